From an optimization exercise on the open Yosys and OpenROAD flow, aimed at small area; shortcuts taken in it are not production practice.
Where RTL was checked, it was by simulation tests only, not by an equivalence proof against the original.
The runs stand in the order in which they began. Some may have run side by side, so a run need not build on the results above it, and the first need not be the original design.
The series may have gaps, and a smaller design here may also do less where the tests do not look.
The RTL of runs 2 to 7 was laid out without a check of its function.
In runs 11 to 19 the design's own scripts or RTL, not TritonCTS, make the clock network.
No driver is modelled on the clock port, so clock power and skew are understated where the tree is cut down; a real chip needs a root buffer or a tree.
Power figures rest on the tool's default switching activity, not on a simulated workload.

==> design.v <==
`timescale 1ns / 1ps
module DigitalClock(
    input clk,  
    input rst,  
    input btnC, btnU, btnL, btnR, btnD,  
    input [2:0] sw, 
    output reg [6:0] seg,
    output reg [3:0] an,  
    output reg [0:0] led  
    );
    reg [31:0] counter;
    reg [31:0] d_counter;
    parameter max_counter = 32767;  
    parameter set_counter = 8191;  
    parameter display_counter = 163;  
    reg [5:0] Hours, Minutes, Seconds; 
    reg [3:0] D0,D1, D2, D3; 
    reg current_bit;       
    reg [1:0] current_LED;
    reg [7:0] LED_out [3:0];
    reg [5:0] Seconds_alarm;
    reg [5:0] Minutes_alarm;
    reg [5:0] Seconds_alarm_reset;
    reg [5:0] Minutes_alarm_reset;
    parameter Hours_And_Minutes = 1'b0;  
    parameter Set_Clock = 1'b1;          
    reg Current_Mode;  
    wire [3:0] four_bit_data [3:0]; 
    assign  four_bit_data[0] = D0;
    assign  four_bit_data[1] = D1;
    assign  four_bit_data[2] = D2;
    assign  four_bit_data[3] = D3;
    integer i;
    always @(posedge clk) begin
      if (rst) begin
        counter <= 0;
        d_counter <= 0;
        Hours <= 0;
        Minutes <= 0;
        Seconds <= 0;
        D0 <= 0;
        D1 <= 0;
        D2 <= 0;
        D3 <= 0;
        current_bit <= 0;
        current_LED <= 0;
        for (i = 0; i < 4; i = i + 1)
            LED_out[i] <= 0;
        Seconds_alarm <= 0;
        Minutes_alarm <= 12;
        Seconds_alarm_reset <= 0;
        Minutes_alarm_reset <= 12;
        Current_Mode <= Set_Clock;
        seg <= 0;
        an <= 0;
        led <= 0;
      end else begin
        if (counter < max_counter) begin
            counter <= counter+1;
        end 
        else begin
            counter <= 0;
        end
        if(d_counter < display_counter) begin
            d_counter <= d_counter + 1; 
        end 
        else begin
            current_LED <= current_LED + 1;
            d_counter <= 0;
        end
		case(four_bit_data[current_LED])  
			 4'b0000 : LED_out[current_LED] <= 7'b1000000;  
			 4'b0001 : LED_out[current_LED] <= 7'b1111001;  
			 4'b0010 : LED_out[current_LED] <= 7'b0100100;  
			 4'b0011 : LED_out[current_LED] <= 7'b0110000;  
			 4'b0100 : LED_out[current_LED] <= 7'b0011001;  
			 4'b0101 : LED_out[current_LED] <= 7'b0010010;  
			 4'b0110 : LED_out[current_LED] <= 7'b0000010;  
			 4'b0111 : LED_out[current_LED] <= 7'b1111000;  
			 4'b1000 : LED_out[current_LED] <= 7'b0000000;  
			 4'b1001 : LED_out[current_LED] <= 7'b0011000;  
			 default : LED_out[current_LED] <= 7'b1000000;  
		 endcase
        case(current_LED)
            0: begin
                an <= 4'b1110; 
                seg <= LED_out[0];
            end
            1: begin
                an <= 4'b1101;
                seg <= LED_out[1];            
            end
            2: begin
                an <= 4'b1011;
                seg <= LED_out[2];
            end
            3: begin
                an <= 4'b0111;
                seg <= LED_out[3];
            end                
        endcase 
        case(Current_Mode)
            Hours_And_Minutes: begin  
                if (btnC) begin
                    Current_Mode <= Set_Clock;  
                    counter <= 0;
                    current_bit <= 0;
                    Seconds <= 59;  
                end
                if (counter < max_counter) begin  
                    counter <= counter + 1;
                end 
                else begin
                    counter <= 0;
                    Seconds <= Seconds + 1;
                end                                
            end  
            Set_Clock: begin
                if (btnC) begin  
                    Current_Mode <= Hours_And_Minutes;
                    Seconds_alarm_reset <= Seconds;  
                    Minutes_alarm_reset <= Minutes;  
                end
                if (counter < set_counter) begin  
                    counter <= counter + 1;
                end 
                else begin
                    counter <= 0;
                    case (current_bit)
                        1'b0: begin  
                            if (btnU) begin  
                                Seconds <= Seconds + 1;
                            end
                            if (btnD) begin  
                                if (Seconds > 0) begin
                                    Seconds <= Seconds - 1;
                                end 
                                else if (Minutes > 1) begin
                                    Minutes <= Minutes - 1;
                                    Seconds <= 59;
                                end 
                                else if (Minutes == 1) begin
                                    Minutes <= 12;
                                    Seconds <= 59;
                                end
                            end
                            if (btnL || btnR) begin  
                                current_bit <= 1;
                            end
                        end  
                        1'b1: begin  
                            if (btnU) begin  
                                Minutes <= Minutes + 1;
                            end
                            if (btnD) begin  
                                if (Minutes > 1) begin
                                    Minutes <= Minutes - 1;
                                end else if (Minutes == 1) begin
                                    Minutes <= 12;
                                end
                            end
                            if (btnL || btnR) begin  
                                current_bit <= 0;
                            end
                        end  
                endcase    
                if(sw[2] == 1)begin
                Seconds <= Seconds_alarm_reset;
                Minutes <= Minutes_alarm_reset;
                end
                if(sw[1] == 1)begin
                Seconds_alarm <= Seconds;
                Minutes_alarm <= Minutes;
                end
                if(sw[0] == 1) begin
                    if(Minutes_alarm == Minutes && Seconds_alarm == Seconds)
                        led <= 1; 
                     else 
                        led <= 0;
                    if (counter < max_counter) begin  
                        counter <= counter + 1;
                    end 
                    else begin
                    counter <= 0;
                    Seconds <= Seconds + 1;  
                    end    
                end  
                end                    
            end  
        endcase  
        if (Seconds >= 60) begin  
                Seconds <= 0;
                Minutes <= Minutes + 1;
        end
        if (Minutes >= 12) begin  
                Minutes <= 0;
                Hours <= Hours + 1;
        end
        if (Hours >= 24) begin  
            Hours <= 0;
        end
        D0 <= Seconds % 10;   
        D1 <= Seconds / 10;   
        if (Minutes < 12) begin
            if (Minutes == 0) begin  
                D2 <= 2;
                D3 <= 1;
            end else begin
                D2 <= Minutes % 10;     
                D3 <= Minutes / 10;     
            end
            end else begin  
                if (Minutes == 12) begin  
                    D2 <= 2;
                    D3 <= 1;
                end else begin
                    D2 <= (Minutes - 12) % 10;     
                    D3 <= (Minutes - 12) / 10;     
                end
        end  
      end  
    end  
endmodule
==> run.sh <==
#!/bin/bash
# synth_recipe.tcl (not shown) runs the flow's synth.tcl, then flattens the netlist and writes it again
# the make line also repeats each setting of config.mk as NAME=value (left out here)
make -C /OpenROAD-flow-scripts/flow DESIGN_CONFIG=/design/flow/config.mk WORK_HOME=/design/flow/orfs CLKGATE_MAP_FILE= SYNTH_SCRIPT=/design/flow/synth_recipe.tcl finish
==> config.mk <==
export PLATFORM = sky130hd
export DESIGN_NAME = DigitalClock
export DESIGN_NICKNAME = DigitalClock
export VERILOG_FILES = /design/flow/design.v
export SDC_FILE = /design/flow/constraint.sdc
export NUM_CORES = 4
export LEC_CHECK = 0
export CAP_MARGIN = 20
export CORE_MARGIN = 2
export CORE_UTILIZATION = 40
export SLEW_MARGIN = 20
==> constraint.sdc <==
create_clock -name core_clock -period 10.0 [get_ports {clk}]
set_input_delay 2.0000 -clock core_clock [delete_from_list [all_inputs] [get_ports {clk}]]
set_output_delay 2.0000 -clock core_clock [all_outputs]
set_load 0.01 [all_outputs]
==> results of run 1 <==
-- kinds of logic after synthesis --
| kind of cell | after synthesis |
|---|---|
| AND/OR/NAND/NOR | 335 |
| AO/OA/AOI/OAI | 184 |
| flip-flops | 159 |
| buffers and inverters | 78 |
| XOR/XNOR | 45 |
| multiplexers | 27 |
| adder cells (fa/ha/maj) | 24 |
| other | 1 |
-- routing by layer --
| layer | up-vias | global-route usage [%] | wire [µm] |
|---|---|---|---|
| li1 | 3114 | - | - |
| met1 | 2881 | 25.5 | 8480 |
| met2 | 194 | 28.1 | 7870 |
| met3 | 21 | 3.62 | 911 |
| met4 | 0 | 7.09 | 277 |
| met5 | - | 0 | 0 |
-- worst register-to-register path, stage by stage (launching register included) --
cell and delay [ps]:
dfxtp_1 700, ha_1 630, o31ai_1 170, xnor2_1 680
nand2_1 120, a21oi_1 170, a31oi_1 60, ha_1 270
or4_1 500, nand3_1 110, a22oi_1 100, o32ai_1 270
-- power breakdown --
part	internal, mW	switching (mW)	total [mW]	leakage, nW
logic	0.165	0.252	0.417	1.71
clock network	0.356	0.291	0.646	0.287
registers	0.703	0.0438	0.747	1.37
total	1.22	0.587	1.81	3.37
-- state kept, by name, indices dropped and copies added, names as in the netlist, 3 cells and up --
| register | flops |
|---|---|
| D2 | 4 |
| d_counter | 32 |
| Minutes | 6 |
| Seconds_alarm_reset | 6 |
| Minutes_alarm | 6 |
| Minutes_alarm_reset | 6 |
| seg | 7 |
| D3 | 4 |
| D1 | 3 |
| counter | 32 |
| Seconds_alarm | 6 |
| an | 4 |
| Seconds | 6 |
| LED_out | 28 |
| D0 | 4 |
-- final cells by class --
cell class | count | area (µm²) | area share (%)
sequential | 159 | 3460 | 39.5
tap | 234 | 293 | 3.34
multi-input combinational | 656 | 4060 | 46.3
clock inverter | 15 | 166 | 1.90
timing repair buffer | 27 | 250 | 2.85
inverter | 31 | 116 | 1.33
clock buffer | 17 | 425 | 4.85
-- per-stage QoR --
stage | setup WS, ps | utilization [%] | instance area (µm²) | hold WS, ps
after floorplan | 6620 | - | 7850 | 430
after global placement | 5560 | 43.6 | 8180 | 443
after detailed placement | 5530 | 43.6 | 8180 | 450
after CTS | 5980 | 46.8 | 8780 | 468
after global routing | 5740 | 46.8 | 8780 | 508
final | 5910 | 46.8 | 8780 | 461
-- final timing paths --
kind	slack, ps	depth (start not counted)	end
setup / recovery	5910	7	Minutes[2]$_SDFFE_PP0P_
hold / removal	460	1	counter[0]$_SDFF_PP0_
setup reg to reg	6150	11	D2[3]$_SDFF_PP0_
hold reg to reg	460	1	counter[0]$_SDFF_PP0_
-- cells in the final DEF (no fill, tap or decap), types with 5 or more instances in the layout --
master / instances
a211o_1: 5
a21o_1: 7
a21oi_1: 41
a222oi_1: 11
a311oi_1: 5
a31oi_1: 10
and2_1: 7
and3_1: 5
buf_4: 6
clkbuf_16: 17
clkdlybuf4s50_1: 20
conb_1: 41
dfxtp_1: 131
edfxtp_1: 28
ha_1: 22
inv_1: 29
inv_8: 5
mux2i_1: 25
nand2_1: 58
nand2b_1: 10
nand3_1: 41
nand3b_1: 5
nand4_1: 13
nor2_1: 127
nor2b_1: 13
nor3_1: 19
nor4_1: 10
o211ai_1: 7
o21ai_0: 31
o31ai_1: 7
or2_2: 10
xnor2_1: 30
xor2_1: 15
==> results.tsv, run 1 <==
metric	value	unit
via_per_inst	5.45	
yosysTopAreaCellShare	34.1	%
layout.nets	924	
synth-main-ff-cell	dfxtp_1	
die_y	143	µm
min_from	counter[0]$_SDFF_PP0_	
tritoncts	yes	
synth_top_family_by_area	simple AND/OR/NAND/NOR gates	
critPathTopFamily	buffers and inverters	
irDropWorstVdd	0.128	mV
muxShareOfSynthArea	3.54	%
drc	0	
routabilityCongestion	0.884	
die_area	20400	µm²
fin_crit_sh	40.9	%
drtAntennaViolNets	0	
grt_pass1_vias	5773	
cts_setup_buffers	0	
setup_viol	0	
finalPower	1.81	mW
ys_ff_latch	159	
syn_to_final_growth	14.0	%
max_stage_delay	1050	ps
io_buffers	21	
die_x	143	µm
ys_seq_area_share	45.0	%
yosys.cell_count.top_type	dfxtp_1	
finalSetupTns	0	ps
numCtsBuffers	17	
path_buf_inv	2	
dp_cells	1107	
start_util	41.0	%
grt_overflow	0	
core	18800	µm²
first_pass_iters	7	
crit_chain	clkdlybuf4s50_1 -> inv_1 -> a32o_1 -> a221oi_1 -> a21oi_1 -> a211o_1 -> a31oi_1	
clockRootBuffer	clkbuf_16	
post-route-min-period	4090	ps
num_rows	50	
post_cts_resized	0	
clock-sinks	159	
synth_edf_count	28	
cts_hold_buf	0	
cp-end-kind	register	
routed_wl	17500	µm
r2r-start	Minutes[3]$_SDFFE_PP0P_	
cts-htree-levels	4	
clk_latency	430	ps
drt_iter0_markers	528	
critPathLaunchType	input pin	
clockBufferDepth	2	
grt_pass1_wl	29700	µm
wire_per_inst	15.4	µm
maxCapViolCount	0	
hold_viol_final	0	
yosys.area_share.simple	21.1	%
synth_cell_types	79	
max_freq	0.244	GHz
synth_fa_ha_area_share	3.84	%
antenna_found_initial	0	
critPathLaunch	sw[2]	
tightest_slew	909	ps
synth_xor_area_share	5.12	%
synthArstFlopShare	0	%
critPathSlowestCell	clkdlybuf4s50_1	
syn_area_per_cell	9.03	µm²
maxSlewViolCount	0	
path_class	input pin to register	
synth_commonest_cells	dfxtp_1, nor2_1, nand2_1, a21oi_1, nand3_1	
clk_pin_slew	70	ps
hold_class	register to register	
cp.required	10340	ps
synth.area.top_cells	dfxtp_1, edfxtp_1, nor2_1	
dpl.hpwl	11500	µm
fillCellCount	1798	
final_cells	1139	
drive_above_1_share	6.63	%
fin_skew	11.0	ps
ys.warnings.count	1	
cp.arrival	4430	ps
grt_usage	18.3	%
dr_total_vias	6210	
synth_compound_area_share	17.2	%
slew-limit-headroom	39.4	%
status	complete, no violations	
powerDensity	206	nW/µm²
ios	22	
synth_area	7700	µm²
synth_top_cell_by_area	dfxtp_1	
cp_max_fo	23	
total_leakage_power	3.37	nW
grt_max_degree	58	
rsz0062_at_grt	false	
n_antenna_cell	0	
synthCells	853	
==> run 2: changes to the inputs <==
==> design.v (replaced) <==
`timescale 1ns / 1ps
module DigitalClock(
    input clk,  
    input rst,  
    input btnC, btnU, btnL, btnR, btnD,  
    input [2:0] sw,
    output reg [6:0] seg,
    output reg [3:0] an,
    output reg [0:0] led
    );
    reg [14:0] counter;
    reg [7:0]  d_counter;
    reg [1:0]  current_LED;
    reg [2:0]  Sec_t;   
    reg [3:0]  Sec_u;   
    wire [6:0] Seconds = {Sec_t, Sec_u};
    reg [3:0]  Minutes;
    reg        current_bit;
    reg        Current_Mode;       
    reg [6:0]  Seconds_alarm, Seconds_alarm_reset;
    reg [3:0]  Minutes_alarm, Minutes_alarm_reset;
    reg [3:0]  dig;                
    reg [3:0]  mem0, mem2;   
    reg [2:0]  mem1;         
    reg [1:0]  mem3;         
    reg [3:0]  seg_code;           
    wire full  = &counter;                                    
    wire tick  = Current_Mode & ((|counter[14:13]) | (&counter[12:0]));  
    wire sec_inc = full & (~Current_Mode | sw[0]);
    wire d_wrap = (d_counter == 8'd163);
    wire [1:0] cl_next = current_LED + {1'b0, d_wrap};
    wire S_pos   = |Seconds;
    wire S_ge60  = Sec_t[2] & Sec_t[1];
    wire [6:0] S_inc = (Sec_u == 4'd9) ? {Sec_t + 3'd1, 4'd0} : {Sec_t, Sec_u + 4'd1};
    wire [6:0] S_dec = (Sec_u == 4'd0) ? {Sec_t - 3'd1, 4'd9} : {Sec_t, Sec_u - 4'd1};
    wire M_gt1   = |Minutes[3:1];
    wire M_eq1   = (Minutes == 4'd1);
    wire M_ge12  = Minutes[3] & Minutes[2];
    reg [6:0] S1;
    reg [3:0] M1;
    always @* begin
        S1 = Seconds;
        M1 = Minutes;
        if (!Current_Mode) begin
            if (btnC) S1 = 7'h59;
        end else if (tick) begin
            if (!current_bit) begin
                if (btnU) S1 = S_inc;
                if (btnD) begin
                    if (S_pos) S1 = S_dec;
                    else if (M_gt1) begin M1 = Minutes - 4'd1; S1 = 7'h59; end
                    else if (M_eq1) begin M1 = 4'd12; S1 = 7'h59; end
                end
            end else begin
                if (btnU) M1 = Minutes + 4'd1;
                if (btnD) begin
                    if (M_gt1) M1 = Minutes - 4'd1;
                    else if (M_eq1) M1 = 4'd12;
                end
            end
            if (sw[2]) begin S1 = Seconds_alarm_reset; M1 = Minutes_alarm_reset; end
        end
        if (sec_inc) S1 = S_inc;
        if (S_ge60) begin S1 = 7'd0; M1 = Minutes + 4'd1; end
        if (M_ge12) M1 = 4'd0;
    end
    reg [3:0] dig_next;
    always @* begin
        case (cl_next)
            2'd0: dig_next = Sec_u;
            2'd1: dig_next = {1'b0, Sec_t};
            2'd2: dig_next = (Minutes == 4'd0 || Minutes >= 4'd12) ? 4'd2 : Minutes % 10;
            default: dig_next = (Minutes == 4'd0 || Minutes >= 4'd12) ? 4'd1 : Minutes / 10;
        endcase
    end
    reg [3:0] mem_cur;
    always @* begin
        case (current_LED)
            2'd0: mem_cur = mem0;
            2'd1: mem_cur = (&mem1) ? 4'd8 : {1'b0, mem1};
            2'd2: mem_cur = mem2;
            default: mem_cur = {mem3[1], 2'b00, mem3[0]};
        endcase
    end
    reg [6:0] pattern;
    always @* begin
        case (seg_code)
            4'd1: pattern = 7'b1111001;
            4'd2: pattern = 7'b0100100;
            4'd3: pattern = 7'b0110000;
            4'd4: pattern = 7'b0011001;
            4'd5: pattern = 7'b0010010;
            4'd6: pattern = 7'b0000010;
            4'd7: pattern = 7'b1111000;
            4'd8: pattern = 7'b0000000;
            4'd9: pattern = 7'b0011000;
            default: pattern = 7'b1000000;
        endcase
        seg = pattern;
    end
    always @(posedge clk) begin
        if (rst) begin
            counter <= 0;
            d_counter <= 0;
            current_LED <= 0;
            Sec_t <= 0;
            Sec_u <= 0;
            Minutes <= 0;
            current_bit <= 0;
            Current_Mode <= 1'b1;
            Seconds_alarm <= 0;
            Minutes_alarm <= 12;
            Seconds_alarm_reset <= 0;
            Minutes_alarm_reset <= 12;
            dig <= 0;
            mem0 <= 8; mem1 <= 7; mem2 <= 8; mem3 <= 2;
            seg_code <= 8;
            an <= 0;
            led <= 0;
        end else begin
            counter <= (tick & ~sw[0]) ? 15'd0 : counter + 15'd1;
            d_counter <= d_wrap ? 8'd0 : d_counter + 8'd1;
            current_LED <= cl_next;
            Current_Mode <= Current_Mode ^ btnC;
            if (!Current_Mode && btnC) current_bit <= 0;
            else if (tick && (btnL || btnR)) current_bit <= ~current_bit;
            if (Current_Mode && btnC) begin
                Seconds_alarm_reset <= Seconds;
                Minutes_alarm_reset <= Minutes;
            end
            if (tick && sw[1]) begin
                Seconds_alarm <= Seconds;
                Minutes_alarm <= Minutes;
            end
            if (tick && sw[0])
                led <= (Minutes_alarm == Minutes) && (Seconds_alarm == Seconds);
            {Sec_t, Sec_u} <= S1;
            Minutes <= M1;
            dig <= dig_next;
            case (current_LED)
                2'd0: mem0 <= dig;
                2'd1: mem1 <= dig[2:0] | {3{dig[3]}};
                2'd2: mem2 <= dig;
                default: mem3 <= {dig[3], dig[0]};
            endcase
            seg_code <= mem_cur;
            case (current_LED)
                2'd0: an <= 4'b1110;
                2'd1: an <= 4'b1101;
                2'd2: an <= 4'b1011;
                default: an <= 4'b0111;
            endcase
        end
    end
endmodule
--- a/config.mk
+++ b/config.mk
@@ -5,6 +5,7 @@
 export SDC_FILE = /design/flow/constraint.sdc
 export NUM_CORES = 4
 export LEC_CHECK = 0
+export ABC_AREA = 1
 export CAP_MARGIN = 20
 export CORE_MARGIN = 2
 export CORE_UTILIZATION = 40
==> results.tsv, run 2 <==
metric	value	unit
n_antenna_cell	0	
synth_edf_count	0	
synth_commonest_cells	nand2_1, nor2_1, dfxtp_1, inv_1, o21ai_0	
synthArstFlopShare	0	%
yosys.cell_count.top_type	nand2_1	
core	12000	µm²
cp.arrival	4600	ps
cp-end-kind	register	
syn_to_final_growth	11.4	%
critPathLaunchType	input pin	
clk_pin_slew	70	ps
grt_overflow	0	
ios	22	
die_area	13200	µm²
setup_viol	0	
reg2reg_depth	10	
max_stage_delay	830	ps
grt_max_degree	40	
synthCells	709	
num_rows	40	
reg_top3	counter (15), d_counter (8)	
routed_wl	11900	µm
cts_setup_buffers	0	
clk_latency	350	ps
finalSetupTns	0	ps
cts-htree-levels	3	
grt_pass1_wl	20000	µm
max_freq	0.232	GHz
layout.nets	748	
drive_above_1_share	7.33	%
numCtsBuffers	9	
io_buffers	21	
wire_per_inst	13.7	µm
slew-limit-headroom	45.4	%
powerDensity	152	nW/µm²
hold_class	register to register	
hold_viol_final	0	
min_from	counter[0]$_SDFF_PP0_	
tritoncts	yes	
crit_chain	clkdlybuf4s50_1 -> inv_2 -> nand2_1 -> a21oi_1 -> inv_1 -> ha_1 -> o21ai_0	
yosysTopAreaCellShare	36.3	%
routabilityCongestion	0.905	
clock-sinks	89	
first_pass_iters	5	
start_util	40.8	%
grt_usage	19.0	%
maxSlewViolCount	0	
syn_area_per_cell	6.91	µm²
grt_pass1_vias	4285	
die_y	115	µm
cp_max_fo	39	
dr_total_vias	4546	
synth_cell_types	44	
synth.area.top_cells	dfxtp_1, nand2_1, nor2_1	
synth_top_cell_by_area	dfxtp_1	
status	complete, no violations	
drc	0	
rsz0062_at_grt	false	
total_leakage_power	2.40	nW
maxCapViolCount	0	
via_per_inst	5.23	
layout_common_cells	nand2_1, nor2_1, dfxtp_1	
irDropWorstVdd	0.115	mV
ys.warnings.count	1	
die_x	115	µm
drt_iter0_markers	317	
path_class	input pin to register	
final_common_cell	nand2_1	
fin_skew	9.30	ps
antenna_found_initial	0	
clockRootBuffer	clkbuf_16	
synth_area	4900	µm²
clockBufferDepth	2	
post_cts_resized	0	
whs_path_depth	1	
largest_reg_flops	15	
ys_seq_area_share	36.3	%
r2r-start	Sec_u[0]$_SDFFE_PP0P_	
cp.required	10280	ps
post-route-min-period	4320	ps
tightest_slew	816	ps
fin_crit_sh	43.2	%
ys_ff_latch	89	
cts_hold_buf	0	
critPathSlowestCell	clkdlybuf4s50_1	
drtAntennaViolNets	0	
whs	440	ps
dpl.hpwl	8450	µm
top_register	counter	
critPathLaunch	rst	
synth-main-ff-cell	dfxtp_1	
==> run 2: cell types whose count changed after synthesis, sizes merged, moves of 12 or more <==
cell    previous run  this run
clkbuf            28         9
dfxtp            131        89
edfxtp            28         0
inv               29        80
mux2i             25         0
nand2             58       149
nor2             127       113
nor2b             13         0
nor3              19         7
o21ai             33        58
xnor2             30         7
==> run 2: final timing paths <==
kind | slack [ps] | to
worst max-delay path | 5680 | seg[3]$_DFF_P_
worst min-delay path | 440 | counter[0]$_SDFF_PP0_
worst max register to register | 7750 | Sec_t[0]$_SDFFE_PP0P_
worst min register to register | 440 | counter[0]$_SDFF_PP0_
==> run 2: through the flow <==
step	utilization (%)	cell area [µm²]	cells	total power [mW]	setup WS, ps
after floorplan	-	4900	709	0.479	6600
after global placement	43.1	5180	854	0.511	5100
after detailed placement	43.1	5180	854	0.513	4960
after CTS	45.5	5460	870	0.839	5300
after global routing	45.5	5460	870	0.872	5440
final	45.5	5460	870	0.831	5680
==> run 2: report_power, final <==
part | switching, mW | total (mW) | internal, mW
Sequential | 0.0167 | 0.385 | 0.368
Combinational | 0.0798 | 0.123 | 0.0434
Clock | 0.152 | 0.324 | 0.172
Total | 0.248 | 0.831 | 0.583
==> run 2: routing by layer <==
layer  global-route usage (%)  up-vias  routed length, µm
met2                     31.6      138               5650
met5                        0        -                  0
met4                     8.03        0                196
met3                     3.81       17                579
li1                         -     2311                  -
met1                     24.1     2080               5470
==> run 2: final cells by class <==
type | count | area, µm²
tap | 147 | 184
clock buffer | 10 | 229
timing repair buffer | 21 | 210
clock inverter | 6 | 51.3
sequential | 89 | 1780
multi-input combinational | 516 | 2700
inverter | 81 | 304
fill | 1205 | 6550
==> run 2: critical path, delay by kind of cell <==
family	cells	cell delay, ps
buffers and inverters	3	1660
AO/OA/AOI/OAI	2	490
adder cells (fa/ha/maj)	1	320
AND/OR/NAND/NOR	1	110
==> run 2: kinds of logic (layout without fill, tap and decap cells) <==
group,count (synthesis),count (layout),synth area share (%)
simple gates,346,346,31.4
compound gates,129,129,14.9
buf+inv,104,118,8.52
flops,89,89,36.3
xor+xnor,21,21,3.75
fa+ha+maj,20,20,5.10
==> run 3: changes to the inputs <==
--- a/design.v
+++ b/design.v
@@ -8,7 +8,8 @@
     output reg [3:0] an,
     output reg [0:0] led
     );
-    reg [14:0] counter;
+    reg [1:0]  cnt_hi;
+    reg [12:0] cnt_lo;
     reg [7:0]  d_counter;
     reg [1:0]  current_LED;
     reg [2:0]  Sec_t;   
@@ -24,10 +25,14 @@
     reg [2:0]  mem1;         
     reg [1:0]  mem3;         
     reg [3:0]  seg_code;           
-    wire full  = &counter;                                    
-    wire tick  = Current_Mode & ((|counter[14:13]) | (&counter[12:0]));  
+    wire lo_zero12 = ~|cnt_lo[11:0];
+    wire lo_last = cnt_lo[12] & lo_zero12;                    
+    wire [12:0] lo_next = {cnt_lo[11:0], cnt_lo[12] ^ cnt_lo[3] ^ cnt_lo[2] ^ cnt_lo[0] ^ lo_zero12};
+    wire full  = lo_last & (&cnt_hi);                         
+    wire tick  = Current_Mode & ((|cnt_hi) | lo_last);        
     wire sec_inc = full & (~Current_Mode | sw[0]);
-    wire d_wrap = (d_counter == 8'd163);
+    wire d_wrap = d_counter[1] & d_counter[2] & d_counter[3] & d_counter[4] & d_counter[6];
+    wire [7:0] d_next = {d_counter[6:0], ~(d_counter[7] ^ d_counter[3] ^ d_counter[2] ^ d_counter[1])};
     wire [1:0] cl_next = current_LED + {1'b0, d_wrap};
     wire S_pos   = |Seconds;
     wire S_ge60  = Sec_t[2] & Sec_t[1];
@@ -100,8 +105,9 @@
     end
     always @(posedge clk) begin
         if (rst) begin
-            counter <= 0;
-            d_counter <= 0;
+            cnt_hi <= 0;
+            cnt_lo <= 0;
+            d_counter <= 8'h60;
             current_LED <= 0;
             Sec_t <= 0;
             Sec_u <= 0;
@@ -118,8 +124,14 @@
             an <= 0;
             led <= 0;
         end else begin
-            counter <= (tick & ~sw[0]) ? 15'd0 : counter + 15'd1;
-            d_counter <= d_wrap ? 8'd0 : d_counter + 8'd1;
+            if (tick & ~sw[0]) begin
+                cnt_hi <= 0;
+                cnt_lo <= 0;
+            end else begin
+                cnt_hi <= cnt_hi + {1'b0, lo_last};
+                cnt_lo <= lo_next;
+            end
+            d_counter <= d_wrap ? 8'h60 : d_next;
             current_LED <= cl_next;
             Current_Mode <= Current_Mode ^ btnC;
             if (!Current_Mode && btnC) current_bit <= 0;
--- a/config.mk
+++ b/config.mk
@@ -5,8 +5,9 @@
 export SDC_FILE = /design/flow/constraint.sdc
 export NUM_CORES = 4
 export LEC_CHECK = 0
-export ABC_AREA = 1
 export CAP_MARGIN = 20
 export CORE_MARGIN = 2
 export CORE_UTILIZATION = 40
+export CTS_CLUSTER_DIAMETER = 500
+export CTS_CLUSTER_SIZE = 100
 export SLEW_MARGIN = 20
==> results.tsv, run 3 <==
metric	value	unit
critPathLaunchType	input pin	
die_area	12700	µm²
reg2reg_depth	8	
routabilityCongestion	0.967	
numCtsBuffers	9	
yosys.cell_count.top_type	dfxtp_1	
synth-main-ff-cell	dfxtp_1	
dr_total_vias	3867	
fin_crit_sh	40.8	%
fin_ws	5920	ps
layout.area.seq	1780	µm²
tightest_slew	819	ps
drive_above_1_share	6.17	%
ios	22	
ys_seq_area_share	37.8	%
path_class	input pin to register	
cp.required	10250	ps
pre_cts_slack	5610	ps
ys.warnings.count	1	
path_buf_inv	2	
whs	434	ps
max_stage_delay	830	ps
core	11500	µm²
cp-end-kind	register	
irDropWorstVdd	0.0822	mV
antenna_found_initial	0	
critPathTopFamily	buffers and inverters	
hold_class	register to register	
tritoncts	yes	
synth_cell_types	65	
hold_viol_final	0	
syn_to_final_growth	12.5	%
layout_common_cells	dfxtp_1, nand2_1, nor2_1	
finalPower	0.867	mW
cellInternalPower	0.656	mW
syn_area_per_cell	8.58	µm²
finalSetupTns	0	ps
whs_path_depth	1	
grt_max_degree	51	
die_y	112	µm
synth_edf_count	0	
setup_viol	0	
powerDensity	164	nW/µm²
yosys.area_share.simple	23.0	%
p_seq_share	44.6	%
wire_per_inst	15.6	µm
synth.area.top_cells	dfxtp_1, ha_1, xnor2_1	
post_cts_resized	0	
power_switching	0.211	mW
switching_share	24.3	%
grt_overflow	0	
yosysTopAreaCellShare	37.8	%
maxCapViolCount	0	
status	complete, no violations	
io_buffers	21	
clockBufferDepth	2	
cts_setup_buffers	0	
combPwrFrac	11.2	%
post-route-min-period	4080	ps
synth_fa_ha_area_share	6.11	%
clk_pin_slew	70	ps
synthCells	549	
grt_usage	17.4	%
muxShareOfSynthArea	5.71	%
cp_num_cells	7	
total_leakage_power	1.98	nW
die_x	112	µm
grt_pass1_vias	3444	
drc	0	
clk_latency	340	ps
synth_area	4710	µm²
clock-sinks	89	
multi_input_area	2720	µm²
final_common_cell	dfxtp_1	
num_rows	39	
synth_xor_area_share	5.39	%
cts_hold_buf	0	
synth_commonest_cells	dfxtp_1, nand2_1, nor2_1, a21oi_1, clkbuf_1	
routed_wl	10800	µm
clockRootBuffer	clkbuf_16	
ys_ff_latch	89	
drt_iter0_markers	293	
crit_chain	clkdlybuf4s50_1 -> clkinv_1 -> nand2_1 -> nor3b_1 -> o221ai_2 -> a21oi_1 -> a211oi_1	
cp.arrival	4320	ps
synth_top_cell_by_area	dfxtp_1	
first_pass_iters	5	
synthArstFlopShare	0	%
start_util	41.1	%
rsz0062_at_grt	false	
slew-limit-headroom	45.0	%
top_register	cnt_lo	
max_freq	0.245	GHz
largest_reg_flops	13	
n_antenna_cell	0	
maxSlewViolCount	0	
fin_skew	6.59	ps
dpl.hpwl	7630	µm
layout.nets	580	
cts-htree-levels	3	
drtAntennaViolNets	0	
clkPwrFrac	44.2	%
cp_max_fo	15	
via_per_inst	5.57	
fillCellCount	1108	
grt_pass1_wl	17800	µm
synth_compound_area_share	17.5	%
synth_top_family_by_area	simple AND/OR/NAND/NOR gates	
reg_top3	cnt_lo (13), d_counter (8)	
critPathSlowestCell	clkdlybuf4s50_1	
## run 3: changes by cell type after synthesis, moves of 23 or more
| cell | before | now |
|---|---|---|
| and2_1 | 0 | 24 |
| inv_1 | 77 | 19 |
| nand2_1 | 139 | 54 |
| nand3_1 | 47 | 24 |
| nor2_1 | 106 | 43 |
| o21ai_0 | 53 | 21 |
## run 3: layout make-up
cell class	count	share of cell area, %
Clock inverter	5	1.96
Tap cell	143	3.38
Sequential cell	89	33.6
Inverter	20	1.42
Multi-Input combinational cell	405	51.3
Timing Repair Buffer	22	4.02
Clock buffer	10	4.32
## run 3: worst reg2reg max path, delay by kind of cell, from the launching register on
family,cells,cell delay (ps)
simple gates,2,240
buf+inv,1,240
compound gates,4,1260
fa+ha+maj,1,230
flops,1,590
## run 3: cell families (layout without fill, tap and decap cells)
| family | after synthesis | in the layout |
|---|---|---|
| XOR/XNOR | 29 | 29 |
| adder cells (fa/ha/maj) | 23 | 23 |
| flip-flops | 89 | 89 |
| multiplexers | 24 | 24 |
| buffers and inverters | 55 | 57 |
| AO/OA/AOI/OAI | 122 | 122 |
| AND/OR/NAND/NOR | 207 | 207 |
## run 3: through the flow
step           utilization, %  std cells  area, µm²
2_1_floorplan               -        549       4710
3_3_place_gp             43.3        679       4960
3_5_place_dp             43.3        679       4960
4_1_cts                  46.2        694       5300
5_1_grt                  46.2        694       5300
6_report                 46.2        694       5300
## run 3: final timing paths
check / from / end / slack, ps
max: sw[2] / Sec_t[2]$_SDFFE_PP0P_ / 5920
min: d_counter[5]$_SDFF_PP1_ / d_counter[6]$_SDFF_PP1_ / 430
max reg2reg: Minutes[1]$_SDFFE_PP0P_ / Minutes[0]$_SDFFE_PP0P_ / 7360
min reg2reg: d_counter[5]$_SDFF_PP1_ / d_counter[6]$_SDFF_PP1_ / 430
## run 3: power groups by stage
stage | clock [mW] | combinational (mW) | sequential [mW]
after floorplan | 0 | 0.0803 | 0.384
after global placement | 0 | 0.0949 | 0.395
after detailed placement | 0 | 0.0959 | 0.396
after CTS | 0.389 | 0.0966 | 0.388
after global routing | 0.404 | 0.107 | 0.389
final | 0.383 | 0.0969 | 0.387
## run 3: layer usage
| metal | share of wire (%) | track usage [%] | vias up |
|---|---|---|---|
| li1 | - | - | 1931 |
| met1 | 50 | 25.9 | 1801 |
| met2 | 43 | 26.0 | 125 |
| met3 | 5.5 | 2.32 | 10 |
| met4 | 1.2 | 5.93 | 0 |
| met5 | 0 | 0 | - |
==> run 4: changes to the inputs <==
--- a/config.mk
+++ b/config.mk
@@ -8,6 +8,7 @@
 export CAP_MARGIN = 20
 export CORE_MARGIN = 2
 export CORE_UTILIZATION = 40
+export CTS_BUF_LIST = sky130_fd_sc_hd__clkbuf_8
 export CTS_CLUSTER_DIAMETER = 500
 export CTS_CLUSTER_SIZE = 100
 export SLEW_MARGIN = 20
==> results.tsv, run 4 <==
metric	value	unit
fillCellCount	1123	
fin_crit_sh	40.7	%
slew-limit-headroom	44.8	%
dpl.hpwl	7630	µm
drive_above_1_share	6.17	%
max_stage_delay	840	ps
cp-end-kind	register	
synth_commonest_cells	dfxtp_1, nand2_1, nor2_1, a21oi_1, clkbuf_1	
layout_common_cells	dfxtp_1, nand2_1, nor2_1	
finalSetupTns	0	ps
dpl_cell_area	4960	µm²
fin_ws	5930	ps
cp.required	10270	ps
grt_overflow	0	
die_x	112	µm
synthCells	549	
ios	22	
io_buffers	21	
rsz0062_at_grt	false	
first_pass_iters	5	
drc	0	
drt_iter0_markers	322	
ys.warnings.count	1	
drtAntennaViolNets	0	
pre_cts_slack	5610	ps
clockBufferDepth	2	
post-route-min-period	4070	ps
stdcell_area	5200	µm²
maxCapViolCount	0	
core	11500	µm²
crit_chain	clkdlybuf4s50_1 -> clkinv_1 -> nand2_1 -> nor3b_1 -> o221ai_2 -> a21oi_1 -> a211oi_1	
clock-sinks	89	
antenna_found_initial	0	
layout.area.seq	1780	µm²
cts_hold_buf	0	
total_leakage_power	1.94	nW
fin_util	45.3	%
power_switching	0.201	mW
critPathTopFamily	buffers and inverters	
critPathSlowestCell	clkdlybuf4s50_1	
die_y	112	µm
path_class	input pin to register	
ys_seq_area_share	37.8	%
switching_share	25.8	%
syn_to_final_growth	10.4	%
status	complete, no violations	
grt_usage	17.4	%
critPathLaunch	sw[2]	
irDropWorstVdd	0.0781	mV
setup_viol	0	
hold_end	d_counter[6]$_SDFF_PP1_	
hold_class	register to register	
wire_per_inst	15.6	µm
grt_pass1_wl	17900	µm
clkPwrFrac	37.7	%
die_area	12700	µm²
grt_max_degree	51	
syn_area_per_cell	8.58	µm²
synth.area.top_cells	dfxtp_1, ha_1, xnor2_1	
synth_cell_types	65	
combPwrFrac	12.5	%
post_cts_resized	0	
cts_setup_buffers	0	
layout.nets	580	
cellInternalPower	0.577	mW
dr_total_vias	3867	
min_from	d_counter[5]$_SDFF_PP1_	
cts-htree-levels	3	
synthArstFlopShare	0	%
tritoncts	yes	
grt_pass1_vias	3448	
worstReg2RegEnd	Minutes[0]$_SDFFE_PP0P_	
yosysTopAreaCellShare	37.8	%
clk_pin_slew	90	ps
fin_skew	10.5	ps
routabilityCongestion	0.967	
critPathLaunchType	input pin	
synth-main-ff-cell	dfxtp_1	
n_antenna_cell	0	
top_register	cnt_lo	
tightest_slew	822	ps
synth_top_cell_by_area	dfxtp_1	
multi_input_area	2720	µm²
synth_area	4710	µm²
cp.arrival	4340	ps
cp_max_fo	15	
whs_path_depth	1	
largest_reg_flops	13	
via_per_inst	5.57	
clk_latency	360	ps
ys_ff_latch	89	
hold_viol_final	0	
max_freq	0.246	GHz
r2r-start	Minutes[1]$_SDFFE_PP0P_	
reg2reg_depth	8	
powerDensity	150	nW/µm²
reg_top3	cnt_lo (13), d_counter (8)	
routed_wl	10800	µm
num_rows	39	
path_buf_inv	2	
maxSlewViolCount	0	
yosys.cell_count.top_type	dfxtp_1	
numCtsBuffers	9	
final_common_cell	dfxtp_1	
r2r_slack	7360	ps
p_seq_share	49.8	%
clockRootBuffer	clkbuf_8	
synth_edf_count	0	
start_util	41.1	%
==> run 4: worst max path at each step <==
stage | endpoint | slack (ps) | cells past startpoint
2_1_floorplan | Sec_t[0]$_SDFFE_PP0P_ | 6620 | 7
3_3_place_gp | Sec_t[2]$_SDFFE_PP0P_ | 5750 | 7
3_5_place_dp | Sec_t[2]$_SDFFE_PP0P_ | 5610 | 7
4_1_cts | Sec_t[2]$_SDFFE_PP0P_ | 5980 | 7
5_1_grt | Sec_t[2]$_SDFFE_PP0P_ | 5750 | 7
6_report | Sec_t[2]$_SDFFE_PP0P_ | 5930 | 7
==> run 4: per-layer routing <==
layer | vias up | wire length [µm] | track usage (%)
met3 | 14 | 545 | 2.48
met4 | 0 | 159 | 5.69
met5 | - | 0 | 0
met2 | 118 | 4580 | 25.9
li1 | 1928 | - | -
met1 | 1807 | 5560 | 26.0
==> run 4: cell type report <==
cell class / instances / area share, %
Multi-Input combinational cell: 405 / 52.3
Sequential cell: 89 / 34.3
Clock inverter: 6 / 2.07
Timing Repair Buffer: 22 / 4.09
Tap cell: 143 / 3.44
Inverter: 20 / 1.44
Clock buffer: 9 / 2.38
==> run 4: logic make-up (layout without fill, tap and decap cells) <==
kind of cell / after synthesis / after routing / share of synthesized area, %
buffers and inverters: 55 / 57 / 4.46
flip-flops: 89 / 89 / 37.8
XOR/XNOR: 29 / 29 / 5.39
AO/OA/AOI/OAI: 122 / 122 / 17.5
adder cells (fa/ha/maj): 23 / 23 / 6.11
AND/OR/NAND/NOR: 207 / 207 / 23.0
multiplexers: 24 / 24 / 5.71
==> run 4: power by group through the flow <==
stage               Combinational, mW  Clock, mW  Sequential [mW]
global route                    0.107      0.315            0.389
global placement               0.0949          0            0.395
CTS                            0.0966      0.299            0.387
finish                         0.0972      0.293            0.387
detailed placement             0.0959          0            0.396
floorplan                      0.0803          0            0.384
==> run 4: metrics by stage <==
stage,instances,hold WS [ps],total power [mW]
floorplan,549,390,0.464
global placement,679,403,0.490
detailed placement,679,429,0.492
CTS,694,446,0.783
global route,694,473,0.811
finish,694,439,0.777
==> run 5: changes to the inputs <==
--- a/design.v
+++ b/design.v
@@ -34,41 +34,35 @@
     wire d_wrap = d_counter[1] & d_counter[2] & d_counter[3] & d_counter[4] & d_counter[6];
     wire [7:0] d_next = {d_counter[6:0], ~(d_counter[7] ^ d_counter[3] ^ d_counter[2] ^ d_counter[1])};
     wire [1:0] cl_next = current_LED + {1'b0, d_wrap};
-    wire S_pos   = |Seconds;
+    wire S_zero  = ~|Seconds;
     wire S_ge60  = Sec_t[2] & Sec_t[1];
-    wire [6:0] S_inc = (Sec_u == 4'd9) ? {Sec_t + 3'd1, 4'd0} : {Sec_t, Sec_u + 4'd1};
-    wire [6:0] S_dec = (Sec_u == 4'd0) ? {Sec_t - 3'd1, 4'd9} : {Sec_t, Sec_u - 4'd1};
-    wire M_gt1   = |Minutes[3:1];
-    wire M_eq1   = (Minutes == 4'd1);
+    wire M_zero  = ~|Minutes;
     wire M_ge12  = Minutes[3] & Minutes[2];
-    reg [6:0] S1;
-    reg [3:0] M1;
-    always @* begin
-        S1 = Seconds;
-        M1 = Minutes;
-        if (!Current_Mode) begin
-            if (btnC) S1 = 7'h59;
-        end else if (tick) begin
-            if (!current_bit) begin
-                if (btnU) S1 = S_inc;
-                if (btnD) begin
-                    if (S_pos) S1 = S_dec;
-                    else if (M_gt1) begin M1 = Minutes - 4'd1; S1 = 7'h59; end
-                    else if (M_eq1) begin M1 = 4'd12; S1 = 7'h59; end
-                end
-            end else begin
-                if (btnU) M1 = Minutes + 4'd1;
-                if (btnD) begin
-                    if (M_gt1) M1 = Minutes - 4'd1;
-                    else if (M_eq1) M1 = 4'd12;
-                end
-            end
-            if (sw[2]) begin S1 = Seconds_alarm_reset; M1 = Minutes_alarm_reset; end
-        end
-        if (sec_inc) S1 = S_inc;
-        if (S_ge60) begin S1 = 7'd0; M1 = Minutes + 4'd1; end
-        if (M_ge12) M1 = 4'd0;
-    end
+    wire u9 = Sec_u[3] & Sec_u[0];
+    wire u0 = ~|Sec_u;
+    wire [6:0] S_inc = u9 ? {Sec_t + 3'd1, 4'd0} : {Sec_t, Sec_u + 4'd1};
+    wire [6:0] S_dec = u0 ? {(Sec_t == 3'd0) ? 3'd5 : Sec_t - 3'd1, 4'd9} : {Sec_t, Sec_u - 4'd1};
+    wire [3:0] M_inc = Minutes + 4'd1;
+    wire [3:0] M_dec = (Minutes == 4'd1) ? 4'd12 : Minutes - 4'd1;
+    wire restore = tick & sw[2];
+    wire bt   = tick & ~sw[2];                    
+    wire dS   = btnD & ~(S_zero & M_zero);        
+    wire zS   = rst | S_ge60;
+    wire sInc = ~zS & (sec_inc | (bt & ~current_bit & btnU & ~dS));
+    wire sSr  = ~zS & ~sec_inc & restore;
+    wire sDec = ~zS & ~sec_inc & bt & ~current_bit & dS;
+    wire s59  = ~zS & ~sec_inc & ~Current_Mode & btnC;
+    wire sHold = ~(zS | sInc | sSr | sDec | s59);
+    wire [6:0] S1 = ({7{sInc}} & S_inc) | ({7{sSr}} & Seconds_alarm_reset) | ({7{sDec}} & S_dec)
+                  | ({7{s59}} & 7'h59) | ({7{sHold}} & Seconds);
+    wire zM   = rst | M_ge12;
+    wire dM   = btnD & ~M_zero & (current_bit | S_zero);
+    wire mInc = ~zM & (S_ge60 | (bt & current_bit & btnU & ~btnD) | (bt & current_bit & btnU & M_zero));
+    wire mMr  = ~zM & ~S_ge60 & restore;
+    wire mDec = ~zM & ~S_ge60 & bt & dM;
+    wire mHold = ~(zM | mInc | mMr | mDec);
+    wire [3:0] M1 = ({4{mInc}} & M_inc) | ({4{mMr}} & Minutes_alarm_reset) | ({4{mDec}} & M_dec)
+                  | ({4{mHold}} & Minutes);
     reg [3:0] dig_next;
     always @* begin
         case (cl_next)
@@ -104,14 +98,13 @@
         seg = pattern;
     end
     always @(posedge clk) begin
+        {Sec_t, Sec_u} <= S1;    
+        Minutes <= M1;
         if (rst) begin
             cnt_hi <= 0;
             cnt_lo <= 0;
             d_counter <= 8'h60;
             current_LED <= 0;
-            Sec_t <= 0;
-            Sec_u <= 0;
-            Minutes <= 0;
             current_bit <= 0;
             Current_Mode <= 1'b1;
             Seconds_alarm <= 0;
@@ -146,8 +139,6 @@
             end
             if (tick && sw[0])
                 led <= (Minutes_alarm == Minutes) && (Seconds_alarm == Seconds);
-            {Sec_t, Sec_u} <= S1;
-            Minutes <= M1;
             dig <= dig_next;
             case (current_LED)
                 2'd0: mem0 <= dig;
==> flow/run.sh (new file) <==
#!/bin/bash
# Own layout flow: the standard ORFS flow, with a smaller clock tree (one cluster,
# no dummy loads) and the smallest buffer cell on the ports.
set -euo pipefail
export BUFFER_PORTS_ARGS="-buffer_cell sky130_fd_sc_hd__buf_1"
export CTS_ARGS="-sink_clustering_enable -repair_clock_nets -sink_clustering_size 100 -sink_clustering_max_diameter 1000 -buf_list sky130_fd_sc_hd__clkbuf_16 -dont_use_dummy_load"
bash standard.sh finish > standard.log 2>&1
==> standard.sh (new file) <==
#!/bin/bash
# synth_recipe.tcl (not shown) runs the flow's synth.tcl, then flattens the netlist and writes it again
# the make line also repeats each setting of config.mk as NAME=value (left out here)
make -C /OpenROAD-flow-scripts/flow DESIGN_CONFIG=/design/flow/config.mk WORK_HOME=/design/flow/orfs CLKGATE_MAP_FILE= SYNTH_SCRIPT=/design/flow/synth_recipe.tcl "${@:-finish}"
--- a/config.mk
+++ b/config.mk
@@ -8,7 +8,4 @@
 export CAP_MARGIN = 20
 export CORE_MARGIN = 2
 export CORE_UTILIZATION = 40
-export CTS_BUF_LIST = sky130_fd_sc_hd__clkbuf_8
-export CTS_CLUSTER_DIAMETER = 500
-export CTS_CLUSTER_SIZE = 100
 export SLEW_MARGIN = 20
removed: run.sh
==> results.tsv, run 5 <==
metric	value	unit
synth_fa_ha_area_share	5.83	%
io_buffers	21	
start_util	41.2	%
ys_ff_latch	89	
cts_hold_buf	0	
critPathTopFamily	compound AO/OA/AOI/OAI gates	
total_leakage_power	1.89	nW
rsz0062_at_grt	false	
crit_chain	clkbuf_2 -> buf_4 -> a21oi_1 -> and2_1 -> a21bo_1 -> a2111oi_4 -> o21ai_1 -> o311ai_1	
clockRootBuffer	clkbuf_16	
synth_top_family_by_area	simple AND/OR/NAND/NOR gates	
synth_edf_count	0	
synth_compound_area_share	17.3	%
tightest_slew	955	ps
muxShareOfSynthArea	5.22	%
layout.nets	536	
reg_top3	cnt_lo (13), d_counter (8)	
largest_reg_flops	13	
clk_latency	340	ps
synth_area	4510	µm²
dpl_cell_area	4610	µm²
setup_viol	0	
clockBufferDepth	2	
top_register	cnt_lo	
slew-limit-headroom	35.9	%
drtAntennaViolNets	0	
yosysTopAreaCellShare	39.5	%
grt_overflow	0	
endpoint	Sec_t[0]$_DFF_P_	
drt_iter0_markers	217	
num_rows	38	
post-route-min-period	3840	ps
die_y	110	µm
ios	22	
cp_num_cells	8	
critPathSlowestCell	a2111oi_4	
reg2reg_depth	8	
cts-htree-levels	3	
yosys.cell_count.top_type	dfxtp_1	
n_antenna_cell	0	
post_cts_resized	0	
tritoncts	yes	
hold_class	register to register	
critPathLaunch	rst	
cp_max_fo	65	
via_per_inst	5.44	
finalSetupTns	0	ps
clk_pin_slew	70	ps
path_buf_inv	2	
hold_viol_final	0	
cp.arrival	4080	ps
cp-end-kind	register	
layout_common_cells	dfxtp_1, nor2_1, nand2_1	
ys_seq_area_share	39.5	%
grt_pass1_wl	16000	µm
r2r_slack	7280	ps
wire_per_inst	14.7	µm
grt_usage	17.0	%
routabilityCongestion	0.884	
cts_setup_buffers	0	
cp.required	10240	ps
ys.warnings.count	1	
yosys.area_share.simple	22.9	%
final_common_cell	dfxtp_1	
synthCells	504	
grt_max_degree	66	
core	10900	µm²
synth_top_cell_by_area	dfxtp_1	
grt_pass1_vias	3226	
synth_commonest_cells	dfxtp_1, nor2_1, nand2_1, a21oi_1	
maxSlewViolCount	0	
synth_cell_types	68	
maxCapViolCount	0	
die_area	12100	µm²
drc	0	
synth.area.top_cells	dfxtp_1, ha_1, mux2i_1	
synthArstFlopShare	0	%
drive_above_1_share	5.96	%
max_stage_delay	530	ps
first_pass_iters	4	
status	complete, no violations	
dr_total_vias	3496	
dpl.hpwl	6530	µm
irDropWorstVdd	0.113	mV
r2r-start	Minutes[1]$_DFF_P_	
numCtsBuffers	9	
routed_wl	9430	µm
worstReg2RegEnd	Sec_t[0]$_DFF_P_	
die_x	110	µm
powerDensity	159	nW/µm²
fin_skew	17.1	ps
synth_xor_area_share	4.47	%
antenna_found_initial	0	
synth-main-ff-cell	dfxtp_1	
clock-sinks	89	
syn_area_per_cell	8.94	µm²
stdcell_area	4840	µm²
max_freq	0.260	GHz
fin_crit_sh	38.4	%
critPathLaunchType	input pin	
path_class	input pin to register	
finalPower	0.771	mW
syn_to_final_growth	7.41	%
run 5: cell types whose count changed after synthesis, sizes merged, moves of 4 or more:
cell	previous run	this run
nand2	54	39
xnor2	24	20
a211o	3	8
and2	25	19
o31ai	5	1
clkbuf	26	20
o21ai	21	17
o21a	4	0
a21oi	37	41
a31oi	6	1
run 5: where the power goes:
group / internal, mW / total (mW) / switching (mW) / leakage [nW]
clock network: 0.158 / 0.279 / 0.121 / 0.111
logic: 0.0460 / 0.101 / 0.0552 / 1.05
registers: 0.370 / 0.391 / 0.0210 / 0.723
total: 0.574 / 0.771 / 0.197 / 1.89
run 5: layout make-up:
class                      instances  area (µm²)
sequential                        89        1780
tap                              140         175
fill                            1077        6100
inverter                          16        60.1
clock buffer                       9         225
timing repair buffer              22        87.6
multi-input combinational        367        2510
run 5: worst min path at each step:
stage,startpoint,depth (start not counted),slack (ps),to
final,d_counter[5]$_SDFF_PP1_,1,420,d_counter[6]$_SDFF_PP1_
after global routing,d_counter[5]$_SDFF_PP1_,1,450,d_counter[6]$_SDFF_PP1_
after CTS,d_counter[5]$_SDFF_PP1_,1,430,d_counter[6]$_SDFF_PP1_
after detailed placement,d_counter[5]$_SDFF_PP1_,1,400,d_counter[6]$_SDFF_PP1_
after global placement,d_counter[5]$_SDFF_PP1_,1,400,d_counter[6]$_SDFF_PP1_
after floorplan,d_counter[5]$_SDFF_PP1_,1,390,d_counter[6]$_SDFF_PP1_
run 5: routing by layer:
layer  routed length, µm  part of all wire (%)  global-route usage [%]  up-vias
met2                4390                    47                    26.7       66
met4                 161                   1.7                    5.80        0
met5                   0                     0                       0        -
li1                    -                     -                       -     1778
met1                4510                    48                    22.3     1643
met3                 372                   3.9                    4.76        9
run 5: cells by family after synthesis:
kind of cell    count (synthesis)
compound gates                113
xor+xnor                       23
fa+ha+maj                      21
buf+inv                        48
flops                          89
mux                            22
simple gates                  188
run 5: stage by stage:
step / worst slack [ps] / hold slack (ps) / cells / utilization [%]
floorplan: 6560 / 390 / 504 / -
global placement: 5830 / 398 / 634 / 42.2
detailed placement: 5780 / 397 / 634 / 42.2
CTS: 6140 / 430 / 643 / 44.3
global route: 5900 / 449 / 643 / 44.3
finish: 6160 / 425 / 643 / 44.3
==> run 6: changes to the inputs <==
--- a/design.v
+++ b/design.v
@@ -81,21 +81,15 @@
             default: mem_cur = {mem3[1], 2'b00, mem3[0]};
         endcase
     end
-    reg [6:0] pattern;
+    wire [3:0] c = seg_code;
     always @* begin
-        case (seg_code)
-            4'd1: pattern = 7'b1111001;
-            4'd2: pattern = 7'b0100100;
-            4'd3: pattern = 7'b0110000;
-            4'd4: pattern = 7'b0011001;
-            4'd5: pattern = 7'b0010010;
-            4'd6: pattern = 7'b0000010;
-            4'd7: pattern = 7'b1111000;
-            4'd8: pattern = 7'b0000000;
-            4'd9: pattern = 7'b0011000;
-            default: pattern = 7'b1000000;
-        endcase
-        seg = pattern;
+        seg[0] = (~c[0] & ~c[1] & c[2]) | (c[0] & ~c[1] & ~c[2] & ~c[3]);
+        seg[1] = c[2] & (c[0] ^ c[1]);
+        seg[2] = ~c[0] & c[1] & ~c[2];
+        seg[3] = (c[0] & ~c[1] & ~c[2]) | (~c[0] & ~c[1] & c[2]) | (c[0] & c[1] & c[2]);
+        seg[4] = c[0] | (~c[1] & c[2]);
+        seg[5] = (c[0] & c[1]) | (c[1] & ~c[2]) | (c[0] & ~c[2] & ~c[3]);
+        seg[6] = (c[0] & c[1] & c[2]) | (~c[1] & ~c[2] & ~c[3]);
     end
     always @(posedge clk) begin
         {Sec_t, Sec_u} <= S1;    
==> flow/run.sh (replaced) <==
#!/bin/bash
# Own layout flow: the standard ORFS flow with a smaller clock tree (small leaf
# buffers, no dummy loads) and the smallest buffer cell on the ports.
set -euo pipefail
export BUFFER_PORTS_ARGS="-buffer_cell sky130_fd_sc_hd__buf_1"
export CTS_ARGS="-sink_clustering_enable -repair_clock_nets -sink_clustering_size 100 -sink_clustering_max_diameter 1000 -root_buf sky130_fd_sc_hd__clkbuf_16 -buf_list sky130_fd_sc_hd__clkbuf_4 -dont_use_dummy_load"
bash standard.sh finish > standard.log 2>&1
==> results.tsv, run 6 <==
metric	value	unit
critPathSlowestCell	nor4b_4	
core	10300	µm²
clock-sinks	86	
n_antenna_cell	0	
path_class	input pin to register	
total_leakage_power	1.72	nW
clockBufferDepth	2	
ys_ff_latch	86	
grt_overflow	0	
io_buffers	21	
yosys.cell_count.top_type	dfxtp_1	
antenna_found_initial	0	
synth_edf_count	0	
synth_top_cell_by_area	dfxtp_1	
num_rows	37	
reg_top3	cnt_lo (13), d_counter (8)	
clk_pin_slew	50	ps
die_y	107	µm
final_common_cell	dfxtp_1	
max_stage_delay	580	ps
tightest_slew	949	ps
hold_class	register to register	
dr_total_vias	3286	
ys_seq_area_share	40.9	%
drc	0	
grt_max_degree	65	
synth_commonest_cells	dfxtp_1, nor2_1, a21oi_1, nand2_1, clkbuf_1	
synthArstFlopShare	0	%
critPathLaunchType	input pin	
wire_per_inst	13.9	µm
maxCapViolCount	0	
maxSlewViolCount	0	
drtAntennaViolNets	0	
status	complete, no violations	
crit_chain	clkbuf_2 -> buf_4 -> or2_4 -> or3_4 -> nor4b_4 -> nor4b_2 -> a221oi_1 -> o2111ai_1	
numCtsBuffers	9	
drive_above_1_share	6.54	%
clk_latency	330	ps
fin_crit_sh	41.0	%
finalPower	0.697	mW
cts_hold_buf	0	
cts_setup_buffers	0	
layout_common_cells	dfxtp_1, nor2_1, a21oi_1	
routed_wl	8690	µm
synth_area	4210	µm²
top_register	cnt_lo	
ys.warnings.count	1	
grt_pass1_vias	3116	
setup_viol	0	
layout.nets	521	
hold_viol_final	0	
synth_cell_types	62	
clockRootBuffer	clkbuf_16	
fillCellCount	1056	
routabilityCongestion	0.781	
first_pass_iters	4	
rsz0062_at_grt	false	
post-route-min-period	4100	ps
irDropWorstVdd	0.0711	mV
cts-htree-levels	3	
post_cts_resized	0	
syn_area_per_cell	8.67	µm²
cp.arrival	4290	ps
die_area	11400	µm²
via_per_inst	5.26	
synthCells	485	
max_freq	0.244	GHz
cp_max_fo	64	
dpl.hpwl	6070	µm
slew-limit-headroom	36.3	%
die_x	107	µm
syn_to_final_growth	8.89	%
synth.area.top_cells	dfxtp_1, ha_1, a21oi_1	
cp-end-kind	register	
grt_pass1_wl	15000	µm
synth-main-ff-cell	dfxtp_1	
cp.required	10190	ps
finalSetupTns	0	ps
drt_iter0_markers	246	
ios	22	
powerDensity	152	nW/µm²
start_util	40.9	%
tritoncts	yes	
fin_skew	14.0	ps
grt_usage	16.4	%
yosysTopAreaCellShare	40.9	%
largest_reg_flops	13	
==> run 6: metrics by stage <==
step                      util, %  setup slack, ps  cell area, µm²  hold slack, ps  std cells
after detailed placement     42.4             5560            4360             408        616
final                        44.6             5900            4580             413        625
after global routing         44.6             5730            4580             447        625
after CTS                    44.6             5910            4580             420        625
after global placement       42.4             5660            4360             398        616
after floorplan                 -             6090            4210             390        485
==> run 6: critical path, delay by kind of cell <==
family / cells / cell delay (ps)
AO/OA/AOI/OAI: 2 / 390
buffers and inverters: 2 / 380
AND/OR/NAND/NOR: 4 / 1490
==> run 6: final timing paths <==
check                           depth (start not counted)  slack [ps]                    start                      end
worst max-delay path                                    8        5900                      rst         Sec_t[2]$_DFF_P_
worst min-delay path                                    1         410  d_counter[5]$_SDFF_PP1_  d_counter[6]$_SDFF_PP1_
worst max register to register                          9        7060       Minutes[1]$_DFF_P_         Sec_t[2]$_DFF_P_
worst min register to register                          1         410  d_counter[5]$_SDFF_PP1_  d_counter[6]$_SDFF_PP1_
==> run 6: cell families after synthesis <==
family	share of synthesized area (%)
compound gates	16.4
simple gates	24.5
fa+ha+maj	5.95
flops	40.9
buf+inv	4.19
mux	3.69
xor+xnor	4.37
==> run 6: layout make-up <==
type                    instances  area, µm²  area share [%]
well taps                     136        170            3.71
repair buffers                 22       87.6            1.91
inverters                      18       67.6            1.48
clock buffers                   9        225            4.92
multi-input cells             354       2310            50.4
flip-flops and latches         86       1720            37.6
==> run 6: routing by layer <==
metal,global-route usage [%],wire (µm)
met1,22.1,4320
met2,26.3,3980
met3,3.00,285
met4,5.84,98
met5,0,0
==> run 6: power by group <==
| group | total (mW) | internal [mW] | leakage [nW] | switching, mW |
|---|---|---|---|---|
| Sequential | 0.363 | 0.353 | 0.699 | 0.00968 |
| Combinational | 0.0594 | 0.0279 | 0.915 | 0.0315 |
| Clock | 0.275 | 0.158 | 0.111 | 0.117 |
| Total | 0.697 | 0.539 | 1.72 | 0.158 |
==> run 7: changes to the inputs <==
==> flow/run.sh (replaced) <==
#!/bin/bash
# Own layout flow: the standard ORFS flow with a smaller clock tree (small leaf
# buffers, no dummy loads) and the smallest buffer cell on the ports.
set -euo pipefail
export BUFFER_PORTS_ARGS="-buffer_cell sky130_fd_sc_hd__buf_1"
export CTS_ARGS="-sink_clustering_enable -repair_clock_nets -sink_clustering_size 100 -sink_clustering_max_diameter 1000 -root_buf sky130_fd_sc_hd__clkbuf_8 -buf_list sky130_fd_sc_hd__clkbuf_2 -dont_use_dummy_load"
bash standard.sh finish > standard.log 2>&1
==> results.tsv, run 7 <==
metric	value	unit
status	complete, no violations	
synth_edf_count	0	
syn_to_final_growth	6.48	%
slew-limit-headroom	36.6	%
stdcell_area	4480	µm²
fin_util	43.6	%
drt_iter0_markers	248	
n_antenna_cell	0	
p_seq_share	59.5	%
met1_usage	21.9	%
cp-end-kind	register	
core	10300	µm²
die_y	107	µm
met2_usage	26.1	%
synthCells	485	
grt_pass1_wl	14900	µm
cp.arrival	4320	ps
tightest_slew	944	ps
hold_class	register to register	
clkPwrFrac	30.7	%
reg2reg_depth	9	
whs	417	ps
cp_max_fo	64	
cts-htree-levels	3	
synth.area.top_cells	dfxtp_1, ha_1, a21oi_1	
grt_pass1_vias	3107	
reg_top3	cnt_lo (13), d_counter (8)	
grt_busiest_layer	met2	
start_util	40.9	%
dpl_cell_area	4360	µm²
top_register	cnt_lo	
die_x	107	µm
grt_overflow	0	
fin_crit_sh	41.2	%
syn_area_per_cell	8.67	µm²
num_rows	37	
ios	22	
clk_latency	350	ps
finalPower	0.609	mW
met3_usage	2.45	%
maxSlewViolCount	0	
routabilityCongestion	0.781	
max_freq	0.243	GHz
path_class	input pin to register	
clk_pin_slew	60	ps
grt_usage	16.2	%
dpl.hpwl	6070	µm
synth_cell_types	62	
powerDensity	136	nW/µm²
synth_top_cell_by_area	dfxtp_1	
r2r_slack	7050	ps
worstReg2RegEnd	Sec_t[2]$_DFF_P_	
die_area	11400	µm²
clockRootBuffer	clkbuf_8	
first_pass_iters	5	
wire_per_inst	13.9	µm
cts_hold_buf	0	
synth-main-ff-cell	dfxtp_1	
r2r-start	Minutes[1]$_DFF_P_	
fin_skew	26.8	ps
cellInternalPower	0.462	mW
routed_wl	8680	µm
via_per_inst	5.28	
setup_viol	0	
switching_share	24.2	%
hold_end	d_counter[6]$_SDFF_PP1_	
combPwrFrac	9.8	%
power_switching	0.147	mW
rsz0062_at_grt	false	
yosysTopAreaCellShare	40.9	%
post_cts_resized	0	
total_leakage_power	1.68	nW
largest_reg_flops	13	
drtAntennaViolNets	0	
cts_setup_buffers	0	
irDropWorstVdd	0.0709	mV
maxCapViolCount	0	
io_buffers	21	
layout.nets	521	
ys.warnings.count	1	
synth_commonest_cells	dfxtp_1, nor2_1, a21oi_1, nand2_1, clkbuf_1	
clock-sinks	86	
whs_path_depth	1	
ys_ff_latch	86	
ys_seq_area_share	40.9	%
synth_area	4210	µm²
final_common_cell	dfxtp_1	
hold_viol_final	0	
yosys.cell_count.top_type	dfxtp_1	
min_from	d_counter[5]$_SDFF_PP1_	
finalSetupTns	0	ps
synthArstFlopShare	0	%
tritoncts	yes	
numCtsBuffers	9	
drive_above_1_share	6.54	%
cp.required	10210	ps
post-route-min-period	4120	ps
grt_max_degree	65	
critPathLaunchType	input pin	
layout_common_cells	dfxtp_1, nor2_1, a21oi_1	
dr_total_vias	3297	
drc	0	
antenna_found_initial	0	
clockBufferDepth	2	
[run 7: cell types whose count changed in the layout (fill, tap and decap cells not counted)]
cell,previous run,this run
clkbuf_16,9,0
clkbuf_8,0,9
[run 7: final cells by class]
cell class,instances,area [µm²]
fill,1070,5800
multi-input combinational,354,2310
sequential,86,1720
tap,136,170
clock buffer,9,124
timing repair buffer,22,87.6
inverter,18,67.6
[run 7: per-stage QoR]
stage	worst slack, ps	std cells
detailed placement	5560	616
finish	5880	625
global placement	5660	616
CTS	5930	625
floorplan	6090	485
global route	5740	625
[run 7: cells by family after synthesis]
logic type / share of synthesized area, %
AOI/OAI and AO/OA: 16.4
xor gates and xnor gates: 4.37
adders and majority gates: 5.95
buffers and inverters: 4.19
DFF: 40.9
muxes: 3.69
and+or+nand+nor: 24.5
[run 7: metal layers]
metal	up-vias	wire, µm
li1	1693	-
met4	0	84
met3	8	279
met5	-	0
met1	1530	4400
met2	66	3920
[run 7: worst max path at each step]
| stage | start | endpoint |
|---|---|---|
| after floorplan | rst | Minutes[1]$_DFF_P_ |
| after global placement | rst | Sec_u[1]$_DFF_P_ |
| after detailed placement | rst | Sec_t[2]$_DFF_P_ |
| after CTS | rst | Sec_t[2]$_DFF_P_ |
| after global routing | rst | Sec_t[2]$_DFF_P_ |
| final | rst | Sec_u[1]$_DFF_P_ |
[run 7: power by group through the flow]
stage          combinational [mW]  sequential (mW)  clock (mW)
2_1_floorplan              0.0502            0.367           0
3_3_place_gp               0.0586            0.370           0
3_5_place_dp               0.0591            0.371           0
4_1_cts                    0.0598            0.363       0.195
5_1_grt                    0.0667            0.364       0.210
6_report                   0.0595            0.363       0.187
[run 7: worst max-delay path, cell delays in order]
cell      delay [ps]
clkbuf_2          80
buf_4            310
or2_4            350
or3_4            350
nor4b_4          600
nor4b_2          210
a222oi_1         320
nand2_1           80
==> run 8: changes to the inputs <==
--- a/design.v
+++ b/design.v
@@ -5,7 +5,7 @@
     input btnC, btnU, btnL, btnR, btnD,  
     input [2:0] sw,
     output reg [6:0] seg,
-    output reg [3:0] an,
+    output [3:0] an,
     output reg [0:0] led
     );
     reg [1:0]  cnt_hi;
@@ -25,14 +25,17 @@
     reg [2:0]  mem1;         
     reg [1:0]  mem3;         
     reg [3:0]  seg_code;           
+    reg        fresh;              
     wire lo_zero12 = ~|cnt_lo[11:0];
     wire lo_last = cnt_lo[12] & lo_zero12;                    
     wire [12:0] lo_next = {cnt_lo[11:0], cnt_lo[12] ^ cnt_lo[3] ^ cnt_lo[2] ^ cnt_lo[0] ^ lo_zero12};
     wire full  = lo_last & (&cnt_hi);                         
     wire tick  = Current_Mode & ((|cnt_hi) | lo_last);        
     wire sec_inc = full & (~Current_Mode | sw[0]);
-    wire d_wrap = d_counter[1] & d_counter[2] & d_counter[3] & d_counter[4] & d_counter[6];
-    wire [7:0] d_next = {d_counter[6:0], ~(d_counter[7] ^ d_counter[3] ^ d_counter[2] ^ d_counter[1])};
+    wire d_z = ~(d_counter[0] | d_counter[3] | d_counter[4] | d_counter[7]);
+    wire d_wrap  = d_z & d_counter[5];     
+    wire d_start = d_z & ~d_counter[1];    
+    wire [7:0] d_next = {d_counter[6:0], ~(d_counter[7] ^ d_counter[6] ^ d_counter[5] ^ d_counter[0])};
     wire [1:0] cl_next = current_LED + {1'b0, d_wrap};
     wire S_zero  = ~|Seconds;
     wire S_ge60  = Sec_t[2] & Sec_t[1];
@@ -63,13 +66,14 @@
     wire mHold = ~(zM | mInc | mMr | mDec);
     wire [3:0] M1 = ({4{mInc}} & M_inc) | ({4{mMr}} & Minutes_alarm_reset) | ({4{mDec}} & M_dec)
                   | ({4{mHold}} & Minutes);
+    wire M_ge10 = Minutes[3] & (Minutes[2] | Minutes[1]);
     reg [3:0] dig_next;
     always @* begin
         case (cl_next)
             2'd0: dig_next = Sec_u;
             2'd1: dig_next = {1'b0, Sec_t};
-            2'd2: dig_next = (Minutes == 4'd0 || Minutes >= 4'd12) ? 4'd2 : Minutes % 10;
-            default: dig_next = (Minutes == 4'd0 || Minutes >= 4'd12) ? 4'd1 : Minutes / 10;
+            2'd2: dig_next = M_zero ? 4'd2 : M_ge10 ? {2'b00, Minutes[2], Minutes[0]} : Minutes;
+            default: dig_next = {3'b000, M_zero | M_ge10};
         endcase
     end
     reg [3:0] mem_cur;
@@ -81,6 +85,8 @@
             default: mem_cur = {mem3[1], 2'b00, mem3[0]};
         endcase
     end
+    wire [1:0] shown = current_LED - {1'b0, d_start};
+    assign an = fresh ? 4'b0000 : ~(4'b0001 << shown);
     wire [3:0] c = seg_code;
     always @* begin
         seg[0] = (~c[0] & ~c[1] & c[2]) | (c[0] & ~c[1] & ~c[2] & ~c[3]);
@@ -93,11 +99,12 @@
     end
     always @(posedge clk) begin
         {Sec_t, Sec_u} <= S1;    
+        fresh <= rst;
         Minutes <= M1;
         if (rst) begin
             cnt_hi <= 0;
             cnt_lo <= 0;
-            d_counter <= 8'h60;
+            d_counter <= 8'h00;
             current_LED <= 0;
             current_bit <= 0;
             Current_Mode <= 1'b1;
@@ -108,7 +115,6 @@
             dig <= 0;
             mem0 <= 8; mem1 <= 7; mem2 <= 8; mem3 <= 2;
             seg_code <= 8;
-            an <= 0;
             led <= 0;
         end else begin
             if (tick & ~sw[0]) begin
@@ -118,7 +124,7 @@
                 cnt_hi <= cnt_hi + {1'b0, lo_last};
                 cnt_lo <= lo_next;
             end
-            d_counter <= d_wrap ? 8'h60 : d_next;
+            d_counter <= d_wrap ? 8'h00 : d_next;
             current_LED <= cl_next;
             Current_Mode <= Current_Mode ^ btnC;
             if (!Current_Mode && btnC) current_bit <= 0;
@@ -141,12 +147,6 @@
                 default: mem3 <= {dig[3], dig[0]};
             endcase
             seg_code <= mem_cur;
-            case (current_LED)
-                2'd0: an <= 4'b1110;
-                2'd1: an <= 4'b1101;
-                2'd2: an <= 4'b1011;
-                default: an <= 4'b0111;
-            endcase
         end
     end
 endmodule
--- a/config.mk
+++ b/config.mk
@@ -5,7 +5,7 @@
 export SDC_FILE = /design/flow/constraint.sdc
 export NUM_CORES = 4
 export LEC_CHECK = 0
-export CAP_MARGIN = 20
+export CAP_MARGIN = 0
 export CORE_MARGIN = 2
 export CORE_UTILIZATION = 40
-export SLEW_MARGIN = 20
+export SLEW_MARGIN = 0
==> results.tsv, run 8 <==
metric	value	unit
powerDensity	146	nW/µm²
die_x	106	µm
drtAntennaViolNets	0	
multi_input_area	2320	µm²
pre_cts_slack	5620	ps
cts_setup_buffers	0	
path_buf_inv	2	
num_rows	37	
clockRootBuffer	clkbuf_8	
fillCellCount	1016	
first_pass_iters	5	
slew-limit-headroom	38.8	%
n_antenna_cell	0	
path_class	input pin to register	
cts_hold_buf	0	
synthCells	487	
yosysTopAreaCellShare	39.9	%
clock-sinks	83	
path_common_cell	a21oi_1	
fin_crit_sh	40.5	%
tritoncts	yes	
top_register	cnt_lo	
fin_skew	20.9	ps
max_stage_delay	650	ps
drive_above_1_share	4.68	%
setup_viol	0	
grt_usage	17.1	%
die_area	11200	µm²
clk_latency	350	ps
synth_cell_types	57	
clk_pin_slew	70	ps
grt_max_degree	60	
maxSlewViolCount	0	
drt_iter0_markers	196	
dr_total_vias	3350	
drc	0	
largest_reg_flops	13	
syn_area_per_cell	8.54	µm²
fin_ws	5950	ps
ys_seq_area_share	39.9	%
total_leakage_power	1.76	nW
rsz0062_at_grt	false	
grt_pass1_wl	15600	µm
die_y	106	µm
ys_ff_latch	83	
hold_class	register to register	
reg_top3	cnt_lo (13), d_counter (8)	
maxCapViolCount	0	
routabilityCongestion	0.876	
antenna_found_initial	0	
post_cts_resized	0	
synth-main-ff-cell	dfxtp_1	
layout.area.seq	1660	µm²
tightest_slew	912	ps
synth.area.top_cells	dfxtp_1, nor2_1, ha_1	
critPathTopFamily	simple AND/OR/NAND/NOR gates	
synth_top_cell_by_area	dfxtp_1	
finalSetupTns	0	ps
syn_to_final_growth	6.74	%
grt_overflow	0	
post-route-min-period	4050	ps
synth_commonest_cells	dfxtp_1, nor2_1, a21oi_1, clkbuf_1, nand2_1	
grt_pass1_vias	3236	
ios	22	
critPathLaunchType	input pin	
critPathSlowestCell	nor4_2	
cts-htree-levels	3	
synth_edf_count	0	
max_freq	0.247	GHz
cp.arrival	4300	ps
cp-end-kind	register	
hold_viol_final	0	
yosys.cell_count.top_type	dfxtp_1	
routed_wl	9010	µm
synthArstFlopShare	0	%
via_per_inst	5.34	
layout.nets	520	
start_util	40.7	%
crit_chain	clkbuf_2 -> buf_4 -> a21oi_1 -> and3_1 -> o311a_1 -> nor4_2 -> a21oi_1 -> o221ai_1	
io_buffers	21	
core	10200	µm²
cp_max_fo	59	
numCtsBuffers	9	
final_common_cell	dfxtp_1	
layout_common_cells	dfxtp_1, nor2_1, a21oi_1	
ys.warnings.count	1	
cp.required	10250	ps
irDropWorstVdd	0.0668	mV
dpl.hpwl	6280	µm
status	complete, no violations	
clockBufferDepth	2	
wire_per_inst	14.4	µm
synth_area	4160	µm²
==> run 8: cell families (layout without fill, tap and decap cells) <==
logic type | count (synthesis) | in the layout | share of synthesized area [%]
mux | 22 | 22 | 5.65
xor+xnor | 24 | 24 | 5.05
fa+ha+maj | 17 | 17 | 5.11
buf+inv | 47 | 51 | 4.24
compound gates | 100 | 100 | 16.2
flops | 83 | 83 | 39.9
simple gates | 194 | 194 | 23.8
==> run 8: area by class of cell <==
cell class	count	share of cell area (%)
Inverter	20	1.69
Multi-Input combinational cell	357	52.3
Sequential cell	83	37.4
Tap cell	136	3.83
Timing Repair Buffer	22	1.97
Clock buffer	9	2.79
==> run 8: metal layers <==
layer  vias up  GRT usage (%)  wire, µm  share of wire (%)
li1       1714              -         -                  -
met1      1545           22.2      4220                 47
met2        81           28.1      4220                 47
met3        10           4.17       442                4.9
met4         0           5.55       124                1.4
met5         -              0         0                  0
==> run 8: worst paths after layout <==
kind	depth (start not counted)	slack [ps]	start	endpoint
max	8	5950	rst	Sec_t[1]$_DFF_P_
min	1	430	d_counter[2]$_SDFF_PP0_	d_counter[3]$_SDFF_PP0_
max reg2reg	8	7170	Minutes[0]$_DFF_P_	Sec_t[1]$_DFF_P_
min reg2reg	1	430	d_counter[2]$_SDFF_PP0_	d_counter[3]$_SDFF_PP0_
==> run 8: report_power, final <==
part           switching (mW)  internal, mW  total [mW]
Combinational          0.0575        0.0429       0.100
Clock                   0.106        0.0806       0.187
Sequential             0.0181         0.343       0.362
Total                   0.182         0.467       0.649
==> run 8: through the flow <==
| step | cell area (µm²) | power, mW | instances | utilization, % | hold slack, ps |
|---|---|---|---|---|---|
| 2_1_floorplan | 4160 | 0.443 | 487 | - | 406 |
| 3_3_place_gp | 4320 | 0.469 | 618 | 42.2 | 412 |
| 3_5_place_dp | 4320 | 0.469 | 618 | 42.2 | 412 |
| 4_1_cts | 4440 | 0.657 | 627 | 43.4 | 429 |
| 5_1_grt | 4440 | 0.687 | 627 | 43.4 | 455 |
| 6_report | 4440 | 0.649 | 627 | 43.4 | 426 |
==> run 9: changes to the inputs <==
--- a/config.mk
+++ b/config.mk
@@ -5,7 +5,7 @@
 export SDC_FILE = /design/flow/constraint.sdc
 export NUM_CORES = 4
 export LEC_CHECK = 0
-export CAP_MARGIN = 0
+export CAP_MARGIN = 20
 export CORE_MARGIN = 2
 export CORE_UTILIZATION = 40
-export SLEW_MARGIN = 0
+export SLEW_MARGIN = 20
==> results.tsv, run 9 <==
metric	value	unit
status	complete, no violations	
cp_num_cells	8	
met1_usage	22.2	%
syn_area_per_cell	8.54	µm²
synthCells	487	
grt_max_degree	60	
start_util	40.7	%
post-route-min-period	4050	ps
synth_top_cell_by_area	dfxtp_1	
numCtsBuffers	9	
ys_ff_latch	83	
core	10200	µm²
critPathTopFamily	simple AND/OR/NAND/NOR gates	
routabilityCongestion	0.876	
setup_viol	0	
powerDensity	146	nW/µm²
clk_latency	350	ps
largest_reg_flops	13	
hold_class	register to register	
clockBufferDepth	2	
die_y	106	µm
total_leakage_power	1.76	nW
synth.area.top_cells	dfxtp_1, nor2_1, ha_1	
drt_iter0_markers	196	
layout.nets	520	
grt_busiest_layer	met2	
clock-sinks	83	
layout.area.seq	1660	µm²
multi_input_area	2320	µm²
top_register	cnt_lo	
drc	0	
synth_cell_types	57	
ys_seq_area_share	39.9	%
cp.arrival	4300	ps
dr_total_vias	3350	
path_buf_inv	2	
fillCellCount	1016	
post_cts_resized	0	
synth_area	4160	µm²
grt_pass1_vias	3236	
cts-htree-levels	3	
ios	22	
n_antenna_cell	0	
yosysTopAreaCellShare	39.9	%
routed_wl	9010	µm
cp_max_fo	59	
wire_per_inst	14.4	µm
path_class	input pin to register	
io_buffers	21	
layout_common_cells	dfxtp_1, nor2_1, a21oi_1	
grt_overflow	0	
path_common_cell	a21oi_1	
num_rows	37	
critPathSlowestCell	nor4_2	
syn_to_final_growth	6.74	%
reg2reg_depth	8	
cts_setup_buffers	0	
clockRootBuffer	clkbuf_8	
met3_usage	4.17	%
slew-limit-headroom	38.8	%
synthArstFlopShare	0	%
clk_pin_slew	70	ps
grt_pass1_wl	15600	µm
cp-end-kind	register	
critPathLaunchType	input pin	
met2_usage	28.1	%
finalSetupTns	0	ps
antenna_found_initial	0	
drive_above_1_share	4.68	%
die_area	11200	µm²
fin_crit_sh	40.5	%
dpl_cell_area	4320	µm²
fin_skew	20.9	ps
synth_commonest_cells	dfxtp_1, nor2_1, a21oi_1, clkbuf_1, nand2_1	
ys.warnings.count	1	
irDropWorstVdd	0.0668	mV
die_x	106	µm
cts_hold_buf	0	
via_per_inst	5.34	
rsz0062_at_grt	false	
reg_top3	cnt_lo (13), d_counter (8)	
drtAntennaViolNets	0	
tritoncts	yes	
final_common_cell	dfxtp_1	
grt_usage	17.1	%
whs_path_depth	1	
max_stage_delay	650	ps
yosys.cell_count.top_type	dfxtp_1	
synth_edf_count	0	
tightest_slew	912	ps
synth-main-ff-cell	dfxtp_1	
dpl.hpwl	6280	µm
maxSlewViolCount	0	
first_pass_iters	5	
hold_viol_final	0	
crit_chain	clkbuf_2 -> buf_4 -> a21oi_1 -> and3_1 -> o311a_1 -> nor4_2 -> a21oi_1 -> o221ai_1	
maxCapViolCount	0	
stdcell_area	4440	µm²
cp.required	10250	ps
max_freq	0.247	GHz
## run 9: path summary, 6_finish.rpt
kind,from,to,slack (ps)
min reg2reg,d_counter[2]$_SDFF_PP0_,d_counter[3]$_SDFF_PP0_,430
max reg2reg,Minutes[0]$_DFF_P_,Sec_t[1]$_DFF_P_,7170
max,rst,Sec_t[1]$_DFF_P_,5950
min,d_counter[2]$_SDFF_PP0_,d_counter[3]$_SDFF_PP0_,430
## run 9: final cells by class
| type | count | area share [%] |
|---|---|---|
| inverters | 20 | 1.69 |
| multi-input cells | 357 | 52.3 |
| repair buffers | 22 | 1.97 |
| well taps | 136 | 3.83 |
| flip-flops and latches | 83 | 37.4 |
| clock buffers | 9 | 2.79 |
## run 9: kinds of logic (layout without fill, tap and decap cells)
logic type | after synthesis | after routing | synth area share (%)
mux | 22 | 22 | 5.65
simple gates | 194 | 194 | 23.8
flops | 83 | 83 | 39.9
compound gates | 100 | 100 | 16.2
buf+inv | 47 | 51 | 4.24
xor+xnor | 24 | 24 | 5.05
fa+ha+maj | 17 | 17 | 5.11
## run 9: worst register-to-register path, cell delays in order (launching register included)
cell and delay, ps:
dfxtp_1 410, inv_1 170, ha_1 260, nor3b_1 560, a31oi_1 250, o2111a_1 300
nor4_2 510, a21oi_1 90, o221ai_1 190
## run 9: power breakdown
| group | internal (mW) | switching (mW) | total [mW] | leakage (nW) |
|---|---|---|---|---|
| sequential | 0.343 | 0.0181 | 0.362 | 0.673 |
| clock | 0.0806 | 0.106 | 0.187 | 0.0647 |
| combinational | 0.0429 | 0.0575 | 0.100 | 1.02 |
## run 9: layer usage
layer  share of wire, %  wire [µm]  vias up
met5                  0          0        -
met3                4.9        442       10
li1                   -          -     1714
met1                 47       4220     1545
met2                 47       4220       81
met4                1.4        124        0
## run 9: through the flow
stage | utilization, % | hold slack, ps | instances | total power, mW | setup slack, ps
floorplan | - | 406 | 487 | 0.443 | 6580
global placement | 42.2 | 412 | 618 | 0.469 | 5700
detailed placement | 42.2 | 412 | 618 | 0.469 | 5620
CTS | 43.4 | 429 | 627 | 0.657 | 5990
global route | 43.4 | 455 | 627 | 0.687 | 5680
finish | 43.4 | 426 | 627 | 0.649 | 5950
==> run 10: changes to the inputs <==
--- a/design.v
+++ b/design.v
@@ -90,16 +90,21 @@
     wire [3:0] c = seg_code;
     always @* begin
         seg[0] = (~c[0] & ~c[1] & c[2]) | (c[0] & ~c[1] & ~c[2] & ~c[3]);
-        seg[1] = c[2] & (c[0] ^ c[1]);
+        seg[1] = (c[0] & ~c[1] & c[2]) | (~c[0] & c[1] & c[2]);
         seg[2] = ~c[0] & c[1] & ~c[2];
         seg[3] = (c[0] & ~c[1] & ~c[2]) | (~c[0] & ~c[1] & c[2]) | (c[0] & c[1] & c[2]);
         seg[4] = c[0] | (~c[1] & c[2]);
         seg[5] = (c[0] & c[1]) | (c[1] & ~c[2]) | (c[0] & ~c[2] & ~c[3]);
         seg[6] = (c[0] & c[1] & c[2]) | (~c[1] & ~c[2] & ~c[3]);
     end
+    wire [10:0] sm_r = rst ? {7'd0, 4'd12} : {Seconds, Minutes};
     always @(posedge clk) begin
         {Sec_t, Sec_u} <= S1;    
         fresh <= rst;
+        if (rst | (Current_Mode & btnC))
+            {Seconds_alarm_reset, Minutes_alarm_reset} <= sm_r;
+        if (rst | (tick & sw[1]))
+            {Seconds_alarm, Minutes_alarm} <= sm_r;
         Minutes <= M1;
         if (rst) begin
             cnt_hi <= 0;
@@ -108,10 +113,6 @@
             current_LED <= 0;
             current_bit <= 0;
             Current_Mode <= 1'b1;
-            Seconds_alarm <= 0;
-            Minutes_alarm <= 12;
-            Seconds_alarm_reset <= 0;
-            Minutes_alarm_reset <= 12;
             dig <= 0;
             mem0 <= 8; mem1 <= 7; mem2 <= 8; mem3 <= 2;
             seg_code <= 8;
@@ -129,14 +130,6 @@
             Current_Mode <= Current_Mode ^ btnC;
             if (!Current_Mode && btnC) current_bit <= 0;
             else if (tick && (btnL || btnR)) current_bit <= ~current_bit;
-            if (Current_Mode && btnC) begin
-                Seconds_alarm_reset <= Seconds;
-                Minutes_alarm_reset <= Minutes;
-            end
-            if (tick && sw[1]) begin
-                Seconds_alarm <= Seconds;
-                Minutes_alarm <= Minutes;
-            end
             if (tick && sw[0])
                 led <= (Minutes_alarm == Minutes) && (Seconds_alarm == Seconds);
             dig <= dig_next;
==> flow/run.sh (replaced) <==
#!/bin/bash
# Own layout flow: the standard ORFS flow (standard.sh) with three changes:
#  - synthesis maps the logic with an area-oriented ABC script and without
#    extracting half/full adder cells (registers are mapped exactly as before);
#  - the smallest buffer cell on the ports;
#  - a clock tree without dummy loads.
set -euo pipefail
here=$(pwd)
export BUFFER_PORTS_ARGS="-buffer_cell sky130_fd_sc_hd__buf_1"
export CTS_ARGS="-sink_clustering_enable -repair_clock_nets -sink_clustering_size 100 -sink_clustering_max_diameter 1000 -root_buf sky130_fd_sc_hd__clkbuf_8 -buf_list sky130_fd_sc_hd__clkbuf_2 -dont_use_dummy_load"
export ADDER_MAP_FILE=
export AREA_ABC_SCRIPT=$here/flow/area.abc
export FLOW_SYNTH_TCL=$here/synth_recipe.tcl
# synthesis: standard.sh's make command with the synthesis script above
sed -e "s#SYNTH_SCRIPT=[^ ]*#SYNTH_SCRIPT=$here/flow/synth_area.tcl#" standard.sh > synth_area.sh
bash synth_area.sh synth > synth.log 2>&1
bash standard.sh finish > standard.log 2>&1
==> flow/area.abc (new file) <==
strash
dch -f
amap
topo
==> flow/synth_area.tcl (new file) <==
# The standard synthesis (synth_recipe.tcl), with ABC's technology mapping of the
# combinational logic run with an area-oriented script (flow/area.abc) in place of
# ORFS's delay-oriented one. Flip-flop mapping, flattening and naming are unchanged.
proc abc {args} {
  set i [lsearch -exact $args -script]
  if { $i >= 0 } {
    set args [lreplace $args $i [expr {$i + 1}] -script $::env(AREA_ABC_SCRIPT)]
  }
  yosys abc {*}$args
}
source $::env(FLOW_SYNTH_TCL)
==> results.tsv, run 10 <==
metric	value	unit
largest_reg_flops	13	
clockRootBuffer	clkbuf_8	
clkPwrFrac	30.2	%
num_rows	34	
synth_fa_ha_area_share	0	%
synth_cell_types	32	
cp_max_fo	3	
power_switching	0.143	mW
yosys.area_share.simple	20.4	%
yosys.cell_count.top_type	nor2_1	
whs_path_depth	2	
drc	0	
ys_seq_area_share	53.2	%
syn_area_per_cell	8.46	µm²
synth_area	3530	µm²
finalSetupTns	0	ps
combPwrFrac	8.7	%
synth_top_cell_by_area	dfxtp_1	
routabilityCongestion	0.847	
synth_compound_area_share	20.2	%
synth_top_family_by_area	simple AND/OR/NAND/NOR gates	
fin_skew	33.0	ps
yosysTopAreaCellShare	34.5	%
grt_pass1_vias	2812	
irDropWorstVdd	0.0890	mV
r2r_slack	6770	ps
ys.warnings.count	1	
first_pass_iters	5	
hold_viol_final	0	
fillCellCount	907	
maxCapViolCount	0	
path_class	register to output port	
critPathLaunchType	register	
synth-main-ff-cell	dfxtp_1	
setup_viol	0	
n_antenna_cell	0	
cts-htree-levels	3	
grt_max_degree	31	
rsz0062_at_grt	false	
synthArstFlopShare	0	%
maxSlewViolCount	0	
synth_commonest_cells	nor2_1, dfxtp_1, clkinv_1, o21ai_0, a21oi_1	
dr_total_vias	2990	
numCtsBuffers	9	
powerDensity	154	nW/µm²
die_x	98.0	µm
post_cts_resized	0	
switching_share	23.8	%
slew-limit-headroom	45.8	%
cellInternalPower	0.457	mW
layout_common_cells	nor2_1, dfxtp_1, clkinv_1	
clock-sinks	83	
cp-end-kind	output port	
start_util	40.9	%
wire_per_inst	13.3	µm
synth.area.top_cells	dfxtp_1, edfxtp_1, nor2_1	
synth_xor_area_share	0	%
synth_edf_count	22	
cp.arrival	1750	ps
reg2reg_depth	9	
status	complete, no violations	
grt_overflow	0	
die_y	98.0	µm
p_seq_share	61.0	%
syn_to_final_growth	10.2	%
drive_above_1_share	2.66	%
whs	430	ps
ios	22	
layout.nets	463	
max_freq	0.267	GHz
drt_iter0_markers	239	
hold_class	register to register	
fin_crit_sh	37.5	%
synthCells	418	
drtAntennaViolNets	0	
grt_usage	16.4	%
muxShareOfSynthArea	0	%
fin_util	45.1	%
cp.required	8000	ps
grt_pass1_wl	12800	µm
tightest_slew	806	ps
final_common_cell	nor2_1	
io_buffers	21	
tritoncts	yes	
antenna_found_initial	0	
routed_wl	7420	µm
ys_ff_latch	83	
core	8640	µm²
clk_latency	370	ps
post-route-min-period	3750	ps
cts_setup_buffers	0	
clockBufferDepth	2	
finalPower	0.600	mW
dpl.hpwl	5490	µm
die_area	9600	µm²
total_leakage_power	1.35	nW
clk_pin_slew	60	ps
top_register	cnt_lo	
reg_top3	cnt_lo (13), d_counter (8)	
via_per_inst	5.35	
cts_hold_buf	0	
## run 10: routing by layer
| layer | routed length (µm) | track usage (%) | up-vias |
|---|---|---|---|
| li1 | - | - | 1547 |
| met1 | 3490 | 20.7 | 1351 |
| met2 | 3450 | 27.2 | 74 |
| met3 | 326 | 4.29 | 18 |
| met5 | 0 | 0 | - |
| met4 | 152 | 5.56 | 0 |
## run 10: layout make-up
cell class	instances	area (µm²)	share of cell area (%)
sequential	83	1880	48.3
timing repair buffer	24	101	2.60
multi-input combinational	277	1440	36.8
inverter	58	218	5.59
clock buffer	9	124	3.18
tap	108	135	3.47
## run 10: worst max-delay path, stage by stage (launching register included)
cell,delay [ps]
dfxtp_1,310
clkinv_1,70
nand4_1,120
nor2_1,140
nand2_1,90
o21ai_0,230
clkinv_1,120
a21oi_1,160
buf_1,160
## run 10: path summary, 6_finish.rpt
path / endpoint / start
worst max-delay path: an[3] / d_counter[0]$_SDFF_PP0_
worst min-delay path: d_counter[5]$_SDFF_PP0_ / d_counter[4]$_SDFF_PP0_
worst max register to register: Sec_t[1]$_DFF_P_ / cnt_lo[9]$_SDFF_PP0_
worst min register to register: d_counter[5]$_SDFF_PP0_ / d_counter[4]$_SDFF_PP0_
## run 10: per-stage QoR
| stage | instances | worst slack (ps) | cell area [µm²] |
|---|---|---|---|
| CTS | 559 | 6220 | 3890 |
| detailed placement | 550 | 5980 | 3770 |
| global route | 559 | 6000 | 3890 |
| global placement | 550 | 6060 | 3770 |
| finish | 559 | 6250 | 3890 |
| floorplan | 418 | 6520 | 3530 |
## run 10: power by group through the flow
stage          sequential (mW)  clock [mW]  combinational (mW)
2_1_floorplan            0.371           0              0.0377
6_report                 0.366       0.181              0.0524
4_1_cts                  0.366       0.189              0.0530
3_5_place_dp             0.374           0              0.0528
3_3_place_gp             0.374           0              0.0521
5_1_grt                  0.367       0.204              0.0613
## run 10: kinds of logic after synthesis
logic type | after synthesis
AO/OA/AOI/OAI | 111
buffers and inverters | 58
flip-flops | 83
AND/OR/NAND/NOR | 166
==> run 11: changes to the inputs <==
--- a/design.v
+++ b/design.v
@@ -101,6 +101,8 @@
     always @(posedge clk) begin
         {Sec_t, Sec_u} <= S1;    
         fresh <= rst;
+        if (rst | (tick & sw[0]))
+            led <= ~rst & (Minutes_alarm == Minutes) & (Seconds_alarm == Seconds);
         if (rst | (Current_Mode & btnC))
             {Seconds_alarm_reset, Minutes_alarm_reset} <= sm_r;
         if (rst | (tick & sw[1]))
@@ -116,7 +118,6 @@
             dig <= 0;
             mem0 <= 8; mem1 <= 7; mem2 <= 8; mem3 <= 2;
             seg_code <= 8;
-            led <= 0;
         end else begin
             if (tick & ~sw[0]) begin
                 cnt_hi <= 0;
@@ -130,8 +131,6 @@
             Current_Mode <= Current_Mode ^ btnC;
             if (!Current_Mode && btnC) current_bit <= 0;
             else if (tick && (btnL || btnR)) current_bit <= ~current_bit;
-            if (tick && sw[0])
-                led <= (Minutes_alarm == Minutes) && (Seconds_alarm == Seconds);
             dig <= dig_next;
             case (current_LED)
                 2'd0: mem0 <= dig;
==> flow/run.sh (replaced) <==
#!/bin/bash
# Own layout flow: the standard ORFS flow (standard.sh) with these changes:
#  - synthesis maps the logic with an area-oriented ABC script and without
#    extracting half/full adder cells (registers are mapped exactly as before);
#  - the smallest buffer cell on the ports;
#  - a one-level clock tree (flow/cts.tcl) in place of TritonCTS: four buf_12
#    buffers, each at the centre of a quarter of the flip-flops, driven by the
#    clock port.
set -euo pipefail
here=$(pwd)
export BUFFER_PORTS_ARGS="-buffer_cell sky130_fd_sc_hd__buf_1"
export ADDER_MAP_FILE=
export AREA_ABC_SCRIPT=$here/flow/area.abc
export FLOW_SYNTH_TCL=$here/synth_recipe.tcl
sed -e "s#SYNTH_SCRIPT=[^ ]*#SYNTH_SCRIPT=$here/flow/synth_area.tcl#" standard.sh > synth_area.sh
bash synth_area.sh synth > synth.log 2>&1
bash standard.sh place > place.log 2>&1
RESULTS_DIR=$here/orfs/results/sky130hd/DigitalClock/base CLK_K=4 CLK_LEAF=sky130_fd_sc_hd__buf_12 CLK_ROOT= \
  openroad -no_init -exit flow/cts.tcl > cts.log 2>&1
bash standard.sh finish > standard.log 2>&1
==> flow/cts.tcl (new file) <==
# Clock tree for the standard flow's layout flow: the flip-flops are split into CLK_K groups by
# location (k-means); each group gets one CLK_LEAF buffer at its centre driving the
# group's clock pins. With CLK_ROOT set, one CLK_ROOT buffer at the centre of the
# leaf buffers drives them from the clock port; otherwise the port drives the leaves.
set plat $::env(FLOW_HOME)/platforms/sky130hd
read_liberty $plat/lib/sky130_fd_sc_hd__tt_025C_1v80.lib
read_db $::env(RESULTS_DIR)/3_place.odb
read_sdc $::env(RESULTS_DIR)/3_place.sdc
source $plat/setRC.tcl
set db [ord::get_db]
set block [ord::get_db_block]
set clknet [$block findNet clk]
set K $::env(CLK_K)
set leaf_master [$db findMaster $::env(CLK_LEAF)]
set pins {}
foreach iterm [$clknet getITerms] {
  set bb [[$iterm getInst] getBBox]
  lappend pins [list $iterm [expr {([$bb xMin] + [$bb xMax]) / 2.0}] [expr {([$bb yMin] + [$bb yMax]) / 2.0}]]
}
set n [llength $pins]
set sorted [lsort -real -index 1 $pins]
for {set k 0} {$k < $K} {incr k} {
  set p [lindex $sorted [expr {int(($k + 0.5) * $n / $K)}]]
  set cx($k) [lindex $p 1]; set cy($k) [lindex $p 2]
}
for {set it 0} {$it < 100} {incr it} {
  for {set k 0} {$k < $K} {incr k} { set sx($k) 0; set sy($k) 0; set cn($k) 0 }
  set assign {}
  foreach p $pins {
    set best 0; set bd 1e30
    for {set k 0} {$k < $K} {incr k} {
      set d [expr {abs([lindex $p 1] - $cx($k)) + abs([lindex $p 2] - $cy($k))}]
      if {$d < $bd} { set bd $d; set best $k }
    }
    lappend assign $best
    set sx($best) [expr {$sx($best) + [lindex $p 1]}]
    set sy($best) [expr {$sy($best) + [lindex $p 2]}]
    incr cn($best)
  }
  for {set k 0} {$k < $K} {incr k} {
    if {$cn($k) > 0} { set cx($k) [expr {$sx($k) / $cn($k)}]; set cy($k) [expr {$sy($k) / $cn($k)}] }
  }
}
set drv $clknet
if { [info exists ::env(CLK_ROOT)] && $::env(CLK_ROOT) ne "" } {
  set rx 0; set ry 0
  for {set k 0} {$k < $K} {incr k} { set rx [expr {$rx + $cx($k) / $K}]; set ry [expr {$ry + $cy($k) / $K}] }
  set root [odb::dbInst_create $block [$db findMaster $::env(CLK_ROOT)] clkbuf_root]
  set drv [odb::dbNet_create $block clknet_root]
  $drv setSigType CLOCK
  [$root findITerm A] connect $clknet
  [$root findITerm X] connect $drv
  $root setLocation [expr {int($rx)}] [expr {int($ry)}]
  $root setPlacementStatus PLACED
}
for {set k 0} {$k < $K} {incr k} {
  set inst($k) [odb::dbInst_create $block $leaf_master clkbuf_leaf_$k]
  set net($k) [odb::dbNet_create $block clknet_leaf_$k]
  $net($k) setSigType CLOCK
  [$inst($k) findITerm A] connect $drv
  [$inst($k) findITerm X] connect $net($k)
  $inst($k) setLocation [expr {int($cx($k))}] [expr {int($cy($k))}]
  $inst($k) setPlacementStatus PLACED
  puts "group $k: $cn($k) flip-flops"
}
foreach p $pins a $assign {
  set iterm [lindex $p 0]
  $iterm disconnect
  $iterm connect $net($a)
}
global_connect
detailed_placement
check_placement
set_propagated_clock [all_clocks]
estimate_parasitics -placement
set worst 0
for {set k 0} {$k < $K} {incr k} {
  foreach p [get_pins -of_objects [get_nets clknet_leaf_$k]] {
    set s [get_property $p slew_max]
    if {$s > $worst} { set worst $s }
  }
}
puts "worst clock slew: $worst"
report_clock_skew
report_worst_slack -max
report_worst_slack -min
# the files ORFS's CTS step leaves, in the order make expects them
set res $::env(RESULTS_DIR)
write_db $res/4_1_cts.odb
write_db $res/4_cts.odb
write_sdc -no_timestamp $res/4_cts.sdc
==> results.tsv, run 11 <==
metric	value	unit
status	complete, no violations	
max_freq	0.258	GHz
cellInternalPower	0.442	mW
max_stage_delay	530	ps
dpl.hpwl	5520	µm
stdcell_area	3860	µm²
power_switching	0.123	mW
hold_end	d_counter[5]$_SDFF_PP0_	
core	8640	µm²
reg_top3	cnt_lo (13), d_counter (8)	
io_buffers	21	
synth_area	3540	µm²
grt_pass1_wl	12400	µm
cp.required	10000	ps
synth_commonest_cells	nor2_1, dfxtp_1, clkinv_1, nand2_1	
first_pass_iters	4	
layout.nets	457	
slew-limit-headroom	48.1	%
clk_pin_slew	90	ps
layout.area.seq	1890	µm²
tightest_slew	772	ps
crit_chain	buf_1 -> buf_4 -> clkinv_1 -> o21ai_0 -> nor2_1 -> o21ai_0 -> a21oi_1 -> a211oi_1 -> o221ai_1	
num_rows	34	
fin_crit_sh	38.7	%
synth_xor_area_share	0	%
rsz0062_at_grt	false	
n_antenna_cell	0	
synth_compound_area_share	20.1	%
final_common_cell	nor2_1	
combPwrFrac	9.2	%
routabilityCongestion	0.881	
yosysTopAreaCellShare	33.9	%
grt_max_degree	31	
finalSetupTns	0	ps
multi_input_area	1430	µm²
clk_latency	130	ps
synthArstFlopShare	0	%
cp-end-kind	register	
synth_cell_types	31	
fillCellCount	872	
reg2reg_depth	9	
routed_wl	7280	µm
dpl_cell_area	3780	µm²
yosys.cell_count.top_type	nor2_1	
hold_class	register to register	
synthCells	417	
maxSlewViolCount	0	
total_leakage_power	1.32	nW
powerDensity	147	nW/µm²
clkPwrFrac	25.8	%
p_seq_share	65.0	%
die_area	9620	µm²
muxShareOfSynthArea	0	%
die_x	98.1	µm
r2r-start	cnt_lo[9]$_SDFF_PP0_	
synth_fa_ha_area_share	0	%
drt_iter0_markers	164	
path_common_cell	o21ai_0	
r2r_slack	6860	ps
die_y	98.1	µm
antenna_found_initial	0	
ys_seq_area_share	53.4	%
dr_total_vias	2907	
drc	0	
syn_to_final_growth	8.94	%
setup_viol	0	
synth-main-ff-cell	dfxtp_1	
synth_edf_count	23	
cp_max_fo	30	
start_util	41.0	%
yosys.area_share.simple	20.3	%
critPathLaunchType	input pin	
drtAntennaViolNets	0	
switching_share	21.7	%
grt_usage	14.9	%
largest_reg_flops	13	
drive_above_1_share	1.57	%
whs_path_depth	2	
top_register	cnt_lo	
via_per_inst	5.26	
wire_per_inst	13.2	µm
grt_overflow	0	
post-route-min-period	3870	ps
synth_top_family_by_area	simple AND/OR/NAND/NOR gates	
irDropWorstVdd	0.0962	mV
critPathSlowestCell	clkinv_1	
layout_common_cells	nor2_1, dfxtp_1, clkinv_1	
worstReg2RegEnd	Sec_t[2]$_DFF_P_	
critPathTopFamily	buffers and inverters	
hold_viol_final	0	
path_class	input pin to register	
cp.arrival	3880	ps
path_buf_inv	3	
grt_pass1_vias	2740	
maxCapViolCount	0	
ios	22	
synth.area.top_cells	dfxtp_1, edfxtp_1, nor2_1	
synth_top_cell_by_area	dfxtp_1	
fin_skew	19.1	ps
ys.warnings.count	1	
min_from	d_counter[4]$_SDFF_PP0_	
syn_area_per_cell	8.49	µm²
ys_ff_latch	83	
run 11: changes by cell type after synthesis, sizes merged, moves of 2 or more:
cell / previous run / this run
a211oi: 2 / 7
o21ai: 30 / 26
o221a: 2 / 0
o221ai: 6 / 8
a21oi: 29 / 26
nor4: 7 / 3
nor2: 88 / 91
run 11: cell families (layout without fill, tap and decap cells):
logic type	after synthesis	after routing
AOI/OAI and AO/OA	109	109
DFF	83	83
buffers and inverters	58	86
and+or+nand+nor	167	167
run 11: area by class of cell:
type	count	area share, %
Buffer	4	2.08
Tap cell	108	3.50
Timing Repair Buffer	24	2.63
Multi-Input combinational cell	276	37.1
Sequential cell	83	49.1
Inverter	58	5.65
run 11: worst min-delay path: stages (launching register included):
cell	delay (ps)
dfxtp_1	300
clkinv_1	50
nor2_1	40
run 11: worst max path at each step:
stage | startpoint | endpoint | slack (ps) | cells after the start
global route | rst | Sec_u[3]$_DFF_P_ | 5870 | 9
global placement | rst | Seconds_alarm_reset[2]$_DFFE_PP_ | 6060 | 5
floorplan | sw[0] | Sec_t[0]$_DFF_P_ | 6510 | 6
detailed placement | rst | Sec_u[3]$_DFF_P_ | 6000 | 9
finish | rst | Sec_u[3]$_DFF_P_ | 6130 | 9
run 11: layer usage:
layer | wire length, µm | vias to the layer above | part of all wire, % | GRT usage [%]
met5 | 0 | - | 0 | 0
met4 | 114 | 0 | 1.6 | 2.14
met3 | 282 | 10 | 3.9 | 0.931
met2 | 3470 | 55 | 48 | 26.6
met1 | 3420 | 1309 | 47 | 20.5
li1 | - | 1533 | - | -
run 11: power by group through the flow:
stage	combinational, mW	sequential (mW)	clock (mW)
floorplan	0.0375	0.372	0
global placement	0.0511	0.374	0
detailed placement	0.0523	0.375	0
global route	0.0606	0.369	0.165
finish	0.0519	0.367	0.146
run 11: per-stage QoR:
step / setup WS [ps] / util [%] / hold slack [ps] / power, mW / instances
finish: 6130 / 44.7 / 421 / 0.565 / 553
global route: 5870 / 44.7 / 439 / 0.594 / 553
global placement: 6060 / 43.7 / 412 / 0.425 / 549
detailed placement: 6000 / 43.7 / 410 / 0.427 / 549
floorplan: 6510 / - / 403 / 0.410 / 417
==> run 12: changes to the inputs <==
--- a/config.mk
+++ b/config.mk
@@ -5,7 +5,8 @@
 export SDC_FILE = /design/flow/constraint.sdc
 export NUM_CORES = 4
 export LEC_CHECK = 0
-export CAP_MARGIN = 20
+export CAP_MARGIN = 0
 export CORE_MARGIN = 2
 export CORE_UTILIZATION = 40
-export SLEW_MARGIN = 20
+export GPL_TIMING_DRIVEN = 0
+export SLEW_MARGIN = 0
==> results.tsv, run 12 <==
metric	value	unit
largest_reg_flops	13	
fin_ws	5760	ps
total_leakage_power	1.33	nW
whs	425	ps
synth-main-ff-cell	dfxtp_1	
ys.warnings.count	1	
dp_cells	548	
ys_ff_latch	83	
maxSlewViolCount	0	
ios	22	
routabilityCongestion	0.865	
grt_overflow	0	
critPathLaunchType	input pin	
synthArstFlopShare	0	%
die_y	98.1	µm
maxCapViolCount	0	
synth_area	3540	µm²
status	complete, no violations	
synthCells	417	
via_per_inst	5.17	
antenna_found_initial	0	
clk_pin_slew	70	ps
whs_path_depth	2	
powerDensity	146	nW/µm²
fin_skew	31.2	ps
setup_viol	0	
drc	0	
routed_wl	7010	µm
drt_iter0_markers	145	
tightest_slew	854	ps
max_stage_delay	540	ps
core	8640	µm²
multi_input_area	1430	µm²
die_area	9620	µm²
io_buffers	21	
layout_common_cells	nor2_1, dfxtp_1, clkinv_1	
dr_total_vias	2859	
post-route-min-period	4240	ps
rsz0062_at_grt	false	
first_pass_iters	5	
max_freq	0.236	GHz
syn_area_per_cell	8.49	µm²
fin_util	44.7	%
irDropWorstVdd	0.103	mV
synth_cell_types	31	
reg_top3	cnt_lo (13), d_counter (8)	
cp-end-kind	register	
hold_class	register to register	
hold_viol_final	0	
final_common_cell	nor2_1	
top_register	cnt_lo	
pre_cts_slack	4840	ps
num_rows	34	
syn_to_final_growth	9.16	%
grt_pass1_wl	12100	µm
cp.required	9830	ps
reg2reg_depth	9	
layout.nets	457	
fin_crit_sh	42.4	%
ys_seq_area_share	53.4	%
n_antenna_cell	0	
critPathSlowestCell	o21ai_1	
synth_commonest_cells	nor2_1, dfxtp_1, clkinv_1, nand2_1	
synth.area.top_cells	dfxtp_1, edfxtp_1, nor2_1	
grt_usage	14.3	%
yosysTopAreaCellShare	33.9	%
yosys.cell_count.top_type	nor2_1	
slew-limit-headroom	42.6	%
drive_above_1_share	1.57	%
start_util	41.0	%
grt_pass1_vias	2694	
path_class	input pin to register	
layout.area.seq	1890	µm²
cp_max_fo	20	
crit_chain	buf_1 -> buf_8 -> clkinv_1 -> o21ai_1 -> buf_4	
wire_per_inst	12.7	µm
finalSetupTns	0	ps
die_x	98.1	µm
grt_max_degree	31	
cp.arrival	4070	ps
clk_latency	130	ps
drtAntennaViolNets	0	
dpl.hpwl	5310	µm
synth_edf_count	23	
fillCellCount	871	
final_cells	553	
synth_top_cell_by_area	dfxtp_1	
run 12: cell counts after synthesis:
No cell type changed its count.
run 12: power breakdown:
group          internal (mW)  switching (mW)
logic                 0.0185          0.0335
clock network         0.0648          0.0801
registers              0.359         0.00776
total                  0.442           0.121
run 12: critical path: cells and delay by family:
family,cells,cell delay [ps]
compound gates,1,540
buf+inv,4,1520
run 12: area by class of cell:
class / instances / area share [%]
tap: 108 / 3.50
buffer: 4 / 2.07
multi-input combinational: 276 / 37.0
timing repair buffer: 24 / 2.82
inverter: 58 / 5.63
sequential: 83 / 49.0
run 12: final timing paths:
path	startpoint	end	slack, ps
min	d_counter[3]$_SDFF_PP0_	d_counter[4]$_SDFF_PP0_	420
max reg2reg	cnt_lo[5]$_SDFF_PP0_	Sec_t[2]$_DFF_P_	6810
max	rst	Seconds_alarm_reset[5]$_DFFE_PP_	5760
min reg2reg	d_counter[3]$_SDFF_PP0_	d_counter[4]$_SDFF_PP0_	420
run 12: per-layer routing:
metal / up-vias / wire length, µm / global-route usage, %
met1: 1286 / 3380 / 19.4
met3: 9 / 259 / 1.07
met4: 0 / 97 / 2.03
li1: 1520 / - / -
met2: 44 / 3270 / 25.6
met5: - / 0 / 0
run 12: logic make-up after synthesis:
logic type	Yosys count	share of synthesized area (%)
flip-flops	83	53.4
AND/OR/NAND/NOR	167	20.3
buffers and inverters	58	6.15
AO/OA/AOI/OAI	109	20.1
run 12: through the flow:
step,power (mW),area (µm²)
finish,0.564,3860
detailed placement,0.426,3770
global placement,0.425,3750
floorplan,0.410,3540
global route,0.590,3860
==> run 13: changes to the inputs <==
==> config.mk (replaced) <==
export PLATFORM = sky130hd
export DESIGN_NAME = DigitalClock
export DESIGN_NICKNAME = DigitalClock
export VERILOG_FILES = /design/flow/design.v
export SDC_FILE = /design/flow/constraint.sdc
export NUM_CORES = 4
export LEC_CHECK = 0
export CAP_MARGIN = 20
export CORE_MARGIN = 2
export CORE_UTILIZATION = 65
export PLACE_DENSITY = 0.8
export SLEW_MARGIN = 20
==> results.tsv, run 13 <==
metric	value	unit
status	complete, no violations	
path_class	input pin to register	
hold_viol_final	0	
dpl_cell_area	3730	µm²
reg_top3	cnt_lo (13), d_counter (8)	
cp.arrival	3960	ps
stdcell_area	3810	µm²
grt_pass1_wl	12900	µm
p_seq_share	65.2	%
core	5170	µm²
top_register	cnt_lo	
layout_common_cells	nor2_1, dfxtp_1, clkinv_1	
powerDensity	148	nW/µm²
routed_wl	7610	µm
max_stage_delay	680	ps
start_util	68.4	%
via_per_inst	5.87	
whs_path_depth	2	
irDropWorstVdd	0.110	mV
multi_input_area	1430	µm²
r2r_slack	6600	ps
synth_edf_count	23	
syn_area_per_cell	8.49	µm²
die_y	77.8	µm
routabilityCongestion	0.863	
clkPwrFrac	25.3	%
clk_latency	130	ps
path_common_cell	nor3_1	
setup_viol	0	
wire_per_inst	14.8	µm
dr_total_vias	3024	
power_switching	0.121	mW
hold_end	d_counter[4]$_SDFF_PP0_	
io_buffers	21	
ys.warnings.count	1	
cp-end-kind	register	
finalSetupTns	0	ps
critPathSlowestCell	nor3_1	
fillCellCount	419	
ios	22	
tightest_slew	856	ps
rsz0062_at_grt	false	
num_rows	26	
synth_top_cell_by_area	dfxtp_1	
min_from	d_counter[3]$_SDFF_PP0_	
dpl.hpwl	5540	µm
ys_ff_latch	83	
grt_max_degree	31	
synth.area.top_cells	dfxtp_1, edfxtp_1, nor2_1	
fin_crit_sh	39.7	%
first_pass_iters	5	
synth_cell_types	31	
clk_pin_slew	80	ps
cp.required	9990	ps
antenna_found_initial	0	
reg2reg_depth	9	
synth_commonest_cells	nor2_1, dfxtp_1, clkinv_1, nand2_1	
layout.area.seq	1890	µm²
maxCapViolCount	0	
drive_above_1_share	1.57	%
syn_to_final_growth	7.60	%
slew-limit-headroom	42.5	%
total_leakage_power	1.32	nW
combPwrFrac	9.5	%
synthCells	417	
synthArstFlopShare	0	%
synth_area	3540	µm²
grt_pass1_vias	2828	
yosysTopAreaCellShare	33.9	%
drc	0	
crit_chain	buf_1 -> buf_4 -> or3_1 -> nor3_1 -> nor3_1 -> nand3_1 -> o221ai_1	
synth-main-ff-cell	dfxtp_1	
grt_overflow	0	
critPathLaunchType	input pin	
maxSlewViolCount	0	
drt_iter0_markers	187	
ys_seq_area_share	53.4	%
fin_skew	21.6	ps
n_antenna_cell	0	
yosys.cell_count.top_type	nor2_1	
r2r-start	cnt_lo[5]$_SDFF_PP0_	
final_common_cell	nor2_1	
hold_class	register to register	
grt_usage	25.9	%
die_x	77.8	µm
max_freq	0.252	GHz
cp_max_fo	30	
cellInternalPower	0.442	mW
switching_share	21.5	%
worstReg2RegEnd	Sec_u[2]$_DFF_P_	
largest_reg_flops	13	
drtAntennaViolNets	0	
post-route-min-period	3970	ps
layout.nets	457	
die_area	6050	µm²
run 13: cell counts after synthesis:
No cell type changed its count.
run 13: how the worst max path moves through the flow:
stage / startpoint / end / slack [ps] / cells after the start
2_1_floorplan: sw[0] / Sec_t[0]$_DFF_P_ / 6510 / 6
3_3_place_gp: rst / Sec_u[2]$_DFF_P_ / 6060 / 7
3_5_place_dp: rst / Sec_u[2]$_DFF_P_ / 5960 / 7
5_1_grt: rst / Sec_u[3]$_DFF_P_ / 5870 / 9
6_report: rst / Sec_u[2]$_DFF_P_ / 6030 / 7
run 13: cell families (layout without fill, tap and decap cells):
kind of cell	after synthesis	count (layout)	share of synthesized area [%]
compound gates	109	109	20.1
buf+inv	58	86	6.15
flops	83	83	53.4
simple gates	167	167	20.3
run 13: worst max-delay path: cells and delay by family:
family                 cells  cell delay (ps)
buffers and inverters      2              290
AO/OA/AOI/OAI              1              160
AND/OR/NAND/NOR            4             1510
run 13: layout make-up:
cell class,instances,share of cell area (%)
buffer,4,2.10
sequential,83,49.7
tap,70,2.30
inverter,58,5.72
multi-input combinational,276,37.5
timing repair buffer,24,2.66
run 13: routing by layer:
layer  global-route usage, %  wire (µm)  vias to the layer above  part of all wire, %
met5                       0          0                        -                    0
met4                    3.21         86                        0                  1.1
met3                    1.98        461                        9                  6.1
met2                    47.7       3750                       94                   49
met1                    34.1       3320                     1392                   44
li1                        -          -                     1529                    -
run 13: through the flow:
step                      hold slack [ps]  utilization [%]  setup slack (ps)  cells  total power, mW
after floorplan                       403                -              6510    417            0.410
after global placement                416             72.1              6060    511            0.425
after detailed placement              420             72.1              5960    511            0.427
after global routing                  453             73.6              5870    515            0.586
final                                 428             73.6              6030    515            0.564
run 13: power by group through the flow:
stage,Sequential [mW],Clock [mW],Combinational (mW)
after global placement,0.375,0,0.0508
after detailed placement,0.375,0,0.0526
after floorplan,0.372,0,0.0375
after global routing,0.369,0.156,0.0610
final,0.368,0.143,0.0534
==> run 14: changes to the inputs <==
--- a/flow/run.sh
+++ b/flow/run.sh
@@ -15,6 +15,7 @@
 sed -e "s#SYNTH_SCRIPT=[^ ]*#SYNTH_SCRIPT=$here/flow/synth_area.tcl#" standard.sh > synth_area.sh
 bash synth_area.sh synth > synth.log 2>&1
 bash standard.sh place > place.log 2>&1
-RESULTS_DIR=$here/orfs/results/sky130hd/DigitalClock/base CLK_K=4 CLK_LEAF=sky130_fd_sc_hd__buf_12 CLK_ROOT= \
+RESULTS_DIR=$here/orfs/results/sky130hd/DigitalClock/base CLK_K=4 CLK_LEAF=sky130_fd_sc_hd__buf_8 CLK_ROOT= CLK_SLEW_NS=0.110 \
+  CLK_SIZES="sky130_fd_sc_hd__buf_8 sky130_fd_sc_hd__buf_12 sky130_fd_sc_hd__buf_16" \
   openroad -no_init -exit flow/cts.tcl > cts.log 2>&1
 bash standard.sh finish > standard.log 2>&1
==> flow/area.abc (replaced) <==
strash
&get -n
&deepsyn -T 40
&put
dch -f
amap
strash
dch -f
amap
topo
--- a/flow/cts.tcl
+++ b/flow/cts.tcl
@@ -73,6 +73,28 @@
 check_placement
 set_propagated_clock [all_clocks]
 estimate_parasitics -placement
+proc leaf_slew { k } {
+  set w 0
+  foreach p [get_pins -of_objects [get_nets clknet_leaf_$k]] {
+    set s [get_property $p slew_max]
+    if {$s > $w} { set w $s }
+  }
+  return $w
+}
+if { [info exists ::env(CLK_SIZES)] } {
+  for {set k 0} {$k < $K} {incr k} {
+    foreach size $::env(CLK_SIZES) {
+      $inst($k) swapMaster [$db findMaster $size]
+      estimate_parasitics -placement
+      set s [leaf_slew $k]
+      puts "group $k: $size slew $s"
+      if { $s <= $::env(CLK_SLEW_NS) } { break }
+    }
+  }
+  detailed_placement
+  check_placement
+  estimate_parasitics -placement
+}
 set worst 0
 for {set k 0} {$k < $K} {incr k} {
   foreach p [get_pins -of_objects [get_nets clknet_leaf_$k]] {
--- a/config.mk
+++ b/config.mk
@@ -7,6 +7,5 @@
 export LEC_CHECK = 0
 export CAP_MARGIN = 20
 export CORE_MARGIN = 2
-export CORE_UTILIZATION = 65
-export PLACE_DENSITY = 0.8
+export CORE_UTILIZATION = 40
 export SLEW_MARGIN = 20
==> results.tsv, run 14 <==
metric	value	unit
status	complete, no violations	
maxCapViolCount	0	
die_area	9430	µm²
ys_ff_latch	83	
yosys.cell_count.top_type	nor2_1	
drtAntennaViolNets	0	
ys_seq_area_share	54.6	%
critPathTopFamily	simple AND/OR/NAND/NOR gates	
dr_total_vias	2920	
grt_usage	15.4	%
cellInternalPower	0.458	mW
top_register	cnt_lo	
whs	426	ps
antenna_found_initial	0	
ios	22	
synth_edf_count	23	
clk_pin_slew	80	ps
synth.area.top_cells	dfxtp_1, edfxtp_1, nor2_1	
via_per_inst	5.46	
total_leakage_power	1.33	nW
slew-limit-headroom	53.8	%
p_seq_share	62.2	%
critPathLaunchType	input pin	
fin_util	45.5	%
tightest_slew	686	ps
finalPower	0.613	mW
clk_latency	130	ps
grt_pass1_vias	2687	
reg_top3	cnt_lo (13), d_counter (8)	
power_switching	0.155	mW
switching_share	25.3	%
num_rows	33	
fin_skew	9.77	ps
layout_common_cells	nor2_1, clkinv_1, dfxtp_1	
hold_class	register to register	
routabilityCongestion	0.938	
fillCellCount	823	
ys.warnings.count	1	
first_pass_iters	5	
die_y	97.1	µm
dp_cells	531	
synth_area	3470	µm²
synth_commonest_cells	nor2_1, clkinv_1, dfxtp_1, nand2_1, o21ai_0	
stdcell_area	3770	µm²
fin_ws	6040	ps
synthArstFlopShare	0	%
io_buffers	21	
core	8300	µm²
irDropWorstVdd	0.0836	mV
post-route-min-period	3960	ps
wire_per_inst	14.0	µm
start_util	41.8	%
clkPwrFrac	23.0	%
grt_pass1_wl	12600	µm
dpl.hpwl	5560	µm
cp_max_fo	26	
routed_wl	7510	µm
cp.required	9990	ps
hold_viol_final	0	
max_freq	0.252	GHz
crit_chain	buf_1 -> buf_4 -> or3_1 -> nor2_1 -> or3_1 -> nor3_1 -> nor3_1 -> o221ai_1	
syn_to_final_growth	8.88	%
synth-main-ff-cell	dfxtp_1	
path_buf_inv	2	
layout.nets	442	
dpl_cell_area	3700	µm²
syn_area_per_cell	8.62	µm²
drc	0	
path_class	input pin to register	
drive_above_1_share	1.63	%
cp.arrival	3950	ps
critPathSlowestCell	or3_1	
final_cells	535	
synth_cell_types	35	
synthCells	402	
combPwrFrac	14.7	%
largest_reg_flops	13	
max_stage_delay	430	ps
n_antenna_cell	0	
setup_viol	0	
finalSetupTns	0	ps
die_x	97.1	µm
grt_overflow	0	
cp-end-kind	register	
final_common_cell	nor2_1	
synth_top_cell_by_area	dfxtp_1	
powerDensity	162	nW/µm²
fin_crit_sh	39.6	%
yosysTopAreaCellShare	34.7	%
rsz0062_at_grt	false	
drt_iter0_markers	178	
grt_max_degree	27	
maxSlewViolCount	0	
pre_cts_slack	5920	ps
-- run 14: final cells by class --
cell class              instances  area [µm²]  share of cell area (%)
flip-flops and latches         83        1890                    50.1
multi-input cells             258        1350                    35.6
inverters                      61         229                    6.07
well taps                     105         131                    3.48
repair buffers                 24         101                    2.69
plain buffers                   4        75.1                    1.99
-- run 14: logic make-up after synthesis --
family                 Yosys count  share of synthesized area [%]
buffers and inverters           61                           6.61
and+or+nand+nor                158                           19.6
DFF                             83                           54.6
AOI/OAI and AO/OA              100                           19.2
-- run 14: worst register-to-register path: stages (launching register included) --
cell      delay, ps
dfxtp_1         320
clkinv_1         70
nand2_1          50
or4_1           460
nor4_1          280
nand2_1         150
nand2_1         100
o21ai_0         160
o21a_1          230
or3_1           340
nor2_1          410
or3_1           250
nor3_1          130
nor3_1          300
o221ai_1        150
-- run 14: per-layer routing --
| metal | GRT usage, % | share of wire (%) | vias to the layer above |
|---|---|---|---|
| met2 | 24.7 | 43 | 83 |
| met5 | 0 | 0 | - |
| met4 | 2.82 | 2.1 | 0 |
| li1 | - | - | 1477 |
| met3 | 1.37 | 5.7 | 12 |
| met1 | 23.0 | 49 | 1348 |
-- run 14: path summary, 6_finish.rpt --
| path | start | to | slack, ps | cells past startpoint |
|---|---|---|---|---|
| worst max-delay path | rst | Sec_u[3]$_DFF_P_ | 6040 | 8 |
| worst min register to register | cnt_lo[6]$_SDFF_PP0_ | cnt_lo[7]$_SDFF_PP0_ | 430 | 2 |
| worst min-delay path | cnt_lo[6]$_SDFF_PP0_ | cnt_lo[7]$_SDFF_PP0_ | 430 | 2 |
| worst max register to register | cnt_lo[3]$_SDFF_PP0_ | Sec_u[3]$_DFF_P_ | 6460 | 14 |
-- run 14: power by group through the flow --
stage / registers, mW / clock network, mW / logic, mW
2_1_floorplan: 0.385 / 0 / 0.0643
3_3_place_gp: 0.389 / 0 / 0.0880
3_5_place_dp: 0.389 / 0 / 0.0885
5_1_grt: 0.383 / 0.156 / 0.102
6_report: 0.381 / 0.141 / 0.0903
==> run 15: changes to the inputs <==
--- a/design.v
+++ b/design.v
@@ -41,12 +41,37 @@
     wire S_ge60  = Sec_t[2] & Sec_t[1];
     wire M_zero  = ~|Minutes;
     wire M_ge12  = Minutes[3] & Minutes[2];
-    wire u9 = Sec_u[3] & Sec_u[0];
-    wire u0 = ~|Sec_u;
-    wire [6:0] S_inc = u9 ? {Sec_t + 3'd1, 4'd0} : {Sec_t, Sec_u + 4'd1};
-    wire [6:0] S_dec = u0 ? {(Sec_t == 3'd0) ? 3'd5 : Sec_t - 3'd1, 4'd9} : {Sec_t, Sec_u - 4'd1};
-    wire [3:0] M_inc = Minutes + 4'd1;
-    wire [3:0] M_dec = (Minutes == 4'd1) ? 4'd12 : Minutes - 4'd1;
+    wire [3:0] u = Sec_u;
+    wire [2:0] t = Sec_t;
+    wire [3:0] m = Minutes;
+    wire u9 = u[3] & u[0];
+    wire u0 = ~(u[3] | u[2] | u[1] | u[0]);
+    wire [3:0] u_inc, u_dec, M_inc, M_dec;
+    wire [2:0] t_inc, t_dec;
+    assign u_inc[0] = ~u[0];
+    assign u_inc[1] = (u[0] & ~u[1] & ~u[3]) | (~u[0] & u[1]);
+    assign u_inc[2] = (u[0] & u[1] & ~u[2]) | (~u[0] & u[2]) | (~u[1] & u[2]);
+    assign u_inc[3] = (u[0] & u[1] & u[2]) | (~u[0] & u[3]);
+    assign u_dec[0] = ~u[0];
+    assign u_dec[1] = (u[0] & u[1]) | (~u[0] & ~u[1] & u[2]) | (~u[0] & u[3]);
+    assign u_dec[2] = (u[0] & u[2]) | (u[1] & u[2]) | (~u[0] & u[3]);
+    assign u_dec[3] = u0 | (u[0] & u[3]);
+    assign t_inc[0] = t[0] ^ u9;
+    assign t_inc[1] = (~t[0] & t[1]) | (t[1] & ~u9) | (t[0] & ~t[1] & u9);
+    assign t_inc[2] = t[2] | (t[0] & t[1] & u9);
+    assign t_dec[0] = t[0] ^ u0;
+    assign t_dec[1] = (t[1] & ~u0) | (t[0] & t[1]) | (~t[0] & t[2] & u0);
+    assign t_dec[2] = (t[2] & ~u0) | (~t[0] & ~t[1] & ~t[2] & u0) | (t[0] & t[2]);
+    assign M_inc[0] = ~m[0];
+    assign M_inc[1] = m[0] ^ m[1];
+    assign M_inc[2] = (m[0] & m[1] & ~m[2]) | (~m[0] & m[2]) | (~m[1] & m[2]);
+    assign M_inc[3] = (m[0] & m[1] & m[2]) | m[3];
+    assign M_dec[0] = ~m[0];
+    assign M_dec[1] = ~(m[0] ^ m[1]);
+    assign M_dec[2] = ~((m[1] & ~m[2]) | (~m[0] & ~m[1] & m[2]) | (m[0] & m[3]));
+    assign M_dec[3] = (m[0] & ~m[1] & ~m[2]) | (m[1] & m[3]);
+    wire [6:0] S_inc = {t_inc, u_inc};
+    wire [6:0] S_dec = {t_dec, u_dec};
     wire restore = tick & sw[2];
     wire bt   = tick & ~sw[2];                    
     wire dS   = btnD & ~(S_zero & M_zero);        
@@ -97,16 +122,9 @@
         seg[5] = (c[0] & c[1]) | (c[1] & ~c[2]) | (c[0] & ~c[2] & ~c[3]);
         seg[6] = (c[0] & c[1] & c[2]) | (~c[1] & ~c[2] & ~c[3]);
     end
-    wire [10:0] sm_r = rst ? {7'd0, 4'd12} : {Seconds, Minutes};
     always @(posedge clk) begin
         {Sec_t, Sec_u} <= S1;    
         fresh <= rst;
-        if (rst | (tick & sw[0]))
-            led <= ~rst & (Minutes_alarm == Minutes) & (Seconds_alarm == Seconds);
-        if (rst | (Current_Mode & btnC))
-            {Seconds_alarm_reset, Minutes_alarm_reset} <= sm_r;
-        if (rst | (tick & sw[1]))
-            {Seconds_alarm, Minutes_alarm} <= sm_r;
         Minutes <= M1;
         if (rst) begin
             cnt_hi <= 0;
@@ -115,9 +133,14 @@
             current_LED <= 0;
             current_bit <= 0;
             Current_Mode <= 1'b1;
+            Seconds_alarm <= 0;
+            Minutes_alarm <= 12;
+            Seconds_alarm_reset <= 0;
+            Minutes_alarm_reset <= 12;
             dig <= 0;
             mem0 <= 8; mem1 <= 7; mem2 <= 8; mem3 <= 2;
             seg_code <= 8;
+            led <= 0;
         end else begin
             if (tick & ~sw[0]) begin
                 cnt_hi <= 0;
@@ -131,6 +154,16 @@
             Current_Mode <= Current_Mode ^ btnC;
             if (!Current_Mode && btnC) current_bit <= 0;
             else if (tick && (btnL || btnR)) current_bit <= ~current_bit;
+            if (Current_Mode && btnC) begin
+                Seconds_alarm_reset <= Seconds;
+                Minutes_alarm_reset <= Minutes;
+            end
+            if (tick && sw[1]) begin
+                Seconds_alarm <= Seconds;
+                Minutes_alarm <= Minutes;
+            end
+            if (tick && sw[0])
+                led <= (Minutes_alarm == Minutes) && (Seconds_alarm == Seconds);
             dig <= dig_next;
             case (current_LED)
                 2'd0: mem0 <= dig;
==> results.tsv, run 15 <==
metric	value	unit
clk_pin_slew	80	ps
r2r_slack	5940	ps
die_x	95.8	µm
synth_fa_ha_area_share	0	%
maxCapViolCount	0	
cp-end-kind	register	
reg_top3	cnt_lo (13), d_counter (8)	
largest_reg_flops	13	
routabilityCongestion	0.866	
syn_area_per_cell	7.97	µm²
powerDensity	149	nW/µm²
grt_max_degree	26	
core	8180	µm²
total_leakage_power	1.25	nW
grt_overflow	0	
yosysTopAreaCellShare	49.3	%
power_switching	0.126	mW
fin_skew	12.1	ps
num_rows	33	
syn_to_final_growth	9.13	%
worstReg2RegEnd	Sec_t[0]$_DFF_P_	
max_freq	0.244	GHz
synthCells	423	
slew-limit-headroom	49.0	%
p_seq_share	64.1	%
hold_class	register to register	
switching_share	23.0	%
status	complete, no violations	
hold_end	d_counter[4]$_SDFF_PP0_	
synth_commonest_cells	dfxtp_1, clkinv_1, nor2_1, o22ai_1, nand2_1	
dpl.hpwl	5650	µm
cellInternalPower	0.422	mW
fin_ws	5900	ps
layout_common_cells	dfxtp_1, clkinv_1, nor2_1	
synth_cell_types	35	
synth-main-ff-cell	dfxtp_1	
maxSlewViolCount	0	
critPathLaunchType	input pin	
whs_path_depth	2	
fin_crit_sh	41.0	%
fin_util	45.0	%
pre_cts_slack	5770	ps
min_from	d_counter[3]$_SDFF_PP0_	
r2r-start	cnt_lo[2]$_SDFF_PP0_	
first_pass_iters	5	
dr_total_vias	2943	
clkPwrFrac	25.3	%
grt_usage	16.3	%
antenna_found_initial	0	
post-route-min-period	4100	ps
wire_per_inst	13.0	µm
cp.arrival	4100	ps
synth_xor_area_share	0	%
ys.warnings.count	1	
synth_top_family_by_area	compound AO/OA/AOI/OAI gates	
n_antenna_cell	0	
final_common_cell	dfxtp_1	
die_y	95.8	µm
reg2reg_depth	17	
synth_compound_area_share	23.8	%
path_class	input pin to register	
synth_edf_count	0	
irDropWorstVdd	0.0596	mV
synth_area	3370	µm²
muxShareOfSynthArea	0	%
grt_pass1_wl	12400	µm
ys_seq_area_share	49.3	%
io_buffers	21	
synthArstFlopShare	0	%
drt_iter0_markers	155	
drive_above_1_share	1.55	%
hold_viol_final	0	
synth_top_cell_by_area	dfxtp_1	
rsz0062_at_grt	false	
stdcell_area	3680	µm²
die_area	9170	µm²
combPwrFrac	10.5	%
cp_max_fo	4	
tightest_slew	757	ps
cp.required	10010	ps
yosys.area_share.simple	18.6	%
grt_pass1_vias	2671	
ios	22	
layout.nets	463	
top_register	cnt_lo	
drc	0	
clk_latency	130	ps
yosys.cell_count.top_type	dfxtp_1	
finalSetupTns	0	ps
via_per_inst	5.29	
synth.area.top_cells	dfxtp_1, clkinv_1, nor2_1	
ys_ff_latch	83	
dpl_cell_area	3600	µm²
start_util	41.2	%
drtAntennaViolNets	0	
setup_viol	0	
routed_wl	7260	µm
-- run 15: logic make-up after synthesis --
| logic type | count (synthesis) |
|---|---|
| AO/OA/AOI/OAI | 119 |
| buffers and inverters | 74 |
| flip-flops | 83 |
| AND/OR/NAND/NOR | 147 |
-- run 15: per-stage QoR --
stage	hold WS [ps]	total power, mW	std cells
after global routing	449	0.577	556
after floorplan	401	0.397	423
final	428	0.548	556
after global placement	407	0.416	552
after detailed placement	417	0.416	552
-- run 15: worst max-delay path, cell delays in order --
cell and delay, ps:
buf_1 140, nor2_1 70, o31ai_1 450, a21oi_1 110, nor3_1 350, clkinv_1 190, nor2_1 160, a211oi_1 100
nand3_1 190, o21ai_0 120, nor3_1 150, a21oi_1 70
-- run 15: cell type report --
| class | instances | area [µm²] |
|---|---|---|
| well taps | 105 | 131 |
| plain buffers | 4 | 75.1 |
| repair buffers | 24 | 101 |
| flip-flops and latches | 83 | 1660 |
| inverters | 74 | 278 |
| fillers | 832 | 4500 |
| multi-input cells | 266 | 1430 |
-- run 15: power groups by stage --
stage	combinational, mW	clock (mW)	sequential, mW
2_1_floorplan	0.0412	0	0.356
3_3_place_gp	0.0573	0	0.359
3_5_place_dp	0.0574	0	0.359
5_1_grt	0.0654	0.159	0.353
6_report	0.0578	0.139	0.352
-- run 15: worst max-delay path by stage --
| stage | start | end | slack, ps | cells past startpoint |
|---|---|---|---|---|
| floorplan | sw[0] | Sec_t[0]$_DFF_P_ | 6300 | 11 |
| detailed placement | sw[0] | Sec_t[0]$_DFF_P_ | 5770 | 12 |
| global placement | sw[0] | Sec_t[0]$_DFF_P_ | 5850 | 12 |
| finish | sw[0] | Sec_t[0]$_DFF_P_ | 5900 | 12 |
| global route | cnt_lo[3]$_SDFF_PP0_ | Sec_t[0]$_DFF_P_ | 5340 | 17 |
-- run 15: routing by layer --
layer  GRT usage [%]  wire length [µm]  vias to the layer above
met5               0                 0                        -
met4            3.21               150                        0
met3            1.10               363                       11
met2            27.9              3250                       78
met1            22.8              3490                     1308
li1                -                 -                     1546
==> run 16: changes to the inputs <==
--- a/design.v
+++ b/design.v
@@ -12,13 +12,11 @@
     reg [12:0] cnt_lo;
     reg [7:0]  d_counter;
     reg [1:0]  current_LED;
-    reg [2:0]  Sec_t;   
-    reg [3:0]  Sec_u;   
-    wire [6:0] Seconds = {Sec_t, Sec_u};
+    reg [5:0]  Seconds;   
     reg [3:0]  Minutes;
     reg        current_bit;
     reg        Current_Mode;       
-    reg [6:0]  Seconds_alarm, Seconds_alarm_reset;
+    reg [5:0]  Seconds_alarm, Seconds_alarm_reset;
     reg [3:0]  Minutes_alarm, Minutes_alarm_reset;
     reg [3:0]  dig;                
     reg [3:0]  mem0, mem2;   
@@ -38,30 +36,13 @@
     wire [7:0] d_next = {d_counter[6:0], ~(d_counter[7] ^ d_counter[6] ^ d_counter[5] ^ d_counter[0])};
     wire [1:0] cl_next = current_LED + {1'b0, d_wrap};
     wire S_zero  = ~|Seconds;
-    wire S_ge60  = Sec_t[2] & Sec_t[1];
+    wire S_ge60  = Seconds[5] & Seconds[4] & Seconds[3] & Seconds[2];
     wire M_zero  = ~|Minutes;
     wire M_ge12  = Minutes[3] & Minutes[2];
-    wire [3:0] u = Sec_u;
-    wire [2:0] t = Sec_t;
+    wire [5:0] S_inc = Seconds + 6'd1;
+    wire [5:0] S_dec = S_zero ? 6'd59 : Seconds - 6'd1;
     wire [3:0] m = Minutes;
-    wire u9 = u[3] & u[0];
-    wire u0 = ~(u[3] | u[2] | u[1] | u[0]);
-    wire [3:0] u_inc, u_dec, M_inc, M_dec;
-    wire [2:0] t_inc, t_dec;
-    assign u_inc[0] = ~u[0];
-    assign u_inc[1] = (u[0] & ~u[1] & ~u[3]) | (~u[0] & u[1]);
-    assign u_inc[2] = (u[0] & u[1] & ~u[2]) | (~u[0] & u[2]) | (~u[1] & u[2]);
-    assign u_inc[3] = (u[0] & u[1] & u[2]) | (~u[0] & u[3]);
-    assign u_dec[0] = ~u[0];
-    assign u_dec[1] = (u[0] & u[1]) | (~u[0] & ~u[1] & u[2]) | (~u[0] & u[3]);
-    assign u_dec[2] = (u[0] & u[2]) | (u[1] & u[2]) | (~u[0] & u[3]);
-    assign u_dec[3] = u0 | (u[0] & u[3]);
-    assign t_inc[0] = t[0] ^ u9;
-    assign t_inc[1] = (~t[0] & t[1]) | (t[1] & ~u9) | (t[0] & ~t[1] & u9);
-    assign t_inc[2] = t[2] | (t[0] & t[1] & u9);
-    assign t_dec[0] = t[0] ^ u0;
-    assign t_dec[1] = (t[1] & ~u0) | (t[0] & t[1]) | (~t[0] & t[2] & u0);
-    assign t_dec[2] = (t[2] & ~u0) | (~t[0] & ~t[1] & ~t[2] & u0) | (t[0] & t[2]);
+    wire [3:0] M_inc, M_dec;
     assign M_inc[0] = ~m[0];
     assign M_inc[1] = m[0] ^ m[1];
     assign M_inc[2] = (m[0] & m[1] & ~m[2]) | (~m[0] & m[2]) | (~m[1] & m[2]);
@@ -70,8 +51,6 @@
     assign M_dec[1] = ~(m[0] ^ m[1]);
     assign M_dec[2] = ~((m[1] & ~m[2]) | (~m[0] & ~m[1] & m[2]) | (m[0] & m[3]));
     assign M_dec[3] = (m[0] & ~m[1] & ~m[2]) | (m[1] & m[3]);
-    wire [6:0] S_inc = {t_inc, u_inc};
-    wire [6:0] S_dec = {t_dec, u_dec};
     wire restore = tick & sw[2];
     wire bt   = tick & ~sw[2];                    
     wire dS   = btnD & ~(S_zero & M_zero);        
@@ -81,8 +60,8 @@
     wire sDec = ~zS & ~sec_inc & bt & ~current_bit & dS;
     wire s59  = ~zS & ~sec_inc & ~Current_Mode & btnC;
     wire sHold = ~(zS | sInc | sSr | sDec | s59);
-    wire [6:0] S1 = ({7{sInc}} & S_inc) | ({7{sSr}} & Seconds_alarm_reset) | ({7{sDec}} & S_dec)
-                  | ({7{s59}} & 7'h59) | ({7{sHold}} & Seconds);
+    wire [5:0] S1 = ({6{sInc}} & S_inc) | ({6{sSr}} & Seconds_alarm_reset) | ({6{sDec}} & S_dec)
+                  | ({6{s59}} & 6'd59) | ({6{sHold}} & Seconds);
     wire zM   = rst | M_ge12;
     wire dM   = btnD & ~M_zero & (current_bit | S_zero);
     wire mInc = ~zM & (S_ge60 | (bt & current_bit & btnU & ~btnD) | (bt & current_bit & btnU & M_zero));
@@ -95,8 +74,8 @@
     reg [3:0] dig_next;
     always @* begin
         case (cl_next)
-            2'd0: dig_next = Sec_u;
-            2'd1: dig_next = {1'b0, Sec_t};
+            2'd0: dig_next = Seconds % 10;
+            2'd1: dig_next = Seconds / 10;
             2'd2: dig_next = M_zero ? 4'd2 : M_ge10 ? {2'b00, Minutes[2], Minutes[0]} : Minutes;
             default: dig_next = {3'b000, M_zero | M_ge10};
         endcase
@@ -123,7 +102,7 @@
         seg[6] = (c[0] & c[1] & c[2]) | (~c[1] & ~c[2] & ~c[3]);
     end
     always @(posedge clk) begin
-        {Sec_t, Sec_u} <= S1;    
+        Seconds <= S1;    
         fresh <= rst;
         Minutes <= M1;
         if (rst) begin
==> flow/area.abc (replaced) <==
strash
&get -n
&deepsyn -J 300 -T 300 -S 0
&put
dch -f
amap
strash
dch -f
amap
topo
==> results.tsv, run 16 <==
metric	value	unit
fin_crit_sh	42.3	%
die_y	95.1	µm
reg2reg_depth	14	
r2r_slack	6070	ps
drc	0	
syn_to_final_growth	8.89	%
core	8130	µm²
start_util	40.8	%
slew-limit-headroom	46.9	%
setup_viol	0	
routed_wl	7650	µm
pre_cts_slack	5710	ps
die_x	95.1	µm
path_class	input pin to register	
routabilityCongestion	0.959	
dpl_cell_area	3550	µm²
worstReg2RegEnd	Seconds[5]$_DFF_P_	
irDropWorstVdd	0.0990	mV
r2r-start	cnt_lo[0]$_SDFF_PP0_	
grt_pass1_vias	2670	
die_area	9050	µm²
grt_max_degree	25	
grt_pass1_wl	12800	µm
yosys.cell_count.top_type	dfxtp_1	
maxCapViolCount	0	
dr_total_vias	3007	
synth-main-ff-cell	dfxtp_1	
clk_latency	130	ps
finalSetupTns	0	ps
drt_iter0_markers	175	
layout_common_cells	dfxtp_1, clkinv_1, nor2_1	
hold_viol_final	0	
synth_area	3320	µm²
fin_skew	19.6	ps
cp.required	10010	ps
critPathLaunchType	input pin	
final_cells	552	
synth_top_cell_by_area	dfxtp_1	
ios	22	
grt_overflow	0	
ys.warnings.count	1	
clk_pin_slew	90	ps
post-route-min-period	4230	ps
dp_cells	548	
total_leakage_power	1.25	nW
powerDensity	144	nW/µm²
yosysTopAreaCellShare	48.2	%
synthArstFlopShare	0	%
whs	421	ps
via_per_inst	5.45	
maxSlewViolCount	0	
syn_area_per_cell	7.91	µm²
io_buffers	21	
layout.nets	459	
ys_ff_latch	80	
synthCells	420	
drtAntennaViolNets	0	
synth_cell_types	34	
max_freq	0.236	GHz
tightest_slew	789	ps
synth_commonest_cells	dfxtp_1, clkinv_1, nor2_1, o21ai_0, nand2_1	
reg_top3	cnt_lo (13), d_counter (8)	
synth_edf_count	0	
dpl.hpwl	5860	µm
critPathLaunch	sw[2]	
finalPower	0.521	mW
largest_reg_flops	13	
fin_util	44.5	%
final_common_cell	dfxtp_1	
cp-end-kind	register	
ys_seq_area_share	48.2	%
rsz0062_at_grt	false	
cp.arrival	4240	ps
stdcell_area	3620	µm²
top_register	cnt_lo	
cp_max_fo	3	
min_from	d_counter[3]$_SDFF_PP0_	
fin_ws	5770	ps
wire_per_inst	13.9	µm
first_pass_iters	5	
status	complete, no violations	
antenna_found_initial	0	
drive_above_1_share	1.34	%
grt_usage	17.1	%
synth.area.top_cells	dfxtp_1, clkinv_1, nor2_1	
hold_class	register to register	
endpoint	Seconds[5]$_DFF_P_	
fillCellCount	833	
n_antenna_cell	0	
num_rows	33	
==> run 16: cells by family (layout without fill, tap and decap cells) <==
logic type	count (synthesis)	in the layout	share of synthesized area, %
and+or+nand+nor	140	140	18.5
AOI/OAI and AO/OA	127	127	25.0
DFF	80	80	48.2
buffers and inverters	73	100	8.25
==> run 16: worst min-delay path by stage <==
stage | depth (start not counted) | to
5_1_grt | 2 | d_counter[4]$_SDFF_PP0_
3_3_place_gp | 2 | cnt_lo[9]$_SDFF_PP0_
2_1_floorplan | 2 | d_counter[4]$_SDFF_PP0_
3_5_place_dp | 2 | d_counter[4]$_SDFF_PP0_
6_report | 2 | d_counter[4]$_SDFF_PP0_
==> run 16: layer usage <==
| metal | routed length (µm) | track usage (%) |
|---|---|---|
| met5 | 0 | 0 |
| met4 | 207 | 3.74 |
| met3 | 460 | 1.34 |
| met2 | 3490 | 29.2 |
| met1 | 3490 | 23.6 |
==> run 16: power breakdown <==
group          switching, mW  internal [mW]  total [mW]
clock                 0.0777         0.0554       0.133
sequential           0.00794          0.328       0.336
combinational         0.0336         0.0183      0.0518
==> run 16: layout make-up <==
| class | count | area, µm² | share of cell area [%] |
|---|---|---|---|
| Sequential cell | 80 | 1600 | 44.3 |
| Multi-Input combinational cell | 267 | 1450 | 40.0 |
| Buffer | 4 | 70.1 | 1.94 |
| Tap cell | 105 | 131 | 3.63 |
| Inverter | 73 | 274 | 7.58 |
| Timing Repair Buffer | 23 | 93.8 | 2.59 |
==> run 16: critical path, stage by stage <==
cell      delay (ps)
buf_1             70
clkinv_1          60
nand2_1           70
o41ai_1          590
nand2_1          190
nor2_1           150
nand2_1          100
o32a_1           380
nor3_1           210
a211oi_1         110
a311o_1          320
==> run 17: changes to the inputs <==
--- a/flow/run.sh
+++ b/flow/run.sh
@@ -1,11 +1,9 @@
 #!/bin/bash
 # Own layout flow: the standard ORFS flow (standard.sh) with these changes:
-#  - synthesis maps the logic with an area-oriented ABC script and without
-#    extracting half/full adder cells (registers are mapped exactly as before);
-#  - the smallest buffer cell on the ports;
-#  - a one-level clock tree (flow/cts.tcl) in place of TritonCTS: four buf_12
-#    buffers, each at the centre of a quarter of the flip-flops, driven by the
-#    clock port.
+#  - synthesis (flow/synth_area.tcl) is synth_recipe.tcl with ABC's mapping of the
+#    combinational logic done by an area-oriented script (flow/area.abc) and
+#    without extracting half/full adder cells; registers are mapped as before;
+#  - the smallest buffer cell (buf_1) on the ports;
 set -euo pipefail
 here=$(pwd)
 export BUFFER_PORTS_ARGS="-buffer_cell sky130_fd_sc_hd__buf_1"
==> results.tsv, run 17 <==
metric	value	unit
status	complete, no violations	
synth_area	3320	µm²
dpl.hpwl	5860	µm
routabilityCongestion	0.959	
critPathLaunchType	input pin	
finalPower	0.521	mW
antenna_found_initial	0	
syn_to_final_growth	8.89	%
top_register	cnt_lo	
synth_cell_types	34	
synthArstFlopShare	0	%
reg_top3	cnt_lo (13), d_counter (8)	
syn_area_per_cell	7.91	µm²
wire_per_inst	13.9	µm
path_class	input pin to register	
core	8130	µm²
first_pass_iters	5	
critPathTopFamily	compound AO/OA/AOI/OAI gates	
rsz0062_at_grt	false	
maxSlewViolCount	0	
start_util	40.8	%
largest_reg_flops	13	
min_from	d_counter[3]$_SDFF_PP0_	
reg2reg_depth	14	
clk_latency	130	ps
final_common_cell	dfxtp_1	
drtAntennaViolNets	0	
via_per_inst	5.45	
finalSetupTns	0	ps
whs_path_depth	2	
synth-main-ff-cell	dfxtp_1	
irDropWorstVdd	0.0990	mV
die_x	95.1	µm
clk_pin_slew	90	ps
path_common_cell	nand2_1	
fin_crit_sh	42.3	%
yosys.cell_count.top_type	dfxtp_1	
fin_ws	5770	ps
ys_seq_area_share	48.2	%
powerDensity	144	nW/µm²
synth_top_cell_by_area	dfxtp_1	
ys_ff_latch	80	
fillCellCount	833	
synth_commonest_cells	dfxtp_1, clkinv_1, nor2_1, o21ai_0, nand2_1	
max_stage_delay	590	ps
layout_common_cells	dfxtp_1, clkinv_1, nor2_1	
dr_total_vias	3007	
die_area	9050	µm²
io_buffers	21	
die_y	95.1	µm
fin_skew	19.6	ps
cp.arrival	4240	ps
num_rows	33	
hold_viol_final	0	
worstReg2RegEnd	Seconds[5]$_DFF_P_	
cp.required	10010	ps
final_cells	552	
grt_overflow	0	
max_freq	0.236	GHz
grt_pass1_wl	12800	µm
hold_class	register to register	
layout.nets	459	
grt_pass1_vias	2670	
post-route-min-period	4230	ps
dp_cells	548	
critPathLaunch	sw[2]	
tightest_slew	789	ps
setup_viol	0	
fin_util	44.5	%
drive_above_1_share	1.34	%
synthCells	420	
synth.area.top_cells	dfxtp_1, clkinv_1, nor2_1	
cp_max_fo	3	
drt_iter0_markers	175	
crit_chain	buf_1 -> clkinv_1 -> nand2_1 -> o41ai_1 -> nand2_1 -> nor2_1 -> nand2_1 -> o32a_1 -> nor3_1 -> a211oi_1 -> a311o_1	
r2r-start	cnt_lo[0]$_SDFF_PP0_	
routed_wl	7650	µm
total_leakage_power	1.25	nW
r2r_slack	6070	ps
slew-limit-headroom	46.9	%
synth_edf_count	0	
critPathSlowestCell	o41ai_1	
drc	0	
yosysTopAreaCellShare	48.2	%
grt_max_degree	25	
maxCapViolCount	0	
ys.warnings.count	1	
cp-end-kind	register	
pre_cts_slack	5710	ps
hold_end	d_counter[4]$_SDFF_PP0_	
path_buf_inv	2	
grt_usage	17.1	%
ios	22	
n_antenna_cell	0	
==> run 17: cell counts in the layout (fill, tap and decap cells not counted) <==
No cell type changed its count.
==> run 17: through the flow <==
step | area [µm²] | hold slack [ps]
floorplan | 3320 | 398
global placement | 3550 | 410
detailed placement | 3550 | 411
global route | 3620 | 439
finish | 3620 | 421
==> run 17: layout make-up <==
type	count	area (µm²)	area share (%)
tap	105	131	3.63
multi-input combinational	267	1450	40.0
inverter	73	274	7.58
sequential	80	1600	44.3
buffer	4	70.1	1.94
timing repair buffer	23	93.8	2.59
==> run 17: how the worst max path moves through the flow <==
stage	end	slack, ps	cells after the start
6_report	Seconds[5]$_DFF_P_	5770	11
5_1_grt	Seconds[5]$_DFF_P_	5590	11
3_5_place_dp	Seconds[5]$_DFF_P_	5710	11
3_3_place_gp	Seconds[5]$_DFF_P_	5760	11
2_1_floorplan	Seconds[5]$_DFF_P_	6040	10
==> run 17: power breakdown <==
part	internal [mW]	total (mW)	switching (mW)
Clock	0.0554	0.133	0.0777
Sequential	0.328	0.336	0.00794
Combinational	0.0183	0.0518	0.0336
Total	0.402	0.521	0.119
==> run 17: cells by family after synthesis <==
group | Yosys count | synth area share, %
simple gates | 140 | 18.5
flops | 80 | 48.2
buf+inv | 73 | 8.25
compound gates | 127 | 25.0
==> run 17: worst register-to-register path: stages, from the launching register on <==
cell	delay, ps
dfxtp_1	330
clkinv_1	60
nand2_1	60
or4_1	460
nor4_1	270
nand2_1	140
nand2_1	100
o21ai_0	260
o21ai_0	680
nand4_1	290
or2_0	320
o32a_1	210
nor3_1	210
a211oi_1	110
a311o_1	320
==> run 17: per-layer routing <==
| layer | track usage (%) | routed length [µm] |
|---|---|---|
| met1 | 23.6 | 3490 |
| met2 | 29.2 | 3490 |
| met4 | 3.74 | 207 |
| met5 | 0 | 0 |
| met3 | 1.34 | 460 |
==> run 18: changes to the inputs <==
--- a/config.mk
+++ b/config.mk
@@ -5,7 +5,7 @@
 export SDC_FILE = /design/flow/constraint.sdc
 export NUM_CORES = 4
 export LEC_CHECK = 0
-export CAP_MARGIN = 20
+export CAP_MARGIN = 0
 export CORE_MARGIN = 2
 export CORE_UTILIZATION = 40
-export SLEW_MARGIN = 20
+export SLEW_MARGIN = 0
==> results.tsv, run 18 <==
metric	value	unit
grt_pass1_vias	2670	
die_x	95.1	µm
setup_viol	0	
hold_class	register to register	
yosysTopAreaCellShare	48.2	%
routabilityCongestion	0.959	
syn_area_per_cell	7.91	µm²
wire_per_inst	13.9	µm
grt_usage	17.1	%
io_buffers	21	
via_per_inst	5.45	
synth_edf_count	0	
grt_overflow	0	
tightest_slew	789	ps
final_common_cell	dfxtp_1	
antenna_found_initial	0	
synth_commonest_cells	dfxtp_1, clkinv_1, nor2_1, o21ai_0, nand2_1	
cellInternalPower	0.402	mW
dpl_cell_area	3550	µm²
finalSetupTns	0	ps
core	8130	µm²
path_class	input pin to register	
first_pass_iters	5	
ys.warnings.count	1	
synth-main-ff-cell	dfxtp_1	
ios	22	
routed_wl	7650	µm
switching_share	22.9	%
power_switching	0.119	mW
irDropWorstVdd	0.0990	mV
yosys.cell_count.top_type	dfxtp_1	
status	complete, no violations	
grt_max_degree	25	
drive_above_1_share	1.34	%
drc	0	
largest_reg_flops	13	
powerDensity	144	nW/µm²
whs	421	ps
synth_area	3320	µm²
synth_cell_types	34	
p_seq_share	64.5	%
max_freq	0.236	GHz
syn_to_final_growth	8.89	%
hold_viol_final	0	
combPwrFrac	9.9	%
layout_common_cells	dfxtp_1, clkinv_1, nor2_1	
drtAntennaViolNets	0	
die_y	95.1	µm
slew-limit-headroom	46.9	%
clk_pin_slew	90	ps
synth_top_cell_by_area	dfxtp_1	
total_leakage_power	1.25	nW
critPathLaunchType	input pin	
cp_max_fo	3	
top_register	cnt_lo	
ys_ff_latch	80	
layout.nets	459	
clk_latency	130	ps
ys_seq_area_share	48.2	%
fin_crit_sh	42.3	%
clkPwrFrac	25.5	%
maxSlewViolCount	0	
reg_top3	cnt_lo (13), d_counter (8)	
cp.required	10010	ps
cp.arrival	4240	ps
synthArstFlopShare	0	%
dr_total_vias	3007	
finalPower	0.521	mW
maxCapViolCount	0	
dpl.hpwl	5860	µm
rsz0062_at_grt	false	
drt_iter0_markers	175	
post-route-min-period	4230	ps
n_antenna_cell	0	
num_rows	33	
stdcell_area	3620	µm²
fin_skew	19.6	ps
synthCells	420	
cp-end-kind	register	
grt_pass1_wl	12800	µm
start_util	40.8	%
synth.area.top_cells	dfxtp_1, clkinv_1, nor2_1	
die_area	9050	µm²
run 18: metrics by stage:
step	setup slack (ps)	instances	util [%]
finish	5770	552	44.5
floorplan	6040	420	-
global route	5590	552	44.5
global placement	5760	548	43.6
detailed placement	5710	548	43.6
run 18: cell families (layout without fill, tap and decap cells):
logic type	Yosys count	in the layout	share of synthesized area (%)
buffers and inverters	73	100	8.25
and+or+nand+nor	140	140	18.5
AOI/OAI and AO/OA	127	127	25.0
DFF	80	80	48.2
run 18: final cells by class:
type	count	area (µm²)
buffer	4	70.1
sequential	80	1600
tap	105	131
inverter	73	274
multi-input combinational	267	1450
fill	833	4520
timing repair buffer	23	93.8
run 18: layer usage:
layer  global-route usage (%)  up-vias  share of wire [%]
met5                        0        -                  0
met1                     23.6     1374                 46
met3                     1.34       13                6.0
met4                     3.74        0                2.7
li1                         -     1536                  -
met2                     29.2       84                 46
run 18: power groups by stage:
stage               clock network (mW)  logic (mW)  registers (mW)
detailed placement                   0      0.0515           0.343
floorplan                            0      0.0375           0.341
global placement                     0      0.0507           0.343
global route                     0.150      0.0589           0.337
finish                           0.133      0.0518           0.336
run 18: critical path, stage by stage:
cell      delay [ps]
buf_1             70
clkinv_1          60
nand2_1           70
o41ai_1          590
nand2_1          190
nor2_1           150
nand2_1          100
o32a_1           380
nor3_1           210
a211oi_1         110
a311o_1          320
run 18: worst paths after layout:
check | from | to | slack, ps | cells after the start
setup / recovery | sw[2] | Seconds[5]$_DFF_P_ | 5770 | 11
hold / removal | d_counter[3]$_SDFF_PP0_ | d_counter[4]$_SDFF_PP0_ | 420 | 2
setup reg to reg | cnt_lo[0]$_SDFF_PP0_ | Seconds[5]$_DFF_P_ | 6070 | 14
hold reg to reg | d_counter[3]$_SDFF_PP0_ | d_counter[4]$_SDFF_PP0_ | 420 | 2
==> run 19: changes to the inputs <==
==> flow/area.abc (replaced) <==
strash
&get -n
&deepsyn -J 1000 -T 900
&put
dch -f
amap
strash
dch -f
amap
strash
dch -f
amap
topo
--- a/config.mk
+++ b/config.mk
@@ -5,7 +5,7 @@
 export SDC_FILE = /design/flow/constraint.sdc
 export NUM_CORES = 4
 export LEC_CHECK = 0
-export CAP_MARGIN = 0
+export CAP_MARGIN = 20
 export CORE_MARGIN = 2
 export CORE_UTILIZATION = 40
-export SLEW_MARGIN = 0
+export SLEW_MARGIN = 20
==> results.tsv, run 19 <==
metric	value	unit
grt_max_degree	25	
critPathSlowestCell	or2_0	
synth_fa_ha_area_share	0	%
synth_edf_count	0	
fillCellCount	812	
cp-end-kind	register	
max_freq	0.258	GHz
synthCells	421	
critPathTopFamily	compound AO/OA/AOI/OAI gates	
synth_commonest_cells	dfxtp_1, clkinv_1, nor2_1, o22ai_1, nand2_1	
final_common_cell	dfxtp_1	
power_switching	0.118	mW
grt_overflow	0	
layout_common_cells	dfxtp_1, clkinv_1, nor2_1	
ys_ff_latch	80	
hold_viol_final	0	
clk_latency	130	ps
cellInternalPower	0.402	mW
syn_area_per_cell	7.87	µm²
synth_cell_types	36	
yosys.area_share.simple	18.5	%
finalPower	0.520	mW
reg_top3	cnt_lo (13), d_counter (8)	
max_stage_delay	270	ps
yosysTopAreaCellShare	48.4	%
grt_pass1_vias	2743	
critPathLaunchType	input pin	
rsz0062_at_grt	false	
die_y	95.0	µm
setup_viol	0	
core	8130	µm²
ios	22	
die_x	95.0	µm
largest_reg_flops	13	
routabilityCongestion	0.928	
drive_above_1_share	1.12	%
synth_top_family_by_area	compound AO/OA/AOI/OAI gates	
cp_max_fo	4	
num_rows	33	
combPwrFrac	10.2	%
wire_per_inst	13.1	µm
drc	0	
cp.arrival	3880	ps
tightest_slew	757	ps
clkPwrFrac	25.2	%
switching_share	22.7	%
start_util	40.7	%
synthArstFlopShare	0	%
drt_iter0_markers	147	
synth_area	3310	µm²
path_common_cell	nor2_1	
die_area	9020	µm²
syn_to_final_growth	8.69	%
drtAntennaViolNets	0	
hold_class	register to register	
powerDensity	144	nW/µm²
ys.warnings.count	1	
muxShareOfSynthArea	0	%
finalSetupTns	0	ps
irDropWorstVdd	0.0901	mV
synth.area.top_cells	dfxtp_1, clkinv_1, nor2_1	
ys_seq_area_share	48.4	%
fin_skew	7.26	ps
antenna_found_initial	0	
cp.required	10010	ps
dr_total_vias	2954	
layout.nets	459	
synth_top_cell_by_area	dfxtp_1	
via_per_inst	5.35	
crit_chain	buf_1 -> o21a_1 -> a31oi_1 -> nor2_1 -> o21ai_0 -> or2_0 -> nor2_1 -> clkinv_1 -> o22ai_1 -> nor2_1 -> a211oi_1 -> o22ai_1	
io_buffers	21	
status	complete, no violations	
path_buf_inv	2	
post-route-min-period	3870	ps
total_leakage_power	1.22	nW
grt_pass1_wl	12600	µm
grt_usage	16.8	%
path_class	input pin to register	
n_antenna_cell	0	
dpl.hpwl	5570	µm
synth_compound_area_share	24.9	%
synth_xor_area_share	0	%
top_register	cnt_lo	
p_seq_share	64.6	%
yosys.cell_count.top_type	dfxtp_1	
fin_crit_sh	38.7	%
first_pass_iters	5	
synth-main-ff-cell	dfxtp_1	
slew-limit-headroom	49.2	%
routed_wl	7250	µm
maxSlewViolCount	0	
maxCapViolCount	0	
clk_pin_slew	90	ps
[run 19: kinds of logic after synthesis]
group                  count (synthesis)
and+or+nand+nor                      139
AOI/OAI and AO/OA                    129
DFF                                   80
buffers and inverters                 73
[run 19: path summary, 6_finish.rpt]
check / end / from / slack, ps / cells after the start
max reg2reg: Seconds[4]$_DFF_P_ / cnt_lo[0]$_SDFF_PP0_ / 6470 / 18
min: cnt_lo[9]$_SDFF_PP0_ / cnt_lo[8]$_SDFF_PP0_ / 430 / 2
min reg2reg: cnt_lo[9]$_SDFF_PP0_ / cnt_lo[8]$_SDFF_PP0_ / 430 / 2
max: Seconds[4]$_DFF_P_ / sw[0] / 6130 / 12
[run 19: final cells by class]
class                      instances  area [µm²]  area share (%)
buffer                             4        70.1            1.95
tap                              105         131            3.65
multi-input combinational        268        1440            39.9
inverter                          73         274            7.61
timing repair buffer              22        86.3            2.40
sequential                        80        1600            44.5
[run 19: per-stage QoR]
stage | hold WS [ps] | utilization, % | setup slack [ps] | std cells | instance area, µm²
6_report | 425 | 44.3 | 6130 | 552 | 3600
5_1_grt | 458 | 44.3 | 5960 | 552 | 3600
3_5_place_dp | 411 | 43.4 | 6040 | 548 | 3530
3_3_place_gp | 413 | 43.4 | 6080 | 548 | 3530
2_1_floorplan | 398 | - | 6380 | 421 | 3310
[run 19: power by group through the flow]
stage | logic [mW] | clock network, mW | registers (mW)
floorplan | 0.0383 | 0 | 0.341
global placement | 0.0517 | 0 | 0.343
detailed placement | 0.0521 | 0 | 0.343
global route | 0.0604 | 0.148 | 0.337
finish | 0.0528 | 0.131 | 0.336
[run 19: worst register-to-register path, delay by kind of cell, from the launching register on]
family,cells,cell delay (ps)
simple gates,10,2050
compound gates,6,880
flops,1,320
buf+inv,2,180
[run 19: metal layers]
layer | wire length, µm | vias up | GRT usage [%] | share of wire, %
li1 | - | 1536 | - | -
met1 | 3610 | 1334 | 23.6 | 50
met2 | 3230 | 74 | 28.9 | 45
met3 | 266 | 10 | 0.958 | 3.7
met4 | 140 | 0 | 2.90 | 1.9
met5 | 0 | - | 0 | 0

==> separate check: timing with driven ports <==
In the flow no input, the clock included, has a driving cell. The finished layouts below were timed again as built, in two steps.
Step 1 (the two cells are an assumption about what drives the block):
set clk [get_ports {clk}]
set_driving_cell -lib_cell sky130_fd_sc_hd__clkbuf_16 $clk
set_driving_cell -lib_cell sky130_fd_sc_hd__buf_2 [delete_from_list [all_inputs] $clk]
Step 2 times the ports against the registers' clock, not the clock port: input delays grow and output delays shrink by t, the midpoint of the rising clock arrivals with the driver on.
Slacks: ideal ports / drivers / drivers and shift; pairs: ideal ports / drivers.
run | shift t [ns] | setup slack, ns | clock arrival spread, ns | slew at the worst register clock pin (ns)
run 1 | 0.461 | 5.909 / 5.922 / 5.461 | 0.012 / 0.012 | 0.07 / 0.07
run 2 | 0.387 | 5.682 / 5.698 / 5.311 | 0.010 / 0.009 | 0.07 / 0.07
run 3 | 0.371 | 5.922 / 5.939 / 5.568 | 0.008 / 0.007 | 0.07 / 0.07
run 4 | 0.386 | 5.927 / 5.939 / 5.554 | 0.011 / 0.011 | 0.09 / 0.09
run 5 | 0.377 | 6.157 / 6.175 / 5.799 | 0.017 / 0.017 | 0.07 / 0.07
run 6 | 0.359 | 5.899 / 5.914 / 5.555 | 0.015 / 0.015 | 0.06 / 0.06
run 7 | 0.365 | 5.885 / 5.894 / 5.529 | 0.027 / 0.027 | 0.09 / 0.09
run 8 | 0.372 | 5.950 / 5.956 / 5.584 | 0.021 / 0.021 | 0.08 / 0.08
run 9 | 0.372 | 5.950 / 5.956 / 5.584 | 0.021 / 0.021 | 0.08 / 0.08
run 10 | 0.384 | 6.254 / 6.223 / 5.955 | 0.033 / 0.034 | 0.09 / 0.09
run 11 | 0.202 | 6.126 / 6.187 / 5.985 | 0.020 / 0.021 | 0.09 / 0.09
run 12 | 0.203 | 5.755 / 5.817 / 5.614 | 0.032 / 0.032 | 0.10 / 0.10
run 13 | 0.200 | 6.033 / 6.098 / 5.898 | 0.022 / 0.023 | 0.09 / 0.09
run 14 | 0.205 | 6.037 / 6.100 / 5.895 | 0.009 / 0.010 | 0.09 / 0.09
run 15 | 0.205 | 5.905 / 5.897 / 5.745 | 0.013 / 0.014 | 0.09 / 0.09
run 16 | 0.202 | 5.765 / 5.827 / 5.625 | 0.020 / 0.020 | 0.09 / 0.09
run 17 | 0.202 | 5.765 / 5.827 / 5.625 | 0.020 / 0.020 | 0.09 / 0.09
run 18 | 0.202 | 5.765 / 5.827 / 5.625 | 0.020 / 0.020 | 0.09 / 0.09
run 19 | 0.204 | 6.129 / 6.189 / 5.986 | 0.008 / 0.007 | 0.09 / 0.09
After both steps setup and hold are still met in every run listed. For run 1, which loses most, drivers alone change the setup slack by +0.013 ns; drivers and shift together by -0.448 ns.
